This is an optimization exercise on Yosys and OpenROAD, whose aim is small area and a short achievable clock period, not a production implementation. At most, simulation tests tie the RTL to the original design; equivalence was not proved. Runs are listed by start time; runs that overlapped did not see each other's results, and the first one shown may already differ from the original design. The series may have gaps, and a smaller design here may also do less where the tests do not look. For run 10, only the layout was checked, not whether the RTL still works.

[flow/design.v]
module data_memory (
    input clk,
    input reset,
    input [15:0] x_in,         
    output [15:0] x_out,       
    input en                  
);
    reg [15:0] data_reg;       
    always @(posedge clk or posedge reset) begin
        if (reset) begin
            data_reg <= 16'b0;
        end else if (en) begin
            data_reg <= x_in;
        end
    end
    assign x_out = data_reg;
endmodule
module coefficient_memory (
    input clk,
    input reset,
    input [15:0] w_in,          
    output [15:0] w_out,        
    input en_wr                 
);
    reg [15:0] coeff_reg;       
    always @(posedge clk or posedge reset) begin
        if (reset) begin
            coeff_reg <= 16'b0;
        end else if (en_wr) begin
            coeff_reg <= w_in;   
        end
    end
    assign w_out = coeff_reg;
endmodule
module mac_filter (
    input [15:0] x_in,          
    input [15:0] w_in,          
    input [31:0] mac_in,        
    output [31:0] mac_out       
);
    wire signed [31:0] prod = $signed(x_in) * $signed(w_in);
    assign mac_out = mac_in + prod;   
endmodule
module saturation_block (
    input [31:0] y_in,        
    output reg [15:0] y_out   
);
    wire [16:0] y_q15 = y_in[31:15];   
    always @(*) begin
        if (y_q15[16] != y_q15[15])
            y_out = y_q15[16] ? 16'h8000 : 16'h7fff;   
        else
            y_out = y_q15[15:0];   
    end
endmodule
module system_output (
    input [15:0] d_in,         
    input [15:0] y_in,         
    output [15:0] e_out        
);
    assign e_out = d_in - y_in;  
endmodule
module adaptation_block (
    input [15:0] e_in,         
    input [15:0] x_in,         
    input [15:0] w_in,         
    input [15:0] mu,           
    output [15:0] w_out        
);
    wire signed [31:0] mu_e = $signed({1'b0, mu}) * $signed(e_in);
    wire signed [15:0] step = mu_e[31:16];           
    wire signed [31:0] weight_update = step * $signed(x_in);
    assign w_out = w_in + weight_update[30:15];
endmodule
module lms_filter #(
    parameter TAPS = 4
) (
    input clk,
    input reset,
    input en,                  
    input [15:0] x_in,         
    input [15:0] d_in,         
    input [15:0] mu,           
    output [15:0] y_out,       
    output [15:0] e_out        
);
    wire [15:0] x_tap [0:TAPS];
    wire [15:0] w_tap [0:TAPS-1];
    wire [15:0] w_new [0:TAPS-1];
    wire [31:0] acc   [0:TAPS];
    wire [15:0] d_q;
    assign x_tap[0] = x_in;
    assign acc[0]   = 32'b0;
    data_memory u_d (.clk(clk), .reset(reset), .x_in(d_in), .x_out(d_q), .en(en));
    genvar k;
    generate
        for (k = 0; k < TAPS; k = k + 1) begin : tap
            data_memory u_x (
                .clk(clk), .reset(reset), .x_in(x_tap[k]), .x_out(x_tap[k+1]), .en(en)
            );
            coefficient_memory u_w (
                .clk(clk), .reset(reset), .w_in(w_new[k]), .w_out(w_tap[k]),
                .en_wr(en)
            );
            mac_filter u_mac (
                .x_in(x_tap[k+1]), .w_in(w_tap[k]), .mac_in(acc[k]), .mac_out(acc[k+1])
            );
            adaptation_block u_adapt (
                .e_in(e_out), .x_in(x_tap[k+1]), .w_in(w_tap[k]), .mu(mu), .w_out(w_new[k])
            );
        end
    endgenerate
    saturation_block u_sat (.y_in(acc[TAPS]), .y_out(y_out));
    system_output u_err (.d_in(d_q), .y_in(y_out), .e_out(e_out));
endmodule
[flow/run.sh]
#!/bin/bash
# synth_recipe.tcl (not shown) runs the flow's synth.tcl, then flattens the netlist and writes it again
# the make line also repeats each setting of config.mk as NAME=value (left out here)
make -C /OpenROAD-flow-scripts/flow DESIGN_CONFIG=/design/flow/config.mk WORK_HOME=/design/flow/orfs CLKGATE_MAP_FILE= SYNTH_SCRIPT=/design/flow/synth_recipe.tcl finish
[flow/config.mk]
export PLATFORM = sky130hd
export DESIGN_NAME = lms_filter
export DESIGN_NICKNAME = lms_filter
export VERILOG_FILES = /design/flow/design.v
export SDC_FILE = /design/flow/constraint.sdc
export NUM_CORES = 4
export LEC_CHECK = 0
export CAP_MARGIN = 20
export CORE_MARGIN = 2
export CORE_UTILIZATION = 40
export SLEW_MARGIN = 20
[flow/constraint.sdc]
create_clock -name core_clock -period 26.0 [get_ports {clk}]
set_input_delay 5.2000 -clock core_clock [delete_from_list [all_inputs] [get_ports {clk}]]
set_output_delay 5.2000 -clock core_clock [all_outputs]
set_load 0.01 [all_outputs]
==> qor.yml, run 1 <==
outcome: "complete, no violations"
min_period_ns: 25.14
r2r_cells: 104
die_x_um: 486
synthFlopType: "dfrtp_1"
remaining_drc_errors: 0
timing.rr.end: "tap[2].u_w.coeff_reg[15]"
worst_clock_skew_ns: 0.0270
antenna_found_initial: 23
cts_made_buffers: 17
htree_levels: 4
routabilityCongestion: 0.972
portBuffers: 82
path_clk_slew_ns: 0.09
syn_avg_cell_area_um2: 9.45
start_util_pct: 40.1
cts_hold_buf: 0
via_count: 65400
die_height_um: 486
crit_slowest_cell: "dfrtp_1"
final_antenna_net_count: 0
async_flop_share_pct: 100
ys_seq_area_share_pct: 3.87
cp-end-kind: "register"
grt_max_degree: 92
worst_ep_required_time_ns: 26.44
clock_path_buffers: 2
drt_wl_total_um: 279000
coreArea_um2: 232000
wire_per_inst_um: 21.4
grtUsageTotal_pct: 24.7
worst-setup-path-type: "reg -> reg"
whs_path_depth: 1
drive_above_1_share_pct: 7.71
drt_iter0_drc: 4077
layout.nets: 13200
cp_data_arrival_time_ns: 25.58
holdPathEnd: "u_d.data_reg[12]"
syn_area_um2: 93100
insertion_delay_ns: 0.56
slowest_delay_ns: 0.82
final_common_cell: "inv_1"
grt_pass1_vias: 74200
cp-start-kind: "register"
pre_cts_slack_ns: -0.452
cts_tree: "built"
finalCritPeriodShare_pct: 96.7
slew_viol_final: 0
synth_cells: 9858
ioPinCount: 83
max_cap_viol_count: 0
synth_edf_count: 0
avgViaCountPerCell: 5.02
timing.final.ws_setup_ns: 0.860
regToRegStartpoint: "tap[1].u_x.data_reg[2]"
dp.cells: 12900
cts-root-buf: "clkbuf_16"
first_pass_iters: 5
r2r_setup_slack_ns: 0.86
synth.distinct_cells: 72
syn_to_final_growth_pct: 8.38
whs_ns: 0.518
grt_pass1_wl_um: 444000
ys_warn_count: 4
max_freq_mhz: 39.8
gr-total-overflow: 0
hold_class: "reg -> reg"
finalSetupViolations: 0
most-common-layout-cells: "inv_1 (2712), fa_1 (2427), nand2_1 (1101), and2_1 (1057), ha_1 (741)"
dieArea_um2: 237000
tightest_slew_ns: 1.05
dp_hpwl_um: 236000
finalHoldViolations: 0
crit_fanout: 29
cts.sinks: 144
slew_headroom_pct: 30.2
stdcell_count: 13000
crit_top_cell: "fa_1"
row_count: 177
min_from: "u_d.data_reg[12]"
yosys_register_bits: 144
## per-layer routing
metal / GRT usage (%) / wire length (um) / vias up / part of all wire [%]
li1: - / - / 28300 / -
met1: 33.4 / 119000 / 34900 / 43
met2: 41.9 / 136000 / 1878 / 49
met3: 3.70 / 17600 / 294 / 6.3
met4: 5.74 / 6890 / 4 / 2.5
met5: 0 / 27 / - / 0.0097
## cells in the mapped netlist (8+ instances only)
| cell | n | area share (%) |
|---|---|---|
| nand2_1 | 1102 | 4.4 |
| or3_1 | 14 | 0.094 |
| nor2_1 | 140 | 0.56 |
| nor3_1 | 29 | 0.16 |
| xor2_1 | 53 | 0.50 |
| inv_1 | 2717 | 11 |
| fa_1 | 2438 | 52 |
| a21o_1 | 64 | 0.52 |
| and3_1 | 56 | 0.38 |
| xnor2_1 | 205 | 1.9 |
| o21bai_1 | 30 | 0.24 |
| a211oi_1 | 8 | 0.064 |
| a31oi_1 | 12 | 0.081 |
| mux2_2 | 125 | 1.5 |
| o21ai_0 | 55 | 0.30 |
| clkbuf_1 | 415 | 1.7 |
| ha_1 | 741 | 10 |
| and2_1 | 1059 | 7.1 |
| dfrtp_1 | 144 | 3.9 |
| nand3_1 | 18 | 0.097 |
| nor2b_1 | 45 | 0.30 |
| o31ai_1 | 8 | 0.064 |
| nand4_1 | 23 | 0.15 |
| o21a_1 | 34 | 0.27 |
| o2111ai_1 | 9 | 0.085 |
| or2_2 | 20 | 0.13 |
| a21oi_1 | 119 | 0.64 |
| nand2b_1 | 68 | 0.46 |
## timing repair
action                     CTS  global route
resized for setup           23           152
setup buffers                5            43
pin swaps                    1            24
setup endpoints to repair   11            47
## final cells by class
type,instances,area (um2)
multi-input cells,6569,78300
diodes,7,17.5
clock buffers,17,425
repair buffers,507,4360
flip-flops and latches,144,3670
well taps,3043,3810
fillers,22500,131000
inverters,2718,10200
clock inverters,15,149
## metrics by stage
stage               TNS (ns)  util, %  cell area [um2]
finish                     0     43.5           101000
global route           -1.75     43.5           101000
CTS                        0     43.1           100000
detailed placement     -1.86     42.8            99300
global placement       -1.12     42.8            99300
floorplan                  0        -            93100
## kinds of logic (layout without fill, tap and decap cells)
kind of cell | count (synthesis) | count (layout) | share of synthesized area [%]
xor+xnor | 264 | 264 | 2.54
other cells | 0 | 7 | 0
compound gates | 400 | 400 | 2.87
flops | 144 | 144 | 3.87
mux | 129 | 129 | 1.55
simple gates | 2597 | 2597 | 14.1
fa+ha+maj | 3179 | 3179 | 62.4
buf+inv | 3145 | 3257 | 12.7
## worst max-delay path: cells and delay by family (launching register included)
kind	cells	cell delay, ns
flip-flops	1	0.82
AO/OA/AOI/OAI	34	6.22
AND/OR/NAND/NOR	18	2.45
adder cells (fa/ha/maj)	28	12.28
XOR/XNOR	7	1.37
buffers and inverters	17	1.76
## worst max-delay path by stage
stage / start / slack, ns / cells after the start / end
after floorplan: tap[3].u_x.data_reg[15] / 1.08 / 102 / tap[3].u_w.coeff_reg[15]
after global placement: tap[1].u_x.data_reg[14] / -0.35 / 89 / tap[2].u_w.coeff_reg[15]
after detailed placement: tap[1].u_x.data_reg[14] / -0.45 / 93 / tap[2].u_w.coeff_reg[15]
after CTS: tap[2].u_w.coeff_reg[2] / 0.00006 / 100 / tap[2].u_w.coeff_reg[15]
after global routing: tap[3].u_w.coeff_reg[3] / -0.25 / 104 / tap[1].u_w.coeff_reg[14]
final: tap[1].u_x.data_reg[2] / 0.86 / 104 / tap[2].u_w.coeff_reg[15]
Power of run 1 is left out: the tool's default activity adds up to more than one toggle a clock period on the data nets, which glitch-free logic cannot reach.
--- run 2: outline of the changes from run 1 ---
flow/design.v: 115 -> 4940 lines; modules unchanged: 0
  lms_filter: edited, 41 -> 4236 lines, shown in part
  lms_fa: new, 7 lines
  lms_ha: new, 7 lines
  lms_add_acc: new, 100 lines
  lms_add_ens: new, 98 lines
  lms_add_mue: new, 100 lines
  lms_add_upd0: new, 98 lines
  lms_add_upd1: new, 98 lines
  lms_add_upd2: new, 98 lines
  lms_add_upd3: new, 98 lines
  removed: data_memory, coefficient_memory, mac_filter, saturation_block, system_output, adaptation_block
==> module lms_filter, changes in run 2, first 49 of 4263 lines <==
@@ -1,5 +1,3 @@
-module lms_filter #(
-    parameter TAPS = 4
-) (
+module lms_filter (
     input clk,
     input reset,
@@ -11,31 +9,4228 @@
     output [15:0] e_out        
 );
-    wire [15:0] x_tap [0:TAPS];
-    wire [15:0] w_tap [0:TAPS-1];
-    wire [15:0] w_new [0:TAPS-1];
-    wire [31:0] acc   [0:TAPS];
-    wire [15:0] d_q;
-    assign x_tap[0] = x_in;
-    assign acc[0]   = 32'b0;
-    data_memory u_d (.clk(clk), .reset(reset), .x_in(d_in), .x_out(d_q), .en(en));
-    genvar k;
-    generate
-        for (k = 0; k < TAPS; k = k + 1) begin : tap
-            data_memory u_x (
-                .clk(clk), .reset(reset), .x_in(x_tap[k]), .x_out(x_tap[k+1]), .en(en)
-            );
-            coefficient_memory u_w (
-                .clk(clk), .reset(reset), .w_in(w_new[k]), .w_out(w_tap[k]),
-                .en_wr(en)
-            );
-            mac_filter u_mac (
-                .x_in(x_tap[k+1]), .w_in(w_tap[k]), .mac_in(acc[k]), .mac_out(acc[k+1])
-            );
-            adaptation_block u_adapt (
-                .e_in(e_out), .x_in(x_tap[k+1]), .w_in(w_tap[k]), .mu(mu), .w_out(w_new[k])
-            );
+    reg [23:0] xd0, xd1, xd2, xd3;
+    wire [23:0] xin_enc;
+    reg [15:0] w0, w1, w2, w3;
+    reg [15:0] dq;
+    wire [15:0] mu_g = mu & {16{en}};
+    wire [15:0] e;
+    wire [15:0] dq1 = dq + 16'd1;
+    wire [15:0] step;
+    wire bxi_one0 = x_in[0] ^ 1'b0;
+    wire bxi_two0 = (x_in[1] & ~x_in[0] & ~1'b0) | (~x_in[1] & x_in[0] & 1'b0);
+    wire bxi_one1 = x_in[2] ^ x_in[1];
+    wire bxi_two1 = (x_in[3] & ~x_in[2] & ~x_in[1]) | (~x_in[3] & x_in[2] & x_in[1]);
+    wire bxi_one2 = x_in[4] ^ x_in[3];
+    wire bxi_two2 = (x_in[5] & ~x_in[4] & ~x_in[3]) | (~x_in[5] & x_in[4] & x_in[3]);
+    wire bxi_one3 = x_in[6] ^ x_in[5];
==> module lms_fa as of run 2 <==
module lms_fa (
    input a, b, c,
    output s, co
);
    assign s = a ^ b ^ c;
    assign co = (a & b) | (a & c) | (b & c);
endmodule
==> module lms_ha as of run 2 <==
module lms_ha (
    input a, b,
    output s, co
);
    assign s = a ^ b;
    assign co = a & b;
endmodule
==> module lms_add_acc as of run 2 <==
module lms_add_acc (
    input [31:0] g, p,
    output [16:0] s
);
    wire n1720 = g[14] | (p[14] & g[13]);
    wire n1721 = p[14] & p[13];
    wire n1722 = g[12] | (p[12] & g[11]);
    wire n1723 = p[12] & p[11];
    wire n1724 = n1720 | (n1721 & n1722);
    wire n1725 = n1721 & n1723;
    wire n1726 = g[10] | (p[10] & g[9]);
    wire n1727 = p[10] & p[9];
    wire n1728 = g[8] | (p[8] & g[7]);
    wire n1729 = p[8] & p[7];
    wire n1730 = n1726 | (n1727 & n1728);
    wire n1731 = n1727 & n1729;
    wire n1732 = n1724 | (n1725 & n1730);
    wire n1733 = n1725 & n1731;
    wire n1734 = g[6] | (p[6] & g[5]);
    wire n1735 = p[6] & p[5];
    wire n1736 = g[4] | (p[4] & g[3]);
    wire n1737 = p[4] & p[3];
    wire n1738 = n1734 | (n1735 & n1736);
    wire n1739 = n1735 & n1737;
    wire n1740 = g[2] | (p[2] & g[1]);
    wire n1741 = p[2] & p[1];
    wire n1742 = n1740 | (n1741 & g[0]);
    wire n1743 = n1741 & p[0];
    wire n1744 = n1738 | (n1739 & n1742);
    wire n1745 = n1739 & n1743;
    wire n1746 = n1732 | (n1733 & n1744);
    wire n1747 = n1733 & n1745;
    wire n1748 = g[15] | (p[15] & n1746);
    wire n1749 = g[17] | (p[17] & g[16]);
    wire n1750 = p[17] & p[16];
    wire n1751 = g[19] | (p[19] & g[18]);
    wire n1752 = p[19] & p[18];
    wire n1753 = g[21] | (p[21] & g[20]);
    wire n1754 = p[21] & p[20];
    wire n1755 = g[23] | (p[23] & g[22]);
    wire n1756 = p[23] & p[22];
    wire n1757 = g[25] | (p[25] & g[24]);
    wire n1758 = p[25] & p[24];
    wire n1759 = g[27] | (p[27] & g[26]);
    wire n1760 = p[27] & p[26];
    wire n1761 = g[29] | (p[29] & g[28]);
    wire n1762 = p[29] & p[28];
    wire n1763 = g[16] | (p[16] & n1748);
    wire n1764 = n1749 | (n1750 & n1748);
    wire n1765 = g[20] | (p[20] & n1751);
    wire n1766 = p[20] & n1752;
    wire n1767 = n1753 | (n1754 & n1751);
    wire n1768 = n1754 & n1752;
    wire n1769 = g[24] | (p[24] & n1755);
    wire n1770 = p[24] & n1756;
    wire n1771 = n1757 | (n1758 & n1755);
    wire n1772 = n1758 & n1756;
    wire n1773 = g[28] | (p[28] & n1759);
    wire n1774 = p[28] & n1760;
    wire n1775 = n1761 | (n1762 & n1759);
    wire n1776 = n1762 & n1760;
    wire n1777 = g[18] | (p[18] & n1764);
    wire n1778 = n1751 | (n1752 & n1764);
    wire n1779 = n1765 | (n1766 & n1764);
    wire n1780 = n1767 | (n1768 & n1764);
    wire n1781 = g[26] | (p[26] & n1771);
    wire n1782 = p[26] & n1772;
    wire n1783 = n1759 | (n1760 & n1771);
    wire n1784 = n1760 & n1772;
    wire n1785 = n1773 | (n1774 & n1771);
    wire n1786 = n1774 & n1772;
    wire n1787 = n1775 | (n1776 & n1771);
    wire n1788 = n1776 & n1772;
    wire n1789 = g[22] | (p[22] & n1780);
    wire n1790 = n1755 | (n1756 & n1780);
    wire n1791 = n1769 | (n1770 & n1780);
    wire n1792 = n1771 | (n1772 & n1780);
    wire n1793 = n1781 | (n1782 & n1780);
    wire n1794 = n1783 | (n1784 & n1780);
    wire n1795 = n1785 | (n1786 & n1780);
    wire n1796 = n1787 | (n1788 & n1780);
    wire n1797 = g[30] | (p[30] & n1796);
    assign s[0] = p[15] ^ n1746;
    assign s[1] = p[16] ^ n1748;
    assign s[2] = p[17] ^ n1763;
    assign s[3] = p[18] ^ n1764;
    assign s[4] = p[19] ^ n1777;
    assign s[5] = p[20] ^ n1778;
    assign s[6] = p[21] ^ n1779;
    assign s[7] = p[22] ^ n1780;
    assign s[8] = p[23] ^ n1789;
    assign s[9] = p[24] ^ n1790;
    assign s[10] = p[25] ^ n1791;
    assign s[11] = p[26] ^ n1792;
    assign s[12] = p[27] ^ n1793;
    assign s[13] = p[28] ^ n1794;
    assign s[14] = p[29] ^ n1795;
    assign s[15] = p[30] ^ n1796;
    assign s[16] = p[31] ^ n1797;
endmodule
==> module lms_add_ens as of run 2 <==
module lms_add_ens (
    input [30:0] g, p,
    output [15:0] s
);
    wire n1983 = g[14] | (p[14] & g[13]);
    wire n1984 = p[14] & p[13];
    wire n1985 = g[12] | (p[12] & g[11]);
    wire n1986 = p[12] & p[11];
    wire n1987 = n1983 | (n1984 & n1985);
    wire n1988 = n1984 & n1986;
    wire n1989 = g[10] | (p[10] & g[9]);
    wire n1990 = p[10] & p[9];
    wire n1991 = g[8] | (p[8] & g[7]);
    wire n1992 = p[8] & p[7];
    wire n1993 = n1989 | (n1990 & n1991);
    wire n1994 = n1990 & n1992;
    wire n1995 = n1987 | (n1988 & n1993);
    wire n1996 = n1988 & n1994;
    wire n1997 = g[6] | (p[6] & g[5]);
    wire n1998 = p[6] & p[5];
    wire n1999 = g[4] | (p[4] & g[3]);
    wire n2000 = p[4] & p[3];
    wire n2001 = n1997 | (n1998 & n1999);
    wire n2002 = n1998 & n2000;
    wire n2003 = g[2] | (p[2] & g[1]);
    wire n2004 = p[2] & p[1];
    wire n2005 = n2003 | (n2004 & g[0]);
    wire n2006 = n2004 & p[0];
    wire n2007 = n2001 | (n2002 & n2005);
    wire n2008 = n2002 & n2006;
    wire n2009 = n1995 | (n1996 & n2007);
    wire n2010 = n1996 & n2008;
    wire n2011 = g[15] | (p[15] & n2009);
    wire n2012 = g[17] | (p[17] & g[16]);
    wire n2013 = p[17] & p[16];
    wire n2014 = g[19] | (p[19] & g[18]);
    wire n2015 = p[19] & p[18];
    wire n2016 = g[21] | (p[21] & g[20]);
    wire n2017 = p[21] & p[20];
    wire n2018 = g[23] | (p[23] & g[22]);
    wire n2019 = p[23] & p[22];
    wire n2020 = g[25] | (p[25] & g[24]);
    wire n2021 = p[25] & p[24];
    wire n2022 = g[27] | (p[27] & g[26]);
    wire n2023 = p[27] & p[26];
    wire n2024 = g[29] | (p[29] & g[28]);
    wire n2025 = p[29] & p[28];
    wire n2026 = g[16] | (p[16] & n2011);
    wire n2027 = n2012 | (n2013 & n2011);
    wire n2028 = g[20] | (p[20] & n2014);
    wire n2029 = p[20] & n2015;
    wire n2030 = n2016 | (n2017 & n2014);
    wire n2031 = n2017 & n2015;
    wire n2032 = g[24] | (p[24] & n2018);
    wire n2033 = p[24] & n2019;
    wire n2034 = n2020 | (n2021 & n2018);
    wire n2035 = n2021 & n2019;
    wire n2036 = g[28] | (p[28] & n2022);
    wire n2037 = p[28] & n2023;
    wire n2038 = n2024 | (n2025 & n2022);
    wire n2039 = n2025 & n2023;
    wire n2040 = g[18] | (p[18] & n2027);
    wire n2041 = n2014 | (n2015 & n2027);
    wire n2042 = n2028 | (n2029 & n2027);
    wire n2043 = n2030 | (n2031 & n2027);
    wire n2044 = g[26] | (p[26] & n2034);
    wire n2045 = p[26] & n2035;
    wire n2046 = n2022 | (n2023 & n2034);
    wire n2047 = n2023 & n2035;
    wire n2048 = n2036 | (n2037 & n2034);
    wire n2049 = n2037 & n2035;
    wire n2050 = n2038 | (n2039 & n2034);
    wire n2051 = n2039 & n2035;
    wire n2052 = g[22] | (p[22] & n2043);
    wire n2053 = n2018 | (n2019 & n2043);
    wire n2054 = n2032 | (n2033 & n2043);
    wire n2055 = n2034 | (n2035 & n2043);
    wire n2056 = n2044 | (n2045 & n2043);
    wire n2057 = n2046 | (n2047 & n2043);
    wire n2058 = n2048 | (n2049 & n2043);
    wire n2059 = n2050 | (n2051 & n2043);
    assign s[0] = p[15] ^ n2009;
    assign s[1] = p[16] ^ n2011;
    assign s[2] = p[17] ^ n2026;
    assign s[3] = p[18] ^ n2027;
    assign s[4] = p[19] ^ n2040;
    assign s[5] = p[20] ^ n2041;
    assign s[6] = p[21] ^ n2042;
    assign s[7] = p[22] ^ n2043;
    assign s[8] = p[23] ^ n2052;
    assign s[9] = p[24] ^ n2053;
    assign s[10] = p[25] ^ n2054;
    assign s[11] = p[26] ^ n2055;
    assign s[12] = p[27] ^ n2056;
    assign s[13] = p[28] ^ n2057;
    assign s[14] = p[29] ^ n2058;
    assign s[15] = p[30] ^ n2059;
endmodule
==> module lms_add_mue as of run 2 <==
module lms_add_mue (
    input [31:0] g, p,
    output [15:0] s
);
    wire n2523 = g[15] | (p[15] & g[14]);
    wire n2524 = p[15] & p[14];
    wire n2525 = g[13] | (p[13] & g[12]);
    wire n2526 = p[13] & p[12];
    wire n2527 = n2523 | (n2524 & n2525);
    wire n2528 = n2524 & n2526;
    wire n2529 = g[11] | (p[11] & g[10]);
    wire n2530 = p[11] & p[10];
    wire n2531 = g[9] | (p[9] & g[8]);
    wire n2532 = p[9] & p[8];
    wire n2533 = n2529 | (n2530 & n2531);
    wire n2534 = n2530 & n2532;
    wire n2535 = n2527 | (n2528 & n2533);
    wire n2536 = n2528 & n2534;
    wire n2537 = g[7] | (p[7] & g[6]);
    wire n2538 = p[7] & p[6];
    wire n2539 = g[5] | (p[5] & g[4]);
    wire n2540 = p[5] & p[4];
    wire n2541 = n2537 | (n2538 & n2539);
    wire n2542 = n2538 & n2540;
    wire n2543 = g[3] | (p[3] & g[2]);
    wire n2544 = p[3] & p[2];
    wire n2545 = g[1] | (p[1] & g[0]);
    wire n2546 = p[1] & p[0];
    wire n2547 = n2543 | (n2544 & n2545);
    wire n2548 = n2544 & n2546;
    wire n2549 = n2541 | (n2542 & n2547);
    wire n2550 = n2542 & n2548;
    wire n2551 = n2535 | (n2536 & n2549);
    wire n2552 = n2536 & n2550;
    wire n2553 = g[16] | (p[16] & n2551);
    wire n2554 = g[18] | (p[18] & g[17]);
    wire n2555 = p[18] & p[17];
    wire n2556 = g[20] | (p[20] & g[19]);
    wire n2557 = p[20] & p[19];
    wire n2558 = g[22] | (p[22] & g[21]);
    wire n2559 = p[22] & p[21];
    wire n2560 = g[24] | (p[24] & g[23]);
    wire n2561 = p[24] & p[23];
    wire n2562 = g[26] | (p[26] & g[25]);
    wire n2563 = p[26] & p[25];
    wire n2564 = g[28] | (p[28] & g[27]);
    wire n2565 = p[28] & p[27];
    wire n2566 = g[30] | (p[30] & g[29]);
    wire n2567 = p[30] & p[29];
    wire n2568 = g[17] | (p[17] & n2553);
    wire n2569 = n2554 | (n2555 & n2553);
    wire n2570 = g[21] | (p[21] & n2556);
    wire n2571 = p[21] & n2557;
    wire n2572 = n2558 | (n2559 & n2556);
    wire n2573 = n2559 & n2557;
    wire n2574 = g[25] | (p[25] & n2560);
    wire n2575 = p[25] & n2561;
    wire n2576 = n2562 | (n2563 & n2560);
    wire n2577 = n2563 & n2561;
    wire n2578 = g[29] | (p[29] & n2564);
    wire n2579 = p[29] & n2565;
    wire n2580 = n2566 | (n2567 & n2564);
    wire n2581 = n2567 & n2565;
    wire n2582 = g[19] | (p[19] & n2569);
    wire n2583 = n2556 | (n2557 & n2569);
    wire n2584 = n2570 | (n2571 & n2569);
    wire n2585 = n2572 | (n2573 & n2569);
    wire n2586 = g[27] | (p[27] & n2576);
    wire n2587 = p[27] & n2577;
    wire n2588 = n2564 | (n2565 & n2576);
    wire n2589 = n2565 & n2577;
    wire n2590 = n2578 | (n2579 & n2576);
    wire n2591 = n2579 & n2577;
    wire n2592 = n2580 | (n2581 & n2576);
    wire n2593 = n2581 & n2577;
    wire n2594 = g[23] | (p[23] & n2585);
    wire n2595 = n2560 | (n2561 & n2585);
    wire n2596 = n2574 | (n2575 & n2585);
    wire n2597 = n2576 | (n2577 & n2585);
    wire n2598 = n2586 | (n2587 & n2585);
    wire n2599 = n2588 | (n2589 & n2585);
    wire n2600 = n2590 | (n2591 & n2585);
    wire n2601 = n2592 | (n2593 & n2585);
    assign s[0] = p[16] ^ n2551;
    assign s[1] = p[17] ^ n2553;
    assign s[2] = p[18] ^ n2568;
    assign s[3] = p[19] ^ n2569;
    assign s[4] = p[20] ^ n2582;
    assign s[5] = p[21] ^ n2583;
    assign s[6] = p[22] ^ n2584;
    assign s[7] = p[23] ^ n2585;
    assign s[8] = p[24] ^ n2594;
    assign s[9] = p[25] ^ n2595;
    assign s[10] = p[26] ^ n2596;
    assign s[11] = p[27] ^ n2597;
    assign s[12] = p[28] ^ n2598;
    assign s[13] = p[29] ^ n2599;
    assign s[14] = p[30] ^ n2600;
    assign s[15] = p[31] ^ n2601;
endmodule
==> module lms_add_upd0 as of run 2 <==
module lms_add_upd0 (
    input [30:0] g, p,
    output [15:0] s
);
    wire n3046 = g[14] | (p[14] & g[13]);
    wire n3047 = p[14] & p[13];
    wire n3048 = g[12] | (p[12] & g[11]);
    wire n3049 = p[12] & p[11];
    wire n3050 = n3046 | (n3047 & n3048);
    wire n3051 = n3047 & n3049;
    wire n3052 = g[10] | (p[10] & g[9]);
    wire n3053 = p[10] & p[9];
    wire n3054 = g[8] | (p[8] & g[7]);
    wire n3055 = p[8] & p[7];
    wire n3056 = n3052 | (n3053 & n3054);
    wire n3057 = n3053 & n3055;
    wire n3058 = n3050 | (n3051 & n3056);
    wire n3059 = n3051 & n3057;
    wire n3060 = g[6] | (p[6] & g[5]);
    wire n3061 = p[6] & p[5];
    wire n3062 = g[4] | (p[4] & g[3]);
    wire n3063 = p[4] & p[3];
    wire n3064 = n3060 | (n3061 & n3062);
    wire n3065 = n3061 & n3063;
    wire n3066 = g[2] | (p[2] & g[1]);
    wire n3067 = p[2] & p[1];
    wire n3068 = n3066 | (n3067 & g[0]);
    wire n3069 = n3067 & p[0];
    wire n3070 = n3064 | (n3065 & n3068);
    wire n3071 = n3065 & n3069;
    wire n3072 = n3058 | (n3059 & n3070);
    wire n3073 = n3059 & n3071;
    wire n3074 = g[15] | (p[15] & n3072);
    wire n3075 = g[17] | (p[17] & g[16]);
    wire n3076 = p[17] & p[16];
    wire n3077 = g[19] | (p[19] & g[18]);
    wire n3078 = p[19] & p[18];
    wire n3079 = g[21] | (p[21] & g[20]);
    wire n3080 = p[21] & p[20];
    wire n3081 = g[23] | (p[23] & g[22]);
    wire n3082 = p[23] & p[22];
    wire n3083 = g[25] | (p[25] & g[24]);
    wire n3084 = p[25] & p[24];
    wire n3085 = g[27] | (p[27] & g[26]);
    wire n3086 = p[27] & p[26];
    wire n3087 = g[29] | (p[29] & g[28]);
    wire n3088 = p[29] & p[28];
    wire n3089 = g[16] | (p[16] & n3074);
    wire n3090 = n3075 | (n3076 & n3074);
    wire n3091 = g[20] | (p[20] & n3077);
    wire n3092 = p[20] & n3078;
    wire n3093 = n3079 | (n3080 & n3077);
    wire n3094 = n3080 & n3078;
    wire n3095 = g[24] | (p[24] & n3081);
    wire n3096 = p[24] & n3082;
    wire n3097 = n3083 | (n3084 & n3081);
    wire n3098 = n3084 & n3082;
    wire n3099 = g[28] | (p[28] & n3085);
    wire n3100 = p[28] & n3086;
    wire n3101 = n3087 | (n3088 & n3085);
    wire n3102 = n3088 & n3086;
    wire n3103 = g[18] | (p[18] & n3090);
    wire n3104 = n3077 | (n3078 & n3090);
    wire n3105 = n3091 | (n3092 & n3090);
    wire n3106 = n3093 | (n3094 & n3090);
    wire n3107 = g[26] | (p[26] & n3097);
    wire n3108 = p[26] & n3098;
    wire n3109 = n3085 | (n3086 & n3097);
    wire n3110 = n3086 & n3098;
    wire n3111 = n3099 | (n3100 & n3097);
    wire n3112 = n3100 & n3098;
    wire n3113 = n3101 | (n3102 & n3097);
    wire n3114 = n3102 & n3098;
    wire n3115 = g[22] | (p[22] & n3106);
    wire n3116 = n3081 | (n3082 & n3106);
    wire n3117 = n3095 | (n3096 & n3106);
    wire n3118 = n3097 | (n3098 & n3106);
    wire n3119 = n3107 | (n3108 & n3106);
    wire n3120 = n3109 | (n3110 & n3106);
    wire n3121 = n3111 | (n3112 & n3106);
    wire n3122 = n3113 | (n3114 & n3106);
    assign s[0] = p[15] ^ n3072;
    assign s[1] = p[16] ^ n3074;
    assign s[2] = p[17] ^ n3089;
    assign s[3] = p[18] ^ n3090;
    assign s[4] = p[19] ^ n3103;
    assign s[5] = p[20] ^ n3104;
    assign s[6] = p[21] ^ n3105;
    assign s[7] = p[22] ^ n3106;
    assign s[8] = p[23] ^ n3115;
    assign s[9] = p[24] ^ n3116;
    assign s[10] = p[25] ^ n3117;
    assign s[11] = p[26] ^ n3118;
    assign s[12] = p[27] ^ n3119;
    assign s[13] = p[28] ^ n3120;
    assign s[14] = p[29] ^ n3121;
    assign s[15] = p[30] ^ n3122;
endmodule
==> module lms_add_upd1 as of run 2 <==
module lms_add_upd1 (
    input [30:0] g, p,
    output [15:0] s
);
    wire n3567 = g[14] | (p[14] & g[13]);
    wire n3568 = p[14] & p[13];
    wire n3569 = g[12] | (p[12] & g[11]);
    wire n3570 = p[12] & p[11];
    wire n3571 = n3567 | (n3568 & n3569);
    wire n3572 = n3568 & n3570;
    wire n3573 = g[10] | (p[10] & g[9]);
    wire n3574 = p[10] & p[9];
    wire n3575 = g[8] | (p[8] & g[7]);
    wire n3576 = p[8] & p[7];
    wire n3577 = n3573 | (n3574 & n3575);
    wire n3578 = n3574 & n3576;
    wire n3579 = n3571 | (n3572 & n3577);
    wire n3580 = n3572 & n3578;
    wire n3581 = g[6] | (p[6] & g[5]);
    wire n3582 = p[6] & p[5];
    wire n3583 = g[4] | (p[4] & g[3]);
    wire n3584 = p[4] & p[3];
    wire n3585 = n3581 | (n3582 & n3583);
    wire n3586 = n3582 & n3584;
    wire n3587 = g[2] | (p[2] & g[1]);
    wire n3588 = p[2] & p[1];
    wire n3589 = n3587 | (n3588 & g[0]);
    wire n3590 = n3588 & p[0];
    wire n3591 = n3585 | (n3586 & n3589);
    wire n3592 = n3586 & n3590;
    wire n3593 = n3579 | (n3580 & n3591);
    wire n3594 = n3580 & n3592;
    wire n3595 = g[15] | (p[15] & n3593);
    wire n3596 = g[17] | (p[17] & g[16]);
    wire n3597 = p[17] & p[16];
    wire n3598 = g[19] | (p[19] & g[18]);
    wire n3599 = p[19] & p[18];
    wire n3600 = g[21] | (p[21] & g[20]);
    wire n3601 = p[21] & p[20];
    wire n3602 = g[23] | (p[23] & g[22]);
    wire n3603 = p[23] & p[22];
    wire n3604 = g[25] | (p[25] & g[24]);
    wire n3605 = p[25] & p[24];
    wire n3606 = g[27] | (p[27] & g[26]);
    wire n3607 = p[27] & p[26];
    wire n3608 = g[29] | (p[29] & g[28]);
    wire n3609 = p[29] & p[28];
    wire n3610 = g[16] | (p[16] & n3595);
    wire n3611 = n3596 | (n3597 & n3595);
    wire n3612 = g[20] | (p[20] & n3598);
    wire n3613 = p[20] & n3599;
    wire n3614 = n3600 | (n3601 & n3598);
    wire n3615 = n3601 & n3599;
    wire n3616 = g[24] | (p[24] & n3602);
    wire n3617 = p[24] & n3603;
    wire n3618 = n3604 | (n3605 & n3602);
    wire n3619 = n3605 & n3603;
    wire n3620 = g[28] | (p[28] & n3606);
    wire n3621 = p[28] & n3607;
    wire n3622 = n3608 | (n3609 & n3606);
    wire n3623 = n3609 & n3607;
    wire n3624 = g[18] | (p[18] & n3611);
    wire n3625 = n3598 | (n3599 & n3611);
    wire n3626 = n3612 | (n3613 & n3611);
    wire n3627 = n3614 | (n3615 & n3611);
    wire n3628 = g[26] | (p[26] & n3618);
    wire n3629 = p[26] & n3619;
    wire n3630 = n3606 | (n3607 & n3618);
    wire n3631 = n3607 & n3619;
    wire n3632 = n3620 | (n3621 & n3618);
    wire n3633 = n3621 & n3619;
    wire n3634 = n3622 | (n3623 & n3618);
    wire n3635 = n3623 & n3619;
    wire n3636 = g[22] | (p[22] & n3627);
    wire n3637 = n3602 | (n3603 & n3627);
    wire n3638 = n3616 | (n3617 & n3627);
    wire n3639 = n3618 | (n3619 & n3627);
    wire n3640 = n3628 | (n3629 & n3627);
    wire n3641 = n3630 | (n3631 & n3627);
    wire n3642 = n3632 | (n3633 & n3627);
    wire n3643 = n3634 | (n3635 & n3627);
    assign s[0] = p[15] ^ n3593;
    assign s[1] = p[16] ^ n3595;
    assign s[2] = p[17] ^ n3610;
    assign s[3] = p[18] ^ n3611;
    assign s[4] = p[19] ^ n3624;
    assign s[5] = p[20] ^ n3625;
    assign s[6] = p[21] ^ n3626;
    assign s[7] = p[22] ^ n3627;
    assign s[8] = p[23] ^ n3636;
    assign s[9] = p[24] ^ n3637;
    assign s[10] = p[25] ^ n3638;
    assign s[11] = p[26] ^ n3639;
    assign s[12] = p[27] ^ n3640;
    assign s[13] = p[28] ^ n3641;
    assign s[14] = p[29] ^ n3642;
    assign s[15] = p[30] ^ n3643;
endmodule
==> module lms_add_upd2 as of run 2 <==
module lms_add_upd2 (
    input [30:0] g, p,
    output [15:0] s
);
    wire n4088 = g[14] | (p[14] & g[13]);
    wire n4089 = p[14] & p[13];
    wire n4090 = g[12] | (p[12] & g[11]);
    wire n4091 = p[12] & p[11];
    wire n4092 = n4088 | (n4089 & n4090);
    wire n4093 = n4089 & n4091;
    wire n4094 = g[10] | (p[10] & g[9]);
    wire n4095 = p[10] & p[9];
    wire n4096 = g[8] | (p[8] & g[7]);
    wire n4097 = p[8] & p[7];
    wire n4098 = n4094 | (n4095 & n4096);
    wire n4099 = n4095 & n4097;
    wire n4100 = n4092 | (n4093 & n4098);
    wire n4101 = n4093 & n4099;
    wire n4102 = g[6] | (p[6] & g[5]);
    wire n4103 = p[6] & p[5];
    wire n4104 = g[4] | (p[4] & g[3]);
    wire n4105 = p[4] & p[3];
    wire n4106 = n4102 | (n4103 & n4104);
    wire n4107 = n4103 & n4105;
    wire n4108 = g[2] | (p[2] & g[1]);
    wire n4109 = p[2] & p[1];
    wire n4110 = n4108 | (n4109 & g[0]);
    wire n4111 = n4109 & p[0];
    wire n4112 = n4106 | (n4107 & n4110);
    wire n4113 = n4107 & n4111;
    wire n4114 = n4100 | (n4101 & n4112);
    wire n4115 = n4101 & n4113;
    wire n4116 = g[15] | (p[15] & n4114);
    wire n4117 = g[17] | (p[17] & g[16]);
    wire n4118 = p[17] & p[16];
    wire n4119 = g[19] | (p[19] & g[18]);
    wire n4120 = p[19] & p[18];
    wire n4121 = g[21] | (p[21] & g[20]);
    wire n4122 = p[21] & p[20];
    wire n4123 = g[23] | (p[23] & g[22]);
    wire n4124 = p[23] & p[22];
    wire n4125 = g[25] | (p[25] & g[24]);
    wire n4126 = p[25] & p[24];
    wire n4127 = g[27] | (p[27] & g[26]);
    wire n4128 = p[27] & p[26];
    wire n4129 = g[29] | (p[29] & g[28]);
    wire n4130 = p[29] & p[28];
    wire n4131 = g[16] | (p[16] & n4116);
    wire n4132 = n4117 | (n4118 & n4116);
    wire n4133 = g[20] | (p[20] & n4119);
    wire n4134 = p[20] & n4120;
    wire n4135 = n4121 | (n4122 & n4119);
    wire n4136 = n4122 & n4120;
    wire n4137 = g[24] | (p[24] & n4123);
    wire n4138 = p[24] & n4124;
    wire n4139 = n4125 | (n4126 & n4123);
    wire n4140 = n4126 & n4124;
    wire n4141 = g[28] | (p[28] & n4127);
    wire n4142 = p[28] & n4128;
    wire n4143 = n4129 | (n4130 & n4127);
    wire n4144 = n4130 & n4128;
    wire n4145 = g[18] | (p[18] & n4132);
    wire n4146 = n4119 | (n4120 & n4132);
    wire n4147 = n4133 | (n4134 & n4132);
    wire n4148 = n4135 | (n4136 & n4132);
    wire n4149 = g[26] | (p[26] & n4139);
    wire n4150 = p[26] & n4140;
    wire n4151 = n4127 | (n4128 & n4139);
    wire n4152 = n4128 & n4140;
    wire n4153 = n4141 | (n4142 & n4139);
    wire n4154 = n4142 & n4140;
    wire n4155 = n4143 | (n4144 & n4139);
    wire n4156 = n4144 & n4140;
    wire n4157 = g[22] | (p[22] & n4148);
    wire n4158 = n4123 | (n4124 & n4148);
    wire n4159 = n4137 | (n4138 & n4148);
    wire n4160 = n4139 | (n4140 & n4148);
    wire n4161 = n4149 | (n4150 & n4148);
    wire n4162 = n4151 | (n4152 & n4148);
    wire n4163 = n4153 | (n4154 & n4148);
    wire n4164 = n4155 | (n4156 & n4148);
    assign s[0] = p[15] ^ n4114;
    assign s[1] = p[16] ^ n4116;
    assign s[2] = p[17] ^ n4131;
    assign s[3] = p[18] ^ n4132;
    assign s[4] = p[19] ^ n4145;
    assign s[5] = p[20] ^ n4146;
    assign s[6] = p[21] ^ n4147;
    assign s[7] = p[22] ^ n4148;
    assign s[8] = p[23] ^ n4157;
    assign s[9] = p[24] ^ n4158;
    assign s[10] = p[25] ^ n4159;
    assign s[11] = p[26] ^ n4160;
    assign s[12] = p[27] ^ n4161;
    assign s[13] = p[28] ^ n4162;
    assign s[14] = p[29] ^ n4163;
    assign s[15] = p[30] ^ n4164;
endmodule
==> module lms_add_upd3 as of run 2 <==
module lms_add_upd3 (
    input [30:0] g, p,
    output [15:0] s
);
    wire n4609 = g[14] | (p[14] & g[13]);
    wire n4610 = p[14] & p[13];
    wire n4611 = g[12] | (p[12] & g[11]);
    wire n4612 = p[12] & p[11];
    wire n4613 = n4609 | (n4610 & n4611);
    wire n4614 = n4610 & n4612;
    wire n4615 = g[10] | (p[10] & g[9]);
    wire n4616 = p[10] & p[9];
    wire n4617 = g[8] | (p[8] & g[7]);
    wire n4618 = p[8] & p[7];
    wire n4619 = n4615 | (n4616 & n4617);
    wire n4620 = n4616 & n4618;
    wire n4621 = n4613 | (n4614 & n4619);
    wire n4622 = n4614 & n4620;
    wire n4623 = g[6] | (p[6] & g[5]);
    wire n4624 = p[6] & p[5];
    wire n4625 = g[4] | (p[4] & g[3]);
    wire n4626 = p[4] & p[3];
    wire n4627 = n4623 | (n4624 & n4625);
    wire n4628 = n4624 & n4626;
    wire n4629 = g[2] | (p[2] & g[1]);
    wire n4630 = p[2] & p[1];
    wire n4631 = n4629 | (n4630 & g[0]);
    wire n4632 = n4630 & p[0];
    wire n4633 = n4627 | (n4628 & n4631);
    wire n4634 = n4628 & n4632;
    wire n4635 = n4621 | (n4622 & n4633);
    wire n4636 = n4622 & n4634;
    wire n4637 = g[15] | (p[15] & n4635);
    wire n4638 = g[17] | (p[17] & g[16]);
    wire n4639 = p[17] & p[16];
    wire n4640 = g[19] | (p[19] & g[18]);
    wire n4641 = p[19] & p[18];
    wire n4642 = g[21] | (p[21] & g[20]);
    wire n4643 = p[21] & p[20];
    wire n4644 = g[23] | (p[23] & g[22]);
    wire n4645 = p[23] & p[22];
    wire n4646 = g[25] | (p[25] & g[24]);
    wire n4647 = p[25] & p[24];
    wire n4648 = g[27] | (p[27] & g[26]);
    wire n4649 = p[27] & p[26];
    wire n4650 = g[29] | (p[29] & g[28]);
    wire n4651 = p[29] & p[28];
    wire n4652 = g[16] | (p[16] & n4637);
    wire n4653 = n4638 | (n4639 & n4637);
    wire n4654 = g[20] | (p[20] & n4640);
    wire n4655 = p[20] & n4641;
    wire n4656 = n4642 | (n4643 & n4640);
    wire n4657 = n4643 & n4641;
    wire n4658 = g[24] | (p[24] & n4644);
    wire n4659 = p[24] & n4645;
    wire n4660 = n4646 | (n4647 & n4644);
    wire n4661 = n4647 & n4645;
    wire n4662 = g[28] | (p[28] & n4648);
    wire n4663 = p[28] & n4649;
    wire n4664 = n4650 | (n4651 & n4648);
    wire n4665 = n4651 & n4649;
    wire n4666 = g[18] | (p[18] & n4653);
    wire n4667 = n4640 | (n4641 & n4653);
    wire n4668 = n4654 | (n4655 & n4653);
    wire n4669 = n4656 | (n4657 & n4653);
    wire n4670 = g[26] | (p[26] & n4660);
    wire n4671 = p[26] & n4661;
    wire n4672 = n4648 | (n4649 & n4660);
    wire n4673 = n4649 & n4661;
    wire n4674 = n4662 | (n4663 & n4660);
    wire n4675 = n4663 & n4661;
    wire n4676 = n4664 | (n4665 & n4660);
    wire n4677 = n4665 & n4661;
    wire n4678 = g[22] | (p[22] & n4669);
    wire n4679 = n4644 | (n4645 & n4669);
    wire n4680 = n4658 | (n4659 & n4669);
    wire n4681 = n4660 | (n4661 & n4669);
    wire n4682 = n4670 | (n4671 & n4669);
    wire n4683 = n4672 | (n4673 & n4669);
    wire n4684 = n4674 | (n4675 & n4669);
    wire n4685 = n4676 | (n4677 & n4669);
    assign s[0] = p[15] ^ n4635;
    assign s[1] = p[16] ^ n4637;
    assign s[2] = p[17] ^ n4652;
    assign s[3] = p[18] ^ n4653;
    assign s[4] = p[19] ^ n4666;
    assign s[5] = p[20] ^ n4667;
    assign s[6] = p[21] ^ n4668;
    assign s[7] = p[22] ^ n4669;
    assign s[8] = p[23] ^ n4678;
    assign s[9] = p[24] ^ n4679;
    assign s[10] = p[25] ^ n4680;
    assign s[11] = p[26] ^ n4681;
    assign s[12] = p[27] ^ n4682;
    assign s[13] = p[28] ^ n4683;
    assign s[14] = p[29] ^ n4684;
    assign s[15] = p[30] ^ n4685;
endmodule
removed: flow/run.sh
==> flow/flow/run.sh (new file) <==
#!/bin/bash
set -euo pipefail
MARGIN=$(tr -d ' \n' < flow/setup_margin)
bash standard.sh SETUP_SLACK_MARGIN="$MARGIN" finish > flow_make.log 2>&1
==> flow/flow/setup_margin (new file) <==
10
==> flow/standard.sh (new file) <==
#!/bin/bash
# synth_recipe.tcl (not shown) runs the flow's synth.tcl, then flattens the netlist and writes it again
# the make line also repeats each setting of config.mk as NAME=value (left out here)
make -C /OpenROAD-flow-scripts/flow DESIGN_CONFIG=/design/flow/config.mk WORK_HOME=/design/flow/orfs CLKGATE_MAP_FILE= SYNTH_SCRIPT=/design/flow/synth_recipe.tcl "${@:-finish}"
--- a/flow/config.mk
+++ b/flow/config.mk
@@ -6,6 +6,8 @@
 export NUM_CORES = 4
 export LEC_CHECK = 0
+export ABC_AREA = 1
 export CAP_MARGIN = 20
 export CORE_MARGIN = 2
-export CORE_UTILIZATION = 40
+export CORE_UTILIZATION = 45
 export SLEW_MARGIN = 20
+export SYNTH_HIERARCHICAL = 1
==> qor.yml, run 2 <==
most-common-layout-cells: "xor2_1 (1094), nand2_1 (1045), fa_1 (1002), o22ai_1 (928), inv_1 (417)"
first_pass_iters: 8
final_antenna_net_count: 0
hold_class: "reg -> reg"
cp.buffers_inverters: 15
htree_levels: 4
wire_per_inst_um: 28.7
clock_path_buffers: 2
grt_pass1_wl_um: 366000
outcome: "complete, no violations"
slew_headroom_pct: 24.2
finalCritPeriodShare_pct: 61.9
cts_hold_buf: 0
min_period_ns: 16.08
max_cap_viol_count: 0
dieArea_um2: 136000
tightest_slew_ns: 1.12
finalSetupViolations: 0
crit_slowest_cell: "fa_1"
cts_tree: "built"
antenna_found_initial: 3
holdPathEnd: "xd3[1]"
rsz0062_at_grt: "yes"
crit_top_cell: "nand2_2"
crit_fanout: 8
cp-end-kind: "register"
grt_max_degree: 88
via_count: 54500
worst_clock_skew_ns: 0.0215
syn_avg_cell_area_um2: 8.67
avgViaCountPerCell: 6.28
slowest_delay_ns: 0.66
row_count: 133
drt_wl_total_um: 249000
worst_ep_required_time_ns: 26.50
cts.sinks: 176
worst-setup-path-type: "reg -> reg"
remaining_drc_errors: 0
die_height_um: 369
regToRegStartpoint: "w1[1]"
timing.rr.end: "w1[12]"
die_x_um: 369
r2r_cells: 85
fillers: 12300
cts-root-buf: "clkbuf_16"
whs_path_depth: 2
dp_hpwl_um: 176000
synth_cells: 6899
drt_iter0_drc: 6709
cp-start-kind: "register"
routabilityCongestion: 0.990
start_util_pct: 45.4
layout.nets: 8395
syn_area_um2: 59800
pre_cts_slack_ns: 7.60
crit_family: "adder cells"
timing.final.ws_setup_ns: 9.92
ioPinCount: 83
cts_made_buffers: 17
whs_ns: 0.537
grtUsageTotal_pct: 36.4
max_freq_mhz: 62.2
slew_viol_final: 0
portBuffers: 82
finalHoldViolations: 0
insertion_delay_ns: 0.57
fin_setup_tns_ns: 0
path_clk_slew_ns: 0.09
drive_above_1_share_pct: 16.6
min_from: "xd2[1]"
final_common_cell: "xor2_1"
coreArea_um2: 132000
gr-total-overflow: 0
stdcell_count: 8680
dp.cells: 8321
cp_data_arrival_time_ns: 16.58
grt_pass1_vias: 55000
ys_warn_count: 7
r2r_setup_slack_ns: 9.92
syn_to_final_growth_pct: 14.4
-- run 2: what timing repair did --
action / CTS / global route
setup buffers: 258 / 49
gates resized for setup: 460 / 314
gates cloned: 14 / 3
setup endpoints to repair: 64 / 64
pin swaps: 109 / 156
-- run 2: how the worst max path moves through the flow --
stage | start | end | slack [ns] | cells past startpoint
2_1_floorplan | xd2[17] | w3[8] | 10.84 | 88
3_3_place_gp | xd0[2] | w2[8] | 7.71 | 76
3_5_place_dp | xd0[2] | w2[8] | 7.60 | 76
4_1_cts | w0[3] | w2[8] | 9.96 | 86
5_1_grt | w1[1] | w2[12] | 9.39 | 89
6_report | w1[1] | w1[12] | 9.92 | 85
-- run 2: worst min-delay path, delay by kind of cell, from the launching register on --
family	cells	cell delay, ns
flip-flops	1	0.36
AO/OA/AOI/OAI	1	0.08
AND/OR/NAND/NOR	1	0.05
-- run 2: cell type report --
type	instances	area (um2)	area share, %
Inverter	559	2470	3.61
Multi-Input combinational cell	5595	53000	77.3
Clock buffer	17	425	0.621
Timing Repair Buffer	556	5660	8.26
Clock inverter	15	194	0.283
Antenna cell	3	7.51	0.0110
Tap cell	1755	2200	3.21
Timing Repair inverter	4	26.3	0.0384
Sequential cell	176	4530	6.62
-- run 2: metal layers --
| metal | global-route usage, % | routed length [um] |
|---|---|---|
| met4 | 18.1 | 15500 |
| met5 | 0 | 24 |
| met3 | 10.4 | 31700 |
| met2 | 53.8 | 106000 |
| met1 | 48.7 | 95900 |
-- run 2: per-stage QoR --
step	utilization, %	area [um2]
final	52.0	68500
after global routing	52.0	68500
after CTS	50.5	66600
after detailed placement	46.9	61800
after global placement	46.9	61800
after floorplan	-	59900
Power of run 2 is left out for the same reason.
## Run 3: large edit since run 2, in outline
flow/design.v: 4940 -> 5102 lines; modules unchanged: 2
  lms_filter: edited, 4236 -> 4236 lines, shown in part
  lms_add_acc: edited, 100 -> 130 lines
  lms_add_ens: edited, 98 -> 120 lines
  lms_add_mue: edited, 100 -> 122 lines
  lms_add_upd0: edited, 98 -> 120 lines
  lms_add_upd1: edited, 98 -> 120 lines
  lms_add_upd2: edited, 98 -> 120 lines
  lms_add_upd3: edited, 98 -> 120 lines
==> module lms_filter as of run 3, first 36 of 4236 lines <==
module lms_filter (
    input clk,
    input reset,
    input en,                  
    input [15:0] x_in,         
    input [15:0] d_in,         
    input [15:0] mu,           
    output [15:0] y_out,       
    output [15:0] e_out        
);
    reg [23:0] xd0, xd1, xd2, xd3;
    wire [23:0] xin_enc;
    reg [15:0] w0, w1, w2, w3;
    reg [15:0] dq;
    wire [15:0] mu_g = mu & {16{en}};
    wire [15:0] e;
    wire [15:0] dq1 = dq + 16'd1;
    wire [15:0] step;
    wire bxi_one0 = x_in[0] ^ 1'b0;
    wire bxi_two0 = (x_in[1] & ~x_in[0] & ~1'b0) | (~x_in[1] & x_in[0] & 1'b0);
    wire bxi_one1 = x_in[2] ^ x_in[1];
    wire bxi_two1 = (x_in[3] & ~x_in[2] & ~x_in[1]) | (~x_in[3] & x_in[2] & x_in[1]);
    wire bxi_one2 = x_in[4] ^ x_in[3];
    wire bxi_two2 = (x_in[5] & ~x_in[4] & ~x_in[3]) | (~x_in[5] & x_in[4] & x_in[3]);
    wire bxi_one3 = x_in[6] ^ x_in[5];
    wire bxi_two3 = (x_in[7] & ~x_in[6] & ~x_in[5]) | (~x_in[7] & x_in[6] & x_in[5]);
    wire bxi_one4 = x_in[8] ^ x_in[7];
    wire bxi_two4 = (x_in[9] & ~x_in[8] & ~x_in[7]) | (~x_in[9] & x_in[8] & x_in[7]);
    wire bxi_one5 = x_in[10] ^ x_in[9];
    wire bxi_two5 = (x_in[11] & ~x_in[10] & ~x_in[9]) | (~x_in[11] & x_in[10] & x_in[9]);
    wire bxi_one6 = x_in[12] ^ x_in[11];
    wire bxi_two6 = (x_in[13] & ~x_in[12] & ~x_in[11]) | (~x_in[13] & x_in[12] & x_in[11]);
    wire bxi_one7 = x_in[14] ^ x_in[13];
    wire bxi_two7 = (x_in[15] & ~x_in[14] & ~x_in[13]) | (~x_in[15] & x_in[14] & x_in[13]);
    assign xin_enc = {x_in[15], bxi_two7, bxi_one7, x_in[13], bxi_two6, bxi_one6, x_in[11], bxi_two5, bxi_one5, x_in[9], bxi_two4, bxi_one4, x_in[7], bxi_two3, bxi_one3, x_in[5], bxi_two2, bxi_one2, x_in[3], bxi_two1, bxi_one1, x_in[1], bxi_two0, bxi_one0};
    wire n0 = ((xd0[0] & w0[0])) ^ xd0[2];
==> module lms_add_acc as of run 3 <==
module lms_add_acc (
    input [31:0] g, p,
    output [16:0] s
);
    wire n1720 = g[14] | (p[14] & g[13]);
    wire n1721 = p[14] & p[13];
    wire n1722 = g[12] | (p[12] & g[11]);
    wire n1723 = p[12] & p[11];
    wire n1724 = n1720 | (n1721 & n1722);
    wire n1725 = n1721 & n1723;
    wire n1726 = g[10] | (p[10] & g[9]);
    wire n1727 = p[10] & p[9];
    wire n1728 = g[8] | (p[8] & g[7]);
    wire n1729 = p[8] & p[7];
    wire n1730 = n1726 | (n1727 & n1728);
    wire n1731 = n1727 & n1729;
    wire n1732 = n1724 | (n1725 & n1730);
    wire n1733 = n1725 & n1731;
    wire n1734 = g[6] | (p[6] & g[5]);
    wire n1735 = p[6] & p[5];
    wire n1736 = g[4] | (p[4] & g[3]);
    wire n1737 = p[4] & p[3];
    wire n1738 = n1734 | (n1735 & n1736);
    wire n1739 = n1735 & n1737;
    wire n1740 = g[2] | (p[2] & g[1]);
    wire n1741 = p[2] & p[1];
    wire n1742 = n1740 | (n1741 & g[0]);
    wire n1743 = n1741 & p[0];
    wire n1744 = n1738 | (n1739 & n1742);
    wire n1745 = n1739 & n1743;
    wire n1746 = n1732 | (n1733 & n1744);
    wire n1747 = n1733 & n1745;
    wire n1748 = g[16] | (p[16] & g[15]);
    wire n1749 = p[16] & p[15];
    wire n1750 = g[18] | (p[18] & g[17]);
    wire n1751 = p[18] & p[17];
    wire n1752 = g[20] | (p[20] & g[19]);
    wire n1753 = p[20] & p[19];
    wire n1754 = g[22] | (p[22] & g[21]);
    wire n1755 = p[22] & p[21];
    wire n1756 = g[24] | (p[24] & g[23]);
    wire n1757 = p[24] & p[23];
    wire n1758 = g[26] | (p[26] & g[25]);
    wire n1759 = p[26] & p[25];
    wire n1760 = g[28] | (p[28] & g[27]);
    wire n1761 = p[28] & p[27];
    wire n1762 = g[30] | (p[30] & g[29]);
    wire n1763 = p[30] & p[29];
    wire n1764 = g[17] | (p[17] & n1748);
    wire n1765 = p[17] & n1749;
    wire n1766 = n1750 | (n1751 & n1748);
    wire n1767 = n1751 & n1749;
    wire n1768 = g[21] | (p[21] & n1752);
    wire n1769 = p[21] & n1753;
    wire n1770 = n1754 | (n1755 & n1752);
    wire n1771 = n1755 & n1753;
    wire n1772 = g[25] | (p[25] & n1756);
    wire n1773 = p[25] & n1757;
    wire n1774 = n1758 | (n1759 & n1756);
    wire n1775 = n1759 & n1757;
    wire n1776 = g[29] | (p[29] & n1760);
    wire n1777 = p[29] & n1761;
    wire n1778 = n1762 | (n1763 & n1760);
    wire n1779 = n1763 & n1761;
    wire n1780 = g[19] | (p[19] & n1766);
    wire n1781 = p[19] & n1767;
    wire n1782 = n1752 | (n1753 & n1766);
    wire n1783 = n1753 & n1767;
    wire n1784 = n1768 | (n1769 & n1766);
    wire n1785 = n1769 & n1767;
    wire n1786 = n1770 | (n1771 & n1766);
    wire n1787 = n1771 & n1767;
    wire n1788 = g[27] | (p[27] & n1774);
    wire n1789 = p[27] & n1775;
    wire n1790 = n1760 | (n1761 & n1774);
    wire n1791 = n1761 & n1775;
    wire n1792 = n1776 | (n1777 & n1774);
    wire n1793 = n1777 & n1775;
    wire n1794 = n1778 | (n1779 & n1774);
    wire n1795 = n1779 & n1775;
    wire n1796 = g[23] | (p[23] & n1786);
    wire n1797 = p[23] & n1787;
    wire n1798 = n1756 | (n1757 & n1786);
    wire n1799 = n1757 & n1787;
    wire n1800 = n1772 | (n1773 & n1786);
    wire n1801 = n1773 & n1787;
    wire n1802 = n1774 | (n1775 & n1786);
    wire n1803 = n1775 & n1787;
    wire n1804 = n1788 | (n1789 & n1786);
    wire n1805 = n1789 & n1787;
    wire n1806 = n1790 | (n1791 & n1786);
    wire n1807 = n1791 & n1787;
    wire n1808 = n1792 | (n1793 & n1786);
    wire n1809 = n1793 & n1787;
    wire n1810 = n1794 | (n1795 & n1786);
    wire n1811 = n1795 & n1787;
    wire n1812 = g[15] | (p[15] & n1746);
    wire n1813 = n1748 | (n1749 & n1746);
    wire n1814 = n1764 | (n1765 & n1746);
    wire n1815 = n1766 | (n1767 & n1746);
    wire n1816 = n1780 | (n1781 & n1746);
    wire n1817 = n1782 | (n1783 & n1746);
    wire n1818 = n1784 | (n1785 & n1746);
    wire n1819 = n1786 | (n1787 & n1746);
    wire n1820 = n1796 | (n1797 & n1746);
    wire n1821 = n1798 | (n1799 & n1746);
    wire n1822 = n1800 | (n1801 & n1746);
    wire n1823 = n1802 | (n1803 & n1746);
    wire n1824 = n1804 | (n1805 & n1746);
    wire n1825 = n1806 | (n1807 & n1746);
    wire n1826 = n1808 | (n1809 & n1746);
    wire n1827 = n1810 | (n1811 & n1746);
    assign s[0] = p[15] ^ n1746;
    assign s[1] = p[16] ^ n1812;
    assign s[2] = p[17] ^ n1813;
    assign s[3] = p[18] ^ n1814;
    assign s[4] = p[19] ^ n1815;
    assign s[5] = p[20] ^ n1816;
    assign s[6] = p[21] ^ n1817;
    assign s[7] = p[22] ^ n1818;
    assign s[8] = p[23] ^ n1819;
    assign s[9] = p[24] ^ n1820;
    assign s[10] = p[25] ^ n1821;
    assign s[11] = p[26] ^ n1822;
    assign s[12] = p[27] ^ n1823;
    assign s[13] = p[28] ^ n1824;
    assign s[14] = p[29] ^ n1825;
    assign s[15] = p[30] ^ n1826;
    assign s[16] = p[31] ^ n1827;
endmodule
==> module lms_add_ens as of run 3 <==
module lms_add_ens (
    input [30:0] g, p,
    output [15:0] s
);
    wire n2013 = g[14] | (p[14] & g[13]);
    wire n2014 = p[14] & p[13];
    wire n2015 = g[12] | (p[12] & g[11]);
    wire n2016 = p[12] & p[11];
    wire n2017 = n2013 | (n2014 & n2015);
    wire n2018 = n2014 & n2016;
    wire n2019 = g[10] | (p[10] & g[9]);
    wire n2020 = p[10] & p[9];
    wire n2021 = g[8] | (p[8] & g[7]);
    wire n2022 = p[8] & p[7];
    wire n2023 = n2019 | (n2020 & n2021);
    wire n2024 = n2020 & n2022;
    wire n2025 = n2017 | (n2018 & n2023);
    wire n2026 = n2018 & n2024;
    wire n2027 = g[6] | (p[6] & g[5]);
    wire n2028 = p[6] & p[5];
    wire n2029 = g[4] | (p[4] & g[3]);
    wire n2030 = p[4] & p[3];
    wire n2031 = n2027 | (n2028 & n2029);
    wire n2032 = n2028 & n2030;
    wire n2033 = g[2] | (p[2] & g[1]);
    wire n2034 = p[2] & p[1];
    wire n2035 = n2033 | (n2034 & g[0]);
    wire n2036 = n2034 & p[0];
    wire n2037 = n2031 | (n2032 & n2035);
    wire n2038 = n2032 & n2036;
    wire n2039 = n2025 | (n2026 & n2037);
    wire n2040 = n2026 & n2038;
    wire n2041 = g[16] | (p[16] & g[15]);
    wire n2042 = p[16] & p[15];
    wire n2043 = g[18] | (p[18] & g[17]);
    wire n2044 = p[18] & p[17];
    wire n2045 = g[20] | (p[20] & g[19]);
    wire n2046 = p[20] & p[19];
    wire n2047 = g[22] | (p[22] & g[21]);
    wire n2048 = p[22] & p[21];
    wire n2049 = g[24] | (p[24] & g[23]);
    wire n2050 = p[24] & p[23];
    wire n2051 = g[26] | (p[26] & g[25]);
    wire n2052 = p[26] & p[25];
    wire n2053 = g[28] | (p[28] & g[27]);
    wire n2054 = p[28] & p[27];
    wire n2055 = g[17] | (p[17] & n2041);
    wire n2056 = p[17] & n2042;
    wire n2057 = n2043 | (n2044 & n2041);
    wire n2058 = n2044 & n2042;
    wire n2059 = g[21] | (p[21] & n2045);
    wire n2060 = p[21] & n2046;
    wire n2061 = n2047 | (n2048 & n2045);
    wire n2062 = n2048 & n2046;
    wire n2063 = g[25] | (p[25] & n2049);
    wire n2064 = p[25] & n2050;
    wire n2065 = n2051 | (n2052 & n2049);
    wire n2066 = n2052 & n2050;
    wire n2067 = g[29] | (p[29] & n2053);
    wire n2068 = p[29] & n2054;
    wire n2069 = g[19] | (p[19] & n2057);
    wire n2070 = p[19] & n2058;
    wire n2071 = n2045 | (n2046 & n2057);
    wire n2072 = n2046 & n2058;
    wire n2073 = n2059 | (n2060 & n2057);
    wire n2074 = n2060 & n2058;
    wire n2075 = n2061 | (n2062 & n2057);
    wire n2076 = n2062 & n2058;
    wire n2077 = g[27] | (p[27] & n2065);
    wire n2078 = p[27] & n2066;
    wire n2079 = n2053 | (n2054 & n2065);
    wire n2080 = n2054 & n2066;
    wire n2081 = n2067 | (n2068 & n2065);
    wire n2082 = n2068 & n2066;
    wire n2083 = g[23] | (p[23] & n2075);
    wire n2084 = p[23] & n2076;
    wire n2085 = n2049 | (n2050 & n2075);
    wire n2086 = n2050 & n2076;
    wire n2087 = n2063 | (n2064 & n2075);
    wire n2088 = n2064 & n2076;
    wire n2089 = n2065 | (n2066 & n2075);
    wire n2090 = n2066 & n2076;
    wire n2091 = n2077 | (n2078 & n2075);
    wire n2092 = n2078 & n2076;
    wire n2093 = n2079 | (n2080 & n2075);
    wire n2094 = n2080 & n2076;
    wire n2095 = n2081 | (n2082 & n2075);
    wire n2096 = n2082 & n2076;
    wire n2097 = g[15] | (p[15] & n2039);
    wire n2098 = n2041 | (n2042 & n2039);
    wire n2099 = n2055 | (n2056 & n2039);
    wire n2100 = n2057 | (n2058 & n2039);
    wire n2101 = n2069 | (n2070 & n2039);
    wire n2102 = n2071 | (n2072 & n2039);
    wire n2103 = n2073 | (n2074 & n2039);
    wire n2104 = n2075 | (n2076 & n2039);
    wire n2105 = n2083 | (n2084 & n2039);
    wire n2106 = n2085 | (n2086 & n2039);
    wire n2107 = n2087 | (n2088 & n2039);
    wire n2108 = n2089 | (n2090 & n2039);
    wire n2109 = n2091 | (n2092 & n2039);
    wire n2110 = n2093 | (n2094 & n2039);
    wire n2111 = n2095 | (n2096 & n2039);
    assign s[0] = p[15] ^ n2039;
    assign s[1] = p[16] ^ n2097;
    assign s[2] = p[17] ^ n2098;
    assign s[3] = p[18] ^ n2099;
    assign s[4] = p[19] ^ n2100;
    assign s[5] = p[20] ^ n2101;
    assign s[6] = p[21] ^ n2102;
    assign s[7] = p[22] ^ n2103;
    assign s[8] = p[23] ^ n2104;
    assign s[9] = p[24] ^ n2105;
    assign s[10] = p[25] ^ n2106;
    assign s[11] = p[26] ^ n2107;
    assign s[12] = p[27] ^ n2108;
    assign s[13] = p[28] ^ n2109;
    assign s[14] = p[29] ^ n2110;
    assign s[15] = p[30] ^ n2111;
endmodule
==> module lms_add_mue as of run 3 <==
module lms_add_mue (
    input [31:0] g, p,
    output [15:0] s
);
    wire n2575 = g[15] | (p[15] & g[14]);
    wire n2576 = p[15] & p[14];
    wire n2577 = g[13] | (p[13] & g[12]);
    wire n2578 = p[13] & p[12];
    wire n2579 = n2575 | (n2576 & n2577);
    wire n2580 = n2576 & n2578;
    wire n2581 = g[11] | (p[11] & g[10]);
    wire n2582 = p[11] & p[10];
    wire n2583 = g[9] | (p[9] & g[8]);
    wire n2584 = p[9] & p[8];
    wire n2585 = n2581 | (n2582 & n2583);
    wire n2586 = n2582 & n2584;
    wire n2587 = n2579 | (n2580 & n2585);
    wire n2588 = n2580 & n2586;
    wire n2589 = g[7] | (p[7] & g[6]);
    wire n2590 = p[7] & p[6];
    wire n2591 = g[5] | (p[5] & g[4]);
    wire n2592 = p[5] & p[4];
    wire n2593 = n2589 | (n2590 & n2591);
    wire n2594 = n2590 & n2592;
    wire n2595 = g[3] | (p[3] & g[2]);
    wire n2596 = p[3] & p[2];
    wire n2597 = g[1] | (p[1] & g[0]);
    wire n2598 = p[1] & p[0];
    wire n2599 = n2595 | (n2596 & n2597);
    wire n2600 = n2596 & n2598;
    wire n2601 = n2593 | (n2594 & n2599);
    wire n2602 = n2594 & n2600;
    wire n2603 = n2587 | (n2588 & n2601);
    wire n2604 = n2588 & n2602;
    wire n2605 = g[17] | (p[17] & g[16]);
    wire n2606 = p[17] & p[16];
    wire n2607 = g[19] | (p[19] & g[18]);
    wire n2608 = p[19] & p[18];
    wire n2609 = g[21] | (p[21] & g[20]);
    wire n2610 = p[21] & p[20];
    wire n2611 = g[23] | (p[23] & g[22]);
    wire n2612 = p[23] & p[22];
    wire n2613 = g[25] | (p[25] & g[24]);
    wire n2614 = p[25] & p[24];
    wire n2615 = g[27] | (p[27] & g[26]);
    wire n2616 = p[27] & p[26];
    wire n2617 = g[29] | (p[29] & g[28]);
    wire n2618 = p[29] & p[28];
    wire n2619 = g[18] | (p[18] & n2605);
    wire n2620 = p[18] & n2606;
    wire n2621 = n2607 | (n2608 & n2605);
    wire n2622 = n2608 & n2606;
    wire n2623 = g[22] | (p[22] & n2609);
    wire n2624 = p[22] & n2610;
    wire n2625 = n2611 | (n2612 & n2609);
    wire n2626 = n2612 & n2610;
    wire n2627 = g[26] | (p[26] & n2613);
    wire n2628 = p[26] & n2614;
    wire n2629 = n2615 | (n2616 & n2613);
    wire n2630 = n2616 & n2614;
    wire n2631 = g[30] | (p[30] & n2617);
    wire n2632 = p[30] & n2618;
    wire n2633 = g[20] | (p[20] & n2621);
    wire n2634 = p[20] & n2622;
    wire n2635 = n2609 | (n2610 & n2621);
    wire n2636 = n2610 & n2622;
    wire n2637 = n2623 | (n2624 & n2621);
    wire n2638 = n2624 & n2622;
    wire n2639 = n2625 | (n2626 & n2621);
    wire n2640 = n2626 & n2622;
    wire n2641 = g[28] | (p[28] & n2629);
    wire n2642 = p[28] & n2630;
    wire n2643 = n2617 | (n2618 & n2629);
    wire n2644 = n2618 & n2630;
    wire n2645 = n2631 | (n2632 & n2629);
    wire n2646 = n2632 & n2630;
    wire n2647 = g[24] | (p[24] & n2639);
    wire n2648 = p[24] & n2640;
    wire n2649 = n2613 | (n2614 & n2639);
    wire n2650 = n2614 & n2640;
    wire n2651 = n2627 | (n2628 & n2639);
    wire n2652 = n2628 & n2640;
    wire n2653 = n2629 | (n2630 & n2639);
    wire n2654 = n2630 & n2640;
    wire n2655 = n2641 | (n2642 & n2639);
    wire n2656 = n2642 & n2640;
    wire n2657 = n2643 | (n2644 & n2639);
    wire n2658 = n2644 & n2640;
    wire n2659 = n2645 | (n2646 & n2639);
    wire n2660 = n2646 & n2640;
    wire n2661 = g[16] | (p[16] & n2603);
    wire n2662 = n2605 | (n2606 & n2603);
    wire n2663 = n2619 | (n2620 & n2603);
    wire n2664 = n2621 | (n2622 & n2603);
    wire n2665 = n2633 | (n2634 & n2603);
    wire n2666 = n2635 | (n2636 & n2603);
    wire n2667 = n2637 | (n2638 & n2603);
    wire n2668 = n2639 | (n2640 & n2603);
    wire n2669 = n2647 | (n2648 & n2603);
    wire n2670 = n2649 | (n2650 & n2603);
    wire n2671 = n2651 | (n2652 & n2603);
    wire n2672 = n2653 | (n2654 & n2603);
    wire n2673 = n2655 | (n2656 & n2603);
    wire n2674 = n2657 | (n2658 & n2603);
    wire n2675 = n2659 | (n2660 & n2603);
    assign s[0] = p[16] ^ n2603;
    assign s[1] = p[17] ^ n2661;
    assign s[2] = p[18] ^ n2662;
    assign s[3] = p[19] ^ n2663;
    assign s[4] = p[20] ^ n2664;
    assign s[5] = p[21] ^ n2665;
    assign s[6] = p[22] ^ n2666;
    assign s[7] = p[23] ^ n2667;
    assign s[8] = p[24] ^ n2668;
    assign s[9] = p[25] ^ n2669;
    assign s[10] = p[26] ^ n2670;
    assign s[11] = p[27] ^ n2671;
    assign s[12] = p[28] ^ n2672;
    assign s[13] = p[29] ^ n2673;
    assign s[14] = p[30] ^ n2674;
    assign s[15] = p[31] ^ n2675;
endmodule
==> module lms_add_upd0 as of run 3 <==
module lms_add_upd0 (
    input [30:0] g, p,
    output [15:0] s
);
    wire n3120 = g[14] | (p[14] & g[13]);
    wire n3121 = p[14] & p[13];
    wire n3122 = g[12] | (p[12] & g[11]);
    wire n3123 = p[12] & p[11];
    wire n3124 = n3120 | (n3121 & n3122);
    wire n3125 = n3121 & n3123;
    wire n3126 = g[10] | (p[10] & g[9]);
    wire n3127 = p[10] & p[9];
    wire n3128 = g[8] | (p[8] & g[7]);
    wire n3129 = p[8] & p[7];
    wire n3130 = n3126 | (n3127 & n3128);
    wire n3131 = n3127 & n3129;
    wire n3132 = n3124 | (n3125 & n3130);
    wire n3133 = n3125 & n3131;
    wire n3134 = g[6] | (p[6] & g[5]);
    wire n3135 = p[6] & p[5];
    wire n3136 = g[4] | (p[4] & g[3]);
    wire n3137 = p[4] & p[3];
    wire n3138 = n3134 | (n3135 & n3136);
    wire n3139 = n3135 & n3137;
    wire n3140 = g[2] | (p[2] & g[1]);
    wire n3141 = p[2] & p[1];
    wire n3142 = n3140 | (n3141 & g[0]);
    wire n3143 = n3141 & p[0];
    wire n3144 = n3138 | (n3139 & n3142);
    wire n3145 = n3139 & n3143;
    wire n3146 = n3132 | (n3133 & n3144);
    wire n3147 = n3133 & n3145;
    wire n3148 = g[16] | (p[16] & g[15]);
    wire n3149 = p[16] & p[15];
    wire n3150 = g[18] | (p[18] & g[17]);
    wire n3151 = p[18] & p[17];
    wire n3152 = g[20] | (p[20] & g[19]);
    wire n3153 = p[20] & p[19];
    wire n3154 = g[22] | (p[22] & g[21]);
    wire n3155 = p[22] & p[21];
    wire n3156 = g[24] | (p[24] & g[23]);
    wire n3157 = p[24] & p[23];
    wire n3158 = g[26] | (p[26] & g[25]);
    wire n3159 = p[26] & p[25];
    wire n3160 = g[28] | (p[28] & g[27]);
    wire n3161 = p[28] & p[27];
    wire n3162 = g[17] | (p[17] & n3148);
    wire n3163 = p[17] & n3149;
    wire n3164 = n3150 | (n3151 & n3148);
    wire n3165 = n3151 & n3149;
    wire n3166 = g[21] | (p[21] & n3152);
    wire n3167 = p[21] & n3153;
    wire n3168 = n3154 | (n3155 & n3152);
    wire n3169 = n3155 & n3153;
    wire n3170 = g[25] | (p[25] & n3156);
    wire n3171 = p[25] & n3157;
    wire n3172 = n3158 | (n3159 & n3156);
    wire n3173 = n3159 & n3157;
    wire n3174 = g[29] | (p[29] & n3160);
    wire n3175 = p[29] & n3161;
    wire n3176 = g[19] | (p[19] & n3164);
    wire n3177 = p[19] & n3165;
    wire n3178 = n3152 | (n3153 & n3164);
    wire n3179 = n3153 & n3165;
    wire n3180 = n3166 | (n3167 & n3164);
    wire n3181 = n3167 & n3165;
    wire n3182 = n3168 | (n3169 & n3164);
    wire n3183 = n3169 & n3165;
    wire n3184 = g[27] | (p[27] & n3172);
    wire n3185 = p[27] & n3173;
    wire n3186 = n3160 | (n3161 & n3172);
    wire n3187 = n3161 & n3173;
    wire n3188 = n3174 | (n3175 & n3172);
    wire n3189 = n3175 & n3173;
    wire n3190 = g[23] | (p[23] & n3182);
    wire n3191 = p[23] & n3183;
    wire n3192 = n3156 | (n3157 & n3182);
    wire n3193 = n3157 & n3183;
    wire n3194 = n3170 | (n3171 & n3182);
    wire n3195 = n3171 & n3183;
    wire n3196 = n3172 | (n3173 & n3182);
    wire n3197 = n3173 & n3183;
    wire n3198 = n3184 | (n3185 & n3182);
    wire n3199 = n3185 & n3183;
    wire n3200 = n3186 | (n3187 & n3182);
    wire n3201 = n3187 & n3183;
    wire n3202 = n3188 | (n3189 & n3182);
    wire n3203 = n3189 & n3183;
    wire n3204 = g[15] | (p[15] & n3146);
    wire n3205 = n3148 | (n3149 & n3146);
    wire n3206 = n3162 | (n3163 & n3146);
    wire n3207 = n3164 | (n3165 & n3146);
    wire n3208 = n3176 | (n3177 & n3146);
    wire n3209 = n3178 | (n3179 & n3146);
    wire n3210 = n3180 | (n3181 & n3146);
    wire n3211 = n3182 | (n3183 & n3146);
    wire n3212 = n3190 | (n3191 & n3146);
    wire n3213 = n3192 | (n3193 & n3146);
    wire n3214 = n3194 | (n3195 & n3146);
    wire n3215 = n3196 | (n3197 & n3146);
    wire n3216 = n3198 | (n3199 & n3146);
    wire n3217 = n3200 | (n3201 & n3146);
    wire n3218 = n3202 | (n3203 & n3146);
    assign s[0] = p[15] ^ n3146;
    assign s[1] = p[16] ^ n3204;
    assign s[2] = p[17] ^ n3205;
    assign s[3] = p[18] ^ n3206;
    assign s[4] = p[19] ^ n3207;
    assign s[5] = p[20] ^ n3208;
    assign s[6] = p[21] ^ n3209;
    assign s[7] = p[22] ^ n3210;
    assign s[8] = p[23] ^ n3211;
    assign s[9] = p[24] ^ n3212;
    assign s[10] = p[25] ^ n3213;
    assign s[11] = p[26] ^ n3214;
    assign s[12] = p[27] ^ n3215;
    assign s[13] = p[28] ^ n3216;
    assign s[14] = p[29] ^ n3217;
    assign s[15] = p[30] ^ n3218;
endmodule
==> module lms_add_upd1 as of run 3 <==
module lms_add_upd1 (
    input [30:0] g, p,
    output [15:0] s
);
    wire n3663 = g[14] | (p[14] & g[13]);
    wire n3664 = p[14] & p[13];
    wire n3665 = g[12] | (p[12] & g[11]);
    wire n3666 = p[12] & p[11];
    wire n3667 = n3663 | (n3664 & n3665);
    wire n3668 = n3664 & n3666;
    wire n3669 = g[10] | (p[10] & g[9]);
    wire n3670 = p[10] & p[9];
    wire n3671 = g[8] | (p[8] & g[7]);
    wire n3672 = p[8] & p[7];
    wire n3673 = n3669 | (n3670 & n3671);
    wire n3674 = n3670 & n3672;
    wire n3675 = n3667 | (n3668 & n3673);
    wire n3676 = n3668 & n3674;
    wire n3677 = g[6] | (p[6] & g[5]);
    wire n3678 = p[6] & p[5];
    wire n3679 = g[4] | (p[4] & g[3]);
    wire n3680 = p[4] & p[3];
    wire n3681 = n3677 | (n3678 & n3679);
    wire n3682 = n3678 & n3680;
    wire n3683 = g[2] | (p[2] & g[1]);
    wire n3684 = p[2] & p[1];
    wire n3685 = n3683 | (n3684 & g[0]);
    wire n3686 = n3684 & p[0];
    wire n3687 = n3681 | (n3682 & n3685);
    wire n3688 = n3682 & n3686;
    wire n3689 = n3675 | (n3676 & n3687);
    wire n3690 = n3676 & n3688;
    wire n3691 = g[16] | (p[16] & g[15]);
    wire n3692 = p[16] & p[15];
    wire n3693 = g[18] | (p[18] & g[17]);
    wire n3694 = p[18] & p[17];
    wire n3695 = g[20] | (p[20] & g[19]);
    wire n3696 = p[20] & p[19];
    wire n3697 = g[22] | (p[22] & g[21]);
    wire n3698 = p[22] & p[21];
    wire n3699 = g[24] | (p[24] & g[23]);
    wire n3700 = p[24] & p[23];
    wire n3701 = g[26] | (p[26] & g[25]);
    wire n3702 = p[26] & p[25];
    wire n3703 = g[28] | (p[28] & g[27]);
    wire n3704 = p[28] & p[27];
    wire n3705 = g[17] | (p[17] & n3691);
    wire n3706 = p[17] & n3692;
    wire n3707 = n3693 | (n3694 & n3691);
    wire n3708 = n3694 & n3692;
    wire n3709 = g[21] | (p[21] & n3695);
    wire n3710 = p[21] & n3696;
    wire n3711 = n3697 | (n3698 & n3695);
    wire n3712 = n3698 & n3696;
    wire n3713 = g[25] | (p[25] & n3699);
    wire n3714 = p[25] & n3700;
    wire n3715 = n3701 | (n3702 & n3699);
    wire n3716 = n3702 & n3700;
    wire n3717 = g[29] | (p[29] & n3703);
    wire n3718 = p[29] & n3704;
    wire n3719 = g[19] | (p[19] & n3707);
    wire n3720 = p[19] & n3708;
    wire n3721 = n3695 | (n3696 & n3707);
    wire n3722 = n3696 & n3708;
    wire n3723 = n3709 | (n3710 & n3707);
    wire n3724 = n3710 & n3708;
    wire n3725 = n3711 | (n3712 & n3707);
    wire n3726 = n3712 & n3708;
    wire n3727 = g[27] | (p[27] & n3715);
    wire n3728 = p[27] & n3716;
    wire n3729 = n3703 | (n3704 & n3715);
    wire n3730 = n3704 & n3716;
    wire n3731 = n3717 | (n3718 & n3715);
    wire n3732 = n3718 & n3716;
    wire n3733 = g[23] | (p[23] & n3725);
    wire n3734 = p[23] & n3726;
    wire n3735 = n3699 | (n3700 & n3725);
    wire n3736 = n3700 & n3726;
    wire n3737 = n3713 | (n3714 & n3725);
    wire n3738 = n3714 & n3726;
    wire n3739 = n3715 | (n3716 & n3725);
    wire n3740 = n3716 & n3726;
    wire n3741 = n3727 | (n3728 & n3725);
    wire n3742 = n3728 & n3726;
    wire n3743 = n3729 | (n3730 & n3725);
    wire n3744 = n3730 & n3726;
    wire n3745 = n3731 | (n3732 & n3725);
    wire n3746 = n3732 & n3726;
    wire n3747 = g[15] | (p[15] & n3689);
    wire n3748 = n3691 | (n3692 & n3689);
    wire n3749 = n3705 | (n3706 & n3689);
    wire n3750 = n3707 | (n3708 & n3689);
    wire n3751 = n3719 | (n3720 & n3689);
    wire n3752 = n3721 | (n3722 & n3689);
    wire n3753 = n3723 | (n3724 & n3689);
    wire n3754 = n3725 | (n3726 & n3689);
    wire n3755 = n3733 | (n3734 & n3689);
    wire n3756 = n3735 | (n3736 & n3689);
    wire n3757 = n3737 | (n3738 & n3689);
    wire n3758 = n3739 | (n3740 & n3689);
    wire n3759 = n3741 | (n3742 & n3689);
    wire n3760 = n3743 | (n3744 & n3689);
    wire n3761 = n3745 | (n3746 & n3689);
    assign s[0] = p[15] ^ n3689;
    assign s[1] = p[16] ^ n3747;
    assign s[2] = p[17] ^ n3748;
    assign s[3] = p[18] ^ n3749;
    assign s[4] = p[19] ^ n3750;
    assign s[5] = p[20] ^ n3751;
    assign s[6] = p[21] ^ n3752;
    assign s[7] = p[22] ^ n3753;
    assign s[8] = p[23] ^ n3754;
    assign s[9] = p[24] ^ n3755;
    assign s[10] = p[25] ^ n3756;
    assign s[11] = p[26] ^ n3757;
    assign s[12] = p[27] ^ n3758;
    assign s[13] = p[28] ^ n3759;
    assign s[14] = p[29] ^ n3760;
    assign s[15] = p[30] ^ n3761;
endmodule
==> module lms_add_upd2 as of run 3 <==
module lms_add_upd2 (
    input [30:0] g, p,
    output [15:0] s
);
    wire n4206 = g[14] | (p[14] & g[13]);
    wire n4207 = p[14] & p[13];
    wire n4208 = g[12] | (p[12] & g[11]);
    wire n4209 = p[12] & p[11];
    wire n4210 = n4206 | (n4207 & n4208);
    wire n4211 = n4207 & n4209;
    wire n4212 = g[10] | (p[10] & g[9]);
    wire n4213 = p[10] & p[9];
    wire n4214 = g[8] | (p[8] & g[7]);
    wire n4215 = p[8] & p[7];
    wire n4216 = n4212 | (n4213 & n4214);
    wire n4217 = n4213 & n4215;
    wire n4218 = n4210 | (n4211 & n4216);
    wire n4219 = n4211 & n4217;
    wire n4220 = g[6] | (p[6] & g[5]);
    wire n4221 = p[6] & p[5];
    wire n4222 = g[4] | (p[4] & g[3]);
    wire n4223 = p[4] & p[3];
    wire n4224 = n4220 | (n4221 & n4222);
    wire n4225 = n4221 & n4223;
    wire n4226 = g[2] | (p[2] & g[1]);
    wire n4227 = p[2] & p[1];
    wire n4228 = n4226 | (n4227 & g[0]);
    wire n4229 = n4227 & p[0];
    wire n4230 = n4224 | (n4225 & n4228);
    wire n4231 = n4225 & n4229;
    wire n4232 = n4218 | (n4219 & n4230);
    wire n4233 = n4219 & n4231;
    wire n4234 = g[16] | (p[16] & g[15]);
    wire n4235 = p[16] & p[15];
    wire n4236 = g[18] | (p[18] & g[17]);
    wire n4237 = p[18] & p[17];
    wire n4238 = g[20] | (p[20] & g[19]);
    wire n4239 = p[20] & p[19];
    wire n4240 = g[22] | (p[22] & g[21]);
    wire n4241 = p[22] & p[21];
    wire n4242 = g[24] | (p[24] & g[23]);
    wire n4243 = p[24] & p[23];
    wire n4244 = g[26] | (p[26] & g[25]);
    wire n4245 = p[26] & p[25];
    wire n4246 = g[28] | (p[28] & g[27]);
    wire n4247 = p[28] & p[27];
    wire n4248 = g[17] | (p[17] & n4234);
    wire n4249 = p[17] & n4235;
    wire n4250 = n4236 | (n4237 & n4234);
    wire n4251 = n4237 & n4235;
    wire n4252 = g[21] | (p[21] & n4238);
    wire n4253 = p[21] & n4239;
    wire n4254 = n4240 | (n4241 & n4238);
    wire n4255 = n4241 & n4239;
    wire n4256 = g[25] | (p[25] & n4242);
    wire n4257 = p[25] & n4243;
    wire n4258 = n4244 | (n4245 & n4242);
    wire n4259 = n4245 & n4243;
    wire n4260 = g[29] | (p[29] & n4246);
    wire n4261 = p[29] & n4247;
    wire n4262 = g[19] | (p[19] & n4250);
    wire n4263 = p[19] & n4251;
    wire n4264 = n4238 | (n4239 & n4250);
    wire n4265 = n4239 & n4251;
    wire n4266 = n4252 | (n4253 & n4250);
    wire n4267 = n4253 & n4251;
    wire n4268 = n4254 | (n4255 & n4250);
    wire n4269 = n4255 & n4251;
    wire n4270 = g[27] | (p[27] & n4258);
    wire n4271 = p[27] & n4259;
    wire n4272 = n4246 | (n4247 & n4258);
    wire n4273 = n4247 & n4259;
    wire n4274 = n4260 | (n4261 & n4258);
    wire n4275 = n4261 & n4259;
    wire n4276 = g[23] | (p[23] & n4268);
    wire n4277 = p[23] & n4269;
    wire n4278 = n4242 | (n4243 & n4268);
    wire n4279 = n4243 & n4269;
    wire n4280 = n4256 | (n4257 & n4268);
    wire n4281 = n4257 & n4269;
    wire n4282 = n4258 | (n4259 & n4268);
    wire n4283 = n4259 & n4269;
    wire n4284 = n4270 | (n4271 & n4268);
    wire n4285 = n4271 & n4269;
    wire n4286 = n4272 | (n4273 & n4268);
    wire n4287 = n4273 & n4269;
    wire n4288 = n4274 | (n4275 & n4268);
    wire n4289 = n4275 & n4269;
    wire n4290 = g[15] | (p[15] & n4232);
    wire n4291 = n4234 | (n4235 & n4232);
    wire n4292 = n4248 | (n4249 & n4232);
    wire n4293 = n4250 | (n4251 & n4232);
    wire n4294 = n4262 | (n4263 & n4232);
    wire n4295 = n4264 | (n4265 & n4232);
    wire n4296 = n4266 | (n4267 & n4232);
    wire n4297 = n4268 | (n4269 & n4232);
    wire n4298 = n4276 | (n4277 & n4232);
    wire n4299 = n4278 | (n4279 & n4232);
    wire n4300 = n4280 | (n4281 & n4232);
    wire n4301 = n4282 | (n4283 & n4232);
    wire n4302 = n4284 | (n4285 & n4232);
    wire n4303 = n4286 | (n4287 & n4232);
    wire n4304 = n4288 | (n4289 & n4232);
    assign s[0] = p[15] ^ n4232;
    assign s[1] = p[16] ^ n4290;
    assign s[2] = p[17] ^ n4291;
    assign s[3] = p[18] ^ n4292;
    assign s[4] = p[19] ^ n4293;
    assign s[5] = p[20] ^ n4294;
    assign s[6] = p[21] ^ n4295;
    assign s[7] = p[22] ^ n4296;
    assign s[8] = p[23] ^ n4297;
    assign s[9] = p[24] ^ n4298;
    assign s[10] = p[25] ^ n4299;
    assign s[11] = p[26] ^ n4300;
    assign s[12] = p[27] ^ n4301;
    assign s[13] = p[28] ^ n4302;
    assign s[14] = p[29] ^ n4303;
    assign s[15] = p[30] ^ n4304;
endmodule
==> module lms_add_upd3 as of run 3 <==
module lms_add_upd3 (
    input [30:0] g, p,
    output [15:0] s
);
    wire n4749 = g[14] | (p[14] & g[13]);
    wire n4750 = p[14] & p[13];
    wire n4751 = g[12] | (p[12] & g[11]);
    wire n4752 = p[12] & p[11];
    wire n4753 = n4749 | (n4750 & n4751);
    wire n4754 = n4750 & n4752;
    wire n4755 = g[10] | (p[10] & g[9]);
    wire n4756 = p[10] & p[9];
    wire n4757 = g[8] | (p[8] & g[7]);
    wire n4758 = p[8] & p[7];
    wire n4759 = n4755 | (n4756 & n4757);
    wire n4760 = n4756 & n4758;
    wire n4761 = n4753 | (n4754 & n4759);
    wire n4762 = n4754 & n4760;
    wire n4763 = g[6] | (p[6] & g[5]);
    wire n4764 = p[6] & p[5];
    wire n4765 = g[4] | (p[4] & g[3]);
    wire n4766 = p[4] & p[3];
    wire n4767 = n4763 | (n4764 & n4765);
    wire n4768 = n4764 & n4766;
    wire n4769 = g[2] | (p[2] & g[1]);
    wire n4770 = p[2] & p[1];
    wire n4771 = n4769 | (n4770 & g[0]);
    wire n4772 = n4770 & p[0];
    wire n4773 = n4767 | (n4768 & n4771);
    wire n4774 = n4768 & n4772;
    wire n4775 = n4761 | (n4762 & n4773);
    wire n4776 = n4762 & n4774;
    wire n4777 = g[16] | (p[16] & g[15]);
    wire n4778 = p[16] & p[15];
    wire n4779 = g[18] | (p[18] & g[17]);
    wire n4780 = p[18] & p[17];
    wire n4781 = g[20] | (p[20] & g[19]);
    wire n4782 = p[20] & p[19];
    wire n4783 = g[22] | (p[22] & g[21]);
    wire n4784 = p[22] & p[21];
    wire n4785 = g[24] | (p[24] & g[23]);
    wire n4786 = p[24] & p[23];
    wire n4787 = g[26] | (p[26] & g[25]);
    wire n4788 = p[26] & p[25];
    wire n4789 = g[28] | (p[28] & g[27]);
    wire n4790 = p[28] & p[27];
    wire n4791 = g[17] | (p[17] & n4777);
    wire n4792 = p[17] & n4778;
    wire n4793 = n4779 | (n4780 & n4777);
    wire n4794 = n4780 & n4778;
    wire n4795 = g[21] | (p[21] & n4781);
    wire n4796 = p[21] & n4782;
    wire n4797 = n4783 | (n4784 & n4781);
    wire n4798 = n4784 & n4782;
    wire n4799 = g[25] | (p[25] & n4785);
    wire n4800 = p[25] & n4786;
    wire n4801 = n4787 | (n4788 & n4785);
    wire n4802 = n4788 & n4786;
    wire n4803 = g[29] | (p[29] & n4789);
    wire n4804 = p[29] & n4790;
    wire n4805 = g[19] | (p[19] & n4793);
    wire n4806 = p[19] & n4794;
    wire n4807 = n4781 | (n4782 & n4793);
    wire n4808 = n4782 & n4794;
    wire n4809 = n4795 | (n4796 & n4793);
    wire n4810 = n4796 & n4794;
    wire n4811 = n4797 | (n4798 & n4793);
    wire n4812 = n4798 & n4794;
    wire n4813 = g[27] | (p[27] & n4801);
    wire n4814 = p[27] & n4802;
    wire n4815 = n4789 | (n4790 & n4801);
    wire n4816 = n4790 & n4802;
    wire n4817 = n4803 | (n4804 & n4801);
    wire n4818 = n4804 & n4802;
    wire n4819 = g[23] | (p[23] & n4811);
    wire n4820 = p[23] & n4812;
    wire n4821 = n4785 | (n4786 & n4811);
    wire n4822 = n4786 & n4812;
    wire n4823 = n4799 | (n4800 & n4811);
    wire n4824 = n4800 & n4812;
    wire n4825 = n4801 | (n4802 & n4811);
    wire n4826 = n4802 & n4812;
    wire n4827 = n4813 | (n4814 & n4811);
    wire n4828 = n4814 & n4812;
    wire n4829 = n4815 | (n4816 & n4811);
    wire n4830 = n4816 & n4812;
    wire n4831 = n4817 | (n4818 & n4811);
    wire n4832 = n4818 & n4812;
    wire n4833 = g[15] | (p[15] & n4775);
    wire n4834 = n4777 | (n4778 & n4775);
    wire n4835 = n4791 | (n4792 & n4775);
    wire n4836 = n4793 | (n4794 & n4775);
    wire n4837 = n4805 | (n4806 & n4775);
    wire n4838 = n4807 | (n4808 & n4775);
    wire n4839 = n4809 | (n4810 & n4775);
    wire n4840 = n4811 | (n4812 & n4775);
    wire n4841 = n4819 | (n4820 & n4775);
    wire n4842 = n4821 | (n4822 & n4775);
    wire n4843 = n4823 | (n4824 & n4775);
    wire n4844 = n4825 | (n4826 & n4775);
    wire n4845 = n4827 | (n4828 & n4775);
    wire n4846 = n4829 | (n4830 & n4775);
    wire n4847 = n4831 | (n4832 & n4775);
    assign s[0] = p[15] ^ n4775;
    assign s[1] = p[16] ^ n4833;
    assign s[2] = p[17] ^ n4834;
    assign s[3] = p[18] ^ n4835;
    assign s[4] = p[19] ^ n4836;
    assign s[5] = p[20] ^ n4837;
    assign s[6] = p[21] ^ n4838;
    assign s[7] = p[22] ^ n4839;
    assign s[8] = p[23] ^ n4840;
    assign s[9] = p[24] ^ n4841;
    assign s[10] = p[25] ^ n4842;
    assign s[11] = p[26] ^ n4843;
    assign s[12] = p[27] ^ n4844;
    assign s[13] = p[28] ^ n4845;
    assign s[14] = p[29] ^ n4846;
    assign s[15] = p[30] ^ n4847;
endmodule
==> qor.yml, run 3 <==
fin_setup_tns_ns: 0
antenna_found_initial: 4
dieArea_um2: 140000
ys_warn_count: 7
insertion_delay_ns: 0.59
slew_headroom_pct: 17.8
final_antenna_net_count: 0
grtUsageTotal_pct: 34.4
finalCritPeriodShare_pct: 59.9
syn_area_um2: 61600
ioPinCount: 83
finalHoldViolations: 0
cp_data_arrival_time_ns: 16.03
htree_levels: 4
worst_clock_skew_ns: 0.0338
slew_viol_final: 0
layout.nets: 8712
gr-total-overflow: 0
remaining_drc_errors: 0
crit_slowest_cell: "fa_1"
drt_wl_total_um: 245000
grt_pass1_vias: 55100
grt_pass1_wl_um: 361000
outcome: "complete, no violations"
dp_hpwl_um: 179000
cts_made_buffers: 17
worst_ep_required_time_ns: 26.47
syn_to_final_growth_pct: 9.16
max_cap_viol_count: 0
crit_top_cell: "fa_1"
die_height_um: 374
cts_tree: "built"
cts-root-buf: "clkbuf_16"
min_period_ns: 15.56
tightest_slew_ns: 1.23
clock_path_buffers: 2
cp-start-kind: "register"
max_freq_mhz: 64.3
hold_class: "reg -> reg"
path_clk_slew_ns: 0.09
routabilityCongestion: 1.06
first_pass_iters: 11
finalSetupViolations: 0
die_x_um: 374
row_count: 135
avgViaCountPerCell: 6.24
worst-setup-path-type: "reg -> reg"
grt_max_degree: 81
coreArea_um2: 136000
drt_iter0_drc: 7882
start_util_pct: 45.4
portBuffers: 82
most-common-layout-cells: "nand2_1 (1386), xor2_1 (1108), fa_1 (1037), o22ai_1 (977), inv_1 (503)"
final_common_cell: "nand2_1"
slowest_delay_ns: 0.75
crit_fanout: 36
via_count: 56400
wire_per_inst_um: 27.0
cts.sinks: 176
syn_avg_cell_area_um2: 8.37
cp-end-kind: "register"
drive_above_1_share_pct: 11.8
rsz0062_at_grt: "yes"
synth_cells: 7365
[run 3: metal layers]
metal / vias to the layer above / routed length [um] / share of wire, % / GRT usage (%)
li1: 23900 / - / - / -
met1: 27900 / 93700 / 38 / 45.6
met2: 3827 / 105000 / 43 / 51.3
met3: 791 / 30700 / 13 / 9.71
met4: 10 / 14900 / 6.1 / 16.8
met5: - / 220 / 0.090 / 1.30
[run 3: final timing paths]
path	start	end	slack, ns	cells after the start
max in group asynchronous	reset	xd3[8]	19.33	3
max	xd0[19]	w1[13]	10.44	66
min	dq[15]	dq[15]	0.59	2
max reg2reg	xd0[19]	w1[13]	10.44	66
min reg2reg	dq[15]	dq[15]	0.59	2
min in group asynchronous	reset	w1[12]	5.05	2
[run 3: repair_timing]
item | in CTS | in global routing
pin swaps | 1 | 12
buffers inserted | 106 | 130
setup endpoints to repair | 64 | 64
gates cloned | 8 | 4
hold buffers | 0 | 0
gates resized for setup | 166 | 250
[run 3: worst max-delay path: cells and delay by family (launching register included)]
kind	cells	cell delay, ns
adder cells (fa/ha/maj)	19	8.89
AND/OR/NAND/NOR	28	2.72
buffers and inverters	11	1.59
AO/OA/AOI/OAI	5	0.87
XOR/XNOR	3	0.75
flip-flops	1	0.47
[run 3: per-stage QoR]
step | hold WS [ns] | worst slack (ns) | instance area (um2) | cells | util, %
floorplan | 0.453 | 11.71 | 61600 | 7369 | -
global placement | 0.540 | 8.34 | 63100 | 8760 | 46.5
detailed placement | 0.545 | 8.23 | 63200 | 8762 | 46.6
CTS | 0.585 | 10.00 | 65200 | 8908 | 48.1
global route | 0.615 | 9.91 | 67200 | 9042 | 49.6
finish | 0.586 | 10.44 | 67300 | 9048 | 49.6
[run 3: cell type report]
class	count	area, um2
diodes	6	15.0
clock buffers	18	439
clock inverters	14	170
fillers	12900	68400
inverters	660	2980
multi-input cells	5953	52800
flip-flops and latches	176	4530
well taps	1781	2230
repair buffers	429	4040
repair inverters	11	60.1
Power of run 3 is left out for the same reason.
--- run 4: outline of the changes from run 3 ---
flow/design.v: 5102 -> 5018 lines; modules unchanged: 2
  lms_filter: edited, 4236 -> 4236 lines, shown in part
  lms_add_acc: edited, 130 -> 118 lines
  lms_add_ens: edited, 120 -> 108 lines
  lms_add_mue: edited, 122 -> 110 lines
  lms_add_upd0: edited, 120 -> 108 lines
  lms_add_upd1: edited, 120 -> 108 lines
  lms_add_upd2: edited, 120 -> 108 lines
  lms_add_upd3: edited, 120 -> 108 lines
==> module lms_filter, changes in run 4, first 50 of 4549 lines <==
@@ -1691,33 +1691,33 @@
     lms_fa un1654 (.a(n1528), .b(n1591), .c(n1590), .s(n1654), .co(n1655));
     wire n1656 = n1592 & n1243;
-    wire n1657 = n1592 ^ n1243;
+    wire n1657 = n1592 | n1243;
     wire n1658 = n1593 & n1594;
-    wire n1659 = n1593 ^ n1594;
+    wire n1659 = n1593 | n1594;
     wire n1660 = n1595 & n1596;
-    wire n1661 = n1595 ^ n1596;
+    wire n1661 = n1595 | n1596;
     wire n1662 = n1597 & n1598;
-    wire n1663 = n1597 ^ n1598;
+    wire n1663 = n1597 | n1598;
     wire n1664 = n1599 & n1600;
-    wire n1665 = n1599 ^ n1600;
+    wire n1665 = n1599 | n1600;
     wire n1666 = n1601 & n1602;
-    wire n1667 = n1601 ^ n1602;
+    wire n1667 = n1601 | n1602;
     wire n1668 = n1603 & n1604;
-    wire n1669 = n1603 ^ n1604;
+    wire n1669 = n1603 | n1604;
     wire n1670 = n1605 & n1606;
-    wire n1671 = n1605 ^ n1606;
+    wire n1671 = n1605 | n1606;
     wire n1672 = n1607 & n1608;
-    wire n1673 = n1607 ^ n1608;
+    wire n1673 = n1607 | n1608;
     wire n1674 = n1609 & n1610;
-    wire n1675 = n1609 ^ n1610;
+    wire n1675 = n1609 | n1610;
     wire n1676 = n1611 & n1612;
-    wire n1677 = n1611 ^ n1612;
+    wire n1677 = n1611 | n1612;
     wire n1678 = n1613 & n1614;
-    wire n1679 = n1613 ^ n1614;
+    wire n1679 = n1613 | n1614;
     wire n1680 = n1615 & n1616;
-    wire n1681 = n1615 ^ n1616;
+    wire n1681 = n1615 | n1616;
     wire n1682 = n1617 & n1618;
-    wire n1683 = n1617 ^ n1618;
+    wire n1683 = n1617 | n1618;
     wire n1684 = n1619 & n1620;
-    wire n1685 = n1619 ^ n1620;
+    wire n1685 = n1619 | n1620;
     wire n1686 = n1621 & n1622;
     wire n1687 = n1621 ^ n1622;
@@ -1757,67 +1757,79 @@
==> module lms_add_acc as of run 4 <==
module lms_add_acc (
    input [31:0] g, p,
    output [16:0] s
);
    wire n1720 = g[14] | (p[14] & g[13]);
    wire n1721 = p[14] & p[13];
    wire n1722 = g[12] | (p[12] & g[11]);
    wire n1723 = p[12] & p[11];
    wire n1724 = n1720 | (n1721 & n1722);
    wire n1725 = n1721 & n1723;
    wire n1726 = g[10] | (p[10] & g[9]);
    wire n1727 = p[10] & p[9];
    wire n1728 = g[8] | (p[8] & g[7]);
    wire n1729 = p[8] & p[7];
    wire n1730 = n1726 | (n1727 & n1728);
    wire n1731 = n1727 & n1729;
    wire n1732 = n1724 | (n1725 & n1730);
    wire n1733 = n1725 & n1731;
    wire n1734 = g[6] | (p[6] & g[5]);
    wire n1735 = p[6] & p[5];
    wire n1736 = g[4] | (p[4] & g[3]);
    wire n1737 = p[4] & p[3];
    wire n1738 = n1734 | (n1735 & n1736);
    wire n1739 = n1735 & n1737;
    wire n1740 = g[2] | (p[2] & g[1]);
    wire n1741 = p[2] & p[1];
    wire n1742 = n1740 | (n1741 & g[0]);
    wire n1743 = n1741 & p[0];
    wire n1744 = n1738 | (n1739 & n1742);
    wire n1745 = n1739 & n1743;
    wire n1746 = n1732 | (n1733 & n1744);
    wire n1747 = n1733 & n1745;
    wire n1748 = g[16] | (p[16] & g[15]);
    wire n1749 = p[16] & p[15];
    wire n1750 = g[18] | (p[18] & g[17]);
    wire n1751 = p[18] & p[17];
    wire n1752 = g[20] | (p[20] & g[19]);
    wire n1753 = p[20] & p[19];
    wire n1754 = g[22] | (p[22] & g[21]);
    wire n1755 = p[22] & p[21];
    wire n1756 = g[24] | (p[24] & g[23]);
    wire n1757 = p[24] & p[23];
    wire n1758 = g[26] | (p[26] & g[25]);
    wire n1759 = p[26] & p[25];
    wire n1760 = g[28] | (p[28] & g[27]);
    wire n1761 = p[28] & p[27];
    wire n1762 = g[30] | (p[30] & g[29]);
    wire n1763 = p[30] & p[29];
    wire n1764 = n1750 | (n1751 & n1748);
    wire n1765 = n1751 & n1749;
    wire n1766 = n1754 | (n1755 & n1752);
    wire n1767 = n1755 & n1753;
    wire n1768 = n1758 | (n1759 & n1756);
    wire n1769 = n1759 & n1757;
    wire n1770 = n1762 | (n1763 & n1760);
    wire n1771 = n1763 & n1761;
    wire n1772 = n1766 | (n1767 & n1764);
    wire n1773 = n1767 & n1765;
    wire n1774 = n1770 | (n1771 & n1768);
    wire n1775 = n1771 & n1769;
    wire n1776 = n1774 | (n1775 & n1772);
    wire n1777 = n1775 & n1773;
    wire n1778 = n1768 | (n1769 & n1772);
    wire n1779 = n1769 & n1773;
    wire n1780 = n1752 | (n1753 & n1764);
    wire n1781 = n1753 & n1765;
    wire n1782 = n1756 | (n1757 & n1772);
    wire n1783 = n1757 & n1773;
    wire n1784 = n1760 | (n1761 & n1778);
    wire n1785 = n1761 & n1779;
    wire n1786 = g[17] | (p[17] & n1748);
    wire n1787 = p[17] & n1749;
    wire n1788 = g[19] | (p[19] & n1764);
    wire n1789 = p[19] & n1765;
    wire n1790 = g[21] | (p[21] & n1780);
    wire n1791 = p[21] & n1781;
    wire n1792 = g[23] | (p[23] & n1772);
    wire n1793 = p[23] & n1773;
    wire n1794 = g[25] | (p[25] & n1782);
    wire n1795 = p[25] & n1783;
    wire n1796 = g[27] | (p[27] & n1778);
    wire n1797 = p[27] & n1779;
    wire n1798 = g[29] | (p[29] & n1784);
    wire n1799 = p[29] & n1785;
    wire n1800 = g[15] | (p[15] & n1746);
    wire n1801 = n1748 | (n1749 & n1746);
    wire n1802 = n1786 | (n1787 & n1746);
    wire n1803 = n1764 | (n1765 & n1746);
    wire n1804 = n1788 | (n1789 & n1746);
    wire n1805 = n1780 | (n1781 & n1746);
    wire n1806 = n1790 | (n1791 & n1746);
    wire n1807 = n1772 | (n1773 & n1746);
    wire n1808 = n1792 | (n1793 & n1746);
    wire n1809 = n1782 | (n1783 & n1746);
    wire n1810 = n1794 | (n1795 & n1746);
    wire n1811 = n1778 | (n1779 & n1746);
    wire n1812 = n1796 | (n1797 & n1746);
    wire n1813 = n1784 | (n1785 & n1746);
    wire n1814 = n1798 | (n1799 & n1746);
    wire n1815 = n1776 | (n1777 & n1746);
    assign s[0] = p[15] ^ n1746;
    assign s[1] = p[16] ^ n1800;
    assign s[2] = p[17] ^ n1801;
    assign s[3] = p[18] ^ n1802;
    assign s[4] = p[19] ^ n1803;
    assign s[5] = p[20] ^ n1804;
    assign s[6] = p[21] ^ n1805;
    assign s[7] = p[22] ^ n1806;
    assign s[8] = p[23] ^ n1807;
    assign s[9] = p[24] ^ n1808;
    assign s[10] = p[25] ^ n1809;
    assign s[11] = p[26] ^ n1810;
    assign s[12] = p[27] ^ n1811;
    assign s[13] = p[28] ^ n1812;
    assign s[14] = p[29] ^ n1813;
    assign s[15] = p[30] ^ n1814;
    assign s[16] = p[31] ^ n1815;
endmodule
==> module lms_add_ens as of run 4 <==
module lms_add_ens (
    input [30:0] g, p,
    output [15:0] s
);
    wire n2001 = g[14] | (p[14] & g[13]);
    wire n2002 = p[14] & p[13];
    wire n2003 = g[12] | (p[12] & g[11]);
    wire n2004 = p[12] & p[11];
    wire n2005 = n2001 | (n2002 & n2003);
    wire n2006 = n2002 & n2004;
    wire n2007 = g[10] | (p[10] & g[9]);
    wire n2008 = p[10] & p[9];
    wire n2009 = g[8] | (p[8] & g[7]);
    wire n2010 = p[8] & p[7];
    wire n2011 = n2007 | (n2008 & n2009);
    wire n2012 = n2008 & n2010;
    wire n2013 = n2005 | (n2006 & n2011);
    wire n2014 = n2006 & n2012;
    wire n2015 = g[6] | (p[6] & g[5]);
    wire n2016 = p[6] & p[5];
    wire n2017 = g[4] | (p[4] & g[3]);
    wire n2018 = p[4] & p[3];
    wire n2019 = n2015 | (n2016 & n2017);
    wire n2020 = n2016 & n2018;
    wire n2021 = g[2] | (p[2] & g[1]);
    wire n2022 = p[2] & p[1];
    wire n2023 = n2021 | (n2022 & g[0]);
    wire n2024 = n2022 & p[0];
    wire n2025 = n2019 | (n2020 & n2023);
    wire n2026 = n2020 & n2024;
    wire n2027 = n2013 | (n2014 & n2025);
    wire n2028 = n2014 & n2026;
    wire n2029 = g[16] | (p[16] & g[15]);
    wire n2030 = p[16] & p[15];
    wire n2031 = g[18] | (p[18] & g[17]);
    wire n2032 = p[18] & p[17];
    wire n2033 = g[20] | (p[20] & g[19]);
    wire n2034 = p[20] & p[19];
    wire n2035 = g[22] | (p[22] & g[21]);
    wire n2036 = p[22] & p[21];
    wire n2037 = g[24] | (p[24] & g[23]);
    wire n2038 = p[24] & p[23];
    wire n2039 = g[26] | (p[26] & g[25]);
    wire n2040 = p[26] & p[25];
    wire n2041 = g[28] | (p[28] & g[27]);
    wire n2042 = p[28] & p[27];
    wire n2043 = n2031 | (n2032 & n2029);
    wire n2044 = n2032 & n2030;
    wire n2045 = n2035 | (n2036 & n2033);
    wire n2046 = n2036 & n2034;
    wire n2047 = n2039 | (n2040 & n2037);
    wire n2048 = n2040 & n2038;
    wire n2049 = n2045 | (n2046 & n2043);
    wire n2050 = n2046 & n2044;
    wire n2051 = n2047 | (n2048 & n2049);
    wire n2052 = n2048 & n2050;
    wire n2053 = n2033 | (n2034 & n2043);
    wire n2054 = n2034 & n2044;
    wire n2055 = n2037 | (n2038 & n2049);
    wire n2056 = n2038 & n2050;
    wire n2057 = n2041 | (n2042 & n2051);
    wire n2058 = n2042 & n2052;
    wire n2059 = g[17] | (p[17] & n2029);
    wire n2060 = p[17] & n2030;
    wire n2061 = g[19] | (p[19] & n2043);
    wire n2062 = p[19] & n2044;
    wire n2063 = g[21] | (p[21] & n2053);
    wire n2064 = p[21] & n2054;
    wire n2065 = g[23] | (p[23] & n2049);
    wire n2066 = p[23] & n2050;
    wire n2067 = g[25] | (p[25] & n2055);
    wire n2068 = p[25] & n2056;
    wire n2069 = g[27] | (p[27] & n2051);
    wire n2070 = p[27] & n2052;
    wire n2071 = g[29] | (p[29] & n2057);
    wire n2072 = p[29] & n2058;
    wire n2073 = g[15] | (p[15] & n2027);
    wire n2074 = n2029 | (n2030 & n2027);
    wire n2075 = n2059 | (n2060 & n2027);
    wire n2076 = n2043 | (n2044 & n2027);
    wire n2077 = n2061 | (n2062 & n2027);
    wire n2078 = n2053 | (n2054 & n2027);
    wire n2079 = n2063 | (n2064 & n2027);
    wire n2080 = n2049 | (n2050 & n2027);
    wire n2081 = n2065 | (n2066 & n2027);
    wire n2082 = n2055 | (n2056 & n2027);
    wire n2083 = n2067 | (n2068 & n2027);
    wire n2084 = n2051 | (n2052 & n2027);
    wire n2085 = n2069 | (n2070 & n2027);
    wire n2086 = n2057 | (n2058 & n2027);
    wire n2087 = n2071 | (n2072 & n2027);
    assign s[0] = p[15] ^ n2027;
    assign s[1] = p[16] ^ n2073;
    assign s[2] = p[17] ^ n2074;
    assign s[3] = p[18] ^ n2075;
    assign s[4] = p[19] ^ n2076;
    assign s[5] = p[20] ^ n2077;
    assign s[6] = p[21] ^ n2078;
    assign s[7] = p[22] ^ n2079;
    assign s[8] = p[23] ^ n2080;
    assign s[9] = p[24] ^ n2081;
    assign s[10] = p[25] ^ n2082;
    assign s[11] = p[26] ^ n2083;
    assign s[12] = p[27] ^ n2084;
    assign s[13] = p[28] ^ n2085;
    assign s[14] = p[29] ^ n2086;
    assign s[15] = p[30] ^ n2087;
endmodule
==> module lms_add_mue as of run 4 <==
module lms_add_mue (
    input [31:0] g, p,
    output [15:0] s
);
    wire n2551 = g[15] | (p[15] & g[14]);
    wire n2552 = p[15] & p[14];
    wire n2553 = g[13] | (p[13] & g[12]);
    wire n2554 = p[13] & p[12];
    wire n2555 = n2551 | (n2552 & n2553);
    wire n2556 = n2552 & n2554;
    wire n2557 = g[11] | (p[11] & g[10]);
    wire n2558 = p[11] & p[10];
    wire n2559 = g[9] | (p[9] & g[8]);
    wire n2560 = p[9] & p[8];
    wire n2561 = n2557 | (n2558 & n2559);
    wire n2562 = n2558 & n2560;
    wire n2563 = n2555 | (n2556 & n2561);
    wire n2564 = n2556 & n2562;
    wire n2565 = g[7] | (p[7] & g[6]);
    wire n2566 = p[7] & p[6];
    wire n2567 = g[5] | (p[5] & g[4]);
    wire n2568 = p[5] & p[4];
    wire n2569 = n2565 | (n2566 & n2567);
    wire n2570 = n2566 & n2568;
    wire n2571 = g[3] | (p[3] & g[2]);
    wire n2572 = p[3] & p[2];
    wire n2573 = g[1] | (p[1] & g[0]);
    wire n2574 = p[1] & p[0];
    wire n2575 = n2571 | (n2572 & n2573);
    wire n2576 = n2572 & n2574;
    wire n2577 = n2569 | (n2570 & n2575);
    wire n2578 = n2570 & n2576;
    wire n2579 = n2563 | (n2564 & n2577);
    wire n2580 = n2564 & n2578;
    wire n2581 = g[17] | (p[17] & g[16]);
    wire n2582 = p[17] & p[16];
    wire n2583 = g[19] | (p[19] & g[18]);
    wire n2584 = p[19] & p[18];
    wire n2585 = g[21] | (p[21] & g[20]);
    wire n2586 = p[21] & p[20];
    wire n2587 = g[23] | (p[23] & g[22]);
    wire n2588 = p[23] & p[22];
    wire n2589 = g[25] | (p[25] & g[24]);
    wire n2590 = p[25] & p[24];
    wire n2591 = g[27] | (p[27] & g[26]);
    wire n2592 = p[27] & p[26];
    wire n2593 = g[29] | (p[29] & g[28]);
    wire n2594 = p[29] & p[28];
    wire n2595 = n2583 | (n2584 & n2581);
    wire n2596 = n2584 & n2582;
    wire n2597 = n2587 | (n2588 & n2585);
    wire n2598 = n2588 & n2586;
    wire n2599 = n2591 | (n2592 & n2589);
    wire n2600 = n2592 & n2590;
    wire n2601 = n2597 | (n2598 & n2595);
    wire n2602 = n2598 & n2596;
    wire n2603 = n2599 | (n2600 & n2601);
    wire n2604 = n2600 & n2602;
    wire n2605 = n2585 | (n2586 & n2595);
    wire n2606 = n2586 & n2596;
    wire n2607 = n2589 | (n2590 & n2601);
    wire n2608 = n2590 & n2602;
    wire n2609 = n2593 | (n2594 & n2603);
    wire n2610 = n2594 & n2604;
    wire n2611 = g[18] | (p[18] & n2581);
    wire n2612 = p[18] & n2582;
    wire n2613 = g[20] | (p[20] & n2595);
    wire n2614 = p[20] & n2596;
    wire n2615 = g[22] | (p[22] & n2605);
    wire n2616 = p[22] & n2606;
    wire n2617 = g[24] | (p[24] & n2601);
    wire n2618 = p[24] & n2602;
    wire n2619 = g[26] | (p[26] & n2607);
    wire n2620 = p[26] & n2608;
    wire n2621 = g[28] | (p[28] & n2603);
    wire n2622 = p[28] & n2604;
    wire n2623 = g[30] | (p[30] & n2609);
    wire n2624 = p[30] & n2610;
    wire n2625 = g[16] | (p[16] & n2579);
    wire n2626 = n2581 | (n2582 & n2579);
    wire n2627 = n2611 | (n2612 & n2579);
    wire n2628 = n2595 | (n2596 & n2579);
    wire n2629 = n2613 | (n2614 & n2579);
    wire n2630 = n2605 | (n2606 & n2579);
    wire n2631 = n2615 | (n2616 & n2579);
    wire n2632 = n2601 | (n2602 & n2579);
    wire n2633 = n2617 | (n2618 & n2579);
    wire n2634 = n2607 | (n2608 & n2579);
    wire n2635 = n2619 | (n2620 & n2579);
    wire n2636 = n2603 | (n2604 & n2579);
    wire n2637 = n2621 | (n2622 & n2579);
    wire n2638 = n2609 | (n2610 & n2579);
    wire n2639 = n2623 | (n2624 & n2579);
    assign s[0] = p[16] ^ n2579;
    assign s[1] = p[17] ^ n2625;
    assign s[2] = p[18] ^ n2626;
    assign s[3] = p[19] ^ n2627;
    assign s[4] = p[20] ^ n2628;
    assign s[5] = p[21] ^ n2629;
    assign s[6] = p[22] ^ n2630;
    assign s[7] = p[23] ^ n2631;
    assign s[8] = p[24] ^ n2632;
    assign s[9] = p[25] ^ n2633;
    assign s[10] = p[26] ^ n2634;
    assign s[11] = p[27] ^ n2635;
    assign s[12] = p[28] ^ n2636;
    assign s[13] = p[29] ^ n2637;
    assign s[14] = p[30] ^ n2638;
    assign s[15] = p[31] ^ n2639;
endmodule
==> module lms_add_upd0 as of run 4 <==
module lms_add_upd0 (
    input [30:0] g, p,
    output [15:0] s
);
    wire n3084 = g[14] | (p[14] & g[13]);
    wire n3085 = p[14] & p[13];
    wire n3086 = g[12] | (p[12] & g[11]);
    wire n3087 = p[12] & p[11];
    wire n3088 = n3084 | (n3085 & n3086);
    wire n3089 = n3085 & n3087;
    wire n3090 = g[10] | (p[10] & g[9]);
    wire n3091 = p[10] & p[9];
    wire n3092 = g[8] | (p[8] & g[7]);
    wire n3093 = p[8] & p[7];
    wire n3094 = n3090 | (n3091 & n3092);
    wire n3095 = n3091 & n3093;
    wire n3096 = n3088 | (n3089 & n3094);
    wire n3097 = n3089 & n3095;
    wire n3098 = g[6] | (p[6] & g[5]);
    wire n3099 = p[6] & p[5];
    wire n3100 = g[4] | (p[4] & g[3]);
    wire n3101 = p[4] & p[3];
    wire n3102 = n3098 | (n3099 & n3100);
    wire n3103 = n3099 & n3101;
    wire n3104 = g[2] | (p[2] & g[1]);
    wire n3105 = p[2] & p[1];
    wire n3106 = n3104 | (n3105 & g[0]);
    wire n3107 = n3105 & p[0];
    wire n3108 = n3102 | (n3103 & n3106);
    wire n3109 = n3103 & n3107;
    wire n3110 = n3096 | (n3097 & n3108);
    wire n3111 = n3097 & n3109;
    wire n3112 = g[16] | (p[16] & g[15]);
    wire n3113 = p[16] & p[15];
    wire n3114 = g[18] | (p[18] & g[17]);
    wire n3115 = p[18] & p[17];
    wire n3116 = g[20] | (p[20] & g[19]);
    wire n3117 = p[20] & p[19];
    wire n3118 = g[22] | (p[22] & g[21]);
    wire n3119 = p[22] & p[21];
    wire n3120 = g[24] | (p[24] & g[23]);
    wire n3121 = p[24] & p[23];
    wire n3122 = g[26] | (p[26] & g[25]);
    wire n3123 = p[26] & p[25];
    wire n3124 = g[28] | (p[28] & g[27]);
    wire n3125 = p[28] & p[27];
    wire n3126 = n3114 | (n3115 & n3112);
    wire n3127 = n3115 & n3113;
    wire n3128 = n3118 | (n3119 & n3116);
    wire n3129 = n3119 & n3117;
    wire n3130 = n3122 | (n3123 & n3120);
    wire n3131 = n3123 & n3121;
    wire n3132 = n3128 | (n3129 & n3126);
    wire n3133 = n3129 & n3127;
    wire n3134 = n3130 | (n3131 & n3132);
    wire n3135 = n3131 & n3133;
    wire n3136 = n3116 | (n3117 & n3126);
    wire n3137 = n3117 & n3127;
    wire n3138 = n3120 | (n3121 & n3132);
    wire n3139 = n3121 & n3133;
    wire n3140 = n3124 | (n3125 & n3134);
    wire n3141 = n3125 & n3135;
    wire n3142 = g[17] | (p[17] & n3112);
    wire n3143 = p[17] & n3113;
    wire n3144 = g[19] | (p[19] & n3126);
    wire n3145 = p[19] & n3127;
    wire n3146 = g[21] | (p[21] & n3136);
    wire n3147 = p[21] & n3137;
    wire n3148 = g[23] | (p[23] & n3132);
    wire n3149 = p[23] & n3133;
    wire n3150 = g[25] | (p[25] & n3138);
    wire n3151 = p[25] & n3139;
    wire n3152 = g[27] | (p[27] & n3134);
    wire n3153 = p[27] & n3135;
    wire n3154 = g[29] | (p[29] & n3140);
    wire n3155 = p[29] & n3141;
    wire n3156 = g[15] | (p[15] & n3110);
    wire n3157 = n3112 | (n3113 & n3110);
    wire n3158 = n3142 | (n3143 & n3110);
    wire n3159 = n3126 | (n3127 & n3110);
    wire n3160 = n3144 | (n3145 & n3110);
    wire n3161 = n3136 | (n3137 & n3110);
    wire n3162 = n3146 | (n3147 & n3110);
    wire n3163 = n3132 | (n3133 & n3110);
    wire n3164 = n3148 | (n3149 & n3110);
    wire n3165 = n3138 | (n3139 & n3110);
    wire n3166 = n3150 | (n3151 & n3110);
    wire n3167 = n3134 | (n3135 & n3110);
    wire n3168 = n3152 | (n3153 & n3110);
    wire n3169 = n3140 | (n3141 & n3110);
    wire n3170 = n3154 | (n3155 & n3110);
    assign s[0] = p[15] ^ n3110;
    assign s[1] = p[16] ^ n3156;
    assign s[2] = p[17] ^ n3157;
    assign s[3] = p[18] ^ n3158;
    assign s[4] = p[19] ^ n3159;
    assign s[5] = p[20] ^ n3160;
    assign s[6] = p[21] ^ n3161;
    assign s[7] = p[22] ^ n3162;
    assign s[8] = p[23] ^ n3163;
    assign s[9] = p[24] ^ n3164;
    assign s[10] = p[25] ^ n3165;
    assign s[11] = p[26] ^ n3166;
    assign s[12] = p[27] ^ n3167;
    assign s[13] = p[28] ^ n3168;
    assign s[14] = p[29] ^ n3169;
    assign s[15] = p[30] ^ n3170;
endmodule
==> module lms_add_upd1 as of run 4 <==
module lms_add_upd1 (
    input [30:0] g, p,
    output [15:0] s
);
    wire n3615 = g[14] | (p[14] & g[13]);
    wire n3616 = p[14] & p[13];
    wire n3617 = g[12] | (p[12] & g[11]);
    wire n3618 = p[12] & p[11];
    wire n3619 = n3615 | (n3616 & n3617);
    wire n3620 = n3616 & n3618;
    wire n3621 = g[10] | (p[10] & g[9]);
    wire n3622 = p[10] & p[9];
    wire n3623 = g[8] | (p[8] & g[7]);
    wire n3624 = p[8] & p[7];
    wire n3625 = n3621 | (n3622 & n3623);
    wire n3626 = n3622 & n3624;
    wire n3627 = n3619 | (n3620 & n3625);
    wire n3628 = n3620 & n3626;
    wire n3629 = g[6] | (p[6] & g[5]);
    wire n3630 = p[6] & p[5];
    wire n3631 = g[4] | (p[4] & g[3]);
    wire n3632 = p[4] & p[3];
    wire n3633 = n3629 | (n3630 & n3631);
    wire n3634 = n3630 & n3632;
    wire n3635 = g[2] | (p[2] & g[1]);
    wire n3636 = p[2] & p[1];
    wire n3637 = n3635 | (n3636 & g[0]);
    wire n3638 = n3636 & p[0];
    wire n3639 = n3633 | (n3634 & n3637);
    wire n3640 = n3634 & n3638;
    wire n3641 = n3627 | (n3628 & n3639);
    wire n3642 = n3628 & n3640;
    wire n3643 = g[16] | (p[16] & g[15]);
    wire n3644 = p[16] & p[15];
    wire n3645 = g[18] | (p[18] & g[17]);
    wire n3646 = p[18] & p[17];
    wire n3647 = g[20] | (p[20] & g[19]);
    wire n3648 = p[20] & p[19];
    wire n3649 = g[22] | (p[22] & g[21]);
    wire n3650 = p[22] & p[21];
    wire n3651 = g[24] | (p[24] & g[23]);
    wire n3652 = p[24] & p[23];
    wire n3653 = g[26] | (p[26] & g[25]);
    wire n3654 = p[26] & p[25];
    wire n3655 = g[28] | (p[28] & g[27]);
    wire n3656 = p[28] & p[27];
    wire n3657 = n3645 | (n3646 & n3643);
    wire n3658 = n3646 & n3644;
    wire n3659 = n3649 | (n3650 & n3647);
    wire n3660 = n3650 & n3648;
    wire n3661 = n3653 | (n3654 & n3651);
    wire n3662 = n3654 & n3652;
    wire n3663 = n3659 | (n3660 & n3657);
    wire n3664 = n3660 & n3658;
    wire n3665 = n3661 | (n3662 & n3663);
    wire n3666 = n3662 & n3664;
    wire n3667 = n3647 | (n3648 & n3657);
    wire n3668 = n3648 & n3658;
    wire n3669 = n3651 | (n3652 & n3663);
    wire n3670 = n3652 & n3664;
    wire n3671 = n3655 | (n3656 & n3665);
    wire n3672 = n3656 & n3666;
    wire n3673 = g[17] | (p[17] & n3643);
    wire n3674 = p[17] & n3644;
    wire n3675 = g[19] | (p[19] & n3657);
    wire n3676 = p[19] & n3658;
    wire n3677 = g[21] | (p[21] & n3667);
    wire n3678 = p[21] & n3668;
    wire n3679 = g[23] | (p[23] & n3663);
    wire n3680 = p[23] & n3664;
    wire n3681 = g[25] | (p[25] & n3669);
    wire n3682 = p[25] & n3670;
    wire n3683 = g[27] | (p[27] & n3665);
    wire n3684 = p[27] & n3666;
    wire n3685 = g[29] | (p[29] & n3671);
    wire n3686 = p[29] & n3672;
    wire n3687 = g[15] | (p[15] & n3641);
    wire n3688 = n3643 | (n3644 & n3641);
    wire n3689 = n3673 | (n3674 & n3641);
    wire n3690 = n3657 | (n3658 & n3641);
    wire n3691 = n3675 | (n3676 & n3641);
    wire n3692 = n3667 | (n3668 & n3641);
    wire n3693 = n3677 | (n3678 & n3641);
    wire n3694 = n3663 | (n3664 & n3641);
    wire n3695 = n3679 | (n3680 & n3641);
    wire n3696 = n3669 | (n3670 & n3641);
    wire n3697 = n3681 | (n3682 & n3641);
    wire n3698 = n3665 | (n3666 & n3641);
    wire n3699 = n3683 | (n3684 & n3641);
    wire n3700 = n3671 | (n3672 & n3641);
    wire n3701 = n3685 | (n3686 & n3641);
    assign s[0] = p[15] ^ n3641;
    assign s[1] = p[16] ^ n3687;
    assign s[2] = p[17] ^ n3688;
    assign s[3] = p[18] ^ n3689;
    assign s[4] = p[19] ^ n3690;
    assign s[5] = p[20] ^ n3691;
    assign s[6] = p[21] ^ n3692;
    assign s[7] = p[22] ^ n3693;
    assign s[8] = p[23] ^ n3694;
    assign s[9] = p[24] ^ n3695;
    assign s[10] = p[25] ^ n3696;
    assign s[11] = p[26] ^ n3697;
    assign s[12] = p[27] ^ n3698;
    assign s[13] = p[28] ^ n3699;
    assign s[14] = p[29] ^ n3700;
    assign s[15] = p[30] ^ n3701;
endmodule
==> module lms_add_upd2 as of run 4 <==
module lms_add_upd2 (
    input [30:0] g, p,
    output [15:0] s
);
    wire n4146 = g[14] | (p[14] & g[13]);
    wire n4147 = p[14] & p[13];
    wire n4148 = g[12] | (p[12] & g[11]);
    wire n4149 = p[12] & p[11];
    wire n4150 = n4146 | (n4147 & n4148);
    wire n4151 = n4147 & n4149;
    wire n4152 = g[10] | (p[10] & g[9]);
    wire n4153 = p[10] & p[9];
    wire n4154 = g[8] | (p[8] & g[7]);
    wire n4155 = p[8] & p[7];
    wire n4156 = n4152 | (n4153 & n4154);
    wire n4157 = n4153 & n4155;
    wire n4158 = n4150 | (n4151 & n4156);
    wire n4159 = n4151 & n4157;
    wire n4160 = g[6] | (p[6] & g[5]);
    wire n4161 = p[6] & p[5];
    wire n4162 = g[4] | (p[4] & g[3]);
    wire n4163 = p[4] & p[3];
    wire n4164 = n4160 | (n4161 & n4162);
    wire n4165 = n4161 & n4163;
    wire n4166 = g[2] | (p[2] & g[1]);
    wire n4167 = p[2] & p[1];
    wire n4168 = n4166 | (n4167 & g[0]);
    wire n4169 = n4167 & p[0];
    wire n4170 = n4164 | (n4165 & n4168);
    wire n4171 = n4165 & n4169;
    wire n4172 = n4158 | (n4159 & n4170);
    wire n4173 = n4159 & n4171;
    wire n4174 = g[16] | (p[16] & g[15]);
    wire n4175 = p[16] & p[15];
    wire n4176 = g[18] | (p[18] & g[17]);
    wire n4177 = p[18] & p[17];
    wire n4178 = g[20] | (p[20] & g[19]);
    wire n4179 = p[20] & p[19];
    wire n4180 = g[22] | (p[22] & g[21]);
    wire n4181 = p[22] & p[21];
    wire n4182 = g[24] | (p[24] & g[23]);
    wire n4183 = p[24] & p[23];
    wire n4184 = g[26] | (p[26] & g[25]);
    wire n4185 = p[26] & p[25];
    wire n4186 = g[28] | (p[28] & g[27]);
    wire n4187 = p[28] & p[27];
    wire n4188 = n4176 | (n4177 & n4174);
    wire n4189 = n4177 & n4175;
    wire n4190 = n4180 | (n4181 & n4178);
    wire n4191 = n4181 & n4179;
    wire n4192 = n4184 | (n4185 & n4182);
    wire n4193 = n4185 & n4183;
    wire n4194 = n4190 | (n4191 & n4188);
    wire n4195 = n4191 & n4189;
    wire n4196 = n4192 | (n4193 & n4194);
    wire n4197 = n4193 & n4195;
    wire n4198 = n4178 | (n4179 & n4188);
    wire n4199 = n4179 & n4189;
    wire n4200 = n4182 | (n4183 & n4194);
    wire n4201 = n4183 & n4195;
    wire n4202 = n4186 | (n4187 & n4196);
    wire n4203 = n4187 & n4197;
    wire n4204 = g[17] | (p[17] & n4174);
    wire n4205 = p[17] & n4175;
    wire n4206 = g[19] | (p[19] & n4188);
    wire n4207 = p[19] & n4189;
    wire n4208 = g[21] | (p[21] & n4198);
    wire n4209 = p[21] & n4199;
    wire n4210 = g[23] | (p[23] & n4194);
    wire n4211 = p[23] & n4195;
    wire n4212 = g[25] | (p[25] & n4200);
    wire n4213 = p[25] & n4201;
    wire n4214 = g[27] | (p[27] & n4196);
    wire n4215 = p[27] & n4197;
    wire n4216 = g[29] | (p[29] & n4202);
    wire n4217 = p[29] & n4203;
    wire n4218 = g[15] | (p[15] & n4172);
    wire n4219 = n4174 | (n4175 & n4172);
    wire n4220 = n4204 | (n4205 & n4172);
    wire n4221 = n4188 | (n4189 & n4172);
    wire n4222 = n4206 | (n4207 & n4172);
    wire n4223 = n4198 | (n4199 & n4172);
    wire n4224 = n4208 | (n4209 & n4172);
    wire n4225 = n4194 | (n4195 & n4172);
    wire n4226 = n4210 | (n4211 & n4172);
    wire n4227 = n4200 | (n4201 & n4172);
    wire n4228 = n4212 | (n4213 & n4172);
    wire n4229 = n4196 | (n4197 & n4172);
    wire n4230 = n4214 | (n4215 & n4172);
    wire n4231 = n4202 | (n4203 & n4172);
    wire n4232 = n4216 | (n4217 & n4172);
    assign s[0] = p[15] ^ n4172;
    assign s[1] = p[16] ^ n4218;
    assign s[2] = p[17] ^ n4219;
    assign s[3] = p[18] ^ n4220;
    assign s[4] = p[19] ^ n4221;
    assign s[5] = p[20] ^ n4222;
    assign s[6] = p[21] ^ n4223;
    assign s[7] = p[22] ^ n4224;
    assign s[8] = p[23] ^ n4225;
    assign s[9] = p[24] ^ n4226;
    assign s[10] = p[25] ^ n4227;
    assign s[11] = p[26] ^ n4228;
    assign s[12] = p[27] ^ n4229;
    assign s[13] = p[28] ^ n4230;
    assign s[14] = p[29] ^ n4231;
    assign s[15] = p[30] ^ n4232;
endmodule
==> module lms_add_upd3 as of run 4 <==
module lms_add_upd3 (
    input [30:0] g, p,
    output [15:0] s
);
    wire n4677 = g[14] | (p[14] & g[13]);
    wire n4678 = p[14] & p[13];
    wire n4679 = g[12] | (p[12] & g[11]);
    wire n4680 = p[12] & p[11];
    wire n4681 = n4677 | (n4678 & n4679);
    wire n4682 = n4678 & n4680;
    wire n4683 = g[10] | (p[10] & g[9]);
    wire n4684 = p[10] & p[9];
    wire n4685 = g[8] | (p[8] & g[7]);
    wire n4686 = p[8] & p[7];
    wire n4687 = n4683 | (n4684 & n4685);
    wire n4688 = n4684 & n4686;
    wire n4689 = n4681 | (n4682 & n4687);
    wire n4690 = n4682 & n4688;
    wire n4691 = g[6] | (p[6] & g[5]);
    wire n4692 = p[6] & p[5];
    wire n4693 = g[4] | (p[4] & g[3]);
    wire n4694 = p[4] & p[3];
    wire n4695 = n4691 | (n4692 & n4693);
    wire n4696 = n4692 & n4694;
    wire n4697 = g[2] | (p[2] & g[1]);
    wire n4698 = p[2] & p[1];
    wire n4699 = n4697 | (n4698 & g[0]);
    wire n4700 = n4698 & p[0];
    wire n4701 = n4695 | (n4696 & n4699);
    wire n4702 = n4696 & n4700;
    wire n4703 = n4689 | (n4690 & n4701);
    wire n4704 = n4690 & n4702;
    wire n4705 = g[16] | (p[16] & g[15]);
    wire n4706 = p[16] & p[15];
    wire n4707 = g[18] | (p[18] & g[17]);
    wire n4708 = p[18] & p[17];
    wire n4709 = g[20] | (p[20] & g[19]);
    wire n4710 = p[20] & p[19];
    wire n4711 = g[22] | (p[22] & g[21]);
    wire n4712 = p[22] & p[21];
    wire n4713 = g[24] | (p[24] & g[23]);
    wire n4714 = p[24] & p[23];
    wire n4715 = g[26] | (p[26] & g[25]);
    wire n4716 = p[26] & p[25];
    wire n4717 = g[28] | (p[28] & g[27]);
    wire n4718 = p[28] & p[27];
    wire n4719 = n4707 | (n4708 & n4705);
    wire n4720 = n4708 & n4706;
    wire n4721 = n4711 | (n4712 & n4709);
    wire n4722 = n4712 & n4710;
    wire n4723 = n4715 | (n4716 & n4713);
    wire n4724 = n4716 & n4714;
    wire n4725 = n4721 | (n4722 & n4719);
    wire n4726 = n4722 & n4720;
    wire n4727 = n4723 | (n4724 & n4725);
    wire n4728 = n4724 & n4726;
    wire n4729 = n4709 | (n4710 & n4719);
    wire n4730 = n4710 & n4720;
    wire n4731 = n4713 | (n4714 & n4725);
    wire n4732 = n4714 & n4726;
    wire n4733 = n4717 | (n4718 & n4727);
    wire n4734 = n4718 & n4728;
    wire n4735 = g[17] | (p[17] & n4705);
    wire n4736 = p[17] & n4706;
    wire n4737 = g[19] | (p[19] & n4719);
    wire n4738 = p[19] & n4720;
    wire n4739 = g[21] | (p[21] & n4729);
    wire n4740 = p[21] & n4730;
    wire n4741 = g[23] | (p[23] & n4725);
    wire n4742 = p[23] & n4726;
    wire n4743 = g[25] | (p[25] & n4731);
    wire n4744 = p[25] & n4732;
    wire n4745 = g[27] | (p[27] & n4727);
    wire n4746 = p[27] & n4728;
    wire n4747 = g[29] | (p[29] & n4733);
    wire n4748 = p[29] & n4734;
    wire n4749 = g[15] | (p[15] & n4703);
    wire n4750 = n4705 | (n4706 & n4703);
    wire n4751 = n4735 | (n4736 & n4703);
    wire n4752 = n4719 | (n4720 & n4703);
    wire n4753 = n4737 | (n4738 & n4703);
    wire n4754 = n4729 | (n4730 & n4703);
    wire n4755 = n4739 | (n4740 & n4703);
    wire n4756 = n4725 | (n4726 & n4703);
    wire n4757 = n4741 | (n4742 & n4703);
    wire n4758 = n4731 | (n4732 & n4703);
    wire n4759 = n4743 | (n4744 & n4703);
    wire n4760 = n4727 | (n4728 & n4703);
    wire n4761 = n4745 | (n4746 & n4703);
    wire n4762 = n4733 | (n4734 & n4703);
    wire n4763 = n4747 | (n4748 & n4703);
    assign s[0] = p[15] ^ n4703;
    assign s[1] = p[16] ^ n4749;
    assign s[2] = p[17] ^ n4750;
    assign s[3] = p[18] ^ n4751;
    assign s[4] = p[19] ^ n4752;
    assign s[5] = p[20] ^ n4753;
    assign s[6] = p[21] ^ n4754;
    assign s[7] = p[22] ^ n4755;
    assign s[8] = p[23] ^ n4756;
    assign s[9] = p[24] ^ n4757;
    assign s[10] = p[25] ^ n4758;
    assign s[11] = p[26] ^ n4759;
    assign s[12] = p[27] ^ n4760;
    assign s[13] = p[28] ^ n4761;
    assign s[14] = p[29] ^ n4762;
    assign s[15] = p[30] ^ n4763;
endmodule
==> qor.yml, run 4 <==
outcome: "complete, no violations"
drive_above_1_share_pct: 13.5
r2r_setup_slack_ns: 10.57
row_count: 133
cts_made_buffers: 17
cp_data_arrival_time_ns: 15.88
worst_clock_skew_ns: 0.0263
start_util_pct: 45.5
die_x_um: 369
grt_pass1_wl_um: 347000
slew_viol_final: 0
tightest_slew_ns: 1.02
fin_util_pct: 50.3
cts_tree: "built"
routabilityCongestion: 1.10
cts-root-buf: "clkbuf_16"
crit_top_cell: "nand2_1"
wire_per_inst_um: 27.6
synth_cells: 7063
worst_ep_required_time_ns: 26.45
slew_headroom_pct: 31.7
min_period_ns: 15.43
clock_path_buffers: 2
ioPinCount: 83
final_antenna_net_count: 0
layout.nets: 8316
syn_avg_cell_area_um2: 8.50
avgViaCountPerCell: 6.19
portBuffers: 82
most-common-layout-cells: "nand2_1 (1209), xor2_1 (1177), fa_1 (1029), o22ai_1 (960), inv_1 (519)"
grtUsageTotal_pct: 34.2
coreArea_um2: 132000
pre_cts_slack_ns: 7.51
dp_hpwl_um: 172000
insertion_delay_ns: 0.58
crit_fanout: 48
cp.buffers_inverters: 14
remaining_drc_errors: 0
first_pass_iters: 14
cts.sinks: 176
final_common_cell: "nand2_1"
cp-end-kind: "register"
grt_pass1_vias: 52000
worst-setup-path-type: "reg -> reg"
cp-start-kind: "register"
die_height_um: 369
finalCritPeriodShare_pct: 59.3
crit_family: "adder cells"
syn_to_final_growth_pct: 10.6
hold_class: "reg -> reg"
slowest_delay_ns: 0.59
max_freq_mhz: 64.8
fin_setup_tns_ns: 0
dieArea_um2: 136000
gr-total-overflow: 0
via_count: 54000
max_cap_viol_count: 0
finalSetupViolations: 0
drt_iter0_drc: 7456
timing.final.ws_setup_ns: 10.57
path_clk_slew_ns: 0.09
grt_max_degree: 89
drt_wl_total_um: 241000
finalHoldViolations: 0
htree_levels: 4
syn_area_um2: 60000
ys_warn_count: 7
rsz0062_at_grt: "no"
crit_slowest_cell: "fa_1"
antenna_found_initial: 4
run 4: stage by stage:
stage / instance area [um2] / hold WS [ns] / std cells
after CTS: 63200 / 0.559 / 8551
final: 66400 / 0.562 / 8720
after global placement: 61600 / 0.532 / 8451
after floorplan: 60000 / 0.453 / 7067
after global routing: 66400 / 0.587 / 8717
after detailed placement: 61600 / 0.524 / 8451
run 4: per-layer routing:
layer  vias up  GRT usage (%)  routed length [um]
met5         -           1.32                 262
met4         6           15.0               15100
met3       783           11.2               33200
met2      3956           49.8              100000
met1     26500           46.2               92100
li1      22800              -                   -
run 4: layout make-up:
cell class | count | area [um2]
Antenna cell | 3 | 7.51
Inverter | 673 | 3030
Clock inverter | 15 | 185
Multi-Input combinational cell | 5643 | 51600
Clock buffer | 17 | 425
Sequential cell | 176 | 4510
Timing Repair inverter | 6 | 40.0
Fill cell | 12400 | 65600
Tap cell | 1755 | 2200
Timing Repair Buffer | 432 | 4420
run 4: tightest hold or removal path, stage by stage, from the launching register on:
cell and delay, ns:
dfrtp_1 0.40, nand2_1 0.07, o21ai_0 0.06
run 4: final timing paths:
kind                        start  endpoint  cells after the start
setup / recovery           w0[13]    w1[15]                     71
hold / removal             xd1[1]    xd2[1]                      2
setup reg to reg           w0[13]    w1[15]                     71
hold reg to reg            xd1[1]    xd2[1]                      2
max in group asynchronous   reset    w3[15]                      4
min in group asynchronous   reset     w0[1]                      2
run 4: repair_timing:
| action | in CTS | in global routing |
|---|---|---|
| gates cloned | 1 | 13 |
| endpoints found under the hold margin | 0 | 0 |
| hold buffers | 0 | 0 |
| pin swaps | 2 | 30 |
| buffers inserted | 67 | 153 |
| setup endpoints to repair | 65 | 64 |
| gates resized for setup | 124 | 371 |
Power of run 4 is left out for the same reason.
==> inputs of run 5 (changes only) <==
--- a/flow/config.mk
+++ b/flow/config.mk
@@ -9,5 +9,5 @@
 export CAP_MARGIN = 20
 export CORE_MARGIN = 2
-export CORE_UTILIZATION = 45
+export CORE_UTILIZATION = 52
 export SLEW_MARGIN = 20
 export SYNTH_HIERARCHICAL = 1
==> qor.yml, run 5 <==
place_area_um2: 61300
holdPathEnd: "xd3[1]"
finalSetupViolations: 0
finalCritPeriodShare_pct: 59.7
die_x_um: 344
ioPinCount: 83
crit_slowest_cell: "fa_1"
fillers: 10300
dp_hpwl_um: 175000
min_from: "xd3[1]"
clock_path_buffers: 2
tightest_slew_ns: 1.09
row_count: 124
dieArea_um2: 118000
insertion_delay_ns: 0.58
timing.final.ws_setup_ns: 10.48
regToRegStartpoint: "xd2[13]"
first_pass_iters: 9
cp-end-kind: "register"
cts_hold_buf: 0
portBuffers: 82
crit_top_cell: "nand2_1"
start_util_pct: 52.5
worst-setup-path-type: "reg -> reg"
coreArea_um2: 114000
cts.sinks: 176
path_clk_slew_ns: 0.09
grt_pass1_vias: 53200
syn_avg_cell_area_um2: 8.50
avgViaCountPerCell: 6.44
fin_setup_tns_ns: 0
final_antenna_net_count: 0
startpoint: "xd2[13]"
slew_viol_final: 0
max_freq_mhz: 64.4
drt_iter0_drc: 7868
outcome: "complete, no violations"
worst_ep_required_time_ns: 26.48
slowest_delay_ns: 0.72
met3_usage_pct: 11.5
r2r_cells: 68
via_count: 54900
wire_per_inst_um: 29.0
grt_util_met1_pct: 54.1
drt_wl_total_um: 247000
cp_data_arrival_time_ns: 16.00
cts-root-buf: "clkbuf_16"
syn_to_final_growth_pct: 10.9
syn_area_um2: 60000
antenna_found_initial: 6
most-common-layout-cells: "nand2_1 (1207), xor2_1 (1181), fa_1 (1018), o22ai_1 (955), inv_1 (512)"
rsz0062_at_grt: "yes"
grt_pass1_wl_um: 352000
max_cap_viol_count: 0
grt-busiest-layer: "met2"
synth_cells: 7063
fin_area_um2: 66600
crit_fanout: 25
grt_use_met2_pct: 60.0
final_common_cell: "nand2_1"
worst_clock_skew_ns: 0.0241
drive_above_1_share_pct: 14.5
min_period_ns: 15.52
remaining_drc_errors: 0
cp-start-kind: "register"
layout.nets: 8360
routabilityCongestion: 1.06
slew_headroom_pct: 27.2
regArea_um2: 4540
pre_cts_slack_ns: 7.55
htree_levels: 4
finalHoldViolations: 0
hold_class: "reg -> reg"
grtUsageTotal_pct: 40.5
cts_made_buffers: 17
timing.rr.end: "w0[15]"
r2r_setup_slack_ns: 10.48
multi_input_area_um2: 51600
gr-total-overflow: 0
ys_warn_count: 7
cts_tree: "built"
die_height_um: 344
whs_path_depth: 2
grt_max_degree: 84
-- run 5: through the flow --
stage,hold slack (ns),cells,util [%]
floorplan,0.453,7067,-
global placement,0.487,8207,53.6
detailed placement,0.533,8207,53.6
CTS,0.545,8330,55.3
global route,0.564,8518,58.2
finish,0.548,8522,58.2
-- run 5: area by class of cell --
class	count	share of cell area [%]
clock inverters	14	0.256
multi-input cells	5644	77.6
inverters	673	4.66
clock buffers	18	0.645
diodes	4	0.0150
repair buffers	472	7.12
repair inverters	9	0.0714
well taps	1512	2.84
flip-flops and latches	176	6.81
-- run 5: per-layer routing --
| metal | routed length (um) | share of wire (%) |
|---|---|---|
| met3 | 33300 | 14 |
| met5 | 115 | 0.047 |
| met1 | 91400 | 37 |
| met4 | 17700 | 7.2 |
| met2 | 104000 | 42 |
-- run 5: worst max path at each step --
| stage | endpoint | cells after the start | slack [ns] |
|---|---|---|---|
| floorplan | w3[11] | 72 | 11.58 |
| finish | w0[15] | 68 | 10.48 |
| global placement | w2[15] | 70 | 7.83 |
| global route | w3[15] | 70 | 9.90 |
| detailed placement | w2[15] | 69 | 7.55 |
| CTS | w1[15] | 67 | 10.01 |
-- run 5: worst max-delay path, delay by kind of cell, from the launching register on --
family                     cells  cell delay [ns]
buffers and inverters         10             1.63
DFF                            1             0.57
AOI/OAI and AO/OA              7             1.11
and+or+nand+nor               31             3.40
xor gates and xnor gates       3             0.60
adders and majority gates     17             7.97
-- run 5: what timing repair did --
action | in CTS | in global routing
gates resized for setup | 163 | 405
setup endpoints to repair | 73 | 64
buffers inserted | 89 | 171
hold endpoints to repair | 0 | 0
pin swaps | 1 | 45
cloned | 2 | 17
Power of run 5 is left out for the same reason.
==> inputs of run 6 (changes only) <==
==> flow/flow/run.sh (replaced) <==
#!/bin/bash
set -euo pipefail
read -r CTS_MARGIN GRT_MARGIN < flow/setup_margin
bash standard.sh SETUP_SLACK_MARGIN="$CTS_MARGIN" cts > flow_make_cts.log 2>&1
bash standard.sh SETUP_SLACK_MARGIN="$GRT_MARGIN" finish > flow_make_finish.log 2>&1
==> flow/flow/setup_margin (replaced) <==
10 9.5
--- a/flow/config.mk
+++ b/flow/config.mk
@@ -9,5 +9,5 @@
 export CAP_MARGIN = 20
 export CORE_MARGIN = 2
-export CORE_UTILIZATION = 52
+export CORE_UTILIZATION = 50
 export SLEW_MARGIN = 20
 export SYNTH_HIERARCHICAL = 1
==> qor.yml, run 6 <==
drt_wl_total_um: 239000
layout.nets: 8288
avgViaCountPerCell: 6.28
insertion_delay_ns: 0.58
remaining_drc_errors: 0
syn_to_final_growth_pct: 8.11
holdPathEnd: "xd3[16]"
via_count: 53700
cts_hold_buf: 0
slew_viol_final: 0
wire_per_inst_um: 28.0
gr-total-overflow: 0
grt_max_degree: 80
worst-setup-path-type: "reg -> reg"
drive_above_1_share_pct: 12.1
whs_path_depth: 2
dp_hpwl_um: 175000
die_height_um: 350
cp_data_arrival_time_ns: 16.35
cp.buffers_inverters: 8
fin_setup_tns_ns: 0
cp-end-kind: "register"
syn_avg_cell_area_um2: 8.50
dieArea_um2: 123000
rsz0062_at_grt: "yes"
grtUsageTotal_pct: 38.9
min_period_ns: 15.90
hold_class: "reg -> reg"
regToRegStartpoint: "xd1[10]"
timing.rr.end: "w0[13]"
cts-root-buf: "clkbuf_16"
drt_iter0_drc: 7337
grt_util_met1_pct: 51.9
slew_headroom_pct: 20.6
finalCritPeriodShare_pct: 61.2
min_from: "xd2[16]"
max_cap_viol_count: 0
r2r_setup_slack_ns: 10.10
clock_path_buffers: 2
path_clk_slew_ns: 0.10
final_common_cell: "nand2_1"
ioPinCount: 83
crit_slowest_cell: "fa_2"
grt_pass1_wl_um: 353000
coreArea_um2: 119000
final_antenna_net_count: 0
ys_warn_count: 7
crit_top_cell: "nand2_1"
antenna_found_initial: 5
row_count: 127
grt_pass1_vias: 53000
met3_usage_pct: 11.5
htree_levels: 4
crit_fanout: 45
crit_family: "adder cells"
cts_tree: "built"
portBuffers: 82
r2r_cells: 68
cts_made_buffers: 17
finalSetupViolations: 0
max_freq_mhz: 62.9
tightest_slew_ns: 1.18
start_util_pct: 50.2
worst_ep_required_time_ns: 26.45
synth_cells: 7063
grt-busiest-layer: "met2"
cts.sinks: 176
finalHoldViolations: 0
syn_area_um2: 60000
outcome: "complete, no violations"
die_x_um: 350
slowest_delay_ns: 0.63
grt_use_met2_pct: 57.1
routabilityCongestion: 1.08
first_pass_iters: 9
worst_clock_skew_ns: 0.0236
cp-start-kind: "register"
most-common-layout-cells: "nand2_1 (1211), xor2_1 (1183), fa_1 (1043), o22ai_1 (984), inv_1 (526)"
==> run 6: what timing repair did <==
action	in CTS	in global routing
endpoints found under the hold margin	0	0
gates cloned	3	4
endpoints found under the setup margin	75	64
pin swaps	2	8
setup buffers	101	99
gates resized for setup	166	168
==> run 6: worst max path at each step <==
stage               slack [ns]     from  cells past startpoint      to
finish                   10.10  xd1[10]                     68  w0[13]
global route              9.48   xd0[3]                     72  w2[13]
CTS                      10.00   xd0[3]                     75  w3[15]
detailed placement        7.41   xd0[0]                     72  w2[15]
global placement          7.64   xd0[0]                     71  w2[15]
floorplan                11.58   xd0[8]                     72  w3[11]
==> run 6: through the flow <==
stage	hold WS, ns	worst slack, ns	instance area [um2]	utilization (%)	std cells
6_report	0.554	10.10	64900	54.3	8548
4_1_cts	0.556	10.00	63500	53.1	8443
3_3_place_gp	0.516	7.64	61500	51.4	8307
3_5_place_dp	0.522	7.41	61500	51.4	8307
5_1_grt	0.575	9.48	64900	54.3	8546
2_1_floorplan	0.453	11.58	60000	-	7067
==> run 6: final cells by class <==
type	count	area [um2]
Antenna cell	2	5.00
Clock buffer	21	470
Clock inverter	11	115
Fill cell	11200	54600
Inverter	673	2860
Multi-Input combinational cell	5644	51200
Sequential cell	176	4520
Tap cell	1612	2020
Timing Repair Buffer	406	3730
Timing Repair inverter	3	15.0
==> run 6: worst register-to-register path, delay by kind of cell (launching register included) <==
kind,cells,cell delay [ns]
AOI/OAI and AO/OA,7,1.18
xor gates and xnor gates,3,0.47
adders and majority gates,18,8.20
buffers and inverters,8,1.73
DFF,1,0.46
and+or+nand+nor,32,3.74
==> run 6: per-layer routing <==
metal / wire (um) / up-vias
li1: - / 22700
met1: 92000 / 26400
met2: 101000 / 3761
met3: 29900 / 789
met4: 16100 / 6
met5: 179 / -
Power of run 6 is left out for the same reason.
==> inputs of run 7 (changes only) <==
==> flow/flow/run.sh (replaced) <==
#!/bin/bash
set -euo pipefail
MARGIN=$(tr -d ' \n' < flow/setup_margin)
bash standard.sh SETUP_SLACK_MARGIN="$MARGIN" finish > flow_make.log 2>&1
==> flow/flow/setup_margin (replaced) <==
10
--- a/flow/config.mk
+++ b/flow/config.mk
@@ -10,4 +10,5 @@
 export CORE_MARGIN = 2
 export CORE_UTILIZATION = 50
+export PLACE_DENSITY = 0.72
 export SLEW_MARGIN = 20
 export SYNTH_HIERARCHICAL = 1
==> qor.yml, run 7 <==
outcome: "complete, no violations"
cts-root-buf: "clkbuf_16"
wire_per_inst_um: 28.3
timing.final.ws_setup_ns: 10.39
rsz0062_at_grt: "no"
htree_levels: 4
die_height_um: 350
slowest_delay_ns: 0.72
pre_cts_slack_ns: 7.31
slew_viol_final: 0
ys_warn_count: 7
first_pass_iters: 10
avgViaCountPerCell: 6.44
drt_iter0_drc: 8803
hold_class: "reg -> reg"
remaining_drc_errors: 0
clock_path_buffers: 2
worst-setup-path-type: "reg -> reg"
cp-start-kind: "register"
drt_wl_total_um: 244000
final_common_cell: "nand2_1"
grtUsageTotal_pct: 38.5
cts.sinks: 176
coreArea_um2: 119000
grt_pass1_vias: 53700
cp-end-kind: "register"
worst_ep_required_time_ns: 26.42
dp_hpwl_um: 172000
syn_to_final_growth_pct: 11.1
worst_clock_skew_ns: 0.0267
path_clk_slew_ns: 0.09
via_count: 55600
finalHoldViolations: 0
fin_setup_tns_ns: 0
multi_input_area_um2: 51700
finalSetupViolations: 0
grt_pass1_wl_um: 350000
antenna_found_initial: 5
synth_cells: 7063
stdcell_count: 8637
regArea_um2: 4560
portBuffers: 82
tightest_slew_ns: 1.06
die_x_um: 350
cts_tree: "built"
most-common-layout-cells: "nand2_1 (1203), xor2_1 (1175), fa_1 (1012), o22ai_1 (972), inv_1 (518)"
fin_util_pct: 55.8
slew_headroom_pct: 29.1
drive_above_1_share_pct: 14.9
ioPinCount: 83
routabilityCongestion: 1.12
gr-total-overflow: 0
finalCritPeriodShare_pct: 60.0
syn_area_um2: 60000
cts_made_buffers: 17
row_count: 127
cp_data_arrival_time_ns: 16.03
final_antenna_net_count: 0
start_util_pct: 50.2
dieArea_um2: 123000
insertion_delay_ns: 0.56
crit_slowest_cell: "fa_2"
cts_hold_buf: 0
max_cap_viol_count: 0
crit_top_cell: "nand2_1"
max_freq_mhz: 64.1
min_period_ns: 15.61
grt_max_degree: 69
syn_avg_cell_area_um2: 8.50
crit_fanout: 29
dp.cells: 8302
fillers: 10600
layout.nets: 8377
## run 7: cell types whose count changed in the layout (fill, tap and decap cells not counted), moves of 11 or more
cell / delta
o22ai_1: -12
ha_1: -17
buf_12: +18
fa_2: +31
fa_1: -31
dfrtp_1: -19
buf_4: +54
o22ai_2: +11
dfrtp_2: +12
ha_4: +15
## run 7: area by class of cell
| cell class | count | share of cell area, % |
|---|---|---|
| sequential | 176 | 6.84 |
| multi-input combinational | 5644 | 77.5 |
| tap | 1612 | 3.03 |
| clock inverter | 11 | 0.223 |
| timing repair inverter | 8 | 0.0601 |
| antenna | 2 | 0.00751 |
| inverter | 673 | 4.46 |
| clock buffer | 21 | 0.661 |
| timing repair buffer | 490 | 7.19 |
## run 7: worst paths after layout
| path | slack (ns) | endpoint | cells past startpoint | startpoint |
|---|---|---|---|---|
| setup / recovery | 10.39 | w0[15] | 72 | xd1[9] |
| hold / removal | 0.56 | xd3[16] | 2 | xd2[16] |
| setup reg to reg | 10.39 | w0[15] | 72 | xd1[9] |
| hold reg to reg | 0.56 | xd3[16] | 2 | xd2[16] |
| max in group asynchronous | 18.62 | xd3[17] | 4 | reset |
| min in group asynchronous | 5.15 | w0[0] | 2 | reset |
## run 7: repair_timing
item                                    in CTS  in global routing
pin swaps                                    3                 55
buffers inserted                            90                194
gates cloned                                 2                 15
gates resized for setup                    161                420
endpoints found under the setup margin      70                 64
## run 7: metal layers
layer,up-vias,global-route usage (%),share of wire [%]
met1,27000,49.9,35
li1,22900,-,-
met2,4633,57.6,42
met4,8,19.1,7.4
met3,1075,12.6,15
met5,-,0,0.042
## run 7: critical path, delay by kind of cell, from the launching register on
kind	cells	cell delay, ns
XOR/XNOR	2	0.39
adder cells (fa/ha/maj)	20	8.93
buffers and inverters	12	1.83
AO/OA/AOI/OAI	4	0.67
AND/OR/NAND/NOR	34	3.14
flip-flops	1	0.48
## run 7: through the flow
stage	hold slack [ns]	instance area, um2
finish	0.563	66700
global route	0.580	66700
CTS	0.566	63200
detailed placement	0.542	61400
global placement	0.530	61400
floorplan	0.453	60000
Power of run 7 is left out for the same reason.
==> inputs of run 8 (changes only) <==
--- a/flow/config.mk
+++ b/flow/config.mk
@@ -9,6 +9,6 @@
 export CAP_MARGIN = 20
 export CORE_MARGIN = 2
-export CORE_UTILIZATION = 50
-export PLACE_DENSITY = 0.72
+export CORE_UTILIZATION = 45
+export GPL_ROUTABILITY_DRIVEN = 0
 export SLEW_MARGIN = 20
 export SYNTH_HIERARCHICAL = 1
==> qor.yml, run 8 <==
cp-start-kind: "register"
cts.sinks: 176
cp_data_arrival_time_ns: 16.02
finalHoldViolations: 0
via_count: 54800
gr-total-overflow: 0
slew_headroom_pct: 35.3
tightest_slew_ns: 0.970
syn_area_um2: 60000
worst-setup-path-type: "reg -> reg"
dieArea_um2: 136000
syn_to_final_growth_pct: 10.1
htree_levels: 4
finalCritPeriodShare_pct: 59.8
first_pass_iters: 9
drt_wl_total_um: 237000
synth_cells: 7063
rsz0062_at_grt: "yes"
cts_hold_buf: 0
grt_pass1_wl_um: 348000
avgViaCountPerCell: 6.27
min_period_ns: 15.54
crit_fanout: 32
grt_use_met2_pct: 49.3
ys_warn_count: 7
cts_made_buffers: 17
ioPinCount: 83
final_antenna_net_count: 0
whs_ns: 0.499
finalSetupViolations: 0
most-common-layout-cells: "nand2_1 (1212), xor2_1 (1186), fa_1 (1035), o22ai_1 (969), inv_1 (519)"
start_util_pct: 45.5
grt_pass1_vias: 52700
stdcell_count: 8743
crit_slowest_cell: "dfrtp_2"
grt_max_degree: 92
grtUsageTotal_pct: 34.2
timing.final.ws_setup_ns: 10.46
dp.cells: 8452
die_height_um: 369
worst_clock_skew_ns: 0.0346
final_common_cell: "nand2_1"
drt_iter0_drc: 8577
fin_setup_tns_ns: 0
wire_per_inst_um: 27.2
layout.nets: 8340
worst_ep_required_time_ns: 26.48
coreArea_um2: 132000
outcome: "complete, no violations"
portBuffers: 82
row_count: 133
clock_path_buffers: 2
syn_avg_cell_area_um2: 8.50
hold_class: "reg -> reg"
antenna_found_initial: 3
max_cap_viol_count: 0
slew_viol_final: 0
grt-busiest-layer: "met2"
cts-root-buf: "clkbuf_16"
max_freq_mhz: 64.3
met3_usage_pct: 12.4
dp_hpwl_um: 171000
drive_above_1_share_pct: 13.4
die_x_um: 369
remaining_drc_errors: 0
pre_cts_slack_ns: 7.80
cts_tree: "built"
insertion_delay_ns: 0.58
cp-end-kind: "register"
path_clk_slew_ns: 0.11
grt_util_met1_pct: 45.4
slowest_delay_ns: 0.71
==> run 8: cell types whose count changed in the layout (fill, tap and decap cells not counted), moves of 11 or more <==
cell / before / now
fa_1: 1012 / 1035
ha_1: 240 / 252
fa_2: 38 / 15
dfrtp_1: 83 / 99
buf_4: 317 / 295
xor2_1: 1175 / 1186
xor2_2: 24 / 12
==> run 8: path summary, 6_finish.rpt <==
kind / startpoint / end / slack [ns] / depth (start not counted)
setup reg to reg: xd3[17] / w0[1] / 10.46 / 59
setup / recovery: xd3[17] / w0[1] / 10.46 / 59
min in group asynchronous: reset / w0[0] / 5.12 / 2
max in group asynchronous: reset / xd2[8] / 18.74 / 4
hold reg to reg: xd1[1] / xd2[1] / 0.50 / 2
hold / removal: xd1[1] / xd2[1] / 0.50 / 2
==> run 8: layer usage <==
| metal | routed length [um] | up-vias |
|---|---|---|
| met1 | 88500 | 26800 |
| met2 | 98000 | 4210 |
| met3 | 35100 | 907 |
| met5 | 50 | - |
| li1 | - | 22800 |
| met4 | 15800 | 2 |
==> run 8: per-stage QoR <==
step,utilization (%),instance area [um2]
finish,50.1,66100
global route,50.1,66100
CTS,48.0,63300
detailed placement,46.7,61700
global placement,46.7,61600
floorplan,-,60000
==> run 8: critical path, delay by kind of cell, from the launching register on <==
kind,cells,cell delay (ns)
AO/OA/AOI/OAI,5,0.71
XOR/XNOR,5,1.35
adder cells (fa/ha/maj),17,7.46
buffers and inverters,7,1.58
flip-flops,1,0.71
AND/OR/NAND/NOR,25,3.52
==> run 8: cell type report <==
class                      count  area, um2
fill                       12300      65900
multi-input combinational   5642      51300
sequential                   176       4510
timing repair buffer         457       4380
inverter                     673       3020
tap                         1755       2200
clock buffer                  17        425
clock inverter                15        168
timing repair inverter         6       33.8
antenna                        2       5.00
==> run 8: what timing repair did <==
item | CTS | global route
buffers inserted | 84 | 166
resized for setup | 140 | 316
pin swaps | 1 | 26
endpoints found under the setup margin | 67 | 64
cloned | 2 | 5
Power of run 8 is left out for the same reason.
==> inputs of run 9 (changes only) <==
==> flow/flow/run.sh (replaced) <==
#!/bin/bash
set -euo pipefail
read -r CTS_MARGIN GRT_MARGIN < flow/setup_margin
bash standard.sh SETUP_SLACK_MARGIN="$CTS_MARGIN" cts > flow_make_cts.log 2>&1
bash standard.sh SETUP_SLACK_MARGIN="$GRT_MARGIN" finish > flow_make_finish.log 2>&1
==> flow/flow/setup_margin (replaced) <==
10.5 0
--- a/flow/config.mk
+++ b/flow/config.mk
@@ -10,5 +10,4 @@
 export CORE_MARGIN = 2
 export CORE_UTILIZATION = 45
-export GPL_ROUTABILITY_DRIVEN = 0
 export SLEW_MARGIN = 20
 export SYNTH_HIERARCHICAL = 1
==> qor.yml, run 9 <==
syn_avg_cell_area_um2: 8.50
path_clk_slew_ns: 0.10
cp_data_arrival_time_ns: 16.45
timing.rr.end: "w1[11]"
crit_slowest_cell: "fa_1"
r2r_cells: 63
grt_max_degree: 89
worst-setup-path-type: "reg -> reg"
crit_top_cell: "nand2_1"
holdPathEnd: "xd3[19]"
crit_family: "adder cells"
drt_wl_total_um: 236000
routabilityCongestion: 1.10
grt_pass1_wl_um: 352000
drt_iter0_drc: 7430
clock_path_buffers: 2
cp-start-kind: "register"
outcome: "complete, no violations"
hold_class: "reg -> reg"
cp.buffers_inverters: 8
syn_to_final_growth_pct: 7.48
slowest_delay_ns: 0.82
fin_setup_tns_ns: 0
timing.final.ws_setup_ns: 10.00
fin_util_pct: 48.9
start_util_pct: 45.5
cts_tree: "built"
portBuffers: 82
final_antenna_net_count: 0
worst_clock_skew_ns: 0.0299
whs_path_depth: 2
insertion_delay_ns: 0.58
max_freq_mhz: 62.5
coreArea_um2: 132000
min_period_ns: 16.00
grt_pass1_vias: 52800
final_common_cell: "nand2_1"
finalCritPeriodShare_pct: 61.5
first_pass_iters: 9
row_count: 133
tightest_slew_ns: 1.02
syn_area_um2: 60000
cts-root-buf: "clkbuf_16"
drive_above_1_share_pct: 11.0
ioPinCount: 83
avgViaCountPerCell: 6.16
r2r_setup_slack_ns: 10.00
rsz0062_at_grt: "no"
min_from: "xd2[19]"
cts_made_buffers: 17
layout.nets: 8250
finalSetupViolations: 0
slew_headroom_pct: 32.0
remaining_drc_errors: 0
max_cap_viol_count: 0
slew_viol_final: 0
cp-end-kind: "register"
synth_cells: 7063
dieArea_um2: 136000
cts.sinks: 176
via_count: 53300
worst_ep_required_time_ns: 26.45
regToRegStartpoint: "xd1[21]"
crit_fanout: 48
die_height_um: 369
ys_warn_count: 7
pre_cts_slack_ns: 7.51
grtUsageTotal_pct: 34.6
finalHoldViolations: 0
antenna_found_initial: 5
dp_hpwl_um: 172000
cts_hold_buf: 0
wire_per_inst_um: 27.2
die_x_um: 369
htree_levels: 4
most-common-layout-cells: "nand2_1 (1214), xor2_1 (1195), fa_1 (1047), o22ai_1 (984), inv_1 (527)"
gr-total-overflow: 0
## run 9: final cells by class
class                   instances  area (um2)
flip-flops and latches        176        4490
multi-input cells            5642       50900
fillers                     12600       67500
well taps                    1755        2200
inverters                     673        2860
clock buffers                  17         425
repair buffers                370        3460
diodes                          4        10.0
clock inverters                15         185
repair inverters                3        15.0
## run 9: metrics by stage
| step | instance area [um2] | instances | hold slack (ns) |
|---|---|---|---|
| 3_5_place_dp | 61600 | 8451 | 0.524 |
| 6_report | 64500 | 8655 | 0.585 |
| 4_1_cts | 64500 | 8651 | 0.559 |
| 5_1_grt | 64500 | 8651 | 0.588 |
| 3_3_place_gp | 61600 | 8451 | 0.532 |
| 2_1_floorplan | 60000 | 7067 | 0.453 |
## run 9: worst max path at each step
stage / from / endpoint / cells after the start
2_1_floorplan: xd0[8] / w3[11] / 72
5_1_grt: xd1[21] / w3[15] / 70
6_report: xd1[21] / w1[11] / 63
3_3_place_gp: xd0[0] / w1[15] / 65
3_5_place_dp: xd0[0] / w0[15] / 66
4_1_cts: xd1[0] / w1[15] / 72
## run 9: worst reg2reg max path: cells and delay by family, from the launching register on
kind | cells | cell delay (ns)
fa+ha+maj | 17 | 8.03
simple gates | 27 | 2.87
buf+inv | 8 | 2.11
compound gates | 7 | 1.26
xor+xnor | 4 | 1.09
flops | 1 | 0.52
## run 9: per-layer routing
metal	track usage (%)	vias up	wire (um)
met5	0	-	0
met4	17.0	0	13800
met3	11.3	679	31700
met2	49.8	3807	98100
met1	46.7	26200	91900
li1	-	22600	-
## run 9: timing repair
action,CTS,global route
endpoints found under the hold margin,0,0
gates resized for setup,254,0
endpoints found under the setup margin,94,0
buffers inserted,164,0
Power of run 9 is left out for the same reason.
==> inputs of run 10 (changes only) <==
--- a/flow/design.v
+++ b/flow/design.v
@@ -4217,5 +4217,5 @@
     wire sat = acc[31] ^ acc[30];
     assign y_out = sat ? {acc[31], {15{~acc[31]}}} : acc[30:15];
-    assign e = sat ? (acc[31] ? (dq ^ 16'h8000) : (dq1 ^ 16'h8000)) : ens[30:15];
+    lms_err u_err (.acc_hi(acc[31:30]), .dq(dq), .dq1(dq1), .ens(ens[30:15]), .e(e));
     assign e_out = e;
     assign step = mue[31:16];
@@ -4235,4 +4235,12 @@
     end
 endmodule
+module lms_err (
+    input [1:0] acc_hi,
+    input [15:0] dq, dq1, ens,
+    output [15:0] e
+);
+    wire sat = acc_hi[1] ^ acc_hi[0];
+    assign e = sat ? (acc_hi[1] ? (dq ^ 16'h8000) : (dq1 ^ 16'h8000)) : ens;
+endmodule
 module lms_fa (
     input a, b, c,
==> flow/flow/run.sh (replaced) <==
#!/bin/bash
set -euo pipefail
MARGIN=$(tr -d ' \n' < flow/setup_margin)
bash standard.sh SETUP_SLACK_MARGIN="$MARGIN" finish > flow_make.log 2>&1
==> flow/flow/setup_margin (replaced) <==
10
==> qor.yml, run 10 <==
whs_path_depth: 2
first_pass_iters: 10
cts_hold_buf: 0
cp-start-kind: "register"
grtUsageTotal_pct: 35.1
syn_avg_cell_area_um2: 8.41
grt_max_degree: 78
die_x_um: 370
final_antenna_net_count: 0
crit_fanout: 27
via_count: 55400
finalHoldViolations: 0
min_period_ns: 15.53
drive_above_1_share_pct: 13.1
fillers: 12500
drt_iter0_drc: 8053
syn_area_um2: 60400
crit_top_cell: "nand2_1"
hold_class: "reg -> reg"
avgViaCountPerCell: 6.24
cts_made_buffers: 17
cp.buffers_inverters: 10
outcome: "complete, no violations"
worst_clock_skew_ns: 0.0417
insertion_delay_ns: 0.59
ys_warn_count: 7
tightest_slew_ns: 0.973
coreArea_um2: 133000
regArea_um2: 4540
cts_tree: "built"
grt_pass1_wl_um: 359000
routabilityCongestion: 1.06
start_util_pct: 45.3
clock_path_buffers: 2
die_height_um: 370
finalSetupViolations: 0
slew_viol_final: 0
grt_pass1_vias: 53500
worst_ep_required_time_ns: 26.47
multi_input_area_um2: 51600
cp_data_arrival_time_ns: 16.00
max_freq_mhz: 64.4
synth_cells: 7180
row_count: 134
most-common-layout-cells: "nand2_1 (1259), xor2_1 (1160), fa_1 (1016), o22ai_1 (952), inv_1 (512)"
finalCritPeriodShare_pct: 59.7
fin_setup_tns_ns: 0
pre_cts_slack_ns: 8.28
antenna_found_initial: 2
r2r_cells: 74
dieArea_um2: 137000
remaining_drc_errors: 0
portBuffers: 82
htree_levels: 4
crit_slowest_cell: "dfrtp_2"
syn_to_final_growth_pct: 10.5
cp_num_cells: 74
cts-root-buf: "clkbuf_16"
layout.nets: 8457
slew_headroom_pct: 35.1
cp-end-kind: "register"
timing.final.ws_setup_ns: 10.47
max_cap_viol_count: 0
crit_family: "adder cells"
wire_per_inst_um: 27.6
ioPinCount: 83
cts.sinks: 176
gr-total-overflow: 0
rsz0062_at_grt: "yes"
dp_hpwl_um: 176000
worst-setup-path-type: "reg -> reg"
final_common_cell: "nand2_1"
path_clk_slew_ns: 0.09
slowest_delay_ns: 0.68
drt_wl_total_um: 245000
## run 10: worst min-delay path, cell delays in order, from the launching register on
cell and delay, ns:
dfrtp_1 0.37, nand2_1 0.05, o21ai_0 0.07
## run 10: layout make-up
cell class	count	area share, %
Multi-Input combinational cell	5761	77.4
Timing Repair Buffer	468	7.05
Antenna cell	1	0.00375
Tap cell	1768	3.32
Inverter	666	4.53
Sequential cell	176	6.80
Clock buffer	18	0.659
Clock inverter	14	0.210
## run 10: repair_timing
item,CTS,global route
pin swaps,0,24
gates cloned,0,6
resized for setup,140,385
setup endpoints to repair,64,64
buffers inserted,71,179
## run 10: worst paths after layout
kind / startpoint / endpoint / slack (ns)
min reg2reg: xd2[1] / xd3[1] / 0.52
min: xd2[1] / xd3[1] / 0.52
min in group asynchronous: reset / w0[6] / 5.08
max reg2reg: xd1[14] / w2[15] / 10.47
max in group asynchronous: reset / w2[15] / 19.43
max: xd1[14] / w2[15] / 10.47
## run 10: routing by layer
metal  part of all wire (%)  track usage, %  routed length (um)
met1                     39            47.7               94400
met2                     42            51.8              104000
met3                     14            10.6               33300
met4                    5.5            14.8               13600
met5                 0.0041               0                  10
## run 10: metrics by stage
step / instances / util [%] / area (um2) / hold slack, ns
after floorplan: 7184 / - / 60400 / 0.453
after global placement: 8583 / 46.5 / 61900 / 0.483
after detailed placement: 8583 / 46.5 / 61900 / 0.492
after CTS: 8686 / 47.7 / 63500 / 0.514
after global routing: 8871 / 50.0 / 66700 / 0.550
final: 8872 / 50.0 / 66700 / 0.522
Power of run 10 is left out for the same reason.

==> static timing again, ports no longer ideal <==
The results above use ideal ports. As a check the final layouts listed here were re-extracted and re-timed, cells and wires unchanged. Step 1 sets driving cells, clkbuf_16 on the clock port and buf_2 on the other inputs (assumed; they add their load-dependent delay and slew). Step 2 times the ports against the registers' clock, not the clock port: input delays grow and output delays shrink by t, the midpoint of the rising clock arrivals with the driver on. a / b / c = ideal ports / drivers / drivers and shift; a / b = the first two.
| run | shift t [ns] | slack for setup (ns) | hold slack, ns | worst slew at a driven data input, ns |
|---|---|---|---|---|
| run 1 | 0.623 | 0.860 / 0.860 / 0.860 | 0.518 / 0.518 / 0.518 | 0.16 |
| run 2 | 0.637 | 9.917 / 9.917 / 9.655 | 0.537 / 0.537 / 0.537 | 0.07 |
| run 3 | 0.648 | 10.439 / 10.439 / 10.040 | 0.586 / 0.586 / 0.586 | 0.07 |
| run 4 | 0.643 | 10.572 / 10.572 / 10.165 | 0.562 / 0.562 / 0.562 | 0.05 |
| run 5 | 0.645 | 10.480 / 10.480 / 9.966 | 0.548 / 0.548 / 0.548 | 0.06 |
| run 6 | 0.643 | 10.100 / 10.100 / 10.012 | 0.554 / 0.554 / 0.554 | 0.05 |
| run 7 | 0.619 | 10.387 / 10.387 / 10.287 | 0.563 / 0.563 / 0.563 | 0.05 |
| run 8 | 0.639 | 10.458 / 10.458 / 10.359 | 0.499 / 0.499 / 0.499 | 0.06 |
| run 9 | 0.641 | 10.003 / 10.003 / 9.916 | 0.585 / 0.585 / 0.585 | 0.05 |
| run 10 | 0.647 | 10.473 / 10.473 / 10.009 | 0.522 / 0.522 / 0.522 | 0.04 |
After both steps setup and hold are still met in every run listed. For run 5, which loses most, drivers alone change the setup slack by 0.000 ns; drivers and shift together by -0.514 ns.
